This design comes from an exercise in tuning for small area on the open sky130 flow, not from production work. Where RTL was checked, it was by simulation tests only, not by an equivalence proof against the original. Order is by start time. A run may have started before the one above it ended, and the first run may already hold edits. The series may have gaps, and a smaller design here may also do less where the tests do not look. Function not checked in runs 7, 8, 12 and 14 to 17: the RTL went through the layout flow alone. The flow treats the clock pin as an ideal source, which a real chip does not have.

`design.v`:
```
`timescale 1ns / 1ps
module param_counter #(
    parameter STEP = 1,
    parameter UPPER_BOUND = 65536)(
    input clk, input por, input en, input rst,
    output reg [$clog2(UPPER_BOUND)-1:0] cnt
    );
    always@(posedge clk) begin
        if (por)
            cnt <= 0;
        else if (en) begin
            if (rst)
                cnt <= 0;
            else
                cnt <= (cnt + STEP) % UPPER_BOUND;
        end
    end
endmodule
`timescale 1ns / 1ps
module synchronizer(
    input d, input clk, input por,
    output out
    );
    reg a, b;
    always@ (posedge clk) begin
        if (por) begin
            a <= 0;
            b <= 0;
        end
        else begin
            a <= d;
            b <= a;
        end
    end
    assign out = b;
endmodule
`timescale 1ns / 1ps
module clk_divider #(parameter DIV=2)
    (input clk, input rst, input por, output tick);
wire [$clog2(DIV)-1:0] cnt;
reg divided_clk;
always@(posedge clk) begin
    if (por)
        divided_clk <= 1'b0;
    else
        divided_clk <= (cnt < DIV / 2) ? 1'b1 : 1'b0;
end
assign tick = (cnt < DIV / 2) & ~divided_clk;
param_counter #(.STEP(1), .UPPER_BOUND(DIV))
        counter(.clk(clk),
                .por(por),
                .en(1'b1),
                .rst(rst),
                .cnt(cnt));
endmodule
`timescale 1ns / 1ps
module debouncer (
    input clk, input por, input clock_enable, input in_signal,
    output out_signal, output out_signal_enable
    );
    localparam UPPER_BOUND = 512;
    wire rst, tmp;
    wire synch;
    synchronizer synchronizer_inst(.d(in_signal), .clk(clk), .por(por), .out(synch));
    reg out_signal_reg;
    reg out_signal_enable_reg;
    wire [$clog2(UPPER_BOUND)-1:0] streak;
    param_counter #(.UPPER_BOUND(UPPER_BOUND))
        counter(.clk(clk), .por(por), .en(1'b1), .rst(rst), .cnt(streak));
    assign out_signal_enable = out_signal_enable_reg;
    assign out_signal = out_signal_reg;
    assign tmp = (streak == UPPER_BOUND-1) && clock_enable;
    assign rst = synch ~^ out_signal_reg;
    always @(posedge clk) begin
        if (por) begin
            out_signal_enable_reg <= 0;
            out_signal_reg        <= 0;
        end
        else begin
            out_signal_enable_reg <= tmp & synch;
            if (tmp)
                out_signal_reg <= synch;
            else
                out_signal_reg <= out_signal_reg;
        end
    end
endmodule
`timescale 1ns / 1ps
module shift_reg(
        input clk,
        input por,
        input reset,
        input enter,
        input [3:0] switches,
        output reg [7:0] MASK,
        output reg [31:0] NUMB
    );
    always@(posedge clk) begin
        if (por) begin
            NUMB <= 0;
            MASK <= 8'b11111111;
        end
        else if (enter) begin
            NUMB <= {NUMB[27:0], switches};
            MASK <= MASK << 1;
        end
        else if (reset) begin
            NUMB <= 0;
            MASK <= 8'b11111111;
        end
        else begin
            NUMB <= NUMB;
        end
    end
endmodule
`timescale 1ns / 1ps
module PS2(
    input clk,
    input por,
    input PS2_clk,
    input PS2_dat,
    output [7:0] out,
    output reg R_O,
    output reg ERROR
);
parameter WAIT_START_BIT = 0,
          IDLE = 1,
          WRITE = 2,
          PARITY_BIT = 3,
          STOP_BIT = 4;
reg [2:0] state_reg;
reg [3:0] cnt_reg;
reg [7:0] PS2_buf_reg;
reg [1:0] PS2_clk_sync_reg, PS2_dat_sync_reg;
reg PS2_clk_prev_reg;
wire PS2_fall = PS2_clk_prev_reg & ~PS2_clk_sync_reg[1];
assign out = PS2_buf_reg;
always@(posedge clk) begin
    if (por) begin
        PS2_clk_sync_reg <= 2'b11;
        PS2_dat_sync_reg <= 2'b11;
        PS2_clk_prev_reg <= 1'b1;
    end
    else begin
        PS2_clk_sync_reg <= {PS2_clk_sync_reg[0], PS2_clk};
        PS2_dat_sync_reg <= {PS2_dat_sync_reg[0], PS2_dat};
        PS2_clk_prev_reg <= PS2_clk_sync_reg[1];
    end
end
always@(posedge clk) begin
    if (por) begin
        R_O <= 0;
        ERROR <= 0;
        state_reg <= WAIT_START_BIT;
        PS2_buf_reg <= 0;
    end
    else if (PS2_fall) begin
        case(state_reg)
        WAIT_START_BIT:
        begin
            R_O <= 0;
            ERROR <= 0;
            state_reg <= ~PS2_dat ? WRITE : IDLE;
        end
        IDLE:
            if (cnt_reg == 4'd10) begin
                ERROR <= 1;
                R_O <= 1;
                state_reg <= WAIT_START_BIT;
            end
        WRITE:
        begin
        if (cnt_reg == 4'd8)
            state_reg <= PARITY_BIT;
        PS2_buf_reg <= {PS2_dat_sync_reg[1], PS2_buf_reg[7:1]};
        end
        PARITY_BIT:
        begin
            if ((~^PS2_buf_reg) == PS2_dat_sync_reg[1])
                state_reg <= STOP_BIT;
            else
                state_reg <= IDLE;
        end
        STOP_BIT:
        begin
            if (!PS2_dat)
                ERROR <= 1;
            R_O <= 1;
            state_reg <= WAIT_START_BIT;
        end
        endcase
    end
end
always@(posedge clk) begin
    if (por)
        cnt_reg <= 0;
    else if (PS2_fall) begin
        cnt_reg <= cnt_reg + 1;
        if (cnt_reg == 4'd10)
            cnt_reg <= 0;
    end
end
endmodule
`timescale 1ns / 1ps
module PS2_DC(
    input [7:0] keycode,
    output reg [3:0] out,
    output reg [1:0] flags
);
localparam [7:0] NUMBERS_0  = 8'h45,
                 NUMBERS_1  = 8'h16,
                 NUMBERS_2  = 8'h1E,
                 NUMBERS_3  = 8'h26,
                 NUMBERS_4  = 8'h25,
                 NUMBERS_5  = 8'h2E,
                 NUMBERS_6  = 8'h36,
                 NUMBERS_7  = 8'h3D,
                 NUMBERS_8  = 8'h3E,
                 NUMBERS_9  = 8'h46,
                 NUMBERS_10 = 8'h1C,
                 NUMBERS_11 = 8'h32,
                 NUMBERS_12 = 8'h21,
                 NUMBERS_13 = 8'h23,
                 NUMBERS_14 = 8'h24,
                 NUMBERS_15 = 8'h2B;
parameter [7:0] ENTER_CODE = 8'h5A;
parameter NUMBER_F = 0, ENTER_F = 1;
always@(*) begin
    case(keycode)
    NUMBERS_0 : out = 4'h0;
    NUMBERS_1 : out = 4'h1;
    NUMBERS_2 : out = 4'h2;
    NUMBERS_3 : out = 4'h3;
    NUMBERS_4 : out = 4'h4;
    NUMBERS_5 : out = 4'h5;
    NUMBERS_6 : out = 4'h6;
    NUMBERS_7 : out = 4'h7;
    NUMBERS_8 : out = 4'h8;
    NUMBERS_9 : out = 4'h9;
    NUMBERS_10: out = 4'hA;
    NUMBERS_11: out = 4'hB;
    NUMBERS_12: out = 4'hC;
    NUMBERS_13: out = 4'hD;
    NUMBERS_14: out = 4'hE;
    NUMBERS_15: out = 4'hF;
    ENTER_CODE: out = 0;
    default: out = 0;
    endcase
end
always@(*) begin
    case(keycode)
    NUMBERS_0, NUMBERS_1, NUMBERS_2, NUMBERS_3,
    NUMBERS_4, NUMBERS_5, NUMBERS_6, NUMBERS_7,
    NUMBERS_8, NUMBERS_9, NUMBERS_10, NUMBERS_11,
    NUMBERS_12, NUMBERS_13, NUMBERS_14, NUMBERS_15:
    flags = 1 << NUMBER_F;
    ENTER_CODE: flags = 1 << ENTER_F;
    default: flags = 0;
    endcase
end
endmodule
`timescale 1ns / 1ps
module PS2_Manager (
    input clk,
    input por,
    input PS2_dat,
    input PS2_clk,
    output reg R_O,
    output [3:0] out,
    output [1:0] flags
);
parameter WAIT_ONE = 0;
parameter WAIT_ZERO = 1;
reg state;
wire PS2_R_O, PS2_ERROR;
wire [7:0] PS2_out;
reg release_flag;
always@(posedge clk) begin
    if (por) begin
        state <= WAIT_ONE;
        R_O <= 0;
        release_flag <= 0;
    end
    else
    case(state)
    WAIT_ONE: begin
        if (PS2_R_O) begin
            if (!PS2_ERROR) begin
                if (PS2_out == 8'hF0)
                    release_flag <= 1;
                else if (release_flag) begin
                    R_O <= 1;
                    release_flag <= 0;
                end
            end
            state <= WAIT_ZERO;
        end
    end
    WAIT_ZERO: begin
        R_O <= 0;
        if (!PS2_R_O)
            state <= WAIT_ONE;
        end
    endcase
end
PS2 ps2(
    .PS2_clk (PS2_clk),
    .PS2_dat (PS2_dat),
    .out     (PS2_out),
    .R_O     (PS2_R_O),
    .ERROR   (PS2_ERROR),
    .clk     (clk),
    .por     (por)
);
PS2_DC dc(.keycode(PS2_out), .out(out), .flags(flags));
endmodule
`timescale 1ns / 1ps
module fsm(
    input [15:0] dataIn,
    input R_I,
    input reset,
    input por,
    input clk,
    output reg REG_ERROR,
    output [15:0] dataOut,
    output reg R_O
);
parameter S0 = 0,
          S1 = 1,
          S2 = 2,
          S3 = 3,
          S4 = 4,
          S5 = 5,
          S6 = 6;
reg [3:0] state;
reg [15:0] REG_IN, REG_RES;
reg [16:0] REG_TMP;
reg REG_SIGN;
integer i, j;
reg [3:0] point;
always@(*) begin
    point = 0;
    for (i = 0; i < 12; i = i + 1) begin
        if (REG_TMP[i] == 1)
            point = i;
    end
end
always@(posedge clk) begin
    if (por) begin
        state     <= S0;
        REG_ERROR <= 0;
        REG_RES   <= 0;
        REG_IN    <= 0;
        REG_TMP   <= 0;
        REG_SIGN  <= 0;
        R_O       <= 0;
    end
    else if (reset)
        state <= S0;
    else begin
        case(state)
            S0: begin
                R_O       <= 0;
                REG_IN    <= 0;
                REG_RES   <= 0;
                REG_TMP   <= 0;
                REG_SIGN  <= 0;
                REG_ERROR <= 0;
                state <= S1;
            end
            S1: begin
                if (R_I) begin
                    REG_IN <= dataIn;
                    state <= S2;
                end
            end
            S2: begin
                REG_SIGN <= REG_IN[15];
                REG_TMP  <= REG_IN;
                if (REG_IN[15])
                    state <= S3;
                else
                    state <= S4;
            end
            S3: begin
                REG_TMP <= {1'b0, ~REG_TMP[15:0]} + 17'd1;
                state <= S4;
            end
            S4: begin
                if (REG_TMP > 2048)
                    state <= S5;
                else
                    state <= S6;
            end
            S5: begin
                REG_ERROR <= 1;
                state <= S5;
            end
            S6: begin
                if (REG_IN == 0) begin
                    REG_RES <= 0;
                end
                else begin
                    REG_RES[15] <= REG_SIGN;
                    REG_RES[14:10] <= 15 + point;
                    case(point)
                        0:  for (j = 0; j < 0; j = j + 1)  REG_RES[9-j] <= REG_TMP[point-j-1];
                        1:  for (j = 0; j < 1; j = j + 1)  REG_RES[9-j] <= REG_TMP[point-j-1];
                        2:  for (j = 0; j < 2; j = j + 1)  REG_RES[9-j] <= REG_TMP[point-j-1];
                        3:  for (j = 0; j < 3; j = j + 1)  REG_RES[9-j] <= REG_TMP[point-j-1];
                        4:  for (j = 0; j < 4; j = j + 1)  REG_RES[9-j] <= REG_TMP[point-j-1];
                        5:  for (j = 0; j < 5; j = j + 1)  REG_RES[9-j] <= REG_TMP[point-j-1];
                        6:  for (j = 0; j < 6; j = j + 1)  REG_RES[9-j] <= REG_TMP[point-j-1];
                        7:  for (j = 0; j < 7; j = j + 1)  REG_RES[9-j] <= REG_TMP[point-j-1];
                        8:  for (j = 0; j < 8; j = j + 1)  REG_RES[9-j] <= REG_TMP[point-j-1];
                        9:  for (j = 0; j < 9; j = j + 1)  REG_RES[9-j] <= REG_TMP[point-j-1];
                        10: for (j = 0; j < 10; j = j + 1) REG_RES[9-j] <= REG_TMP[point-j-1];
                        default: ;
                    endcase
                end
                R_O <= 1;
                state <= S0;
            end
            default: ;
        endcase
    end
end
assign dataOut = REG_RES;
endmodule
`timescale 1ns / 1ps
module segment_controller(
    input clk,
    input por,
    input en,
    input [31:0] NUMB,
    input ERROR,
    input [7:0] MASK,
    output reg [7:0] anodes,
    output reg [7:0] cathodes
);
    wire [2:0] current_number_digit;
    reg [3:0] current_digit;
    always@(*) begin
        case(current_number_digit)
        3'b000: current_digit = NUMB[3:0];
        3'b001: current_digit = NUMB[7:4];
        3'b010: current_digit = NUMB[11:8];
        3'b011: current_digit = NUMB[15:12];
        3'b100: current_digit = NUMB[19:16];
        3'b101: current_digit = NUMB[23:20];
        3'b110: current_digit = NUMB[27:24];
        3'b111: current_digit = NUMB[31:28];
        endcase
    end
    always@(posedge clk) begin
        if (por) begin
            anodes   <= 8'b11111111;
            cathodes <= 8'b11111111;
        end
        else if (en) begin
        if (ERROR == 0) begin
            case(current_digit)
            4'h0: cathodes <= 8'b11000000;
            4'h1: cathodes <= 8'b11111001;
            4'h2: cathodes <= 8'b10100100;
            4'h3: cathodes <= 8'b10110000;
            4'h4: cathodes <= 8'b10011001;
            4'h5: cathodes <= 8'b10010010;
            4'h6: cathodes <= 8'b10000010;
            4'h7: cathodes <= 8'b11111000;
            4'h8: cathodes <= 8'b10000000;
            4'h9: cathodes <= 8'b10010000;
            4'ha: cathodes <= 8'b10001000;
            4'hb: cathodes <= 8'b10000011;
            4'hc: cathodes <= 8'b11000110;
            4'hd: cathodes <= 8'b10100001;
            4'he: cathodes <= 8'b10000110;
            4'hf: cathodes <= 8'b10001110;
            default: cathodes <= 8'b11111111;
            endcase
            if (MASK[current_number_digit] == 1'b0) begin
                case(current_number_digit)
                3'h0: anodes <= 8'b11111110;
                3'h1: anodes <= 8'b11111101;
                3'h2: anodes <= 8'b11111011;
                3'h3: anodes <= 8'b11110111;
                3'h4: anodes <= 8'b11101111;
                3'h5: anodes <= 8'b11011111;
                3'h6: anodes <= 8'b10111111;
                3'h7: anodes <= 8'b01111111;
                default: anodes <= 8'b11111111;
                endcase
            end
            else
                anodes <= 8'b11111111;
        end  
        else begin
            if (current_number_digit <= 4) begin
                case(current_number_digit)
                0: cathodes <= 8'b11001100;  
                1: cathodes <= 8'b11000000;  
                2: cathodes <= 8'b11001100;  
                3: cathodes <= 8'b11001100;  
                4: cathodes <= 8'b10000110;  
                default: ;
                endcase
                case(current_number_digit)
                3'h0: anodes <= 8'b11111110;
                3'h1: anodes <= 8'b11111101;
                3'h2: anodes <= 8'b11111011;
                3'h3: anodes <= 8'b11110111;
                3'h4: anodes <= 8'b11101111;
                default: ;
                endcase
            end
            else
                anodes <= 8'b11111111;
        end  
        end
    end  
    param_counter #(.UPPER_BOUND(8))
        counter(.clk(clk), .por(por), .en(en), .rst(1'b0), .cnt(current_number_digit));
endmodule
`timescale 1ns / 1ps
module top(
    input PS2_dat,
    input PS2_clk,
    input clk100mhz,
    input rst,
    input reset,
    output [7:0] anodes,
    output [7:0] cathodes
);
wire clk100khz_tick;
wire enter_emul;
wire [3:0] ps2_out;
wire R_O;
wire reset_sync, reset_sync_enable;
wire fsm_R_I;
wire [7:0] mask;
reg  [7:0] mask_reg;
wire [31:0] numb;
reg  [31:0] numb_reg;
wire fsm_error;
wire [15:0] fsm_res;
wire fsm_R_O;
reg fsm_R_O_reg;
wire [1:0] flags;
always@(posedge clk100mhz) begin
    if (rst) begin
        numb_reg <= 0;
        mask_reg <= 8'b1111_1111;
        fsm_R_O_reg <= 0;
    end
    else if (fsm_R_O) begin
        mask_reg <= 8'b1111_0000;
        numb_reg[15:0] <= fsm_res;
        fsm_R_O_reg <= 1;
    end
    else if (reset_sync_enable)
        fsm_R_O_reg <= 0;
    else if (fsm_R_O_reg == 0) begin
        mask_reg <= mask;
        numb_reg <= numb;
    end
    else begin
        mask_reg <= mask_reg;
        numb_reg <= numb_reg;
    end
end
assign enter_emul = R_O && flags[0];
assign fsm_R_I = R_O && flags[1];
clk_divider #(
    .DIV(1000)  
)
clk_divider_100khz(
    .tick        (clk100khz_tick),
    .clk         (clk100mhz),
    .por         (rst      ),
    .rst         (1'b0     )
);
debouncer resest_debouncer(
    .clock_enable      (1'b1             ),
    .in_signal         (reset            ),
    .out_signal        (reset_sync       ),
    .out_signal_enable (reset_sync_enable),
    .clk               (clk100mhz        ),
    .por               (rst              )
);
segment_controller display(
    .NUMB     (numb_reg ),
    .MASK     (mask_reg ),
    .ERROR    (fsm_error),
    .anodes   (anodes   ),
    .cathodes (cathodes ),
    .clk      (clk100mhz     ),
    .en       (clk100khz_tick),
    .por      (rst           )
);
shift_reg shift_register(
    .enter    (enter_emul),
    .switches (ps2_out   ),
    .MASK     (mask      ),
    .NUMB     (numb      ),
    .clk      (clk100mhz ),
    .por      (rst       ),
    .reset    (reset     )
);
PS2_Manager ps2(
    .PS2_dat (PS2_dat  ),
    .PS2_clk (PS2_clk  ),
    .R_O     (R_O      ),
    .out     (ps2_out  ),
    .flags   (flags    ),
    .clk     (clk100mhz),
    .por     (rst      )
);
fsm fsm_inst(
    .dataIn    (numb_reg[15:0]   ),
    .R_I       (fsm_R_I          ),
    .REG_ERROR (fsm_error        ),
    .dataOut   (fsm_res          ),
    .R_O       (fsm_R_O          ),
    .reset     (reset_sync_enable),
    .por       (rst              ),
    .clk       (clk100mhz        )
);
endmodule
```
`run.sh`:
```
#!/bin/bash
# synth_recipe.tcl (not shown) runs the flow's synth.tcl, then flattens the netlist and writes it again
# the make line also repeats each setting of config.mk as NAME=value (left out here)
make -C /OpenROAD-flow-scripts/flow DESIGN_CONFIG=/design/flow/config.mk WORK_HOME=/design/flow/orfs CLKGATE_MAP_FILE= SYNTH_SCRIPT=/design/flow/synth_recipe.tcl finish
```
`config.mk`:
```
export PLATFORM = sky130hd
export DESIGN_NAME = top
export DESIGN_NICKNAME = top
export VERILOG_FILES = /design/flow/design.v
export SDC_FILE = /design/flow/constraint.sdc
export NUM_CORES = 4
export LEC_CHECK = 0
export CAP_MARGIN = 20
export CORE_MARGIN = 2
export CORE_UTILIZATION = 40
export SLEW_MARGIN = 20
```
`constraint.sdc`:
```
create_clock -name core_clock -period 10.0 [get_ports {clk100mhz}]
set_input_delay 2.0000 -clock core_clock [delete_from_list [all_inputs] [get_ports {clk100mhz}]]
set_output_delay 2.0000 -clock core_clock [all_outputs]
set_load 0.01 [all_outputs]
```
==> flow_summary_export.csv, run 1 <==
group,metric,value,unit
synth,ys_seq_area_frac,0.3698,
clock_network,h-tree-depth,1,
clock_network,cts_tree,"done",
drt,vias_per_cell,5.587,
global_route,grt_pass1_wl,47.84,mm
synth,synth_top_area_share,0.3698,
layout,drive_above_1_share,0.05688,
sta,finalSetupViolations,0,
setup_path,critPathKind,"register to register",
clock_network,clk_latency,0.53,ns
die,die_w,173.0,um
sta,drv_slew,0,
drt,wl,29.06,mm
clock_network,cts.sinks,211,
synth,synth_edf_count,0,
synth,synth_flop_cell,"dfxtp_1",
global_route,grt-ovfl-total,0,
setup_path,worstPathMaxFanout,19,
clock_network,clockBufferDepth,3,
sta,min_period,4.161,ns
sta,hold_viol_final,0,
clock_network,postCtsSetupRepairBufs,0,
synth,yosysUniqueCellTypes,78,
flow_run,cap_violations,0,
synth,ys_ff_latch,211,
synth,synthTopCellsByCount,"dfxtp_1, nand2_1, nor2_1",
placed_design,port_buffers,19,
synth,syn-cell-area,11420,um2
clock_network,clk_pin_slew,0.06,ns
global_route,antenna_found_initial,0,
die,die_area,29920,um2
synth,yosysTopAreaCell,"dfxtp_1",
global_route,grt_pass1_vias,9373,
setup_path,cp_data_arrival_time,4.58,ns
drt,drc,0,
die,ios,21,
hold_path,hold_start,"ps2.state$_SDFF_PP0_",
setup_path,crit_path_start_kind,"register",
outcome,outcome,"no timing/DRC/antenna violations",
drt,avgRoutedWirePerCell,16.12,um
setup_path,rrSetupSlack,5.84,ns
layout,nets,1465,
placed_design,dp_hpwl,20.03,mm
sta,tightestPinTransition,1.069,ns
synth,synth_nets,1519,
hold_path,min_to,"ps2.R_O$_SDFFE_PP0P_",
synth,syn_area_per_cell,7.823,um2
drt,vias,10070,
synth,synth.most_common_cell,"dfxtp_1",
die,core,27930,um2
clock_network,cts_buffers,25,
die,die_h,173.0,um
clock_network,root_buffer,"clkbuf_16",
sta,tns,0,ns
placed_design,place_ws,5.782,ns
sta,slew_headroom,0.2866,
clock_network,post_cts_resized,0,
layout,layout.cells.non_filler,1802,
drt,dr.pass1.iters,5,
synth,synth_cells,1460,
layout,n_antenna_cell,0,
sta,grt_setup_unrepaired,"false",
setup_path,worst_r2r_endpoint,"fsm_inst.REG_RES[0]$_SDFFE_PP0P_",
sta,finalCritPeriodShare,0.4161,
hold_path,hold_depth,1,
global_route,grt_use_total,0.1891,
global_route,grt_max_degree,115,
sta,clock.fmax,0.2403,GHz
sta,setup_slack,5.839,ns
hold_path,min-delay-path-class,"register to register",
synth,synth_area_leaders,"dfxtp_1, a21oi_1, nand2_1",
layout,fillers,2840,
synth,synth-async-reset-ratio,0,
drt,drt_iter0_drc,891,
setup_path,reg2reg_depth,11,
setup_path,endpoint_kind,"register",
clock_network,cts_hold_buf,0,
setup_path,required,10.42,ns
sta,fin_worst_skew,0.01451,ns
placed_design,gp_congestion,0.8976,
drt,ant_nets,0,
die,initial_utilization,0.4089,
synth,synth_warnings,13,
setup_path,r2r_start,"fsm_inst.REG_TMP[2]$_SDFFE_PP0P_",
placed_design,placed_cells,1756,
layout,syn2layout_area_growth,9.913,%
die,row_count,61,
[worst max-delay path: stages, from the launching register on]
cell      delay [ns]
dfxtp_1         0.54
nor2_1          0.20
o311ai_0        0.57
nand2_1         0.65
inv_1           0.43
ha_1            0.37
clkinv_1        0.36
nor2_1          0.27
nand2_1         0.13
xor2_1          0.20
mux2i_1         0.16
a21o_1          0.18
[kinds of logic after synthesis]
logic type,count (synthesis),synth area share
other cells,1,0.0003283
mux,40,0.04721
buf+inv,157,0.05324
compound gates,377,0.2102
fa+ha+maj,54,0.05915
simple gates,588,0.2355
xor+xnor,32,0.02454
flops,211,0.3698
[area by class of cell]
cell class              instances  area, um2  share of cell area
flip-flops and latches        211       4224              0.3365
repair buffers                 27      259.0             0.02063
well taps                     378      473.0             0.03767
multi-input cells            1092       6614              0.5268
clock inverters                 6      50.05            0.003986
inverters                      49      186.4             0.01485
clock buffers                  39      748.2             0.05960
[per-layer routing]
metal | vias up | global-route usage | wire (um)
li1 | 5031 | - | -
met1 | 4772 | 0.2569 | 13590
met2 | 218 | 0.3137 | 13460
met3 | 46 | 0.02463 | 1308
met4 | 0 | 0.05579 | 695
met5 | - | 0 | 0
[cells in the final DEF (no fill, tap or decap), types with 7 or more instances in the layout]
cell type	count
dfxtp_1	211
nand2_1	192
nor2_1	157
a21oi_1	156
nand3_1	85
ha_1	54
o21ai_0	50
inv_1	47
nor3_1	41
mux2i_1	28
clkbuf_16	25
nor2b_1	22
xnor2_1	21
a211oi_1	19
clkdlybuf4s50_1	18
a22oi_1	17
o21bai_1	16
nand2b_1	15
o31ai_1	13
a31oi_1	12
xor2_1	11
mux4_2	11
and3_1	10
or2_2	10
a21o_1	10
or3_1	9
nand4_1	9
o22ai_1	7
nor4_1	7
a221oi_1	7
clkbuf_8	7
clkbuf_1	7
buf_4	7
[metrics by stage]
stage                     hold slack, ns  instance area [um2]    util
after floorplan                   0.3884                11420       -
after global placement            0.3934                11740  0.4202
after detailed placement          0.4008                11740  0.4202
after CTS                         0.4130                12540  0.4488
after global routing              0.4277                12550  0.4494
final                             0.4108                12550  0.4494
[how the worst max path moves through the flow]
stage	to	slack, ns	cells past startpoint	from
global placement	register	5.80	5	rst
CTS	fsm_inst.REG_RES[0]$_SDFFE_PP0P_	5.90	11	fsm_inst.REG_TMP[2]$_SDFFE_PP0P_
detailed placement	register	5.78	5	rst
global route	fsm_inst.REG_RES[1]$_SDFFE_PP0P_	5.34	12	fsm_inst.REG_TMP[2]$_SDFFE_PP0P_
floorplan	fsm_inst.REG_RES[7]$_SDFFE_PP0P_	6.28	14	fsm_inst.REG_TMP[9]$_SDFFE_PP0P_
finish	fsm_inst.REG_RES[0]$_SDFFE_PP0P_	5.84	11	fsm_inst.REG_TMP[2]$_SDFFE_PP0P_
Power of run 1 is not shown: the default activity estimate is doubtful for this run.
==> run 2: changes to the inputs <==
==> design.v (replaced) <==
`timescale 1ns / 1ps
module top(
    input PS2_dat,
    input PS2_clk,
    input clk100mhz,
    input rst,
    input reset,
    output [7:0] anodes,
    output [7:0] cathodes
);
wire clk = clk100mhz;
reg [1:0] kc_s;
reg       kc_p;
reg [1:0] kd_s;
always @(posedge clk) begin
    if (rst) begin
        kc_s <= 2'b11;
        kc_p <= 1'b1;
    end
    else begin
        kc_s <= {kc_s[0], PS2_clk};
        kc_p <= kc_s[1];
    end
    kd_s <= {kd_s[0], PS2_dat};
end
wire fall = kc_p & ~kc_s[1];
reg [3:0] cnt;
reg       bad;
reg [7:0] kbuf;
wire ws = (cnt == 4'd0);
always @(posedge clk) begin
    if (rst) begin
        cnt <= 4'd0;
        bad <= 1'b1;
    end
    else if (fall) begin
        cnt <= (cnt == 4'd10) ? 4'd0 : cnt + 4'd1;
        if (ws)
            bad <= PS2_dat;
        else if (!bad && cnt == 4'd9)
            bad <= (~^kbuf) != kd_s[1];
        else if (!bad && cnt == 4'd10)
            bad <= ~PS2_dat;
    end
end
always @(posedge clk)
    if (fall && !bad && !ws && cnt <= 4'd8)
        kbuf <= {kd_s[1], kbuf[7:1]};
reg [3:0] nib;
reg       isdig;
always @(*) begin
    isdig = 1'b1;
    case (kbuf)
    8'h45: nib = 4'h0;
    8'h16: nib = 4'h1;
    8'h1E: nib = 4'h2;
    8'h26: nib = 4'h3;
    8'h25: nib = 4'h4;
    8'h2E: nib = 4'h5;
    8'h36: nib = 4'h6;
    8'h3D: nib = 4'h7;
    8'h3E: nib = 4'h8;
    8'h46: nib = 4'h9;
    8'h1C: nib = 4'hA;
    8'h32: nib = 4'hB;
    8'h21: nib = 4'hC;
    8'h23: nib = 4'hD;
    8'h24: nib = 4'hE;
    8'h2B: nib = 4'hF;
    default: begin nib = 4'hx; isdig = 1'b0; end
    endcase
end
wire isent = (kbuf == 8'h5A);
wire isF0  = (kbuf == 8'hF0);
reg [1:0] mst;
reg       rel;
always @(posedge clk) begin
    if (rst) begin
        mst <= 2'd0;
        rel <= 1'b0;
    end
    else case (mst)
    2'd0: if (ws) begin
        if (!bad) begin
            if (isF0)
                rel <= 1'b1;
            else if (rel)
                rel <= 1'b0;
        end
        mst <= (!bad && !isF0 && rel) ? 2'd1 : 2'd3;
    end
    2'd1: mst <= 2'd2;
    2'd2: mst <= ws ? 2'd3 : 2'd0;
    2'd3: if (!ws) mst <= 2'd0;
    endcase
end
wire key_now  = (mst == 2'd1);    
wire key_prev = (mst == 2'd2);    
wire dig_now  = key_now & isdig;
wire ent_now  = key_now & isent;
wire dig_prev = key_prev & isdig;
reg       ra, rb;
reg [8:0] streak;
reg       dout, den;
wire tmp = &streak;
always @(posedge clk) begin
    if (rst) begin
        ra <= 1'b0;
        rb <= 1'b0;
        streak <= 9'd0;
        dout <= 1'b0;
        den <= 1'b0;
    end
    else begin
        ra <= reset;
        rb <= ra;
        streak <= (rb == dout) ? 9'd0 : streak + 9'd1;
        den <= tmp & rb;
        if (tmp)
            dout <= rb;
    end
end
reg [1:0]  tc;      
reg [3:0]  tn;
always @(posedge clk) begin
    if (rst)
        tc <= 2'd0;
    else if (dig_now) begin
        tn <= nib;
        tc <= (tc == 2'd0) ? 2'd1 : 2'd2;
    end
    else if (reset)
        tc <= 2'd0;
end
reg [31:0] D;
reg [3:0]  Dm;      
reg        F;       
wire [31:0] numb = !tc[1] ? {28'd0, tc[0] ? tn : 4'd0} :
                   dig_prev ? {D[27:0], nib} :
                   ra ? 32'd0 : D;
wire [3:0]  mcnt = !tc[1] ? {3'd0, tc[0]} :
                   dig_prev ? (Dm[3] ? Dm : Dm + 4'd1) :
                   ra ? 4'd0 : Dm;
wire        fsm_ro;
wire        fsm_err;
wire [15:0] fsm_res;
always @(posedge clk) begin
    if (rst) begin
        D  <= 32'd0;
        Dm <= 4'd0;
        F  <= 1'b0;
    end
    else if (fsm_ro) begin
        Dm <= 4'd4;
        D[15:0] <= fsm_res;
        F <= 1'b1;
    end
    else if (den)
        F <= 1'b0;
    else if (!F) begin
        D  <= numb;
        Dm <= mcnt;
    end
end
localparam [3:0] S0 = 4'd0, S1 = 4'd1, S2 = 4'd2, S3 = 4'd3, S4 = 4'd4,
                 S5A = 4'd5, S5B = 4'd6, S6 = 4'd7, S0R = 4'd8, S0E = 4'd9;
reg [3:0]  st;
reg        vs;      
reg [11:0] vm;      
wire [15:0] x = D[15:0];
wire xerr = x[15] ? ~&x[14:11] : (|x[14:12] | (x[11] & |x[10:0]));
wire [11:0] xm = x[15] ? (~x[11:0] + 12'd1) : x[11:0];
wire verr = vm[11] & |vm[10:0];
always @(posedge clk) begin
    if (rst)
        st <= S0;
    else if (den)
        st <= (st == S5B || st == S0E) ? S0E : (st == S0R) ? S0R : S0;
    else case (st)
    S0, S0R, S0E: st <= S1;
    S1: if (ent_now) begin
        st <= S2;
        vs <= x[15];
        vm <= {xm[11] | xerr, xm[10:1], xm[0] | xerr};
    end
    S2: st <= vs ? S3 : S4;
    S3: st <= S4;
    S4: st <= verr ? S5A : S6;
    S5A, S5B: st <= S5B;
    S6: st <= S0R;
    default: st <= S0;
    endcase
end
assign fsm_ro  = (st == S0R);
assign fsm_err = (st == S5B) || (st == S0E);
reg [3:0] p;
integer i;
always @(*) begin
    p = 4'd0;
    for (i = 0; i < 12; i = i + 1)
        if (vm[i])
            p = i;
end
wire [11:0] vn = vm << (4'd11 - p);
assign fsm_res = (vm == 12'd0) ? 16'd0 : {vs, 5'd15 + {1'b0, p}, vn[10:1]};
reg [9:0] dc;
always @(posedge clk)
    if (rst)
        dc <= 10'd0;
    else
        dc <= (dc == 10'd999) ? 10'd0 : dc + 10'd1;
wire tick = (dc == 10'd0);
reg [2:0] dg;
reg       blank;
reg [4:0] cc;       
reg [3:0] dn;
always @(*) begin
    case (dg)
    3'd0: dn = D[3:0];
    3'd1: dn = D[7:4];
    3'd2: dn = D[11:8];
    3'd3: dn = D[15:12];
    3'd4: dn = D[19:16];
    3'd5: dn = D[23:20];
    3'd6: dn = D[27:24];
    default: dn = D[31:28];
    endcase
end
always @(posedge clk) begin
    if (rst) begin
        dg <= 3'd0;
        blank <= 1'b1;
        cc <= 5'd31;
    end
    else if (tick) begin
        dg <= dg + 3'd1;
        if (!fsm_err) begin
            cc <= {1'b0, dn};
            blank <= ({1'b0, dg} >= Dm);
        end
        else if (dg <= 3'd4) begin
            cc <= (dg == 3'd1) ? 5'd0 : (dg == 3'd4) ? 5'd14 : 5'd16;
            blank <= 1'b0;
        end
        else
            blank <= 1'b1;
    end
end
wire [2:0] lit = dg - 3'd1;
assign anodes = blank ? 8'hFF : ~(8'd1 << lit);
reg [6:0] seg;
always @(*) begin
    case (cc)
    5'd0:  seg = 7'b1000000;
    5'd1:  seg = 7'b1111001;
    5'd2:  seg = 7'b0100100;
    5'd3:  seg = 7'b0110000;
    5'd4:  seg = 7'b0011001;
    5'd5:  seg = 7'b0010010;
    5'd6:  seg = 7'b0000010;
    5'd7:  seg = 7'b1111000;
    5'd8:  seg = 7'b0000000;
    5'd9:  seg = 7'b0010000;
    5'd10: seg = 7'b0001000;
    5'd11: seg = 7'b0000011;
    5'd12: seg = 7'b1000110;
    5'd13: seg = 7'b0100001;
    5'd14: seg = 7'b0000110;
    5'd15: seg = 7'b0001110;
    5'd16: seg = 7'b1001100;
    default: seg = 7'b1111111;
    endcase
end
assign cathodes = {1'b1, seg};
endmodule
--- a/config.mk
+++ b/config.mk
@@ -5,6 +5,7 @@
 export SDC_FILE = /design/flow/constraint.sdc
 export NUM_CORES = 4
 export LEC_CHECK = 0
+export ABC_AREA = 1
 export CAP_MARGIN = 20
 export CORE_MARGIN = 2
 export CORE_UTILIZATION = 40
==> flow_summary_export.csv, run 2 <==
group,metric,value,unit
clock_network,h-tree-depth,4,
synth,synth_area_leaders,"dfxtp_1, nand2_1, edfxtp_1",
synth,yosysUniqueCellTypes,52,
sta,tightestPinTransition,0.7807,ns
global_route,grt_pass1_wl,26.56,mm
synth,synth_warnings,1,
synth,syn_area_per_cell,7.253,um2
setup_path,endpoint_kind,"output port",
drt,avgRoutedWirePerCell,13.06,um
sta,slew_headroom,0.4738,
layout,syn2layout_area_growth,13.62,%
layout,final_common_cell,"nand2_1",
global_route,antenna_found_initial,0,
setup_path,rrSetupSlack,7.04,ns
drt,topRoutingLayerUsed,"met4",
drt,drc,0,
layout,mostFrequentLayoutCells,"nand2_1, inv_1, dfxtp_1",
synth,synth.most_common_cell,"nand2_1",
placed_design,dp_hpwl,11.80,mm
clock_network,post_cts_resized,0,
setup_path,cp_data_arrival_time,2.26,ns
clock_network,cts_tree,"done",
die,die_w,135.6,um
setup_path,path_buf_inv,3,
drt,wl_met1,8.293,mm
synth,synthTopCellsByCount,"nand2_1, inv_1, dfxtp_1",
drt,route.met2.wl,6.958,mm
setup_path,critPathTopFamily,"buffers and inverters",
drt,wl_met3,353,um
setup_path,cpMaxStageDelayCell,"clkdlybuf4s50_1",
die,die_h,135.6,um
die,ios,21,
placed_design,gp_congestion,0.8358,
sta,clock.fmax,0.2346,GHz
layout,n_antenna_cell,0,
setup_path,crit_path_start_kind,"register",
setup_path,worstPathMaxFanout,5,
layout,final_util,0.4598,
synth,synth_nets,1002,
layout,drive_above_1_share,0.06991,
drt,ant_nets,0,
setup_path,path_cells,"inv_1 > ha_1 > or2_2 > nand2_1 > inv_1 > nand3_1 > clkdlybuf4s50_1",
layout,largest_reg_flops,32,
sta,drv_slew,0,
synth,syn-cell-area,6927,um2
sta,finalCritPeriodShare,0.4262,
synth,ys_ff_latch,120,
sta,grt_setup_unrepaired,"false",
clock_network,cts.sinks,120,
clock_network,clk_pin_slew,0.05,ns
clock_network,root_buffer,"clkbuf_16",
die,die_area,18380,um2
setup_path,crit_top_cell,"inv_1",
drt,vias_per_cell,5.007,
sta,min_period,4.262,ns
synth,yosysTopAreaCell,"dfxtp_1",
global_route,grt_use_total,0.1802,
setup_path,cp_slowest_stage_delay,0.54,ns
sta,fin_worst_skew,0.008483,ns
global_route,grt-ovfl-total,0,
global_route,grt_pass1_vias,5533,
setup_path,required,8.00,ns
flow_run,cap_violations,0,
layout,nets,1021,
placed_design,port_buffers,19,
drt,dr.pass1.iters,5,
synth,synth_edf_count,25,
global_route,grt_max_degree,42,
synth,synth_cells,955,
synth,ys_seq_area_frac,0.3829,
die,core,17120,um2
setup_path,critPathKind,"register to output port",
clock_network,clockBufferDepth,2,
die,initial_utilization,0.4047,
clock_network,cts_buffers,17,
clock_network,cts_hold_buf,0,
synth,synth-async-reset-ratio,0,
sta,hold_viol_final,0,
layout,regMostFlops,"D",
sta,tns,0,ns
hold_path,min-delay-path-class,"register to register",
sta,finalSetupViolations,0,
drt,vias,6068,
synth,synth_flop_cell,"dfxtp_1",
drt,wl,15.83,mm
clock_network,postCtsSetupRepairBufs,0,
die,row_count,48,
synth,synth_top_area_share,0.2746,
outcome,outcome,"no timing/DRC/antenna violations",
clock_network,clk_latency,0.41,ns
drt,drt_iter0_drc,355,
[run 2: cell count changes in the layout (fill, tap and decap cells not counted), moves of 16 or more]
cell      previous run  this run
nor2b_1             22         0
dfxtp_1            211        95
inv_1               47       123
xnor2_1             21         2
nor3_1              41        25
nor2_1             157        93
mux2i_1             28         0
edfxtp_1             0        25
a21oi_1            156        66
[run 2: area by class of cell]
class                   instances  area, um2
clock buffers                  25      496.7
clock inverters                 7      66.31
fillers                      1764       9246
inverters                     131      491.7
multi-input cells             681       3661
flip-flops and latches        120       2653
well taps                     225      281.5
repair buffers                 23      220.2
[run 2: logic make-up (layout without fill, tap and decap cells)]
logic type | after synthesis | count (layout) | synth area share
simple gates | 466 | 466 | 0.3017
compound gates | 156 | 156 | 0.1293
buf+inv | 154 | 186 | 0.08941
flops | 120 | 120 | 0.3829
fa+ha+maj | 42 | 42 | 0.07587
xor+xnor | 16 | 16 | 0.02023
other cells | 1 | 1 | 0.0005414
[run 2: through the flow]
| step | instance area, um2 | hold slack [ns] | setup WS, ns | instances |
|---|---|---|---|---|
| 2_1_floorplan | 6927 | 0.3096 | 6.013 | 955 |
| 3_3_place_gp | 7307 | 0.3106 | 5.947 | 1180 |
| 3_5_place_dp | 7307 | 0.3121 | 5.835 | 1180 |
| 4_1_cts | 7870 | 0.3241 | 5.728 | 1212 |
| 5_1_grt | 7870 | 0.3283 | 5.586 | 1212 |
| 6_report | 7870 | 0.3246 | 5.738 | 1212 |
[run 2: worst paths after layout]
kind / start / to / cells after the start
worst max register to register: dg[1]$_SDFFE_PP0N_ / seg[6]$_SDFF_PP1_ / 14
worst min-delay path: kd_s[0]$_DFF_P_ / kd_s[1]$_DFF_P_ / 0
worst min register to register: kd_s[0]$_DFF_P_ / kd_s[1]$_DFF_P_ / 0
worst max-delay path: dg[0]$_SDFFE_PP0N_ / anodes[5] / 7
[run 2: routing by layer]
layer	vias to the layer above	track usage
li1	3205	-
met1	2775	0.2532
met2	68	0.2769
met3	20	0.03591
met4	0	0.05903
met5	-	0
Power of run 2 is not shown: the default activity estimate is doubtful for this run.
==> run 3: changes to the inputs <==
--- a/design.v
+++ b/design.v
@@ -72,33 +72,33 @@
 end
 wire isent = (kbuf == 8'h5A);
 wire isF0  = (kbuf == 8'hF0);
-reg [1:0] mst;
+reg [2:0] mst;
 reg       rel;
 always @(posedge clk) begin
     if (rst) begin
-        mst <= 2'd0;
+        mst <= 3'd0;
         rel <= 1'b0;
     end
     else case (mst)
-    2'd0: if (ws) begin
+    3'd0: if (ws) begin
         if (!bad) begin
             if (isF0)
                 rel <= 1'b1;
             else if (rel)
                 rel <= 1'b0;
         end
-        mst <= (!bad && !isF0 && rel) ? 2'd1 : 2'd3;
-    end
-    2'd1: mst <= 2'd2;
-    2'd2: mst <= ws ? 2'd3 : 2'd0;
-    2'd3: if (!ws) mst <= 2'd0;
-    endcase
-end
-wire key_now  = (mst == 2'd1);    
-wire key_prev = (mst == 2'd2);    
-wire dig_now  = key_now & isdig;
-wire ent_now  = key_now & isent;
-wire dig_prev = key_prev & isdig;
+        mst <= (!bad && !isF0 && rel) ? 3'd1 : 3'd4;
+    end
+    3'd1: mst <= 3'd2;
+    3'd2: mst <= ws ? 3'd4 : 3'd3;
+    3'd3: mst <= ws ? 3'd4 : 3'd0;
+    default: if (!ws) mst <= 3'd0;
+    endcase
+end
+wire dig_now = (mst == 3'd1) & isdig;    
+wire ent_now = (mst == 3'd1) & isent;
+wire dig_1   = (mst == 3'd2) & isdig;    
+wire dig_2   = (mst == 3'd3) & isdig;    
 reg       ra, rb;
 reg [8:0] streak;
 reg       dout, den;
@@ -120,56 +120,52 @@
             dout <= rb;
     end
 end
-reg [1:0]  tc;      
-reg [3:0]  tn;
-always @(posedge clk) begin
-    if (rst)
-        tc <= 2'd0;
-    else if (dig_now) begin
-        tn <= nib;
-        tc <= (tc == 2'd0) ? 2'd1 : 2'd2;
-    end
-    else if (reset)
-        tc <= 2'd0;
-end
 reg [31:0] D;
 reg [3:0]  Dm;      
-reg        F;       
-wire [31:0] numb = !tc[1] ? {28'd0, tc[0] ? tn : 4'd0} :
-                   dig_prev ? {D[27:0], nib} :
-                   ra ? 32'd0 : D;
-wire [3:0]  mcnt = !tc[1] ? {3'd0, tc[0]} :
-                   dig_prev ? (Dm[3] ? Dm : Dm + 4'd1) :
-                   ra ? 4'd0 : Dm;
+reg [15:0] U;
+reg        Fd;      
+reg        H;       
 wire        fsm_ro;
-wire        fsm_err;
 wire [15:0] fsm_res;
+wire dbl = H & ~Fd;              
+wire e1  = dbl & dig_2;          
+wire c1  = dbl & rb;             
+wire [31:0] n1  = e1 ? {D[27:0], nib} : c1 ? 32'd0 : D;
+wire [3:0]  m1  = e1 ? (Dm[3] ? Dm : Dm + 4'd1) : c1 ? 4'd0 : Dm;
+wire [31:0] numb = dig_1 ? {n1[27:0], nib} : ra ? 32'd0 : n1;
+wire [3:0]  mcnt = dig_1 ? (m1[3] ? m1 : m1 + 4'd1) : ra ? 4'd0 : m1;
 always @(posedge clk) begin
     if (rst) begin
         D  <= 32'd0;
         Dm <= 4'd0;
-        F  <= 1'b0;
-    end
-    else if (fsm_ro) begin
-        Dm <= 4'd4;
-        D[15:0] <= fsm_res;
-        F <= 1'b1;
-    end
-    else if (den)
-        F <= 1'b0;
-    else if (!F) begin
-        D  <= numb;
-        Dm <= mcnt;
-    end
-end
+        Fd <= 1'b0;
+        H  <= 1'b0;
+    end
+    else begin
+        H <= den & ~fsm_ro;
+        if (fsm_ro)
+            Fd <= 1'b1;
+        else if (H)
+            Fd <= 1'b0;
+        if (fsm_ro || !(den && !Fd)) begin
+            D  <= numb;
+            Dm <= mcnt;
+        end
+    end
+end
+always @(posedge clk)
+    if (fsm_ro && !Fd)
+        U <= D[31:16];
 localparam [3:0] S0 = 4'd0, S1 = 4'd1, S2 = 4'd2, S3 = 4'd3, S4 = 4'd4,
-                 S5A = 4'd5, S5B = 4'd6, S6 = 4'd7, S0R = 4'd8, S0E = 4'd9;
+                 S5A = 4'd5, S5B = 4'd6, S6 = 4'd7, S0R = 4'd8, S0E = 4'd9,
+                 S2F = 4'd10, S3F = 4'd11, S4F = 4'd12;
 reg [3:0]  st;
 reg        vs;      
 reg [11:0] vm;      
 wire [15:0] x = D[15:0];
 wire xerr = x[15] ? ~&x[14:11] : (|x[14:12] | (x[11] & |x[10:0]));
 wire [11:0] xm = x[15] ? (~x[11:0] + 12'd1) : x[11:0];
+wire vnz  = |vm;
 wire verr = vm[11] & |vm[10:0];
 always @(posedge clk) begin
     if (rst)
@@ -179,20 +175,25 @@
     else case (st)
     S0, S0R, S0E: st <= S1;
     S1: if (ent_now) begin
-        st <= S2;
-        vs <= x[15];
-        vm <= {xm[11] | xerr, xm[10:1], xm[0] | xerr};
+        st <= Fd ? S2F : S2;
+        if (!Fd) begin
+            vs <= x[15];
+            vm <= {xm[11] | xerr, xm[10:1], xm[0] | xerr};
+        end
     end
     S2: st <= vs ? S3 : S4;
     S3: st <= S4;
     S4: st <= verr ? S5A : S6;
+    S2F: st <= vs ? S3F : S4F;
+    S3F: st <= S4F;
+    S4F: st <= vnz ? S5A : S6;
     S5A, S5B: st <= S5B;
     S6: st <= S0R;
     default: st <= S0;
     endcase
 end
-assign fsm_ro  = (st == S0R);
-assign fsm_err = (st == S5B) || (st == S0E);
+assign fsm_ro = (st == S0R);
+wire fsm_err = (st == S5B) || (st == S0E);
 reg [3:0] p;
 integer i;
 always @(*) begin
@@ -202,7 +203,9 @@
             p = i;
 end
 wire [11:0] vn = vm << (4'd11 - p);
-assign fsm_res = (vm == 12'd0) ? 16'd0 : {vs, 5'd15 + {1'b0, p}, vn[10:1]};
+assign fsm_res = vnz ? {vs, 5'd15 + {1'b0, p}, vn[10:1]} : 16'd0;
+wire [31:0] shown = Fd ? {U, fsm_res} : D;
+wire [3:0]  shown_m = Fd ? 4'd4 : Dm;
 reg [9:0] dc;
 always @(posedge clk)
     if (rst)
@@ -216,14 +219,14 @@
 reg [3:0] dn;
 always @(*) begin
     case (dg)
-    3'd0: dn = D[3:0];
-    3'd1: dn = D[7:4];
-    3'd2: dn = D[11:8];
-    3'd3: dn = D[15:12];
-    3'd4: dn = D[19:16];
-    3'd5: dn = D[23:20];
-    3'd6: dn = D[27:24];
-    default: dn = D[31:28];
+    3'd0: dn = shown[3:0];
+    3'd1: dn = shown[7:4];
+    3'd2: dn = shown[11:8];
+    3'd3: dn = shown[15:12];
+    3'd4: dn = shown[19:16];
+    3'd5: dn = shown[23:20];
+    3'd6: dn = shown[27:24];
+    default: dn = shown[31:28];
     endcase
 end
 always @(posedge clk) begin
@@ -236,7 +239,7 @@
         dg <= dg + 3'd1;
         if (!fsm_err) begin
             cc <= {1'b0, dn};
-            blank <= ({1'b0, dg} >= Dm);
+            blank <= ({1'b0, dg} >= shown_m);
         end
         else if (dg <= 3'd4) begin
             cc <= (dg == 3'd1) ? 5'd0 : (dg == 3'd4) ? 5'd14 : 5'd16;
--- a/config.mk
+++ b/config.mk
@@ -5,7 +5,6 @@
 export SDC_FILE = /design/flow/constraint.sdc
 export NUM_CORES = 4
 export LEC_CHECK = 0
-export ABC_AREA = 1
 export CAP_MARGIN = 20
 export CORE_MARGIN = 2
 export CORE_UTILIZATION = 40
==> flow_summary_export.csv, run 3 <==
group,metric,value,unit
drt,avgRoutedWirePerCell,16.97,um
sta,setup_slack,5.234,ns
sta,clock.fmax,0.2098,GHz
setup_path,endpoint_kind,"register",
layout,syn2layout_area_growth,10.77,%
synth,yosysTopAreaCell,"dfxtp_1",
synth,synth_area_leaders,"dfxtp_1, edfxtp_1, ha_1",
sta,finalSetupViolations,0,
clock_network,root_buffer,"clkbuf_16",
sta,slew_headroom,0.3346,
sta,fin_worst_skew,0.01152,ns
clock_network,postCtsSetupRepairBufs,0,
die,ios,21,
die,row_count,52,
layout,n_antenna_cell,0,
synth,syn_area_per_cell,8.427,um2
layout,mostFrequentLayoutCells,"nor2_1, dfxtp_1, nand2_1",
layout,regMostFlops,"D",
sta,drv_slew,0,
synth,synth_warnings,1,
die,core,20300,um2
synth,yosysUniqueCellTypes,92,
synth,synthTopCellsByCount,"nor2_1, dfxtp_1, nand2_1",
setup_path,cp_data_arrival_time,5.06,ns
synth,synth_nets,1031,
clock_network,clk_pin_slew,0.06,ns
placed_design,gp_congestion,0.9090,
clock_network,h-tree-depth,4,
clock_network,cts_tree,"done",
placed_design,dp_hpwl,14.42,mm
clock_network,cts.sinks,132,
die,die_area,21880,um2
layout,nets,1008,
layout,final_common_cell,"nor2_1",
layout,post-route-cell-area,9176,um2
synth,synth_top_area_share,0.2296,
setup_path,required,10.29,ns
synth,synth-async-reset-ratio,0,
layout,drive_above_1_share,0.07605,
global_route,antenna_found_initial,0,
sta,grt_setup_unrepaired,"false",
layout,fillers,2023,
synth,ys_ff_latch,132,
global_route,grt_max_degree,57,
global_route,grt-ovfl-total,0,
sta,hold_viol_final,0,
clock_network,clockBufferDepth,2,
placed_design,place_ws,4.832,ns
setup_path,worstPathMaxFanout,17,
clock_network,cts_hold_buf,0,
global_route,grt_pass1_wl,34.24,mm
drt,drc,0,
synth,synth_flop_cell,"dfxtp_1",
synth,synth.most_common_cell,"nor2_1",
global_route,grt_use_total,0.1939,
clock_network,post_cts_resized,0,
drt,wl,21.09,mm
placed_design,postPlaceCellArea,8594,um2
layout,largest_reg_flops,32,
die,die_h,147.9,um
setup_path,crit_path_start_kind,"input port",
outcome,outcome,"no timing/DRC/antenna violations",
setup_path,critPathKind,"input port to register",
synth,ys_seq_area_frac,0.3637,
clock_network,clk_latency,0.42,ns
synth,synth_edf_count,37,
synth,synth_cells,983,
die,die_w,147.9,um
placed_design,port_buffers,19,
drt,ant_nets,0,
drt,drt_iter0_drc,581,
drt,dr.pass1.iters,5,
sta,hold_ws,0.3276,ns
flow_run,cap_violations,0,
sta,min_period,4.766,ns
sta,tns,0,ns
drt,vias,7241,
clock_network,cts_buffers,17,
sta,finalCritPeriodShare,0.4766,
hold_path,min-delay-path-class,"register to register",
global_route,grt_pass1_vias,6599,
drt,vias_per_cell,5.825,
sta,tightestPinTransition,0.9980,ns
die,initial_utilization,0.4081,
synth,syn-cell-area,8284,um2
## run 3: cell count changes in the layout (fill, tap and decap cells not counted), sizes merged, moves of 15 or more
cell / change
nand3: -70
nor2b: +16
nand2: -138
o21ai: +15
xnor2: +17
inv: -86
and3: +37
o221ai: +25
nand2b: +18
a22oi: +15
## run 3: path summary, 6_finish.rpt
| check | startpoint | endpoint | slack, ns | cells after the start |
|---|---|---|---|---|
| setup / recovery | rst | seg[0]$_DFF_P_ | 5.23 | 12 |
| hold / removal | kd_s[0]$_DFF_P_ | kd_s[1]$_DFF_P_ | 0.33 | 0 |
| setup reg to reg | vm[9]$_DFFE_PP_ | seg[0]$_DFF_P_ | 5.28 | 14 |
| hold reg to reg | kd_s[0]$_DFF_P_ | kd_s[1]$_DFF_P_ | 0.33 | 0 |
## run 3: stage by stage
step / cells / util
2_1_floorplan: 983 / -
3_3_place_gp: 1211 / 0.4234
3_5_place_dp: 1211 / 0.4234
4_1_cts: 1243 / 0.4520
5_1_grt: 1243 / 0.4520
6_report: 1243 / 0.4520
## run 3: cell type report
cell class                      instances  area [um2]  area share
Clock buffer                           23       520.5     0.05672
Clock inverter                          9       61.31    0.006681
Inverter                               41       161.4     0.01759
Multi-Input combinational cell        741        4837      0.5271
Sequential cell                       132        3013      0.3283
Tap cell                              270       337.8     0.03681
Timing Repair Buffer                   27       245.2     0.02672
## run 3: cell families (layout without fill, tap and decap cells)
group                    Yosys count  count (layout)  synth area share
adder cells (fa/ha/maj)           43              43           0.06495
XOR/XNOR                          32              32           0.03383
multiplexers                      16              16           0.02069
AND/OR/NAND/NOR                  353             353            0.2142
other                              1               1         0.0004527
AO/OA/AOI/OAI                    296             296            0.2483
buffers and inverters            110             100           0.05392
flip-flops                       132             132            0.3637
## run 3: layer usage
metal | global-route usage | up-vias | share of wire
met5 | 0 | - | 0
met4 | 0.06571 | 0 | 0.019
met3 | 0.03488 | 26 | 0.047
met2 | 0.3028 | 194 | 0.46
met1 | 0.2712 | 3435 | 0.48
li1 | - | 3586 | -
## run 3: worst max-delay path, cell delays in order
cell and delay (ns):
buf_2 0.15, inv_1 0.52, o2111ai_1 0.28, a311oi_1 0.28
o21ai_0 0.14, o31ai_2 0.48, inv_1 0.18, ha_1 0.25
and3_1 0.17, o2111a_1 0.14, a2111oi_1 0.34, o21ai_1 0.11
Power of run 3 is not shown: the default activity estimate is doubtful for this run.
==> run 4: changes to the inputs <==
--- a/design.v
+++ b/design.v
@@ -90,7 +90,7 @@
         mst <= (!bad && !isF0 && rel) ? 3'd1 : 3'd4;
     end
     3'd1: mst <= 3'd2;
-    3'd2: mst <= ws ? 3'd4 : 3'd3;
+    3'd2: mst <= 3'd3;
     3'd3: mst <= ws ? 3'd4 : 3'd0;
     default: if (!ws) mst <= 3'd0;
     endcase
@@ -102,7 +102,7 @@
 reg       ra, rb;
 reg [8:0] streak;
 reg       dout, den;
-wire tmp = &streak;
+wire tmp = (streak == 9'h100);    
 always @(posedge clk) begin
     if (rst) begin
         ra <= 1'b0;
@@ -114,7 +114,7 @@
     else begin
         ra <= reset;
         rb <= ra;
-        streak <= (rb == dout) ? 9'd0 : streak + 9'd1;
+        streak <= (rb == dout) ? 9'd0 : {streak[7:0], streak[8] ^ streak[4] ^ ~|streak[7:0]};
         den <= tmp & rb;
         if (tmp)
             dout <= rb;
@@ -130,10 +130,12 @@
 wire dbl = H & ~Fd;              
 wire e1  = dbl & dig_2;          
 wire c1  = dbl & rb;             
-wire [31:0] n1  = e1 ? {D[27:0], nib} : c1 ? 32'd0 : D;
-wire [3:0]  m1  = e1 ? (Dm[3] ? Dm : Dm + 4'd1) : c1 ? 4'd0 : Dm;
-wire [31:0] numb = dig_1 ? {n1[27:0], nib} : ra ? 32'd0 : n1;
-wire [3:0]  mcnt = dig_1 ? (m1[3] ? m1 : m1 + 4'd1) : ra ? 4'd0 : m1;
+wire sh  = dig_1 | e1;                           
+wire zh  = (dig_1 & c1) | (e1 & ra) | (~sh & (ra | c1));    
+wire zl  = sh ? (e1 & ra) : (ra | c1);           
+wire [31:0] numb = {zh ? 28'd0 : (sh ? D[27:0] : D[31:4]),
+                    zl ? 4'd0 : (sh ? nib : D[3:0])};
+wire [3:0]  mcnt = (dig_1 & c1) ? 4'd1 : (zh ? 4'd0 : (sh ? (Dm[3] ? Dm : Dm + 4'd1) : Dm));
 always @(posedge clk) begin
     if (rst) begin
         D  <= 32'd0;
@@ -164,7 +166,14 @@
 reg [11:0] vm;      
 wire [15:0] x = D[15:0];
 wire xerr = x[15] ? ~&x[14:11] : (|x[14:12] | (x[11] & |x[10:0]));
-wire [11:0] xm = x[15] ? (~x[11:0] + 12'd1) : x[11:0];
+reg [11:0] lowor;
+integer k;
+always @(*) begin
+    lowor[0] = 1'b0;
+    for (k = 1; k < 12; k = k + 1)
+        lowor[k] = lowor[k-1] | x[k-1];
+end
+wire [11:0] xm = x[11:0] ^ ({12{x[15]}} & lowor);
 wire vnz  = |vm;
 wire verr = vm[11] & |vm[10:0];
 always @(posedge clk) begin
@@ -194,25 +203,25 @@
 end
 assign fsm_ro = (st == S0R);
 wire fsm_err = (st == S5B) || (st == S0E);
-reg [3:0] p;
-integer i;
-always @(*) begin
-    p = 4'd0;
-    for (i = 0; i < 12; i = i + 1)
-        if (vm[i])
-            p = i;
-end
-wire [11:0] vn = vm << (4'd11 - p);
-assign fsm_res = vnz ? {vs, 5'd15 + {1'b0, p}, vn[10:1]} : 16'd0;
+wire        z3 = ~|vm[11:4];
+wire [11:0] r1 = z3 ? {vm[3:0], 8'd0} : vm;
+wire        z2 = ~|r1[11:8];
+wire [11:0] r2 = z2 ? {r1[7:0], 4'd0} : r1;
+wire        z1 = ~|r2[11:10];
+wire [11:0] r3 = z1 ? {r2[9:0], 2'd0} : r2;
+wire        z0 = ~r3[11];
+wire [11:0] r4 = z0 ? {r3[10:0], 1'b0} : r3;
+wire [4:0]  ex = 5'd26 - {1'b0, z3, z2, z1, z0};
+assign fsm_res = vnz ? {vs, ex, r4[10:1]} : 16'd0;
 wire [31:0] shown = Fd ? {U, fsm_res} : D;
 wire [3:0]  shown_m = Fd ? 4'd4 : Dm;
 reg [9:0] dc;
+wire tick = (dc == 10'h238);
 always @(posedge clk)
     if (rst)
-        dc <= 10'd0;
+        dc <= 10'h238;
     else
-        dc <= (dc == 10'd999) ? 10'd0 : dc + 10'd1;
-wire tick = (dc == 10'd0);
+        dc <= {dc[8:0], dc[9] ^ dc[6] ^ tick};
 reg [2:0] dg;
 reg       blank;
 reg [4:0] cc;       
==> flow_summary_export.csv, run 4 <==
group,metric,value,unit
die,die_w,141.2,um
clock_network,cts_buffers,17,
layout,syn2layout_area_growth,11.79,%
sta,min_period,4.689,ns
hold_path,hold_depth,0,
sta,finalSetupViolations,0,
setup_path,worst_r2r_endpoint,"seg[3]$_SDFF_PP1_",
layout,mostFrequentLayoutCells,"dfxtp_1, nor2_1, nand2_1",
placed_design,place_ws,4.999,ns
synth,synth_edf_count,37,
global_route,grt_pass1_vias,5563,
drt,wl,17.08,mm
clock_network,h-tree-depth,4,
synth,synth_cells,801,
sta,drv_slew,0,
clock_network,cts_tree,"done",
placed_design,gp_congestion,0.8412,
setup_path,critPathTopFamily,"compound AO/OA/AOI/OAI gates",
hold_path,min_to,"kd_s[1]$_DFF_P_",
setup_path,path_cells,"buf_2 > buf_4 > inv_1 > nand3_1 > a2111oi_0 > o221ai_1 > o21bai_1 > inv_1 > o211ai_1 > o211ai_1",
drt,vias_per_cell,5.668,
sta,fin_worst_skew,0.01104,ns
layout,post-route-cell-area,8414,um2
clock_network,post_cts_resized,0,
setup_path,cp_slowest_stage_delay,0.67,ns
clock_network,clk_latency,0.42,ns
setup_path,endpoint_kind,"register",
layout,fillers,1796,
hold_path,min-delay-path-class,"register to register",
clock_network,root_buffer,"clkbuf_16",
drt,drc,0,
clock_network,cts_hold_buf,0,
setup_path,reg2reg_depth,11,
die,initial_utilization,0.4051,
sta,slew_headroom,0.4054,
die,row_count,50,
layout,largest_reg_flops,32,
sta,hold_viol_final,0,
setup_path,critPathKind,"input port to register",
setup_path,cp_data_arrival_time,4.97,ns
synth,synthTopCellsByCount,"dfxtp_1, nor2_1, nand2_1",
drt,vias,5900,
sta,setup_slack,5.311,ns
global_route,antenna_found_initial,0,
sta,hold_ws,0.3259,ns
layout,regMostFlops,"D",
setup_path,crit_path_start_kind,"input port",
synth,yosysUniqueCellTypes,94,
synth,synth_top_area_share,0.2527,
die,ios,21,
die,die_h,141.2,um
global_route,grt_pass1_wl,28.56,mm
synth,synth_flop_cell,"dfxtp_1",
die,die_area,19930,um2
placed_design,port_buffers,19,
synth,synth_nets,841,
global_route,grt_max_degree,48,
placed_design,postPlaceCellArea,7839,um2
layout,n_antenna_cell,0,
sta,tns,0,ns
drt,avgRoutedWirePerCell,16.41,um
synth,synth-async-reset-ratio,0,
sta,grt_setup_unrepaired,"false",
sta,finalCritPeriodShare,0.4689,
clock_network,clockBufferDepth,2,
die,core,18580,um2
setup_path,worstPathMaxFanout,47,
clock_network,clk_pin_slew,0.06,ns
synth,syn-cell-area,7527,um2
layout,nets,834,
drt,drt_iter0_drc,573,
synth,ys_ff_latch,132,
layout,drive_above_1_share,0.1066,
drt,dr.pass1.iters,7,
synth,synth.most_common_cell,"dfxtp_1",
global_route,grt-ovfl-total,0,
placed_design,dp_hpwl,11.86,mm
setup_path,required,10.28,ns
clock_network,cts.sinks,132,
outcome,outcome,"no timing/DRC/antenna violations",
synth,syn_area_per_cell,9.397,um2
synth,ys_seq_area_frac,0.4003,
global_route,grt_use_total,0.1759,
sta,tightestPinTransition,0.8910,ns
sta,clock.fmax,0.2133,GHz
layout,final_common_cell,"dfxtp_1",
clock_network,postCtsSetupRepairBufs,0,
synth,yosysTopAreaCell,"dfxtp_1",
synth,synth_warnings,1,
setup_path,rrSetupSlack,5.74,ns
hold_path,hold_start,"kd_s[0]$_DFF_P_",
setup_path,cpMaxStageDelayCell,"o21bai_1",
setup_path,r2r_start,"dg[2]$_SDFFE_PP0N_",
drt,ant_nets,0,
synth,synth_area_leaders,"dfxtp_1, edfxtp_1, ha_1",
flow_run,cap_violations,0,
setup_path,path_buf_inv,4,
[run 4: changes by cell type in the layout (fill, tap and decap cells not counted), moves of 24 or more]
cell | before | now
o21ai_0 | 64 | 23
a21oi_1 | 71 | 39
and3_1 | 37 | 6
mux2i_1 | 10 | 37
nor2_1 | 105 | 78
nand2_1 | 75 | 51
[run 4: per-stage QoR]
step | util | cells
floorplan | - | 801
global placement | 0.4219 | 1009
detailed placement | 0.4219 | 1009
CTS | 0.4529 | 1041
global route | 0.4529 | 1041
finish | 0.4529 | 1041
[run 4: worst max-delay path by stage]
stage | cells after the start | slack [ns] | endpoint | from
2_1_floorplan | 11 | 5.77 | seg[4]$_DFF_P_ | rst
3_5_place_dp | 10 | 5.00 | seg[3]$_SDFF_PP1_ | rst
3_3_place_gp | 10 | 5.11 | seg[3]$_SDFF_PP1_ | rst
5_1_grt | 10 | 5.10 | seg[3]$_SDFF_PP1_ | rst
4_1_cts | 4 | 5.34 | anodes[7] | dg[2]$_SDFFE_PP0N_
6_report | 10 | 5.31 | seg[3]$_SDFF_PP1_ | rst
[run 4: final cells by class]
cell class	instances	area, um2	share of cell area
clock buffers	18	439.2	0.05219
clock inverters	14	136.4	0.01621
inverters	29	108.9	0.01294
multi-input cells	588	4187	0.4975
flip-flops and latches	132	3013	0.3581
well taps	234	292.8	0.03480
repair buffers	26	237.7	0.02825
[run 4: logic make-up after synthesis]
family / Yosys count / synth area share
and+or+nand+nor: 290 / 0.2096
muxes: 43 / 0.05818
other: 1 / 0.0004982
xor gates and xnor gates: 22 / 0.02560
DFF: 132 / 0.4003
buffers and inverters: 81 / 0.04754
adders and majority gates: 35 / 0.05818
AOI/OAI and AO/OA: 197 / 0.2001
[run 4: metal layers]
metal / GRT usage / wire length [um] / vias up
met1: 0.2482 / 8534 / 2810
met2: 0.2767 / 7783 / 119
li1: - / - / 2954
met5: 0 / 0 / -
met3: 0.03295 / 575 / 17
met4: 0.04842 / 187 / 0
Power of run 4 is not shown: the default activity estimate is doubtful for this run.
==> run 5: changes to the inputs <==
--- a/config.mk
+++ b/config.mk
@@ -8,4 +8,7 @@
 export CAP_MARGIN = 20
 export CORE_MARGIN = 2
 export CORE_UTILIZATION = 40
+export CTS_BUF_LIST = sky130_fd_sc_hd__clkbuf_4
+export CTS_CLUSTER_DIAMETER = 100
+export CTS_CLUSTER_SIZE = 30
 export SLEW_MARGIN = 20
==> flow_summary_export.csv, run 5 <==
group,metric,value,unit
sta,fin_worst_skew,0.01627,ns
sta,finalSetupViolations,0,
flow_run,cap_violations,0,
drt,avgRoutedWirePerCell,16.28,um
synth,syn-cell-area,7527,um2
sta,grt_setup_unrepaired,"false",
global_route,grt_max_degree,48,
synth,synthTopCellsByCount,"dfxtp_1, nor2_1, nand2_1",
sta,clock.fmax,0.2082,GHz
sta,drv_slew,0,
clock_network,clk_pin_slew,0.11,ns
outcome,outcome,"no timing/DRC/antenna violations",
layout,layout.cells.non_filler,1042,
synth,synth_nets,841,
layout,fillers,1835,
setup_path,required,8.00,ns
global_route,grt-ovfl-total,0,
setup_path,worstPathMaxFanout,20,
layout,nets,834,
layout,final_common_cell,"dfxtp_1",
hold_path,min-delay-path-class,"register to register",
drt,drt_iter0_drc,520,
clock_network,postCtsSetupRepairBufs,0,
clock_network,post_cts_resized,0,
setup_path,endpoint_kind,"output port",
clock_network,h-tree-depth,4,
synth,yosysUniqueCellTypes,94,
drt,wl,16.97,mm
drt,dr.pass1.iters,5,
setup_path,cp_data_arrival_time,2.80,ns
global_route,grt_pass1_wl,28.34,mm
synth,synth_area_leaders,"dfxtp_1, edfxtp_1, ha_1",
synth,synth.most_common_cell,"dfxtp_1",
layout,multi_input_area,4187,um2
drt,drc,0,
clock_network,root_buffer,"clkbuf_4",
sta,hold_viol_final,0,
die,die_h,141.2,um
clock_network,cts.sinks,132,
synth,ys_seq_area_frac,0.4003,
global_route,grt_pass1_vias,5503,
setup_path,critPathKind,"register to output port",
placed_design,placed_cells,1009,
sta,min_period,4.802,ns
layout,mostFrequentLayoutCells,"dfxtp_1, nor2_1, nand2_1",
sta,tightestPinTransition,0.9102,ns
synth,synth_flop_cell,"dfxtp_1",
drt,vias_per_cell,5.676,
clock_network,clk_latency,0.56,ns
die,row_count,50,
synth,synth_cells,801,
placed_design,dp_hpwl,11.86,mm
drt,vias,5914,
die,core,18580,um2
synth,synth-async-reset-ratio,0,
sta,slew_headroom,0.3925,
die,ios,21,
clock_network,cts_tree,"done",
synth,ys_ff_latch,132,
layout,drive_above_1_share,0.1053,
global_route,antenna_found_initial,1,
die,initial_utilization,0.4051,
sta,tns,0,ns
synth,synth_edf_count,37,
synth,syn_area_per_cell,9.397,um2
layout,regMostFlops,"D",
synth,synth_warnings,1,
placed_design,port_buffers,19,
setup_path,crit_path_start_kind,"register",
placed_design,gp_congestion,0.8412,
die,die_area,19930,um2
clock_network,cts_buffers,17,
global_route,grt_use_total,0.1752,
die,die_w,141.2,um
clock_network,cts_hold_buf,0,
clock_network,clockBufferDepth,2,
synth,yosysTopAreaCell,"dfxtp_1",
drt,ant_nets,0,
layout,ff_latch_area,3013,um2
layout,syn2layout_area_growth,7.729,%
synth,synth_top_area_share,0.2527,
layout,largest_reg_flops,32,
sta,finalCritPeriodShare,0.4802,
run 5: cell counts after synthesis:
Identical to the previous run, type by type.
run 5: metrics by stage:
step                hold WS (ns)  setup slack (ns)  area, um2  utilization
CTS                       0.3412             5.160       8107       0.4363
floorplan                 0.3096             5.765       7527            -
global placement          0.3115             5.114       7839       0.4219
finish                    0.3367             5.198       8109       0.4364
global route              0.3437             5.007       8109       0.4364
detailed placement        0.3146             4.999       7839       0.4219
run 5: worst paths after layout:
check,startpoint,end,slack [ns],depth (start not counted)
setup / recovery,dg[2]$_SDFFE_PP0N_,anodes[7],5.20,4
hold / removal,kd_s[0]$_DFF_P_,kd_s[1]$_DFF_P_,0.34,0
setup reg to reg,dg[2]$_SDFFE_PP0N_,seg[3]$_SDFF_PP1_,5.76,11
hold reg to reg,kd_s[0]$_DFF_P_,kd_s[1]$_DFF_P_,0.34,0
run 5: area by class of cell:
cell class	instances	share of cell area
inverter	29	0.01342
antenna	1	0.0003086
timing repair buffer	26	0.02932
clock buffer	17	0.01574
multi-input combinational	588	0.5163
tap	234	0.03611
clock inverter	15	0.01728
sequential	132	0.3715
run 5: routing by layer:
| layer | vias to the layer above | track usage | routed length, um |
|---|---|---|---|
| li1 | 2956 | - | - |
| met1 | 2789 | 0.2473 | 8361 |
| met2 | 146 | 0.2716 | 7673 |
| met3 | 23 | 0.03702 | 739 |
| met4 | 0 | 0.04947 | 191 |
| met5 | - | 0 | 0 |
run 5: worst max-delay path, cell delays in order (launching register included):
cell and delay (ns):
dfxtp_1 0.79, inv_1 0.15, ha_1 0.37, or3b_2 0.45, clkdlybuf4s50_1 0.49
run 5: cells by family after synthesis:
| logic type | Yosys count | share of synthesized area |
|---|---|---|
| simple gates | 290 | 0.2096 |
| compound gates | 197 | 0.2001 |
| flops | 132 | 0.4003 |
| buf+inv | 81 | 0.04754 |
| mux | 43 | 0.05818 |
| fa+ha+maj | 35 | 0.05818 |
| xor+xnor | 22 | 0.02560 |
| other cells | 1 | 0.0004982 |
Power of run 5 is not shown: the default activity estimate is doubtful for this run.
==> run 6: changes to the inputs <==
--- a/config.mk
+++ b/config.mk
@@ -8,7 +8,5 @@
 export CAP_MARGIN = 20
 export CORE_MARGIN = 2
 export CORE_UTILIZATION = 40
-export CTS_BUF_LIST = sky130_fd_sc_hd__clkbuf_4
-export CTS_CLUSTER_DIAMETER = 100
-export CTS_CLUSTER_SIZE = 30
+export CTS_BUF_LIST = sky130_fd_sc_hd__clkbuf_4 sky130_fd_sc_hd__clkbuf_8
 export SLEW_MARGIN = 20
==> flow_summary_export.csv, run 6 <==
group,metric,value,unit
synth,synth_warnings,1,
setup_path,worstPathMaxFanout,20,
setup_path,worst_r2r_endpoint,"seg[3]$_SDFF_PP1_",
drt,avgRoutedWirePerCell,16.30,um
synth,ys_ff_latch,132,
setup_path,critPathTopFamily,"flip-flops",
synth,syn-cell-area,7527,um2
synth,synth_edf_count,37,
setup_path,path_buf_inv,2,
clock_network,cts_buffers,17,
placed_design,port_buffers,19,
setup_path,crit_path_start_kind,"register",
clock_network,root_buffer,"clkbuf_8",
drt,drc,0,
synth,syn_area_per_cell,9.397,um2
drt,ant_nets,0,
setup_path,endpoint_kind,"output port",
synth,synthMuxAreaShare,0.05818,
global_route,grt-ovfl-total,0,
synth,synth_compound_area_frac,0.2001,
setup_path,path_cells,"inv_1 > ha_1 > or3b_2 > clkdlybuf4s50_1",
synth,synth_top_area_share,0.2527,
hold_path,min-delay-path-class,"register to register",
clock_network,cts.sinks,132,
layout,drive_above_1_share,0.1066,
clock_network,h-tree-depth,4,
global_route,grt_use_total,0.1760,
die,die_h,141.2,um
sta,drv_slew,0,
sta,fin_worst_skew,0.009976,ns
setup_path,required,8.00,ns
die,die_area,19930,um2
sta,hold_viol_final,0,
synth,synth_simple_gate_area_frac,0.2096,
layout,regMostFlops,"D",
sta,tns,0,ns
synth,yosysTopAreaCell,"dfxtp_1",
sta,clock.fmax,0.2112,GHz
synth,synthAdderAreaFrac,0.05818,
drt,vias_per_cell,5.662,
sta,min_period,4.735,ns
synth,synth-async-reset-ratio,0,
hold_path,min_to,"kd_s[1]$_DFF_P_",
clock_network,postCtsSetupRepairBufs,0,
clock_network,clockBufferDepth,2,
synth,synth_xor_area_frac,0.02560,
die,die_w,141.2,um
setup_path,cp_data_arrival_time,2.74,ns
layout,syn2layout_area_growth,9.242,%
synth,ys_seq_area_frac,0.4003,
global_route,grt_pass1_vias,5525,
synth,synth_nets,841,
clock_network,clk_latency,0.45,ns
sta,finalCritPeriodShare,0.4735,
synth,synth_cells,801,
synth,synth_top_family_by_area,"simple AND/OR/NAND/NOR gates",
die,initial_utilization,0.4051,
clock_network,clk_pin_slew,0.08,ns
setup_path,r2r_start,"dg[2]$_SDFFE_PP0N_",
hold_path,hold_depth,0,
sta,slew_headroom,0.4065,
clock_network,cts_hold_buf,0,
synth,synth.most_common_cell,"dfxtp_1",
setup_path,cpMaxStageDelayCell,"dfxtp_1",
setup_path,critPathKind,"register to output port",
synth,yosysUniqueCellTypes,94,
sta,finalSetupViolations,0,
layout,largest_reg_flops,32,
setup_path,rrSetupSlack,5.78,ns
die,row_count,50,
placed_design,gp_congestion,0.8412,
drt,wl,16.97,mm
clock_network,cts_tree,"done",
global_route,grt_pass1_wl,28.37,mm
die,ios,21,
hold_path,hold_start,"kd_s[0]$_DFF_P_",
global_route,antenna_found_initial,0,
synth,synth_flop_cell,"dfxtp_1",
clock_network,post_cts_resized,0,
synth,synthTopCellsByCount,"dfxtp_1, nor2_1, nand2_1",
layout,nets,834,
layout,mostFrequentLayoutCells,"dfxtp_1, nor2_1, nand2_1",
layout,final_common_cell,"dfxtp_1",
layout,n_antenna_cell,0,
outcome,outcome,"no timing/DRC/antenna violations",
die,core,18580,um2
synth,synth_area_leaders,"dfxtp_1, edfxtp_1, ha_1",
global_route,grt_max_degree,48,
sta,grt_setup_unrepaired,"false",
layout,final_util,0.4426,
drt,dr.pass1.iters,5,
setup_path,reg2reg_depth,11,
sta,tightestPinTransition,0.8892,ns
setup_path,cp_slowest_stage_delay,0.81,ns
drt,drt_iter0_drc,581,
flow_run,cap_violations,0,
placed_design,dp_hpwl,11.86,mm
drt,vias,5894,
[run 6: cell counts after synthesis]
No cell type changed its count.
[run 6: cell type report]
cell class | instances | area, um2
timing repair buffer | 26 | 237.7
multi-input combinational | 588 | 4187
inverter | 29 | 108.9
clock buffer | 18 | 247.7
sequential | 132 | 3013
fill | 1823 | 10360
clock inverter | 14 | 136.4
tap | 234 | 292.8
[run 6: worst max path at each step]
stage / cells past startpoint / endpoint / startpoint / slack (ns)
after floorplan: 11 / seg[4]$_DFF_P_ / rst / 5.77
after global placement: 10 / seg[3]$_SDFF_PP1_ / rst / 5.11
after detailed placement: 10 / seg[3]$_SDFF_PP1_ / rst / 5.00
after CTS: 4 / anodes[7] / dg[2]$_SDFFE_PP0N_ / 5.28
after global routing: 4 / anodes[7] / dg[2]$_SDFFE_PP0N_ / 5.15
final: 4 / anodes[7] / dg[2]$_SDFFE_PP0N_ / 5.26
[run 6: kinds of logic after synthesis]
group | after synthesis
buffers and inverters | 81
other | 1
xor gates and xnor gates | 22
and+or+nand+nor | 290
DFF | 132
AOI/OAI and AO/OA | 197
muxes | 43
adders and majority gates | 35
[run 6: layer usage]
| layer | track usage | part of all wire |
|---|---|---|
| met4 | 0.06421 | 0.016 |
| met1 | 0.2478 | 0.50 |
| met5 | 0 | 0 |
| met3 | 0.03091 | 0.034 |
| met2 | 0.2713 | 0.45 |
[run 6: stage by stage]
step                std cells  cell area (um2)  hold slack [ns]  setup WS (ns)
floorplan                 801             7527           0.3096          5.765
global placement         1009             7839           0.3115          5.114
detailed placement       1009             7839           0.3146          4.999
CTS                      1041             8223           0.3325          5.276
global route             1041             8223           0.3345          5.147
finish                   1041             8223           0.3295          5.265
Power of run 6 is not shown: the default activity estimate is doubtful for this run.
==> run 7: changes to the inputs <==
--- a/design.v
+++ b/design.v
@@ -130,16 +130,17 @@
 wire dbl = H & ~Fd;              
 wire e1  = dbl & dig_2;          
 wire c1  = dbl & rb;             
-wire sh  = dig_1 | e1;                           
-wire zh  = (dig_1 & c1) | (e1 & ra) | (~sh & (ra | c1));    
-wire zl  = sh ? (e1 & ra) : (ra | c1);           
+wire hold = den & ~Fd & ~fsm_ro;
+wire sh  = (dig_1 | e1) & ~hold;                            
+wire zh  = rst | (~hold & ((dig_1 & c1) | (e1 & ra) | (~(dig_1 | e1) & (ra | c1))));   
+wire zl  = rst | (~hold & ((dig_1 | e1) ? (e1 & ra) : (ra | c1)));                      
 wire [31:0] numb = {zh ? 28'd0 : (sh ? D[27:0] : D[31:4]),
                     zl ? 4'd0 : (sh ? nib : D[3:0])};
-wire [3:0]  mcnt = (dig_1 & c1) ? 4'd1 : (zh ? 4'd0 : (sh ? (Dm[3] ? Dm : Dm + 4'd1) : Dm));
-always @(posedge clk) begin
-    if (rst) begin
-        D  <= 32'd0;
-        Dm <= 4'd0;
+wire [3:0]  mcnt = (zh & ~zl) ? 4'd1 : (zh ? 4'd0 : (sh ? (Dm[3] ? Dm : Dm + 4'd1) : Dm));
+always @(posedge clk) begin
+    D  <= numb;
+    Dm <= mcnt;
+    if (rst) begin
         Fd <= 1'b0;
         H  <= 1'b0;
     end
@@ -149,10 +150,6 @@
             Fd <= 1'b1;
         else if (H)
             Fd <= 1'b0;
-        if (fsm_ro || !(den && !Fd)) begin
-            D  <= numb;
-            Dm <= mcnt;
-        end
     end
 end
 always @(posedge clk)
--- a/config.mk
+++ b/config.mk
@@ -7,6 +7,6 @@
 export LEC_CHECK = 0
 export CAP_MARGIN = 20
 export CORE_MARGIN = 2
-export CORE_UTILIZATION = 40
-export CTS_BUF_LIST = sky130_fd_sc_hd__clkbuf_4 sky130_fd_sc_hd__clkbuf_8
+export CORE_UTILIZATION = 65
+export CTS_BUF_LIST = sky130_fd_sc_hd__clkbuf_2 sky130_fd_sc_hd__clkbuf_4
 export SLEW_MARGIN = 20
==> flow_summary_export.csv, run 7 <==
group,metric,value,unit
outcome,outcome,"no timing/DRC/antenna violations",
synth,ys_ff_latch,132,
synth,synth_warnings,1,
setup_path,worst_r2r_endpoint,"seg[4]$_DFF_P_",
global_route,grt_pass1_vias,5707,
placed_design,port_buffers,19,
drt,wl,16.69,mm
synth,synthTopCellsByCount,"dfxtp_1, nor2_1, nand2_1",
hold_path,hold_start,"kd_s[0]$_DFF_P_",
synth,synth_top_area_share,0.2591,
hold_path,min-delay-path-class,"register to register",
synth,synth-async-reset-ratio,0,
layout,nets,836,
clock_network,cts_hold_buf,0,
layout,syn2layout_area_growth,7.176,%
drt,dr.pass1.iters,5,
die,ios,21,
synth,synth.most_common_cell,"dfxtp_1",
clock_network,postCtsSetupRepairBufs,0,
setup_path,worstPathMaxFanout,44,
drt,ant_nets,0,
setup_path,rrSetupSlack,5.29,ns
setup_path,cp_data_arrival_time,5.49,ns
setup_path,cpMaxStageDelayCell,"o31ai_1",
die,die_w,110.3,um
layout,largest_reg_flops,32,
clock_network,cts_buffers,17,
clock_network,cts_tree,"done",
clock_network,clk_latency,0.55,ns
placed_design,dp_hpwl,11.76,mm
clock_network,post_cts_resized,0,
die,die_area,12160,um2
synth,synth_flop_cell,"dfxtp_1",
layout,ff_latch_area,3013,um2
global_route,antenna_found_initial,0,
sta,finalCritPeriodShare,0.5091,
layout,multi_input_area,4020,um2
clock_network,root_buffer,"clkbuf_4",
sta,tightestPinTransition,1.033,ns
synth,yosysTopAreaCell,"dfxtp_1",
die,initial_utilization,0.6713,
synth,ys_seq_area_frac,0.4104,
sta,finalSetupViolations,0,
drt,vias,6092,
placed_design,postPlaceCellArea,7541,um2
clock_network,clk_pin_slew,0.12,ns
layout,post-route-cell-area,7868,um2
setup_path,crit_cells,12,
global_route,grt_pass1_wl,27.51,mm
synth,synth_area_leaders,"dfxtp_1, edfxtp_1, ha_1",
placed_design,gp_congestion,0.9186,
global_route,grt-ovfl-total,0,
drt,drc,0,
synth,synth_nets,846,
synth,syn_area_per_cell,9.108,um2
setup_path,critPathCapture,"seg[4]$_DFF_P_",
sta,slew_headroom,0.3104,
sta,clock.fmax,0.1964,GHz
setup_path,cp_slowest_stage_delay,0.83,ns
setup_path,critPathTopFamily,"compound AO/OA/AOI/OAI gates",
layout,n_antenna_cell,0,
setup_path,reg2reg_depth,13,
sta,grt_setup_unrepaired,"false",
setup_path,crit_path_start_kind,"input port",
setup_path,r2r_start,"dg[2]$_SDFFE_PP0N_",
global_route,grt_use_total,0.2943,
sta,drv_slew,0,
sta,tns,0,ns
setup_path,critPathKind,"input port to register",
layout,fillers,869,
clock_network,cts.sinks,132,
synth,syn-cell-area,7341,um2
drt,avgRoutedWirePerCell,17.58,um
clock_network,clockBufferDepth,2,
synth,synth_edf_count,37,
setup_path,endpoint_kind,"register",
drt,vias_per_cell,6.419,
setup_path,crit_top_cell,"a21oi_1",
global_route,grt_max_degree,45,
setup_path,path_cells,"clkdlybuf4s50_1 > buf_4 > a21oi_1 > o221ai_1 > a221oi_1 > o21ai_0 > o31ai_1 > inv_1 > ha_1 > or3_1 > a31oi_1 > a21oi_1",
sta,hold_viol_final,0,
clock_network,h-tree-depth,4,
layout,final_common_cell,"dfxtp_1",
setup_path,path_buf_inv,3,
flow_run,cap_violations,0,
die,core,10940,um2
synth,synth_cells,806,
layout,drive_above_1_share,0.08776,
die,die_h,110.3,um
layout,regMostFlops,"D",
layout,mostFrequentLayoutCells,"dfxtp_1, nor2_1, nand2_1",
sta,min_period,5.091,ns
drt,drt_iter0_drc,675,
sta,fin_worst_skew,0.02057,ns
synth,yosysUniqueCellTypes,82,
die,row_count,38,
setup_path,required,10.40,ns
setup_path,startpoint,"rst",
run 7: cell types whose count changed after synthesis, sizes merged, moves of 5 or more:
cell     before  now
a211o         1    6
a21o          8    3
a21oi        40   47
a22oi         7   12
a31oi         8   13
a32oi         7    1
buf          21   12
clkbuf       31   41
nor2         79   91
nor4b         5    0
o2111ai       8    0
o211ai       10    3
run 7: through the flow:
stage / utilization / hold WS (ns) / instances / worst slack, ns
floorplan: - / 0.3096 / 806 / 5.440
global placement: 0.6896 / 0.3126 / 917 / 4.615
detailed placement: 0.6896 / 0.3136 / 917 / 4.408
CTS: 0.7192 / 0.3422 / 949 / 4.983
global route: 0.7195 / 0.3592 / 949 / 4.679
finish: 0.7195 / 0.3391 / 949 / 4.909
run 7: worst min-delay path by stage:
stage	end	cells after the start
finish	kd_s[1]$_DFF_P_	0
global route	kd_s[1]$_DFF_P_	0
CTS	kd_s[1]$_DFF_P_	0
detailed placement	kd_s[1]$_DFF_P_	0
global placement	kd_s[1]$_DFF_P_	0
floorplan	kd_s[1]$_DFF_P_	0
run 7: routing by layer:
layer | vias up | GRT usage | wire (um)
met5 | - | 0 | 0
met4 | 0 | 0.1214 | 462
met3 | 53 | 0.07172 | 1028
met2 | 225 | 0.4838 | 7984
met1 | 2891 | 0.3713 | 7212
li1 | 2923 | - | -
run 7: kinds of logic (layout without fill, tap and decap cells):
family          Yosys count  in the layout  synth area share
simple gates            303            303            0.2153
compound gates          185            185            0.1802
flops                   132            132            0.4104
buf+inv                  81             84           0.04329
mux                      43             43           0.05948
fa+ha+maj                36             36           0.06102
xor+xnor                 25             25           0.02983
other cells               1              1         0.0005108
run 7: final cells by class:
class | count | share of cell area
Clock buffer | 19 | 0.01813
Clock inverter | 13 | 0.02306
Inverter | 28 | 0.01368
Multi-Input combinational cell | 593 | 0.5110
Sequential cell | 132 | 0.3830
Tap cell | 140 | 0.02226
Timing Repair Buffer | 24 | 0.02894
run 7: worst reg2reg max path, stage by stage, from the launching register on:
cell,delay [ns]
dfxtp_1,0.84
inv_1,0.19
ha_1,0.38
a221o_1,0.36
a21oi_1,0.21
o221ai_1,0.18
a221oi_1,0.26
o21ai_0,0.13
o31ai_1,0.83
inv_1,0.23
ha_1,0.33
or3_1,0.42
a31oi_1,0.18
a21oi_1,0.06
Power of run 7 is not shown: the default activity estimate is doubtful for this run.
==> run 8: changes to the inputs <==
--- a/config.mk
+++ b/config.mk
@@ -8,5 +8,5 @@
 export CAP_MARGIN = 20
 export CORE_MARGIN = 2
 export CORE_UTILIZATION = 65
-export CTS_BUF_LIST = sky130_fd_sc_hd__clkbuf_2 sky130_fd_sc_hd__clkbuf_4
+export CTS_BUF_LIST = sky130_fd_sc_hd__clkbuf_4
 export SLEW_MARGIN = 20
==> flow_summary_export.csv, run 8 <==
group,metric,value,unit
outcome,outcome,"no timing/DRC/antenna violations",
sta,finalCritPeriodShare,0.5091,
clock_network,clockBufferDepth,2,
hold_path,min-delay-path-class,"register to register",
die,initial_utilization,0.6713,
setup_path,cpMaxStageDelayCell,"o31ai_1",
synth,yosysTopAreaCell,"dfxtp_1",
clock_network,postCtsSetupRepairBufs,0,
sta,grt_setup_unrepaired,"false",
setup_path,critPathTopFamily,"compound AO/OA/AOI/OAI gates",
setup_path,cp_slowest_stage_delay,0.83,ns
sta,fin_worst_skew,0.02057,ns
sta,slew_headroom,0.3104,
synth,ys_ff_latch,132,
layout,drive_above_1_share,0.08776,
die,die_area,12160,um2
clock_network,clk_latency,0.55,ns
clock_network,clk_pin_slew,0.12,ns
drt,drc,0,
layout,multi_input_area,4020,um2
layout,nets,836,
layout,ff_latch_area,3013,um2
sta,min_period,5.091,ns
die,die_h,110.3,um
synth,synth_xor_area_frac,0.02983,
setup_path,cp_data_arrival_time,5.49,ns
synth,ys_seq_area_frac,0.4104,
drt,vias,6092,
clock_network,root_buffer,"clkbuf_4",
die,die_w,110.3,um
synth,synth.most_common_cell,"dfxtp_1",
sta,tns,0,ns
placed_design,port_buffers,19,
setup_path,worstPathMaxFanout,44,
sta,drv_slew,0,
flow_run,cap_violations,0,
synth,synth_edf_count,37,
setup_path,path_buf_inv,3,
sta,finalSetupViolations,0,
synth,synthTopCellsByCount,"dfxtp_1, nor2_1, nand2_1",
placed_design,dp_hpwl,11.76,mm
synth,synthMuxAreaShare,0.05949,
layout,final_util,0.7195,
synth,synth_area_leaders,"dfxtp_1, edfxtp_1, ha_1",
global_route,grt_use_total,0.2943,
setup_path,path_cells,"clkdlybuf4s50_1 > buf_4 > a21oi_1 > o221ai_1 > a221oi_1 > o21ai_0 > o31ai_1 > inv_1 > ha_1 > or3_1 > a31oi_1 > a21oi_1",
layout,syn2layout_area_growth,7.176,%
synth,synth-async-reset-ratio,0,
global_route,grt_max_degree,45,
layout,final_common_cell,"dfxtp_1",
layout,regMostFlops,"D",
synth,yosysUniqueCellTypes,82,
sta,hold_ws,0.3391,ns
setup_path,critPathKind,"input port to register",
drt,avgRoutedWirePerCell,17.58,um
setup_path,crit_path_start_kind,"input port",
layout,fillers,869,
setup_path,required,10.40,ns
synth,synth_compound_area_frac,0.1802,
drt,drt_iter0_drc,675,
synth,synth_top_area_share,0.2591,
sta,clock.fmax,0.1964,GHz
synth,syn_area_per_cell,9.108,um2
global_route,grt_use_met3,0.07172,
clock_network,h-tree-depth,4,
synth,synth_nets,846,
layout,mostFrequentLayoutCells,"dfxtp_1, nor2_1, nand2_1",
global_route,grt_pass1_wl,27.51,mm
drt,wl,16.69,mm
placed_design,gp_congestion,0.9186,
layout,n_antenna_cell,0,
clock_network,post_cts_resized,0,
clock_network,cts.sinks,132,
synth,synth_cells,806,
global_route,met1_usage,0.3713,
die,row_count,38,
clock_network,cts_buffers,17,
sta,hold_viol_final,0,
drt,ant_nets,0,
synth,synth_simple_gate_area_frac,0.2153,
clock_network,cts_hold_buf,0,
synth,synth_top_family_by_area,"simple AND/OR/NAND/NOR gates",
die,ios,21,
setup_path,endpoint_kind,"register",
die,core,10940,um2
global_route,antenna_found_initial,0,
synth,synthAdderAreaFrac,0.06102,
sta,tightestPinTransition,1.033,ns
global_route,grt-ovfl-total,0,
synth,synth_warnings,1,
global_route,busiest_layer,"met2",
synth,synth_flop_cell,"dfxtp_1",
drt,dr.pass1.iters,5,
clock_network,cts_tree,"done",
layout,largest_reg_flops,32,
global_route,grt_pass1_vias,5707,
synth,syn-cell-area,7341,um2
setup_path,crit_top_cell,"a21oi_1",
drt,vias_per_cell,6.419,
global_route,use_met2,0.4838,
-- run 8: cell counts in the layout (fill, tap and decap cells not counted) --
Identical to the previous run, type by type.
-- run 8: metrics by stage --
stage          area, um2  cells  setup WS (ns)
6_report            7868    949          4.909
5_1_grt             7868    949          4.679
4_1_cts             7865    949          4.983
3_5_place_dp        7541    917          4.408
3_3_place_gp        7541    917          4.615
2_1_floorplan       7341    806          5.440
-- run 8: layout make-up --
type                       instances  area share
multi-input combinational        593      0.5110
sequential                       132      0.3830
timing repair buffer              24     0.02894
clock inverter                    13     0.02306
tap                              140     0.02226
clock buffer                      19     0.01813
inverter                          28     0.01368
-- run 8: final timing paths --
kind / cells after the start / startpoint / endpoint / slack, ns
min: 0 / kd_s[0]$_DFF_P_ / kd_s[1]$_DFF_P_ / 0.34
max reg2reg: 13 / dg[2]$_SDFFE_PP0N_ / seg[4]$_DFF_P_ / 5.29
max: 12 / rst / seg[4]$_DFF_P_ / 4.91
min reg2reg: 0 / kd_s[0]$_DFF_P_ / kd_s[1]$_DFF_P_ / 0.34
-- run 8: cell families after synthesis --
group / count (synthesis)
compound gates: 185
xor+xnor: 25
fa+ha+maj: 36
buf+inv: 81
flops: 132
mux: 43
other cells: 1
simple gates: 303
-- run 8: layer usage --
layer | vias up | share of wire
met5 | - | 0
met4 | 0 | 0.028
met3 | 53 | 0.062
met2 | 225 | 0.48
met1 | 2891 | 0.43
li1 | 2923 | -
Power of run 8 is not shown: the default activity estimate is doubtful for this run.
==> run 9: changes to the inputs <==
--- a/design.v
+++ b/design.v
@@ -13,14 +13,11 @@
 reg       kc_p;
 reg [1:0] kd_s;
 always @(posedge clk) begin
-    if (rst) begin
+    if (rst)
         kc_s <= 2'b11;
-        kc_p <= 1'b1;
-    end
-    else begin
+    else
         kc_s <= {kc_s[0], PS2_clk};
-        kc_p <= kc_s[1];
-    end
+    kc_p <= kc_s[1];    
     kd_s <= {kd_s[0], PS2_dat};
 end
 wire fall = kc_p & ~kc_s[1];
@@ -200,16 +197,17 @@
 end
 assign fsm_ro = (st == S0R);
 wire fsm_err = (st == S5B) || (st == S0E);
-wire        z3 = ~|vm[11:4];
-wire [11:0] r1 = z3 ? {vm[3:0], 8'd0} : vm;
-wire        z2 = ~|r1[11:8];
-wire [11:0] r2 = z2 ? {r1[7:0], 4'd0} : r1;
-wire        z1 = ~|r2[11:10];
-wire [11:0] r3 = z1 ? {r2[9:0], 2'd0} : r2;
-wire        z0 = ~r3[11];
-wire [11:0] r4 = z0 ? {r3[10:0], 1'b0} : r3;
-wire [4:0]  ex = 5'd26 - {1'b0, z3, z2, z1, z0};
-assign fsm_res = vnz ? {vs, ex, r4[10:1]} : 16'd0;
+wire [10:0] na = vm[10:0];
+wire        z3 = ~|na[10:3];
+wire [10:0] r1 = {na[10:8] | ({3{z3}} & na[2:0]), na[7:3], na[2:0] & {3{~z3}}};
+wire        z2 = ~|r1[10:7];
+wire [10:0] r2 = {r1[10:7] | ({4{z2}} & r1[6:3]), z2 ? r1[2:0] : r1[6:4], r1[3] & ~z2, r1[2:0] & {3{~z2}}};
+wire        z1 = ~|r2[10:9];
+wire [10:0] r3 = z1 ? {r2[8:0], 2'd0} : r2;
+wire        z0 = ~r3[10];
+wire [10:0] r4 = z0 ? {r3[9:0], 1'b0} : r3;
+wire [4:0]  ex = 5'd25 - {1'b0, z3, z2, z1, z0};
+assign fsm_res = vm[11] ? {vs, 5'd26, 10'd0} : (|na) ? {vs, ex, r4[9:0]} : 16'd0;
 wire [31:0] shown = Fd ? {U, fsm_res} : D;
 wire [3:0]  shown_m = Fd ? 4'd4 : Dm;
 reg [9:0] dc;
@@ -277,7 +275,8 @@
     5'd14: seg = 7'b0000110;
     5'd15: seg = 7'b0001110;
     5'd16: seg = 7'b1001100;
-    default: seg = 7'b1111111;
+    5'd31: seg = 7'b1111111;
+    default: seg = 7'bxxxxxxx;
     endcase
 end
 assign cathodes = {1'b1, seg};
==> config.mk (replaced) <==
export PLATFORM = sky130hd
export DESIGN_NAME = top
export DESIGN_NICKNAME = top
export VERILOG_FILES = /design/flow/design.v
export SDC_FILE = /design/flow/constraint.sdc
export NUM_CORES = 4
export LEC_CHECK = 0
export ABC_AREA = 1
export CAP_MARGIN = 20
export CORE_MARGIN = 2
export CORE_UTILIZATION = 60
export CTS_BUF_LIST = sky130_fd_sc_hd__clkbuf_4 sky130_fd_sc_hd__clkbuf_8
export SLEW_MARGIN = 20
==> flow_summary_export.csv, run 9 <==
group,metric,value,unit
drt,ant_nets,0,
setup_path,cp_data_arrival_time,2.50,ns
sta,slew_headroom,0.3187,
global_route,grt_max_degree,37,
setup_path,critPathTopFamily,"buffers and inverters",
synth,synth_edf_count,37,
layout,mostFrequentLayoutCells,"nand2_1, inv_1, dfxtp_1",
synth,synthAdderAreaFrac,0.06269,
synth,synth_compound_area_frac,0.1165,
layout,drive_above_1_share,0.08714,
drt,drc,0,
setup_path,crit_top_cell,"inv_1",
sta,tns,0,ns
synth,syn-cell-area,7186,um2
synth,synth_xor_area_frac,0.02316,
setup_path,path_cells,"inv_1 > ha_1 > inv_1 > nand3_1 > clkdlybuf4s50_1",
clock_network,postCtsSetupRepairBufs,0,
setup_path,worstPathMaxFanout,14,
synth,synth.most_common_cell,"nand2_1",
setup_path,r2r_start,"Fd$_SDFFE_PP0P_",
synth,synth-async-reset-ratio,0,
die,die_h,113.4,um
drt,vias,6125,
setup_path,rrSetupSlack,6.19,ns
synth,synth_top_family_by_area,"simple AND/OR/NAND/NOR gates",
drt,wl,16.34,mm
synth,ys_ff_latch,132,
die,core,11560,um2
clock_network,clockBufferDepth,2,
die,ios,21,
layout,nets,993,
setup_path,startpoint,"dg[2]$_SDFFE_PP0N_",
synth,synth_area_leaders,"dfxtp_1, edfxtp_1, nand2_1",
synth,yosysUniqueCellTypes,56,
setup_path,path_buf_inv,3,
global_route,grt_pass1_wl,27.81,mm
sta,hold_ws,0.3436,ns
global_route,grt_pass1_vias,5926,
layout,syn2layout_area_growth,10.69,%
placed_design,gp_congestion,0.8714,
sta,finalSetupViolations,0,
setup_path,crit_path_start_kind,"register",
sta,finalCritPeriodShare,0.4498,
global_route,grt-ovfl-total,0,
setup_path,worst_r2r_endpoint,"seg[3]$_SDFF_PP1_",
clock_network,cts_buffers,17,
setup_path,critPathKind,"register to output port",
layout,largest_reg_flops,32,
setup_path,cp_slowest_stage_delay,0.67,ns
die,row_count,39,
sta,grt_setup_unrepaired,"false",
clock_network,h-tree-depth,4,
setup_path,crit_cells,5,
synth,synth_nets,974,
sta,fin_worst_skew,0.01449,ns
hold_path,min-delay-path-class,"register to register",
drt,dr.pass1.iters,5,
clock_network,cts_hold_buf,0,
placed_design,dp_hpwl,11.98,mm
global_route,grt_use_total,0.2687,
clock_network,root_buffer,"clkbuf_8",
synth,synth_top_area_share,0.2647,
synth,ys_seq_area_frac,0.4193,
layout,n_antenna_cell,0,
synth,synthTopCellsByCount,"nand2_1, inv_1, dfxtp_1",
outcome,outcome,"no timing/DRC/antenna violations",
global_route,antenna_found_initial,0,
sta,clock.fmax,0.2223,GHz
sta,min_period,4.498,ns
sta,tightestPinTransition,1.021,ns
drt,vias_per_cell,5.533,
drt,avgRoutedWirePerCell,14.76,um
setup_path,cpMaxStageDelayCell,"dfxtp_1",
clock_network,clk_pin_slew,0.07,ns
die,die_area,12870,um2
clock_network,cts_tree,"done",
synth,synth_flop_cell,"dfxtp_1",
die,initial_utilization,0.6213,
setup_path,critPathCapture,"anodes[5]",
die,die_w,113.4,um
setup_path,required,8.00,ns
clock_network,cts.sinks,132,
synth,synth_cells,933,
sta,drv_slew,0,
layout,regMostFlops,"D",
synth,synthMuxAreaShare,0,
flow_run,cap_violations,0,
clock_network,post_cts_resized,0,
synth,synth_warnings,1,
synth,synth_simple_gate_area_frac,0.2958,
setup_path,endpoint_kind,"output port",
drt,drt_iter0_drc,501,
synth,yosysTopAreaCell,"dfxtp_1",
clock_network,clk_latency,0.44,ns
sta,hold_viol_final,0,
layout,final_common_cell,"nand2_1",
synth,syn_area_per_cell,7.702,um2
setup_path,reg2reg_depth,14,
placed_design,port_buffers,19,
-- run 9: cell families after synthesis --
logic type	Yosys count
simple gates	453
xor+xnor	19
flops	132
fa+ha+maj	36
other cells	1
buf+inv	153
compound gates	139
-- run 9: worst min-delay path by stage --
stage          cells past startpoint               to       startpoint  slack, ns
2_1_floorplan                      0  kd_s[1]$_DFF_P_  kd_s[0]$_DFF_P_       0.31
4_1_cts                            0  kd_s[1]$_DFF_P_  kd_s[0]$_DFF_P_       0.34
3_3_place_gp                       0  kd_s[1]$_DFF_P_  kd_s[0]$_DFF_P_       0.32
3_5_place_dp                       0  kd_s[1]$_DFF_P_  kd_s[0]$_DFF_P_       0.31
5_1_grt                            0  kd_s[1]$_DFF_P_  kd_s[0]$_DFF_P_       0.34
6_report                           0  kd_s[1]$_DFF_P_  kd_s[0]$_DFF_P_       0.34
-- run 9: worst reg2reg max path, cell delays in order (launching register included) --
cell	delay, ns
dfxtp_1	0.84
clkinv_1	0.87
o21ai_0	0.40
o2111ai_1	0.19
a21oi_1	0.17
nand2_1	0.09
nand2_1	0.06
nand2_1	0.09
a21oi_2	0.31
inv_1	0.14
ha_1	0.31
nand2_1	0.08
nand3_1	0.06
nand2_1	0.07
nand2_1	0.04
-- run 9: layout make-up --
class	count	area [um2]
clock inverter	8	145.1
fill	1004	3611
sequential	132	3013
timing repair buffer	23	217.7
inverter	130	495.5
clock buffer	23	310.3
multi-input combinational	648	3593
tap	143	178.9
-- run 9: routing by layer --
layer,part of all wire,global-route usage,vias up
met5,0,0,-
met1,0.44,0.3362,2830
met4,0.016,0.1041,0
met2,0.50,0.4595,179
met3,0.044,0.05420,26
li1,-,-,3090
-- run 9: per-stage QoR --
step / worst slack (ns) / cell area, um2 / cells / utilization
after floorplan: 6.150 / 7186 / 933 / -
after global routing: 5.320 / 7954 / 1107 / 0.6878
after detailed placement: 5.582 / 7493 / 1075 / 0.6480
after global placement: 5.636 / 7493 / 1075 / 0.6480
after CTS: 5.510 / 7949 / 1106 / 0.6873
final: 5.502 / 7954 / 1107 / 0.6878
Power of run 9 is not shown: the default activity estimate is doubtful for this run.
==> run 10: changes to the inputs <==
--- a/config.mk
+++ b/config.mk
@@ -9,5 +9,5 @@
 export CAP_MARGIN = 20
 export CORE_MARGIN = 2
 export CORE_UTILIZATION = 60
-export CTS_BUF_LIST = sky130_fd_sc_hd__clkbuf_4 sky130_fd_sc_hd__clkbuf_8
+export CTS_BUF_LIST = sky130_fd_sc_hd__clkbuf_8
 export SLEW_MARGIN = 20
==> flow_summary_export.csv, run 10 <==
group,metric,value,unit
drt,drt_iter0_drc,498,
die,core,11560,um2
drt,vias_per_cell,5.531,
sta,drv_slew,0,
layout,syn2layout_area_growth,10.64,%
global_route,grt-ovfl-total,0,
sta,finalSetupViolations,0,
synth,synth_flop_cell,"dfxtp_1",
setup_path,startpoint,"dg[2]$_SDFFE_PP0N_",
sta,hold_viol_final,0,
hold_path,min-delay-path-class,"register to register",
die,ios,21,
setup_path,endpoint_kind,"output port",
placed_design,gp_congestion,0.8714,
global_route,antenna_found_initial,0,
outcome,outcome,"no timing/DRC/antenna violations",
setup_path,cp_data_arrival_time,2.48,ns
setup_path,critPathKind,"register to output port",
die,die_area,12870,um2
setup_path,crit_cells,5,
synth,synth-async-reset-ratio,0,
clock_network,cts.sinks,132,
drt,dr.pass1.iters,5,
clock_network,clockBufferDepth,2,
layout,n_antenna_cell,0,
synth,synth_area_leaders,"dfxtp_1, edfxtp_1, nand2_1",
synth,yosysTopAreaCell,"dfxtp_1",
synth,synthTopCellsByCount,"nand2_1, inv_1, dfxtp_1",
setup_path,worst_r2r_endpoint,"seg[3]$_SDFF_PP1_",
setup_path,path_buf_inv,3,
clock_network,cts_tree,"done",
setup_path,rrSetupSlack,6.19,ns
layout,final_common_cell,"nand2_1",
synth,synth_edf_count,37,
layout,mostFrequentLayoutCells,"nand2_1, inv_1, dfxtp_1",
drt,avgRoutedWirePerCell,14.73,um
clock_network,postCtsSetupRepairBufs,0,
synth,synth_cells,933,
die,die_h,113.4,um
sta,grt_setup_unrepaired,"false",
sta,tightestPinTransition,1.018,ns
global_route,grt_pass1_wl,27.81,mm
synth,ys_seq_area_frac,0.4193,
synth,ys_ff_latch,132,
clock_network,clk_latency,0.45,ns
layout,largest_reg_flops,32,
clock_network,clk_pin_slew,0.07,ns
setup_path,critPathCapture,"anodes[5]",
sta,fin_worst_skew,0.01502,ns
layout,drive_above_1_share,0.08610,
clock_network,cts_buffers,17,
drt,ant_nets,0,
synth,synth_top_area_share,0.2647,
setup_path,crit_path_start_kind,"register",
placed_design,port_buffers,19,
setup_path,worstPathMaxFanout,14,
synth,yosysUniqueCellTypes,56,
sta,clock.fmax,0.2232,GHz
placed_design,dp_hpwl,11.98,mm
global_route,grt_use_total,0.2687,
setup_path,critPathTopFamily,"buffers and inverters",
flow_run,cap_violations,0,
sta,hold_ws,0.3436,ns
synth,synth_warnings,1,
setup_path,path_cells,"inv_1 > ha_1 > inv_1 > nand3_1 > clkdlybuf4s50_1",
setup_path,crit_top_cell,"inv_1",
layout,regMostFlops,"D",
synth,syn-cell-area,7186,um2
global_route,grt_max_degree,37,
synth,synth.most_common_cell,"nand2_1",
die,die_w,113.4,um
sta,finalCritPeriodShare,0.4480,
synth,synth_nets,974,
clock_network,h-tree-depth,4,
die,row_count,39,
layout,nets,993,
sta,slew_headroom,0.3203,
clock_network,cts_hold_buf,0,
clock_network,root_buffer,"clkbuf_8",
synth,syn_area_per_cell,7.702,um2
sta,tns,0,ns
drt,wl,16.31,mm
setup_path,cpMaxStageDelayCell,"dfxtp_1",
die,initial_utilization,0.6213,
setup_path,reg2reg_depth,14,
layout,fillers,1004,
setup_path,cp_slowest_stage_delay,0.66,ns
setup_path,r2r_start,"Fd$_SDFFE_PP0P_",
placed_design,postPlaceCellArea,7493,um2
drt,vias,6123,
drt,drc,0,
sta,min_period,4.480,ns
layout,post-route-cell-area,7950,um2
global_route,grt_pass1_vias,5926,
setup_path,required,8.00,ns
clock_network,post_cts_resized,0,
-- run 10: area by class of cell --
class / instances / area [um2] / area share
Inverter: 130 / 495.5 / 0.06232
Clock inverter: 9 / 148.9 / 0.01873
Clock buffer: 22 / 302.8 / 0.03809
Sequential cell: 132 / 3013 / 0.3790
Tap cell: 143 / 178.9 / 0.02251
Multi-Input combinational cell: 648 / 3593 / 0.4520
Timing Repair Buffer: 23 / 217.7 / 0.02738
-- run 10: routing by layer --
metal,GRT usage,wire length (um)
met1,0.3362,7232
met3,0.05420,731
met5,0,0
met4,0.1041,264
met2,0.4595,8083
-- run 10: worst reg2reg max path, delay by kind of cell, from the launching register on --
kind	cells	cell delay, ns
AO/OA/AOI/OAI	4	1.07
AND/OR/NAND/NOR	7	0.49
flip-flops	1	0.84
buffers and inverters	2	1.01
adder cells (fa/ha/maj)	1	0.31
-- run 10: worst min-delay path by stage --
stage,startpoint,to,slack [ns],cells after the start
2_1_floorplan,kd_s[0]$_DFF_P_,kd_s[1]$_DFF_P_,0.31,0
3_3_place_gp,kd_s[0]$_DFF_P_,kd_s[1]$_DFF_P_,0.32,0
3_5_place_dp,kd_s[0]$_DFF_P_,kd_s[1]$_DFF_P_,0.31,0
4_1_cts,kd_s[0]$_DFF_P_,kd_s[1]$_DFF_P_,0.34,0
5_1_grt,kd_s[0]$_DFF_P_,kd_s[1]$_DFF_P_,0.34,0
6_report,kd_s[0]$_DFF_P_,kd_s[1]$_DFF_P_,0.34,0
-- run 10: kinds of logic after synthesis --
group / share of synthesized area
AND/OR/NAND/NOR: 0.2958
buffers and inverters: 0.08201
AO/OA/AOI/OAI: 0.1165
flip-flops: 0.4193
adder cells (fa/ha/maj): 0.06268
XOR/XNOR: 0.02316
other: 0.0005219
-- run 10: per-stage QoR --
step	cells	util	setup slack, ns
after global placement	1075	0.6480	5.636
after global routing	1107	0.6874	5.320
after floorplan	933	-	6.150
after CTS	1106	0.6870	5.510
after detailed placement	1075	0.6480	5.582
final	1107	0.6874	5.520
Power of run 10 is not shown: the default activity estimate is doubtful for this run.
==> run 11: changes to the inputs <==
==> flow/run.sh (new file) <==
#!/bin/bash
# Own layout flow: the standard ORFS flow (standard.sh) with three changes to how the
# layout is built, none to what it builds:
#  1. synthesis is the standard one (synth_recipe.tcl, the same passes and registers), except
#     that abc maps the combinational logic with an area-oriented script (abc_area2.script);
#  2. the port buffers are sky130_fd_sc_hd__buf_1 (every port still gets one);
#  3. clock tree synthesis uses clkbuf_4/clkbuf_8 and inserts no dummy loads.
# standard.log holds the full output of the ORFS run; ORFS keeps each step's log in orfs/logs.
set -euo pipefail
W=$(pwd)
{ cat flow/abc_override.tcl; cat synth_recipe.tcl; } > my_synth.tcl
sed "s#SYNTH_SCRIPT=[^ ]*#SYNTH_SCRIPT=$W/my_synth.tcl#" standard.sh > my_standard.sh
grep -q "SYNTH_SCRIPT=$W/my_synth.tcl" my_standard.sh
export MY_ABC_SCRIPT=$W/flow/abc_area2.script
export BUFFER_PORTS_ARGS="-buffer_cell sky130_fd_sc_hd__buf_1"
export CTS_ARGS="-sink_clustering_enable -repair_clock_nets -buf_list {sky130_fd_sc_hd__clkbuf_4 sky130_fd_sc_hd__clkbuf_8} -dont_use_dummy_load"
bash my_standard.sh > standard.log 2>&1
==> flow/abc_area2.script (new file) <==
strash; &get -n; &fraig -x; &put; scorr; dc2; dretime; strash; &get -n; &dch -f; &nf -R 1000; &put; strash; &get -n; &dch -f; &nf -R 1000; &put
==> flow/abc_override.tcl (new file) <==
# Same synthesis as synth_recipe.tcl, but abc maps the logic with the script in MY_ABC_SCRIPT
# (an area-oriented script) instead of ORFS's abc_area.script. abc only maps combinational
# logic: registers, their names and cell types are those of the standard synthesis.
proc abc {args} {
  set i [lsearch -exact $args -script]
  if {$i >= 0} { lset args [expr {$i + 1}] $::env(MY_ABC_SCRIPT) }
  yosys abc {*}$args
}
==> standard.sh (new file) <==
#!/bin/bash
# synth_recipe.tcl (not shown) runs the flow's synth.tcl, then flattens the netlist and writes it again
# the make line also repeats each setting of config.mk as NAME=value (left out here)
make -C /OpenROAD-flow-scripts/flow DESIGN_CONFIG=/design/flow/config.mk WORK_HOME=/design/flow/orfs CLKGATE_MAP_FILE= SYNTH_SCRIPT=/design/flow/synth_recipe.tcl "${@:-finish}"
--- a/config.mk
+++ b/config.mk
@@ -9,5 +9,4 @@
 export CAP_MARGIN = 20
 export CORE_MARGIN = 2
 export CORE_UTILIZATION = 60
-export CTS_BUF_LIST = sky130_fd_sc_hd__clkbuf_8
 export SLEW_MARGIN = 20
removed: run.sh
==> flow_summary_export.csv, run 11 <==
group,metric,value,unit
setup_path,critPathKind,"register to register",
drt,ant_nets,0,
synth,synth_cells,713,
outcome,outcome,"no timing/DRC/antenna violations",
global_route,grt_max_degree,37,
die,initial_utilization,0.6217,
die,ios,21,
layout,mostFrequentLayoutCells,"nand2_1, dfxtp_1, a21oi_1",
clock_network,cts_hold_buf,0,
sta,clock.fmax,0.1918,GHz
setup_path,reg2reg_depth,19,
synth,synth_edf_count,37,
drt,drt_iter0_drc,378,
layout,layout.cells.non_filler,892,
layout,final_util,0.6737,
hold_path,min-delay-path-class,"register to register",
clock_network,clk_latency,0.45,ns
synth,yosysUniqueCellTypes,55,
die,die_w,107.7,um
sta,slew_headroom,0.3208,
setup_path,worst_r2r_endpoint,"seg[3]$_SDFF_PP1_",
setup_path,path_cells,"nor4_1 > and2_0 > a21o_1 > nor2_1 > and3_1 > a21boi_0 > and2_0 > clkinv_1 > mux2i_1 > and2_0 > a221oi_1 > o21ai_0 > a21oi_1 > o21ai_0 > clkinv_1 > nand2_1 > nor2_1 > a311oi_1 > o21ai_0",
clock_network,cts_buffers,17,
setup_path,worstPathMaxFanout,11,
hold_path,min_to,"kd_s[1]$_DFF_P_",
drt,wl,14.43,mm
hold_path,hold_start,"kd_s[0]$_DFF_P_",
die,core,10370,um2
global_route,grt_pass1_wl,23.65,mm
sta,tns,0,ns
global_route,grt_use_total,0.2593,
synth,synth.most_common_cell,"nand2_1",
drt,dr.pass1.iters,5,
setup_path,crit_path_start_kind,"register",
synth,synth_xor_area_frac,0.02853,
die,die_area,11590,um2
global_route,grt-ovfl-total,0,
flow_run,cap_violations,0,
global_route,antenna_found_initial,0,
clock_network,postCtsSetupRepairBufs,0,
synth,synth-async-reset-ratio,0,
die,row_count,37,
setup_path,required,10.30,ns
synth,synthAdderAreaFrac,0.06986,
drt,vias_per_cell,6.073,
drt,avgRoutedWirePerCell,16.17,um
synth,syn_area_per_cell,9.043,um2
drt,vias,5417,
layout,syn2layout_area_growth,8.364,%
die,die_h,107.7,um
sta,hold_viol_final,0,
synth,synth_top_area_share,0.2950,
clock_network,clockBufferDepth,2,
sta,drv_slew,0,
setup_path,cpMaxStageDelayCell,"o21ai_0",
layout,final_common_cell,"nand2_1",
synth,synth_warnings,1,
synth,ys_ff_latch,132,
layout,n_antenna_cell,0,
clock_network,cts.sinks,132,
synth,yosysTopAreaCell,"dfxtp_1",
synth,synth_flop_cell,"dfxtp_1",
drt,drc,0,
layout,regMostFlops,"D",
setup_path,rrSetupSlack,4.79,ns
clock_network,post_cts_resized,0,
synth,ys_seq_area_frac,0.4673,
synth,synth_area_leaders,"dfxtp_1, edfxtp_1, ha_1",
layout,post-route-cell-area,6987,um2
clock_network,h-tree-depth,4,
clock_network,root_buffer,"clkbuf_8",
placed_design,dp_hpwl,10.14,mm
sta,min_period,5.213,ns
synth,synthTopCellsByCount,"nand2_1, dfxtp_1, a21oi_1",
setup_path,r2r_start,"vm[3]$_DFFE_PP_",
placed_design,placed_cells,875,
sta,finalSetupViolations,0,
sta,grt_setup_unrepaired,"false",
synth,synth_simple_gate_area_frac,0.2183,
sta,finalCritPeriodShare,0.5213,
hold_path,hold_depth,0,
synth,syn-cell-area,6447,um2
layout,nets,799,
placed_design,postPlaceCellArea,6745,um2
global_route,grt_pass1_vias,5026,
sta,fin_worst_skew,0.03403,ns
setup_path,startpoint,"vm[3]$_DFFE_PP_",
synth,synth_compound_area_frac,0.1816,
synth,synth_top_family_by_area,"simple AND/OR/NAND/NOR gates",
setup_path,cp_slowest_stage_delay,0.79,ns
setup_path,endpoint_kind,"register",
clock_network,clk_pin_slew,0.05,ns
placed_design,port_buffers,19,
layout,fillers,837,
synth,synthMuxAreaShare,0.01572,
layout,drive_above_1_share,0.03704,
placed_design,gp_congestion,0.9757,
synth,synth_nets,754,
setup_path,cp_data_arrival_time,5.51,ns
layout,largest_reg_flops,32,
sta,tightestPinTransition,1.008,ns
clock_network,cts_tree,"done",
## run 11: cell count changes in the layout (fill, tap and decap cells not counted), moves of 12 or more
| cell | previous run | this run |
|---|---|---|
| nor2b_1 | 0 | 14 |
| nand2_1 | 213 | 120 |
| nand2_4 | 14 | 0 |
| a21oi_1 | 62 | 75 |
| nand3_1 | 62 | 15 |
| nor3_1 | 25 | 13 |
| nor2_1 | 88 | 53 |
| inv_1 | 127 | 0 |
| and2_0 | 0 | 17 |
| clkdlybuf4s50_1 | 19 | 0 |
| clkinv_1 | 1 | 29 |
| xnor2_1 | 6 | 19 |
| buf_1 | 0 | 19 |
## run 11: logic make-up after synthesis
family          Yosys count
compound gates          189
xor+xnor                 21
fa+ha+maj                36
buf+inv                  30
flops                   132
mux                      10
other cells               1
simple gates            294
## run 11: per-layer routing
layer	share of wire	global-route usage	routed length, um	vias to the layer above
met2	0.49	0.4353	7135	151
met5	0	0	0	-
met3	0.046	0.05206	663	30
met4	0.021	0.1099	305	0
met1	0.44	0.3250	6323	2558
li1	-	-	-	2678
## run 11: area by class of cell
type                            instances  area [um2]  share of cell area
Timing Repair Buffer                   27       131.4             0.01880
Inverter                               29       108.9             0.01558
Multi-Input combinational cell        551        3329              0.4765
Sequential cell                       132        3013              0.4312
Clock buffer                           17       234.0             0.03349
Tap cell                              136       170.2             0.02436
## run 11: how the worst max path moves through the flow
stage / to / depth (start not counted) / slack [ns]
after floorplan: seg[3]$_SDFF_PP1_ / 19 / 5.69
after global placement: seg[3]$_SDFF_PP1_ / 19 / 5.28
after detailed placement: seg[3]$_SDFF_PP1_ / 19 / 4.86
after CTS: seg[3]$_SDFF_PP1_ / 19 / 4.89
after global routing: seg[3]$_SDFF_PP1_ / 19 / 4.30
final: seg[3]$_SDFF_PP1_ / 19 / 4.79
## run 11: per-stage QoR
step	hold slack, ns	worst slack [ns]
2_1_floorplan	0.3096	5.694
3_3_place_gp	0.3227	5.277
3_5_place_dp	0.3164	4.860
4_1_cts	0.3524	4.891
5_1_grt	0.3509	4.296
6_report	0.3438	4.787
## run 11: worst max-delay path, delay by kind of cell, from the launching register on
kind                   cells  cell delay, ns
AOI/OAI and AO/OA          8            2.02
and+or+nand+nor            8            1.79
buffers and inverters      2            0.62
DFF                        1            0.41
muxes                      1            0.24
Power of run 11 is not shown: the default activity estimate is doubtful for this run.
==> run 12: changes to the inputs <==
--- a/design.v
+++ b/design.v
@@ -35,7 +35,7 @@
         if (ws)
             bad <= PS2_dat;
         else if (!bad && cnt == 4'd9)
-            bad <= (~^kbuf) != kd_s[1];
+            bad <= (par == kd_s[1]);     
         else if (!bad && cnt == 4'd10)
             bad <= ~PS2_dat;
     end
@@ -43,6 +43,14 @@
 always @(posedge clk)
     if (fall && !bad && !ws && cnt <= 4'd8)
         kbuf <= {kd_s[1], kbuf[7:1]};
+reg par;
+always @(posedge clk)
+    if (fall) begin
+        if (ws)
+            par <= 1'b0;
+        else if (!bad && cnt <= 4'd8)
+            par <= par ^ kd_s[1];
+    end
 reg [3:0] nib;
 reg       isdig;
 always @(*) begin
@@ -220,24 +228,31 @@
 reg [2:0] dg;
 reg       blank;
 reg [4:0] cc;       
-reg [3:0] dn;
+reg [3:0] dn_d, dn_u, dn_r;
 always @(*) begin
     case (dg)
-    3'd0: dn = shown[3:0];
-    3'd1: dn = shown[7:4];
-    3'd2: dn = shown[11:8];
-    3'd3: dn = shown[15:12];
-    3'd4: dn = shown[19:16];
-    3'd5: dn = shown[23:20];
-    3'd6: dn = shown[27:24];
-    default: dn = shown[31:28];
-    endcase
-end
+    3'd0: dn_d = D[3:0];
+    3'd1: dn_d = D[7:4];
+    3'd2: dn_d = D[11:8];
+    3'd3: dn_d = D[15:12];
+    3'd4: dn_d = D[19:16];
+    3'd5: dn_d = D[23:20];
+    3'd6: dn_d = D[27:24];
+    default: dn_d = D[31:28];
+    endcase
+    case (dg[1:0])
+    2'd0: begin dn_u = U[3:0];   dn_r = fsm_res[3:0];   end
+    2'd1: begin dn_u = U[7:4];   dn_r = fsm_res[7:4];   end
+    2'd2: begin dn_u = U[11:8];  dn_r = fsm_res[11:8];  end
+    default: begin dn_u = U[15:12]; dn_r = fsm_res[15:12]; end
+    endcase
+end
+wire [3:0] dn = Fd ? (dg[2] ? dn_u : dn_r) : dn_d;
 always @(posedge clk) begin
     if (rst) begin
         dg <= 3'd0;
         blank <= 1'b1;
-        cc <= 5'd31;
+        cc <= 5'd17;
     end
     else if (tick) begin
         dg <= dg + 3'd1;
@@ -275,7 +290,7 @@
     5'd14: seg = 7'b0000110;
     5'd15: seg = 7'b0001110;
     5'd16: seg = 7'b1001100;
-    5'd31: seg = 7'b1111111;
+    5'd17: seg = 7'b1111111;
     default: seg = 7'bxxxxxxx;
     endcase
 end
==> flow_summary_export.csv, run 12 <==
group,metric,value,unit
clock_network,clk_pin_slew,0.07,ns
setup_path,rrSetupSlack,4.19,ns
layout,n_antenna_cell,0,
synth,synth_flop_cell,"dfxtp_1",
die,core,10230,um2
drt,dr.pass1.iters,6,
synth,synth_edf_count,38,
layout,drive_above_1_share,0.03654,
sta,tns,0,ns
clock_network,cts_tree,"done",
layout,regMostFlops,"D",
global_route,met1_usage,0.3505,
synth,synth_top_area_share,0.3037,
global_route,grt-ovfl-total,0,
die,ios,21,
drt,wl,14.28,mm
layout,syn2layout_area_growth,8.731,%
sta,hold_viol_final,0,
drt,vias_per_cell,6.078,
setup_path,required,10.32,ns
placed_design,port_buffers,19,
sta,finalCritPeriodShare,0.5811,
placed_design,gp_congestion,0.9704,
layout,final_common_cell,"nor2_1",
synth,syn_area_per_cell,8.997,um2
clock_network,post_cts_resized,0,
die,die_h,106.2,um
placed_design,dp_hpwl,9.948,mm
sta,grt_setup_unrepaired,"false",
sta,tightestPinTransition,1.076,ns
synth,synthTopCellsByCount,"nor2_1, dfxtp_1, nand2_1",
die,die_area,11270,um2
drt,ant_nets,0,
sta,finalSetupViolations,0,
global_route,grt_use_total,0.2692,
global_route,use_met2,0.4542,
die,die_w,106.2,um
layout,mostFrequentLayoutCells,"nor2_1, dfxtp_1, nand2_1",
drt,vias,5318,
setup_path,cp_data_arrival_time,6.13,ns
clock_network,root_buffer,"clkbuf_8",
drt,avgRoutedWirePerCell,16.32,um
clock_network,clk_latency,0.44,ns
clock_network,postCtsSetupRepairBufs,0,
setup_path,crit_path_start_kind,"register",
clock_network,cts_hold_buf,0,
global_route,antenna_found_initial,0,
layout,largest_reg_flops,32,
synth,yosysUniqueCellTypes,53,
outcome,outcome,"no timing/DRC/antenna violations",
drt,drc,0,
setup_path,endpoint_kind,"register",
die,initial_utilization,0.6121,
synth,synth_cells,696,
synth,ys_seq_area_frac,0.4859,
global_route,grt_use_met3,0.05579,
flow_run,cap_violations,0,
synth,synth.most_common_cell,"nor2_1",
synth,syn-cell-area,6262,um2
clock_network,h-tree-depth,4,
synth,yosysTopAreaCell,"dfxtp_1",
sta,drv_slew,0,
synth,synth_warnings,1,
clock_network,cts.sinks,133,
sta,min_period,5.811,ns
die,row_count,37,
synth,ys_ff_latch,133,
sta,slew_headroom,0.2762,
layout,nets,769,
synth,synth_area_leaders,"dfxtp_1, edfxtp_1, nor2_1",
global_route,busiest_layer,"met2",
synth,synth-async-reset-ratio,0,
global_route,grt_pass1_vias,5070,
clock_network,cts_buffers,17,
hold_path,min-delay-path-class,"register to register",
global_route,grt_max_degree,38,
setup_path,worstPathMaxFanout,13,
sta,clock.fmax,0.1721,GHz
sta,fin_worst_skew,0.03216,ns
synth,synth_nets,724,
clock_network,clockBufferDepth,2,
setup_path,critPathKind,"register to register",
drt,drt_iter0_drc,551,
global_route,grt_pass1_wl,24.28,mm
==> run 12: final cells by class <==
| type | instances | area, um2 |
|---|---|---|
| Timing Repair Buffer | 27 | 131.4 |
| Clock buffer | 17 | 234.0 |
| Fill cell | 824 | 3422 |
| Tap cell | 136 | 170.2 |
| Inverter | 18 | 67.56 |
| Multi-Input combinational cell | 544 | 3163 |
| Sequential cell | 133 | 3043 |
==> run 12: logic make-up (layout without fill, tap and decap cells) <==
logic type                 after synthesis  count (layout)  share of synthesized area
and+or+nand+nor                        343             343                     0.2659
AOI/OAI and AO/OA                      155             155                     0.1582
DFF                                    133             133                     0.4859
adders and majority gates               23              23                    0.04595
xor gates and xnor gates                20              20                    0.02797
buffers and inverters                   19              62                    0.01199
muxes                                    2               2                   0.003397
other                                    1               1                  0.0005988
==> run 12: through the flow <==
step	cell area, um2	hold WS [ns]	std cells	setup slack (ns)	utilization
finish	6809	0.3291	875	4.189	0.6655
global route	6809	0.3375	875	3.622	0.6655
CTS	6804	0.3302	875	4.301	0.6650
detailed placement	6570	0.3136	858	4.315	0.6422
global placement	6570	0.3158	858	4.753	0.6422
floorplan	6262	0.3096	696	4.524	-
==> run 12: final timing paths <==
kind                   startpoint                 to  depth (start not counted)
setup / recovery  vm[7]$_DFFE_PP_  seg[3]$_SDFF_PP1_                         22
hold / removal    kd_s[0]$_DFF_P_    kd_s[1]$_DFF_P_                          0
hold reg to reg   kd_s[0]$_DFF_P_    kd_s[1]$_DFF_P_                          0
setup reg to reg  vm[7]$_DFFE_PP_  seg[3]$_SDFF_PP1_                         22
==> run 12: metal layers <==
layer,part of all wire,vias to the layer above
li1,-,2621
met5,0,-
met2,0.48,193
met1,0.45,2478
met4,0.017,0
met3,0.056,26
==> run 12: worst max-delay path, stage by stage, from the launching register on <==
cell and delay (ns):
edfxtp_1 0.42, or4_1 0.57, nor2_1 0.34, a21oi_1 0.17, nand2_1 0.12, a2111oi_1 0.07, buf_4 0.19, a21boi_0 0.39
nand2_1 0.36, a221oi_1 0.30, a21oi_1 0.09, a21oi_1 0.15, o21ai_0 0.09, a21oi_1 0.17, o21ai_0 0.10, and4_1 0.23
a211oi_1 0.81, clkinv_1 0.30, ha_1 0.33, nand2_1 0.09, nand2_1 0.08, o21ai_0 0.25, nand2b_1 0.08
Power of run 12 is not shown: the default activity estimate is doubtful for this run.
==> run 13: changes to the inputs <==
--- a/design.v
+++ b/design.v
@@ -51,28 +51,18 @@
         else if (!bad && cnt <= 4'd8)
             par <= par ^ kd_s[1];
     end
-reg [3:0] nib;
-reg       isdig;
+wire [5:0] kb = kbuf[5:0];
+wire [3:0] nib;
+assign nib[0] = ~((kb[3] & ~kb[5]) | (~kb[1] & ~kb[4]) | (kb[1] & kb[2] & kb[4] & kb[5]));
+assign nib[1] = (kb[0] & kb[3]) | (kb[3] & ~kb[5]) | (~kb[0] & ~kb[3] & kb[5]);
+assign nib[2] = (~kb[2] & ~kb[4]) | (kb[3] & ~kb[4]) | (kb[2] & ~kb[3] & kb[4] & kb[5]) | (~kb[1] & kb[5]);
+assign nib[3] = (kb[1] & kb[3] & kb[4] & kb[5]) | ~kb[2] | (~kb[0] & ~kb[4] & ~kb[5]) | (~kb[0] & ~kb[1]);
+reg isdig;
 always @(*) begin
-    isdig = 1'b1;
     case (kbuf)
-    8'h45: nib = 4'h0;
-    8'h16: nib = 4'h1;
-    8'h1E: nib = 4'h2;
-    8'h26: nib = 4'h3;
-    8'h25: nib = 4'h4;
-    8'h2E: nib = 4'h5;
-    8'h36: nib = 4'h6;
-    8'h3D: nib = 4'h7;
-    8'h3E: nib = 4'h8;
-    8'h46: nib = 4'h9;
-    8'h1C: nib = 4'hA;
-    8'h32: nib = 4'hB;
-    8'h21: nib = 4'hC;
-    8'h23: nib = 4'hD;
-    8'h24: nib = 4'hE;
-    8'h2B: nib = 4'hF;
-    default: begin nib = 4'hx; isdig = 1'b0; end
+    8'h45, 8'h16, 8'h1E, 8'h26, 8'h25, 8'h2E, 8'h36, 8'h3D,
+    8'h3E, 8'h46, 8'h1C, 8'h32, 8'h21, 8'h23, 8'h24, 8'h2B: isdig = 1'b1;
+    default: isdig = 1'b0;
     endcase
 end
 wire isent = (kbuf == 8'h5A);
@@ -270,29 +260,13 @@
 end
 wire [2:0] lit = dg - 3'd1;
 assign anodes = blank ? 8'hFF : ~(8'd1 << lit);
-reg [6:0] seg;
-always @(*) begin
-    case (cc)
-    5'd0:  seg = 7'b1000000;
-    5'd1:  seg = 7'b1111001;
-    5'd2:  seg = 7'b0100100;
-    5'd3:  seg = 7'b0110000;
-    5'd4:  seg = 7'b0011001;
-    5'd5:  seg = 7'b0010010;
-    5'd6:  seg = 7'b0000010;
-    5'd7:  seg = 7'b1111000;
-    5'd8:  seg = 7'b0000000;
-    5'd9:  seg = 7'b0010000;
-    5'd10: seg = 7'b0001000;
-    5'd11: seg = 7'b0000011;
-    5'd12: seg = 7'b1000110;
-    5'd13: seg = 7'b0100001;
-    5'd14: seg = 7'b0000110;
-    5'd15: seg = 7'b0001110;
-    5'd16: seg = 7'b1001100;
-    5'd17: seg = 7'b1111111;
-    default: seg = 7'bxxxxxxx;
-    endcase
-end
+wire [6:0] seg;
+assign seg[0] = ~((~cc[0] & ~cc[2]) | (~cc[1] & ~cc[2] & cc[3]) | (cc[1] & ~cc[3]) | (~cc[0] & cc[3]) | (cc[1] & cc[2]) | (cc[0] & cc[2] & ~cc[3]));  
+assign seg[1] = ~((~cc[0] & ~cc[1] & ~cc[3]) | (~cc[0] & ~cc[2]) | (~cc[2] & ~cc[3] & ~cc[4]) | (cc[0] & cc[1] & ~cc[3]) | (cc[0] & ~cc[1] & cc[3]));  
+assign seg[2] = (~cc[0] & cc[2] & cc[3]) | (cc[4]) | (~cc[0] & cc[1] & ~cc[2] & ~cc[3]) | (cc[1] & cc[2] & cc[3]);  
+assign seg[3] = ~((cc[0] & cc[1] & ~cc[2]) | (cc[0] & ~cc[1] & cc[2]) | (~cc[0] & cc[1] & cc[2]) | (~cc[0] & ~cc[2] & ~cc[3] & ~cc[4]) | (~cc[1] & cc[3]));  
+assign seg[4] = (cc[0] & ~cc[1] & ~cc[2]) | (~cc[1] & cc[2] & ~cc[3]) | (cc[0] & ~cc[3]);  
+assign seg[5] = ~((~cc[0] & cc[2]) | (cc[1] & cc[3]) | (~cc[0] & ~cc[1]) | (~cc[2] & cc[3]) | (~cc[1] & cc[2] & ~cc[3]));  
+assign seg[6] = (~cc[0] & ~cc[1] & cc[2] & cc[3]) | (cc[0] & cc[1] & cc[2] & ~cc[3]) | (~cc[1] & ~cc[2] & ~cc[3]);  
 assign cathodes = {1'b1, seg};
 endmodule
==> flow_summary_export.csv, run 13 <==
group,metric,value,unit
placed_design,dp_hpwl,9.569,mm
hold_path,min-delay-path-class,"register to register",
clock_network,h-tree-depth,4,
drt,vias_per_cell,6.039,
drt,vias,4910,
layout,syn2layout_area_growth,9.044,%
die,die_w,103.9,um
global_route,grt-ovfl-total,0,
layout,regMostFlops,"D",
outcome,outcome,"no timing/DRC/antenna violations",
setup_path,r2r_start,"vm[3]$_DFFE_PP_",
die,ios,21,
synth,synth_edf_count,38,
setup_path,crit_path_start_kind,"register",
setup_path,cp_data_arrival_time,2.42,ns
clock_network,clk_latency,0.43,ns
sta,fin_worst_skew,0.02503,ns
drt,drt_iter0_drc,501,
layout,fillers,836,
sta,min_period,4.416,ns
hold_path,hold_start,"kd_s[0]$_DFF_P_",
sta,drv_slew,0,
global_route,grt_use_total,0.2619,
layout,ff_latch_area,2903,um2
clock_network,root_buffer,"clkbuf_8",
sta,clock.fmax,0.2264,GHz
sta,grt_setup_unrepaired,"false",
synth,synth-async-reset-ratio,0,
clock_network,clk_pin_slew,0.06,ns
sta,finalSetupViolations,0,
synth,synth_warnings,1,
clock_network,cts_tree,"done",
clock_network,cts_hold_buf,0,
drt,wl,13.43,mm
layout,drive_above_1_share,0.03824,
sta,finalCritPeriodShare,0.4416,
drt,ant_nets,0,
layout,mostFrequentLayoutCells,"dfxtp_1, nor2_1, nand2_1",
synth,syn-cell-area,5991,um2
synth,ys_ff_latch,126,
flow_run,cap_violations,0,
synth,synth_top_area_share,0.2941,
clock_network,cts_buffers,17,
die,core,9729,um2
setup_path,worstPathMaxFanout,19,
synth,yosysTopAreaCell,"dfxtp_1",
die,row_count,36,
layout,n_antenna_cell,0,
synth,synth_flop_cell,"dfxtp_1",
die,die_area,10800,um2
global_route,grt_max_degree,39,
clock_network,post_cts_resized,0,
drt,dr.pass1.iters,5,
synth,syn_area_per_cell,9.375,um2
setup_path,endpoint_kind,"output port",
sta,tns,0,ns
drt,drc,0,
clock_network,clockBufferDepth,2,
placed_design,gp_congestion,0.9004,
setup_path,startpoint,"dg[2]$_SDFFE_PP0P_",
layout,multi_input_area,3037,um2
clock_network,postCtsSetupRepairBufs,0,
sta,tightestPinTransition,1.107,ns
synth,synth_nets,661,
placed_design,port_buffers,19,
setup_path,required,8.00,ns
synth,synth.most_common_cell,"dfxtp_1",
synth,ys_seq_area_frac,0.4845,
drt,avgRoutedWirePerCell,16.52,um
die,die_h,103.9,um
layout,final_common_cell,"dfxtp_1",
global_route,grt_pass1_vias,4612,
clock_network,cts.sinks,126,
global_route,grt_pass1_wl,22.75,mm
synth,synth_area_leaders,"dfxtp_1, edfxtp_1, nor2_1",
global_route,antenna_found_initial,0,
sta,slew_headroom,0.2623,
synth,synth_cells,639,
sta,hold_viol_final,0,
synth,yosysUniqueCellTypes,57,
synth,synthTopCellsByCount,"dfxtp_1, nor2_1, nand2_1",
layout,nets,704,
die,initial_utilization,0.6157,
setup_path,critPathKind,"register to output port",
layout,largest_reg_flops,32,
## run 13: changes by cell type after synthesis, sizes merged, moves of 5 or more
cell,delta
nor3b,+6
mux2i,+29
and3,-6
nor3,-28
o21ai,+5
a22o,+6
nor2,-25
dfxtp,-7
ha,-6
a32oi,+5
a211oi,+5
## run 13: kinds of logic after synthesis
kind of cell,after synthesis,share of synthesized area
buffers and inverters,18,0.01191
multiplexers,31,0.05201
AO/OA/AOI/OAI,162,0.1740
AND/OR/NAND/NOR,263,0.2107
flip-flops,126,0.4845
adder cells (fa/ha/maj),17,0.03550
XOR/XNOR,21,0.03070
other,1,0.0006260
## run 13: final timing paths
check,endpoint,slack [ns],depth (start not counted)
worst max register to register,cc[3]$_SDFFE_PP0P_,5.93,19
worst min register to register,kd_s[1]$_DFF_P_,0.35,0
worst min-delay path,kd_s[1]$_DFF_P_,0.35,0
worst max-delay path,anodes[1],5.58,5
## run 13: critical path: stages (launching register included)
cell	delay, ns
dfxtp_1	0.74
clkinv_1	0.36
ha_1	0.41
nor2b_1	0.25
nand2_1	0.10
buf_1	0.13
## run 13: per-stage QoR
step,hold WS [ns],setup WS (ns),std cells,area [um2],util
2_1_floorplan,0.3096,5.440,639,5991,-
3_3_place_gp,0.3183,5.937,795,6274,0.6448
3_5_place_dp,0.3273,5.832,795,6274,0.6448
4_1_cts,0.3571,5.613,812,6507,0.6689
5_1_grt,0.3641,5.369,813,6533,0.6714
6_report,0.3521,5.584,813,6533,0.6714
## run 13: routing by layer
layer | wire length (um) | track usage | vias to the layer above | share of wire
met4 | 166 | 0.07529 | 0 | 0.012
li1 | - | - | 2436 | -
met2 | 6535 | 0.4384 | 158 | 0.49
met3 | 671 | 0.05576 | 16 | 0.050
met1 | 6054 | 0.3441 | 2300 | 0.45
met5 | 0 | 0 | - | 0
## run 13: final cells by class
cell class / instances / area share
Tap cell: 133 / 0.02547
Timing Repair Buffer: 25 / 0.01973
Inverter: 17 / 0.009768
Sequential cell: 126 / 0.4444
Clock buffer: 17 / 0.03582
Multi-Input combinational cell: 495 / 0.4649
Power of run 13 is not shown: the default activity estimate is doubtful for this run.
==> run 14: changes to the inputs <==
--- a/design.v
+++ b/design.v
@@ -25,30 +25,33 @@
 reg       bad;
 reg [7:0] kbuf;
 wire ws = (cnt == 4'd0);
+wire c9  = cnt[3] & cnt[0];
+wire c10 = cnt[3] & cnt[1];
+wire le8 = ~(cnt[3] & (cnt[1] | cnt[0]));
 always @(posedge clk) begin
     if (rst) begin
         cnt <= 4'd0;
         bad <= 1'b1;
     end
     else if (fall) begin
-        cnt <= (cnt == 4'd10) ? 4'd0 : cnt + 4'd1;
+        cnt <= c10 ? 4'd0 : cnt + 4'd1;
         if (ws)
             bad <= PS2_dat;
-        else if (!bad && cnt == 4'd9)
+        else if (!bad && c9)
             bad <= (par == kd_s[1]);     
-        else if (!bad && cnt == 4'd10)
+        else if (!bad && c10)
             bad <= ~PS2_dat;
     end
 end
 always @(posedge clk)
-    if (fall && !bad && !ws && cnt <= 4'd8)
+    if (fall && !bad && !ws && le8)
         kbuf <= {kd_s[1], kbuf[7:1]};
 reg par;
 always @(posedge clk)
     if (fall) begin
         if (ws)
             par <= 1'b0;
-        else if (!bad && cnt <= 4'd8)
+        else if (!bad && le8)
             par <= par ^ kd_s[1];
     end
 wire [5:0] kb = kbuf[5:0];
@@ -248,7 +251,7 @@
         dg <= dg + 3'd1;
         if (!fsm_err) begin
             cc <= {1'b0, dn};
-            blank <= ({1'b0, dg} >= shown_m);
+            blank <= Fd ? dg[2] : ({1'b0, dg} >= Dm);
         end
         else if (dg <= 3'd4) begin
             cc <= (dg == 3'd1) ? 5'd0 : (dg == 3'd4) ? 5'd14 : 5'd16;
--- a/config.mk
+++ b/config.mk
@@ -9,4 +9,5 @@
 export CAP_MARGIN = 20
 export CORE_MARGIN = 2
 export CORE_UTILIZATION = 60
+export GPL_TIMING_DRIVEN = 0
 export SLEW_MARGIN = 20
==> flow_summary_export.csv, run 14 <==
group,metric,value,unit
outcome,outcome,"no timing/DRC/antenna violations",
drt,drc,0,
setup_path,worstPathMaxFanout,24,
layout,syn2layout_area_growth,9.523,%
die,ios,21,
drt,ant_nets,0,
sta,clock.fmax,0.2168,GHz
synth,synth.most_common_cell,"nor2_1",
setup_path,endpoint_kind,"output port",
placed_design,port_buffers,19,
synth,synth_top_area_share,0.2960,
global_route,grt_use_total,0.2536,
synth,syn_area_per_cell,9.018,um2
die,die_area,10730,um2
die,row_count,36,
sta,grt_setup_unrepaired,"false",
synth,synth_warnings,1,
hold_path,hold_depth,0,
global_route,grt-ovfl-total,0,
sta,hold_ws,0.3390,ns
synth,synth_area_leaders,"dfxtp_1, edfxtp_1, nor2_1",
drt,dr.pass1.iters,5,
synth,syn-cell-area,5952,um2
clock_network,cts_buffers,17,
layout,mostFrequentLayoutCells,"nor2_1, dfxtp_1, nand2_1",
die,die_w,103.6,um
synth,synth-async-reset-ratio,0,
clock_network,clk_pin_slew,0.06,ns
global_route,grt_max_degree,37,
synth,ys_ff_latch,126,
setup_path,required,8.00,ns
drt,vias,5012,
clock_network,cts.sinks,126,
sta,fin_worst_skew,0.02714,ns
setup_path,cp_data_arrival_time,2.61,ns
die,initial_utilization,0.6146,
sta,min_period,4.612,ns
sta,finalSetupViolations,0,
drt,drt_iter0_drc,333,
synth,synth_flop_cell,"dfxtp_1",
flow_run,cap_violations,0,
setup_path,reg2reg_depth,16,
synth,synth_nets,684,
hold_path,min-delay-path-class,"register to register",
die,die_h,103.6,um
drt,wl,13.32,mm
synth,synthTopCellsByCount,"nor2_1, dfxtp_1, nand2_1",
synth,synth_cells,660,
sta,finalCritPeriodShare,0.4612,
layout,largest_reg_flops,32,
sta,hold_viol_final,0,
clock_network,postCtsSetupRepairBufs,0,
layout,regMostFlops,"D",
drt,vias_per_cell,6.024,
layout,fillers,833,
layout,drive_above_1_share,0.04149,
clock_network,root_buffer,"clkbuf_8",
global_route,antenna_found_initial,0,
setup_path,crit_path_start_kind,"register",
synth,ys_seq_area_frac,0.4877,
sta,tns,0,ns
synth,synth_edf_count,38,
synth,yosysUniqueCellTypes,56,
sta,drv_slew,0,
layout,nets,725,
drt,avgRoutedWirePerCell,16.01,um
global_route,grt_pass1_vias,4615,
sta,slew_headroom,0.3188,
layout,post-route-cell-area,6519,um2
sta,tightestPinTransition,1.013,ns
clock_network,clockBufferDepth,2,
layout,n_antenna_cell,0,
placed_design,postPlaceCellArea,6280,um2
clock_network,clk_latency,0.44,ns
synth,yosysTopAreaCell,"dfxtp_1",
placed_design,gp_congestion,0.8596,
global_route,grt_pass1_wl,21.80,mm
clock_network,post_cts_resized,0,
layout,final_common_cell,"nor2_1",
clock_network,h-tree-depth,4,
clock_network,cts_hold_buf,0,
die,core,9684,um2
clock_network,cts_tree,"done",
placed_design,dp_hpwl,9.183,mm
setup_path,critPathKind,"register to output port",
-- run 14: cell types whose count changed in the layout (fill, tap and decap cells not counted), sizes merged, moves of 4 or more --
cell	delta
o21ai	-6
nor2	+23
nor3	+32
nor3b	-4
a21oi	+5
mux2i	-29
nand2	-12
nand3	+4
nand2b	-5
-- run 14: worst max-delay path, stage by stage, from the launching register on --
cell	delay, ns
dfxtp_1	0.88
clkinv_1	0.36
ha_1	0.44
nor2b_1	0.28
nand2_1	0.09
buf_1	0.13
-- run 14: worst paths after layout --
kind	start	to	slack [ns]
worst max-delay path	dg[2]$_SDFFE_PP0P_	anodes[3]	5.39
worst min-delay path	kd_s[0]$_DFF_P_	kd_s[1]$_DFF_P_	0.34
worst max register to register	vm[3]$_DFFE_PP_	cc[3]$_SDFFE_PP0P_	5.89
worst min register to register	kd_s[0]$_DFF_P_	kd_s[1]$_DFF_P_	0.34
-- run 14: area by class of cell --
| type | count | area (um2) | share of cell area |
|---|---|---|---|
| multi-input combinational | 513 | 3008 | 0.4614 |
| sequential | 126 | 2903 | 0.4453 |
| clock buffer | 17 | 234.0 | 0.03589 |
| tap | 133 | 166.4 | 0.02553 |
| timing repair buffer | 22 | 125.1 | 0.01919 |
| inverter | 20 | 75.07 | 0.01152 |
| buffer | 1 | 7.507 | 0.001152 |
-- run 14: routing by layer --
layer,part of all wire,vias to the layer above,track usage
met4,0.013,0,0.1004
met1,0.47,2348,0.3494
met5,0,-,0
met2,0.45,143,0.3846
met3,0.060,15,0.06482
li1,-,2506,-
-- run 14: cells by family after synthesis --
group	count (synthesis)	share of synthesized area
muxes	3	0.005465
buffers and inverters	21	0.01387
DFF	126	0.4877
other	1	0.0006300
AOI/OAI and AO/OA	162	0.1745
adders and majority gates	19	0.03994
xor gates and xnor gates	21	0.03090
and+or+nand+nor	307	0.2470
-- run 14: per-stage QoR --
step / instances / worst slack [ns] / utilization
2_1_floorplan: 660 / 5.332 / -
3_3_place_gp: 812 / 4.647 / 0.6391
3_5_place_dp: 815 / 5.406 / 0.6485
4_1_cts: 832 / 5.381 / 0.6726
5_1_grt: 832 / 5.155 / 0.6731
6_report: 832 / 5.388 / 0.6731
Power of run 14 is not shown: the default activity estimate is doubtful for this run.
==> run 15: changes to the inputs <==
--- a/config.mk
+++ b/config.mk
@@ -6,8 +6,8 @@
 export NUM_CORES = 4
 export LEC_CHECK = 0
 export ABC_AREA = 1
-export CAP_MARGIN = 20
+export CAP_MARGIN = 0
 export CORE_MARGIN = 2
 export CORE_UTILIZATION = 60
 export GPL_TIMING_DRIVEN = 0
-export SLEW_MARGIN = 20
+export SLEW_MARGIN = 0
==> flow_summary_export.csv, run 15 <==
group,metric,value,unit
setup_path,cpMaxStageDelayCell,"dfxtp_1",
layout,regMostFlops,"D",
flow_run,cap_violations,0,
synth,syn-cell-area,5952,um2
synth,synthTopCellsByCount,"nor2_1, dfxtp_1, nand2_1",
sta,hold_ws,0.3352,ns
setup_path,critPathKind,"register to output port",
drt,dr.pass1.iters,5,
global_route,grt_pass1_vias,4649,
global_route,grt_max_degree,35,
setup_path,rrSetupSlack,5.70,ns
synth,syn_area_per_cell,9.018,um2
die,row_count,36,
clock_network,post_cts_resized,0,
synth,synth_xor_area_frac,0.03090,
clock_network,postCtsSetupRepairBufs,0,
global_route,use_met2,0.3822,
global_route,antenna_found_initial,0,
setup_path,crit_path_start_kind,"register",
layout,largest_reg_flops,32,
setup_path,cp_data_arrival_time,2.60,ns
drt,vias,5029,
sta,clock.fmax,0.2173,GHz
synth,synth_top_family_by_area,"simple AND/OR/NAND/NOR gates",
global_route,grt_pass1_wl,22.09,mm
setup_path,r2r_start,"vm[7]$_DFFE_PP_",
clock_network,cts_hold_buf,0,
setup_path,cp_slowest_stage_delay,0.87,ns
synth,synth_simple_gate_area_frac,0.2470,
sta,drv_slew,0,
sta,finalSetupViolations,0,
die,die_area,10730,um2
die,die_h,103.6,um
clock_network,cts.sinks,126,
layout,final_util,0.6696,
synth,ys_ff_latch,126,
synth,yosysTopAreaCell,"dfxtp_1",
global_route,grt_use_total,0.2562,
hold_path,min-delay-path-class,"register to register",
synth,synth_edf_count,38,
drt,drc,0,
drt,avgRoutedWirePerCell,15.88,um
clock_network,clockBufferDepth,2,
die,die_w,103.6,um
sta,finalCritPeriodShare,0.4601,
drt,ant_nets,0,
drt,vias_per_cell,6.052,
clock_network,cts_tree,"done",
synth,synth_compound_area_frac,0.1745,
layout,drive_above_1_share,0.03582,
layout,final_common_cell,"nor2_1",
setup_path,reg2reg_depth,16,
synth,synth_flop_cell,"dfxtp_1",
synth,synth_area_leaders,"dfxtp_1, edfxtp_1, nor2_1",
global_route,met1_usage,0.3583,
placed_design,gp_congestion,0.8596,
sta,slew_headroom,0.1322,
die,initial_utilization,0.6146,
sta,fin_worst_skew,0.02796,ns
synth,synth.most_common_cell,"nor2_1",
drt,wl,13.19,mm
synth,synth_cells,660,
clock_network,h-tree-depth,4,
setup_path,endpoint_kind,"output port",
synth,yosysUniqueCellTypes,56,
sta,grt_setup_unrepaired,"false",
synth,ys_seq_area_frac,0.4877,
sta,tightestPinTransition,1.290,ns
clock_network,root_buffer,"clkbuf_8",
layout,syn2layout_area_growth,8.955,%
hold_path,min_to,"kd_s[1]$_DFF_P_",
synth,synth_top_area_share,0.2960,
global_route,grt-ovfl-total,0,
hold_path,hold_depth,0,
drt,drt_iter0_drc,353,
synth,synth_warnings,1,
die,ios,21,
clock_network,clk_latency,0.43,ns
die,core,9684,um2
synth,synth-async-reset-ratio,0,
placed_design,port_buffers,19,
layout,mostFrequentLayoutCells,"nor2_1, dfxtp_1, nand2_1",
hold_path,hold_start,"kd_s[0]$_DFF_P_",
synth,synth_nets,684,
outcome,outcome,"no timing/DRC/antenna violations",
layout,nets,724,
synth,synthMuxAreaShare,0.005466,
sta,hold_viol_final,0,
setup_path,path_cells,"clkinv_1 > ha_1 > nor2b_1 > nand2_1 > buf_1",
synth,synthAdderAreaFrac,0.03994,
clock_network,clk_pin_slew,0.06,ns
setup_path,worstPathMaxFanout,24,
setup_path,required,8.00,ns
sta,min_period,4.601,ns
placed_design,dp_hpwl,9.174,mm
setup_path,worst_r2r_endpoint,"cc[3]$_SDFFE_PP0P_",
clock_network,cts_buffers,17,
global_route,busiest_layer,"met2",
global_route,grt_use_met3,0.06671,
sta,tns,0,ns
layout,n_antenna_cell,0,
## run 15: cell counts after synthesis
No cell type changed its count.
## run 15: area by class of cell
type,instances,area (um2)
multi-input cells,513,2984
well taps,133,166.4
plain buffers,1,7.507
clock buffers,17,234.0
flip-flops and latches,126,2903
fillers,815,3199
inverters,20,75.07
repair buffers,21,115.1
## run 15: worst max path at each step
stage	from	endpoint	slack [ns]	cells past startpoint
final	dg[2]$_SDFFE_PP0P_	anodes[3]	5.40	5
after global routing	vm[7]$_DFFE_PP_	cc[3]$_SDFFE_PP0P_	5.14	16
after CTS	rst	D[9]$_SDFFE_PP0P_	5.01	5
after detailed placement	rst	D[9]$_SDFFE_PP0P_	4.53	5
after global placement	vm[8]$_DFFE_PP_	cc[3]$_SDFFE_PP0P_	4.65	16
after floorplan	vm[8]$_DFFE_PP_	cc[3]$_SDFFE_PP0P_	5.33	16
## run 15: layer usage
layer,vias to the layer above,share of wire
met2,152,0.45
met1,2358,0.48
li1,2500,-
met4,0,0.017
met5,-,0
met3,19,0.052
## run 15: kinds of logic after synthesis
kind of cell | count (synthesis)
compound gates | 162
xor+xnor | 21
fa+ha+maj | 19
buf+inv | 21
flops | 126
mux | 3
other cells | 1
simple gates | 307
## run 15: stage by stage
| stage | instances | worst slack (ns) | area [um2] |
|---|---|---|---|
| after floorplan | 660 | 5.332 | 5952 |
| after global placement | 812 | 4.647 | 6190 |
| after detailed placement | 814 | 4.532 | 6247 |
| after CTS | 831 | 5.006 | 6481 |
| after global routing | 831 | 5.142 | 6485 |
| final | 831 | 5.399 | 6485 |
## run 15: worst max-delay path, delay by kind of cell, from the launching register on
| kind | cells | cell delay [ns] |
|---|---|---|
| simple gates | 2 | 0.38 |
| flops | 1 | 0.87 |
| buf+inv | 2 | 0.49 |
| fa+ha+maj | 1 | 0.43 |
Power of run 15 is not shown: the default activity estimate is doubtful for this run.
==> run 16: changes to the inputs <==
--- a/config.mk
+++ b/config.mk
@@ -6,8 +6,8 @@
 export NUM_CORES = 4
 export LEC_CHECK = 0
 export ABC_AREA = 1
-export CAP_MARGIN = 0
+export CAP_MARGIN = 20
 export CORE_MARGIN = 2
 export CORE_UTILIZATION = 60
-export GPL_TIMING_DRIVEN = 0
-export SLEW_MARGIN = 0
+export GPL_TIMING_DRIVEN = 1
+export SLEW_MARGIN = 20
==> flow_summary_export.csv, run 16 <==
group,metric,value,unit
global_route,grt_pass1_wl,22.80,mm
layout,regMostFlops,"D",
setup_path,r2r_start,"vm[5]$_DFFE_PP_",
die,core,9684,um2
setup_path,rrSetupSlack,5.93,ns
clock_network,cts_tree,"done",
placed_design,dp_hpwl,9.307,mm
flow_run,cap_violations,0,
setup_path,worstPathMaxFanout,24,
drt,vias_per_cell,6.118,
global_route,grt_use_total,0.2650,
layout,mostFrequentLayoutCells,"nor2_1, dfxtp_1, nand2_1",
global_route,antenna_found_initial,0,
hold_path,min_to,"kd_s[1]$_DFF_P_",
clock_network,clk_latency,0.44,ns
layout,final_common_cell,"nor2_1",
synth,ys_seq_area_frac,0.4877,
hold_path,hold_depth,0,
hold_path,hold_start,"kd_s[0]$_DFF_P_",
layout,drive_above_1_share,0.03868,
synth,synthTopCellsByCount,"nor2_1, dfxtp_1, nand2_1",
drt,wl,13.47,mm
synth,syn-cell-area,5952,um2
clock_network,h-tree-depth,4,
setup_path,required,8.00,ns
sta,finalCritPeriodShare,0.4519,
synth,yosysTopAreaCell,"dfxtp_1",
clock_network,root_buffer,"clkbuf_8",
clock_network,postCtsSetupRepairBufs,0,
synth,synth_nets,684,
drt,dr.pass1.iters,5,
clock_network,post_cts_resized,0,
sta,tns,0,ns
layout,largest_reg_flops,32,
synth,synth_cells,660,
layout,n_antenna_cell,0,
sta,clock.fmax,0.2213,GHz
sta,drv_slew,0,
die,die_area,10730,um2
setup_path,worst_r2r_endpoint,"cc[3]$_SDFFE_PP0P_",
layout,multi_input_area,3018,um2
die,ios,21,
setup_path,reg2reg_depth,15,
global_route,grt_pass1_vias,4763,
synth,synth_top_area_share,0.2960,
clock_network,cts_buffers,17,
layout,nets,724,
sta,min_period,4.519,ns
sta,finalSetupViolations,0,
synth,syn_area_per_cell,9.018,um2
clock_network,clockBufferDepth,2,
sta,tightestPinTransition,0.9622,ns
setup_path,critPathKind,"register to output port",
layout,ff_latch_area,2903,um2
synth,ys_ff_latch,126,
clock_network,clk_pin_slew,0.06,ns
synth,synth_area_leaders,"dfxtp_1, edfxtp_1, nor2_1",
synth,synth.most_common_cell,"nor2_1",
sta,hold_viol_final,0,
synth,synth_flop_cell,"dfxtp_1",
setup_path,endpoint_kind,"output port",
clock_network,cts.sinks,126,
sta,fin_worst_skew,0.02532,ns
placed_design,port_buffers,19,
drt,avgRoutedWirePerCell,16.21,um
clock_network,cts_hold_buf,0,
sta,slew_headroom,0.3526,
layout,syn2layout_area_growth,9.039,%
die,initial_utilization,0.6146,
sta,grt_setup_unrepaired,"false",
global_route,grt_max_degree,37,
hold_path,min-delay-path-class,"register to register",
synth,yosysUniqueCellTypes,56,
global_route,grt-ovfl-total,0,
drt,vias,5084,
synth,synth_edf_count,38,
placed_design,gp_congestion,0.8427,
setup_path,crit_path_start_kind,"register",
drt,drc,0,
outcome,outcome,"no timing/DRC/antenna violations",
die,die_w,103.6,um
drt,ant_nets,0,
drt,drt_iter0_drc,394,
die,die_h,103.6,um
die,row_count,36,
layout,fillers,835,
synth,synth_warnings,1,
synth,synth-async-reset-ratio,0,
setup_path,cp_data_arrival_time,2.52,ns
-- run 16: cell counts after synthesis --
Identical to the previous run, type by type.
-- run 16: cells by family (layout without fill, tap and decap cells) --
group	after synthesis	in the layout	synth area share
muxes	3	3	0.005465
xor gates and xnor gates	21	21	0.03090
DFF	126	126	0.4877
other	1	1	0.0006300
AOI/OAI and AO/OA	162	162	0.1745
adders and majority gates	19	19	0.03994
and+or+nand+nor	307	307	0.2470
buffers and inverters	21	59	0.01387
-- run 16: worst max-delay path by stage --
stage,startpoint,end,slack [ns],cells after the start
floorplan,vm[8]$_DFFE_PP_,cc[3]$_SDFFE_PP0P_,5.33,16
global placement,rst,D[14]$_SDFFE_PP0P_,5.88,6
detailed placement,vm[8]$_DFFE_PP_,cc[3]$_SDFFE_PP0P_,5.71,16
CTS,dg[2]$_SDFFE_PP0P_,anodes[2],5.48,5
global route,dg[2]$_SDFFE_PP0P_,anodes[1],5.26,5
finish,dg[2]$_SDFFE_PP0P_,anodes[2],5.48,5
-- run 16: layer usage --
layer	track usage	vias to the layer above	share of wire
li1	-	2505	-
met1	0.3739	2365	0.46
met2	0.4030	194	0.45
met3	0.06230	20	0.073
met4	0.09170	0	0.014
met5	0	-	0
-- run 16: through the flow --
step	hold slack, ns	setup WS (ns)	instances	utilization	instance area, um2
global placement	0.3166	5.885	814	0.6422	6220
finish	0.3276	5.481	831	0.6702	6490
floorplan	0.3096	5.332	660	-	5952
CTS	0.3276	5.481	831	0.6672	6461
detailed placement	0.3121	5.707	814	0.6430	6227
global route	0.3343	5.256	831	0.6702	6490
-- run 16: area by class of cell --
| cell class | instances | share of cell area |
|---|---|---|
| inverters | 20 | 0.01157 |
| flip-flops and latches | 126 | 0.4473 |
| multi-input cells | 513 | 0.4650 |
| well taps | 133 | 0.02564 |
| repair buffers | 22 | 0.01446 |
| clock buffers | 17 | 0.03605 |
-- run 16: worst max-delay path: stages, from the launching register on --
cell and delay (ns):
dfxtp_1 0.86, clkinv_1 0.34, ha_1 0.41, nor2b_1 0.26, nand2_1 0.09, buf_1 0.13
Power of run 16 is not shown: the default activity estimate is doubtful for this run.
==> run 17: changes to the inputs <==
==> flow/run.sh (replaced) <==
#!/bin/bash
# Own layout flow: the standard ORFS flow (standard.sh) with three changes to how the
# layout is built, none to what it builds:
#  1. synthesis is the standard one (synth_recipe.tcl, the same passes and registers), except
#     that abc maps the combinational logic with an area-oriented script (abc_area2.script);
#  2. the port buffers are sky130_fd_sc_hd__buf_1 (every port still gets one);
#  3. the clock tree is built by flow/manual_cts.tcl (a root clkbuf_8 and 16 clkbuf_4 leaves,
#     one per group of registers) instead of TritonCTS's H-tree of 17 larger buffers.
# standard.log holds the full output of the ORFS run; ORFS keeps each step's log in orfs/logs.
set -euo pipefail
W=$(pwd)
{ cat flow/abc_override.tcl; cat synth_recipe.tcl; } > my_synth.tcl
sed "s#SYNTH_SCRIPT=[^ ]*#SYNTH_SCRIPT=$W/my_synth.tcl#" standard.sh > my_standard.sh
grep -q "SYNTH_SCRIPT=$W/my_synth.tcl" my_standard.sh
export MY_ABC_SCRIPT=$W/flow/abc_area2.script
export BUFFER_PORTS_ARGS="-buffer_cell sky130_fd_sc_hd__buf_1"
export PRE_CTS_TCL=$W/flow/manual_cts.tcl
export CTS_ARGS="-clk_nets clk100mhz -buf_list {sky130_fd_sc_hd__clkbuf_8} -dont_use_dummy_load"
bash my_standard.sh > standard.log 2>&1
==> flow/manual_cts.tcl (new file) <==
proc mct_place {inst x y} {
  $inst setLocation [expr {int($x)}] [expr {int($y)}]
  $inst setPlacementStatus PLACED
}
proc manual_clock_tree {netname rootcell leafcell k} {
  set db [ord::get_db]
  set block [ord::get_db_block]
  set net [$block findNet $netname]
  set sinks {}
  foreach it [$net getITerms] {
    if {[$it getIoType] == "INPUT"} { lappend sinks $it }
  }
  set sx 0; set sy 0
  set pts {}
  foreach it $sinks {
    set b [[$it getInst] getBBox]
    set x [expr {([$b xMin] + [$b xMax]) / 2.0}]
    set y [expr {([$b yMin] + [$b yMax]) / 2.0}]
    lappend pts [list $it $x $y]
    set sx [expr {$sx + $x}]; set sy [expr {$sy + $y}]
  }
  set n [llength $pts]
  set cx [expr {$sx / $n}]; set cy [expr {$sy / $n}]
  set rm [$db findMaster $rootcell]
  set root [odb::dbInst_create $block $rm "clkroot_buf"]
  set rnet [odb::dbNet_create $block "clk_root"]
  $rnet setSigType CLOCK
  foreach it $sinks { $it disconnect }
  [$root findITerm A] connect $net
  [$root findITerm X] connect $rnet
  mct_place $root $cx $cy
  if {$k <= 1} {
    foreach it $sinks { $it connect $rnet }
    return
  }
  # k = nx * ny groups: cut by x into nx slices, each slice by y into ny groups
  set nx [expr {$k >= 4 ? 2 : 1}]
  if {$k >= 16} { set nx 4 }
  if {$k == 2} { set nx 2 }
  set ny [expr {$k / $nx}]
  set byx [lsort -real -index 1 $pts]
  set groups {}
  for {set i 0} {$i < $nx} {incr i} {
    set sl [lrange $byx [expr {$i * $n / $nx}] [expr {($i + 1) * $n / $nx - 1}]]
    set byy [lsort -real -index 2 $sl]
    set m [llength $byy]
    for {set j 0} {$j < $ny} {incr j} {
      lappend groups [lrange $byy [expr {$j * $m / $ny}] [expr {($j + 1) * $m / $ny - 1}]]
    }
  }
  set lm [$db findMaster $leafcell]
  set i 0
  foreach g $groups {
    set gx 0; set gy 0
    foreach p $g { set gx [expr {$gx + [lindex $p 1]}]; set gy [expr {$gy + [lindex $p 2]}] }
    set gx [expr {$gx / [llength $g]}]; set gy [expr {$gy / [llength $g]}]
    set leaf [odb::dbInst_create $block $lm "clkleaf_buf_$i"]
    set lnet [odb::dbNet_create $block "clk_leaf_$i"]
    $lnet setSigType CLOCK
    [$leaf findITerm A] connect $rnet
    [$leaf findITerm X] connect $lnet
    foreach p $g { [lindex $p 0] connect $lnet }
    mct_place $leaf $gx $gy
    incr i
  }
}

manual_clock_tree clk100mhz sky130_fd_sc_hd__clkbuf_8 sky130_fd_sc_hd__clkbuf_4 16
--- a/config.mk
+++ b/config.mk
@@ -9,5 +9,4 @@
 export CAP_MARGIN = 20
 export CORE_MARGIN = 2
 export CORE_UTILIZATION = 60
-export GPL_TIMING_DRIVEN = 1
 export SLEW_MARGIN = 20
==> flow_summary_export.csv, run 17 <==
group,metric,value,unit
outcome,outcome,"no timing/DRC/antenna violations",
setup_path,cp_data_arrival_time,2.52,ns
layout,multi_input_area,3018,um2
die,row_count,36,
global_route,grt_pass1_vias,4792,
clock_network,post_cts_resized,0,
clock_network,cts_hold_buf,0,
setup_path,endpoint_kind,"output port",
sta,grt_setup_unrepaired,"false",
layout,drive_above_1_share,0.03868,
synth,synth_nets,684,
global_route,grt_pass1_wl,22.96,mm
global_route,antenna_found_initial,0,
sta,tns,0,ns
die,ios,21,
setup_path,critPathKind,"register to output port",
drt,vias,5061,
placed_design,gp_congestion,0.8427,
layout,largest_reg_flops,32,
layout,regMostFlops,"D",
die,die_area,10730,um2
sta,finalSetupViolations,0,
synth,yosysUniqueCellTypes,56,
die,die_h,103.6,um
sta,setup_slack,5.478,ns
placed_design,postPlaceCellArea,6227,um2
drt,drt_iter0_drc,391,
clock_network,postCtsSetupRepairBufs,0,
sta,min_period,4.522,ns
drt,drc,0,
sta,hold_viol_final,0,
drt,dr.pass1.iters,5,
drt,vias_per_cell,6.090,
layout,nets,724,
sta,finalCritPeriodShare,0.4522,
layout,post-route-cell-area,6390,um2
hold_path,min-delay-path-class,"register to register",
layout,ff_latch_area,2903,um2
layout,fillers,855,
sta,drv_slew,0,
drt,ant_nets,0,
sta,tightestPinTransition,0.9137,ns
synth,synth_warnings,1,
synth,yosysTopAreaCell,"dfxtp_1",
synth,synthTopCellsByCount,"nor2_1, dfxtp_1, nand2_1",
clock_network,clk_pin_slew,0.09,ns
synth,synth-async-reset-ratio,0,
synth,synth_top_area_share,0.2960,
setup_path,crit_path_start_kind,"register",
drt,avgRoutedWirePerCell,16.20,um
die,core,9684,um2
sta,clock.fmax,0.2212,GHz
layout,syn2layout_area_growth,7.358,%
layout,mostFrequentLayoutCells,"nor2_1, dfxtp_1, nand2_1",
synth,synth.most_common_cell,"nor2_1",
synth,synth_flop_cell,"dfxtp_1",
placed_design,place_ws,5.707,ns
flow_run,cap_violations,0,
synth,syn_area_per_cell,9.018,um2
synth,ys_ff_latch,126,
synth,synth_area_leaders,"dfxtp_1, edfxtp_1, nor2_1",
placed_design,port_buffers,19,
sta,fin_worst_skew,0.01834,ns
die,initial_utilization,0.6146,
clock_network,clk_latency,0.42,ns
drt,wl,13.47,mm
setup_path,rrSetupSlack,5.89,ns
global_route,grt_max_degree,37,
synth,ys_seq_area_frac,0.4877,
layout,n_antenna_cell,0,
placed_design,dp_hpwl,9.307,mm
layout,final_common_cell,"nor2_1",
setup_path,required,8.00,ns
global_route,grt_use_total,0.2510,
die,die_w,103.6,um
global_route,grt-ovfl-total,0,
setup_path,worstPathMaxFanout,24,
sta,slew_headroom,0.3853,
synth,synth_cells,660,
synth,syn-cell-area,5952,um2
synth,synth_edf_count,38,
-- run 17: changes by cell type in the layout (fill, tap and decap cells not counted) --
| cell | previous run | this run |
|---|---|---|
| clkbuf_4 | 0 | 16 |
| clkbuf_8 | 17 | 1 |
-- run 17: layer usage --
metal  track usage  vias up  wire [um]  part of all wire
met2        0.4044      154       6038              0.45
met4       0.04923        0        291             0.022
li1              -     2508          -                 -
met5             0        -          0                 0
met1        0.3750     2370       6416              0.48
met3       0.02140       29        719             0.053
-- run 17: metrics by stage --
step / utilization / cells / hold slack, ns
final: 0.6598 / 831 / 0.3232
after global routing: 0.6598 / 831 / 0.3377
after CTS: 0.6568 / 831 / 0.3121
after detailed placement: 0.6430 / 814 / 0.3121
after global placement: 0.6422 / 814 / 0.3166
after floorplan: - / 660 / 0.3096
-- run 17: cell families (layout without fill, tap and decap cells) --
| family | count (synthesis) | after routing | share of synthesized area |
|---|---|---|---|
| other cells | 1 | 1 | 0.0006300 |
| mux | 3 | 3 | 0.005465 |
| buf+inv | 21 | 59 | 0.01387 |
| xor+xnor | 21 | 21 | 0.03090 |
| compound gates | 162 | 162 | 0.1745 |
| fa+ha+maj | 19 | 19 | 0.03994 |
| flops | 126 | 126 | 0.4877 |
| simple gates | 307 | 307 | 0.2470 |
-- run 17: worst max-delay path, cell delays in order (launching register included) --
cell	delay, ns
dfxtp_1	0.87
clkinv_1	0.34
ha_1	0.41
nor2b_1	0.26
nand2_1	0.09
buf_1	0.13
-- run 17: final cells by class --
| cell class | instances | share of cell area |
|---|---|---|
| plain buffers | 17 | 0.02095 |
| inverters | 20 | 0.01175 |
| multi-input cells | 513 | 0.4723 |
| flip-flops and latches | 126 | 0.4543 |
| well taps | 133 | 0.02604 |
| repair buffers | 22 | 0.01469 |
-- run 17: worst paths after layout --
path | from | end | depth (start not counted)
worst max register to register | vm[3]$_DFFE_PP_ | cc[3]$_SDFFE_PP0P_ | 15
worst min register to register | kd_s[0]$_DFF_P_ | kd_s[1]$_DFF_P_ | 0
worst max-delay path | dg[2]$_SDFFE_PP0P_ | anodes[2] | 5
worst min-delay path | kd_s[0]$_DFF_P_ | kd_s[1]$_DFF_P_ | 0
Power of run 17 is not shown: the default activity estimate is doubtful for this run.
==> run 18: changes to the inputs <==
--- a/design.v
+++ b/design.v
@@ -24,6 +24,7 @@
 reg [3:0] cnt;
 reg       bad;
 reg [7:0] kbuf;
+reg       par;
 wire ws = (cnt == 4'd0);
 wire c9  = cnt[3] & cnt[0];
 wire c10 = cnt[3] & cnt[1];
@@ -46,7 +47,6 @@
 always @(posedge clk)
     if (fall && !bad && !ws && le8)
         kbuf <= {kd_s[1], kbuf[7:1]};
-reg par;
 always @(posedge clk)
     if (fall) begin
         if (ws)
@@ -264,12 +264,12 @@
 wire [2:0] lit = dg - 3'd1;
 assign anodes = blank ? 8'hFF : ~(8'd1 << lit);
 wire [6:0] seg;
-assign seg[0] = ~((~cc[0] & ~cc[2]) | (~cc[1] & ~cc[2] & cc[3]) | (cc[1] & ~cc[3]) | (~cc[0] & cc[3]) | (cc[1] & cc[2]) | (cc[0] & cc[2] & ~cc[3]));  
-assign seg[1] = ~((~cc[0] & ~cc[1] & ~cc[3]) | (~cc[0] & ~cc[2]) | (~cc[2] & ~cc[3] & ~cc[4]) | (cc[0] & cc[1] & ~cc[3]) | (cc[0] & ~cc[1] & cc[3]));  
-assign seg[2] = (~cc[0] & cc[2] & cc[3]) | (cc[4]) | (~cc[0] & cc[1] & ~cc[2] & ~cc[3]) | (cc[1] & cc[2] & cc[3]);  
-assign seg[3] = ~((cc[0] & cc[1] & ~cc[2]) | (cc[0] & ~cc[1] & cc[2]) | (~cc[0] & cc[1] & cc[2]) | (~cc[0] & ~cc[2] & ~cc[3] & ~cc[4]) | (~cc[1] & cc[3]));  
-assign seg[4] = (cc[0] & ~cc[1] & ~cc[2]) | (~cc[1] & cc[2] & ~cc[3]) | (cc[0] & ~cc[3]);  
-assign seg[5] = ~((~cc[0] & cc[2]) | (cc[1] & cc[3]) | (~cc[0] & ~cc[1]) | (~cc[2] & cc[3]) | (~cc[1] & cc[2] & ~cc[3]));  
-assign seg[6] = (~cc[0] & ~cc[1] & cc[2] & cc[3]) | (cc[0] & cc[1] & cc[2] & ~cc[3]) | (~cc[1] & ~cc[2] & ~cc[3]);  
+assign seg[0] = ~((~cc[0] & ~cc[2]) | (~cc[1] & ~cc[2] & cc[3]) | (cc[1] & ~cc[3]) | (~cc[0] & cc[3]) | (cc[1] & cc[2]) | (cc[0] & cc[2] & ~cc[3]));
+assign seg[1] = ~((~cc[0] & ~cc[1] & ~cc[3]) | (~cc[0] & ~cc[2]) | (~cc[2] & ~cc[3] & ~cc[4]) | (cc[0] & cc[1] & ~cc[3]) | (cc[0] & ~cc[1] & cc[3]));
+assign seg[2] = (~cc[0] & cc[2] & cc[3]) | (cc[4]) | (~cc[0] & cc[1] & ~cc[2] & ~cc[3]) | (cc[1] & cc[2] & cc[3]);
+assign seg[3] = ~((cc[0] & cc[1] & ~cc[2]) | (cc[0] & ~cc[1] & cc[2]) | (~cc[0] & cc[1] & cc[2]) | (~cc[0] & ~cc[2] & ~cc[3] & ~cc[4]) | (~cc[1] & cc[3]));
+assign seg[4] = (cc[0] & ~cc[1] & ~cc[2]) | (~cc[1] & cc[2] & ~cc[3]) | (cc[0] & ~cc[3]);
+assign seg[5] = ~((~cc[0] & cc[2]) | (cc[1] & cc[3]) | (~cc[0] & ~cc[1]) | (~cc[2] & cc[3]) | (~cc[1] & cc[2] & ~cc[3]));
+assign seg[6] = (~cc[0] & ~cc[1] & cc[2] & cc[3]) | (cc[0] & cc[1] & cc[2] & ~cc[3]) | (~cc[1] & ~cc[2] & ~cc[3]);
 assign cathodes = {1'b1, seg};
 endmodule
==> flow_summary_export.csv, run 18 <==
group,metric,value,unit
synth,syn-cell-area,5952,um2
setup_path,critPathTopFamily,"flip-flops",
synth,ys_seq_area_frac,0.4877,
synth,syn_area_per_cell,9.018,um2
die,initial_utilization,0.6146,
sta,tns,0,ns
global_route,grt_use_total,0.2510,
setup_path,cp_slowest_stage_delay,0.87,ns
layout,regMostFlops,"D",
global_route,antenna_found_initial,0,
synth,synth_top_family_by_area,"simple AND/OR/NAND/NOR gates",
setup_path,rrSetupSlack,5.89,ns
clock_network,clk_pin_slew,0.09,ns
drt,drt_iter0_drc,391,
layout,largest_reg_flops,32,
clock_network,cts_hold_buf,0,
synth,synthMuxAreaShare,0.005466,
layout,nets,724,
synth,synth_nets,684,
setup_path,path_buf_inv,2,
global_route,grt_pass1_wl,22.96,mm
drt,vias_per_cell,6.090,
synth,synth.most_common_cell,"nor2_1",
sta,finalCritPeriodShare,0.4522,
die,ios,21,
drt,dr.pass1.iters,5,
synth,synthAdderAreaFrac,0.03994,
sta,fin_worst_skew,0.01834,ns
drt,ant_nets,0,
layout,final_common_cell,"nor2_1",
placed_design,port_buffers,19,
synth,synth_flop_cell,"dfxtp_1",
setup_path,required,8.00,ns
die,row_count,36,
outcome,outcome,"no timing/DRC/antenna violations",
setup_path,worstPathMaxFanout,24,
sta,finalSetupViolations,0,
drt,drc,0,
hold_path,hold_start,"kd_s[0]$_DFF_P_",
sta,min_period,4.522,ns
synth,synth_cells,660,
sta,grt_setup_unrepaired,"false",
sta,clock.fmax,0.2212,GHz
flow_run,cap_violations,0,
global_route,grt_max_degree,37,
synth,synth_warnings,1,
synth,synth_area_leaders,"dfxtp_1, edfxtp_1, nor2_1",
layout,fillers,855,
synth,yosysTopAreaCell,"dfxtp_1",
layout,syn2layout_area_growth,7.358,%
setup_path,endpoint_kind,"output port",
setup_path,crit_path_start_kind,"register",
die,die_area,10730,um2
synth,synth_compound_area_frac,0.1745,
die,core,9684,um2
setup_path,cpMaxStageDelayCell,"dfxtp_1",
setup_path,r2r_start,"vm[3]$_DFFE_PP_",
synth,synth_edf_count,38,
die,die_h,103.6,um
synth,synth_xor_area_frac,0.03090,
sta,drv_slew,0,
layout,n_antenna_cell,0,
synth,synth_top_area_share,0.2960,
hold_path,hold_depth,0,
sta,hold_viol_final,0,
clock_network,postCtsSetupRepairBufs,0,
setup_path,critPathKind,"register to output port",
clock_network,post_cts_resized,0,
synth,synth_simple_gate_area_frac,0.2470,
drt,wl,13.47,mm
synth,ys_ff_latch,126,
setup_path,reg2reg_depth,15,
synth,synth-async-reset-ratio,0,
die,die_w,103.6,um
setup_path,worst_r2r_endpoint,"cc[3]$_SDFFE_PP0P_",
clock_network,clk_latency,0.42,ns
layout,drive_above_1_share,0.03868,
global_route,grt-ovfl-total,0,
drt,vias,5061,
setup_path,path_cells,"clkinv_1 > ha_1 > nor2b_1 > nand2_1 > buf_1",
global_route,grt_pass1_vias,4792,
placed_design,gp_congestion,0.8427,
sta,tightestPinTransition,0.9137,ns
drt,avgRoutedWirePerCell,16.20,um
setup_path,cp_data_arrival_time,2.52,ns
synth,synthTopCellsByCount,"nor2_1, dfxtp_1, nand2_1",
sta,slew_headroom,0.3853,
hold_path,min_to,"kd_s[1]$_DFF_P_",
hold_path,min-delay-path-class,"register to register",
placed_design,dp_hpwl,9.307,mm
layout,mostFrequentLayoutCells,"nor2_1, dfxtp_1, nand2_1",
synth,yosysUniqueCellTypes,56,
run 18: cell counts in the layout (fill, tap and decap cells not counted):
No cell type changed its count.
run 18: worst reg2reg max path, cell delays in order (launching register included):
cell and delay (ns):
edfxtp_1 0.43, nor4_1 0.37, and3_1 0.35, a21oi_1 0.12, nand2_1 0.15, a2111oi_4 0.11
a21boi_0 0.42, clkinv_1 0.14, o21ai_0 0.67, mux2_1 0.38, a21oi_1 0.15, nor2_1 0.05
o31ai_1 0.28, a311oi_1 0.15, o22ai_1 0.16, nor2_1 0.06
run 18: kinds of logic (layout without fill, tap and decap cells):
logic type	count (synthesis)	count (layout)
other	1	1
XOR/XNOR	21	21
adder cells (fa/ha/maj)	19	19
AND/OR/NAND/NOR	307	307
flip-flops	126	126
buffers and inverters	21	59
multiplexers	3	3
AO/OA/AOI/OAI	162	162
run 18: worst max path at each step:
stage                             from                  to  slack [ns]  cells after the start
floorplan              vm[8]$_DFFE_PP_  cc[3]$_SDFFE_PP0P_        5.33                     16
global placement                   rst  D[14]$_SDFFE_PP0P_        5.88                      6
detailed placement     vm[8]$_DFFE_PP_  cc[3]$_SDFFE_PP0P_        5.71                     16
CTS                    vm[8]$_DFFE_PP_  cc[3]$_SDFFE_PP0P_        5.70                     16
global route        dg[0]$_SDFFE_PP0P_           anodes[1]        5.25                      6
finish              dg[2]$_SDFFE_PP0P_           anodes[2]        5.48                      5
run 18: per-stage QoR:
step                hold slack (ns)  instance area [um2]  instances    util  setup slack [ns]
finish                       0.3232                 6390        831  0.6598             5.478
global route                 0.3377                 6390        831  0.6598             5.246
CTS                          0.3121                 6361        831  0.6568             5.700
detailed placement           0.3121                 6227        814  0.6430             5.707
global placement             0.3166                 6220        814  0.6422             5.885
floorplan                    0.3096                 5952        660       -             5.332
run 18: area by class of cell:
cell class	count	area [um2]	share of cell area
buffer	17	133.9	0.02095
inverter	20	75.07	0.01175
multi-input combinational	513	3018	0.4723
sequential	126	2903	0.4543
tap	133	166.4	0.02604
timing repair buffer	22	93.84	0.01469
run 18: layer usage:
layer  vias up  share of wire  global-route usage
met4         0          0.022             0.04923
met5         -              0                   0
met3        29          0.053             0.02140
met2       154           0.45              0.4044
met1      2370           0.48              0.3750
li1       2508              -                   -
Power of run 18 is not shown: the default activity estimate is doubtful for this run.
==> run 19: changes to the inputs <==
==> flow/abc_area2.script (replaced) <==
strash; &get -n; &fraig -x; &put; scorr; dc2; dretime; strash; &get -n; &dc2; &dch -f; &nf -R 1000; &put; strash; &get -n; &dch -f; &nf -R 1000; &put;
==> flow_summary_export.csv, run 19 <==
group,metric,value,unit
clock_network,postCtsSetupRepairBufs,0,
layout,n_antenna_cell,0,
synth,synthTopCellsByCount,"nor2_1, dfxtp_1, nand2_1",
setup_path,reg2reg_depth,16,
drt,drt_iter0_drc,418,
layout,syn2layout_area_growth,6.962,%
drt,dr.pass1.iters,8,
synth,synth_area_leaders,"dfxtp_1, edfxtp_1, nor2_1",
hold_path,min-delay-path-class,"register to register",
global_route,grt_use_total,0.2606,
layout,mostFrequentLayoutCells,"nor2_1, dfxtp_1, nand2_1",
clock_network,post_cts_resized,0,
flow_run,cap_violations,0,
layout,final_common_cell,"nor2_1",
layout,nets,736,
synth,synth_simple_gate_area_frac,0.2461,
die,die_area,10670,um2
global_route,grt_max_degree,35,
clock_network,clk_pin_slew,0.09,ns
synth,synth_nets,694,
sta,tightestPinTransition,0.9628,ns
placed_design,dp_hpwl,9.699,mm
drt,avgRoutedWirePerCell,16.69,um
sta,finalSetupViolations,0,
synth,syn-cell-area,5913,um2
setup_path,worstPathMaxFanout,27,
drt,vias_per_cell,6.069,
placed_design,gp_congestion,0.8559,
layout,drive_above_1_share,0.03662,
synth,synthAdderAreaFrac,0.04020,
clock_network,clk_latency,0.44,ns
die,initial_utilization,0.6106,
hold_path,hold_depth,0,
global_route,grt_pass1_wl,22.36,mm
setup_path,rrSetupSlack,5.90,ns
drt,route.met2.wl,6.758,mm
synth,yosysUniqueCellTypes,47,
sta,finalCritPeriodShare,0.4506,
die,ios,21,
synth,ys_ff_latch,126,
drt,wl,14.07,mm
drt,vias,5116,
die,die_h,103.3,um
synth,synth_flop_cell,"dfxtp_1",
synth,syn_area_per_cell,8.826,um2
sta,hold_viol_final,0,
synth,synth_xor_area_frac,0.02518,
drt,ant_nets,0,
drt,drc,0,
synth,synth_cells,670,
setup_path,endpoint_kind,"output port",
synth,synth_compound_area_frac,0.1799,
global_route,grt-ovfl-total,0,
synth,synth_edf_count,38,
synth,synthMuxAreaShare,0,
setup_path,critPathKind,"register to output port",
drt,wl_met1,6.332,mm
sta,fin_worst_skew,0.02005,ns
sta,drv_slew,0,
clock_network,cts_hold_buf,0,
synth,synth_warnings,1,
synth,synth.most_common_cell,"nor2_1",
synth,ys_seq_area_frac,0.4909,
die,row_count,36,
die,die_w,103.3,um
drt,wl_met3,682,um
sta,min_period,4.506,ns
sta,tns,0,ns
setup_path,crit_path_start_kind,"register",
setup_path,cp_data_arrival_time,2.51,ns
global_route,grt_pass1_vias,4553,
setup_path,required,8.00,ns
synth,synth-async-reset-ratio,0,
sta,clock.fmax,0.2219,GHz
synth,synth_top_area_share,0.2979,
sta,grt_setup_unrepaired,"false",
synth,synth_top_family_by_area,"simple AND/OR/NAND/NOR gates",
synth,yosysTopAreaCell,"dfxtp_1",
sta,slew_headroom,0.3568,
layout,largest_reg_flops,32,
outcome,outcome,"no timing/DRC/antenna violations",
placed_design,port_buffers,19,
die,core,9684,um2
global_route,antenna_found_initial,0,
layout,regMostFlops,"D",
drt,topRoutingLayerUsed,"met4",
-- run 19: cell count changes after synthesis, sizes merged, moves of 4 or more --
cell,previous run,this run
nor2b,19,15
o21ai,39,47
xnor2,19,15
a21oi,47,51
clkinv,20,25
nand2,52,65
nor2,109,99
o22ai,2,6
-- run 19: path summary, 6_finish.rpt --
path                 startpoint                 end
max          dg[2]$_SDFFE_PP0P_           anodes[2]
min             kd_s[0]$_DFF_P_     kd_s[1]$_DFF_P_
max reg2reg     vm[3]$_DFFE_PP_  cc[3]$_SDFFE_PP0P_
min reg2reg     kd_s[0]$_DFF_P_     kd_s[1]$_DFF_P_
-- run 19: cell families (layout without fill, tap and decap cells) --
| kind of cell | count (synthesis) | in the layout |
|---|---|---|
| AOI/OAI and AO/OA | 171 | 171 |
| other | 1 | 1 |
| and+or+nand+nor | 310 | 310 |
| xor gates and xnor gates | 17 | 17 |
| DFF | 126 | 126 |
| adders and majority gates | 19 | 19 |
| buffers and inverters | 26 | 66 |
-- run 19: routing by layer --
layer,track usage,up-vias
met1,0.3639,2405
met5,0,-
met2,0.4441,158
met4,0.06275,0
met3,0.02083,22
li1,-,2531
-- run 19: layout make-up --
type | instances | area [um2]
sequential | 126 | 2903
timing repair buffer | 24 | 108.9
tap | 133 | 166.4
multi-input combinational | 518 | 2919
fill | 858 | 3359
buffer | 17 | 133.9
inverter | 25 | 93.84
-- run 19: per-stage QoR --
step	util	hold WS (ns)	std cells	setup slack (ns)	cell area, um2
2_1_floorplan	-	0.3096	670	6.438	5913
3_5_place_dp	0.6386	0.3154	826	5.684	6185
6_report	0.6531	0.3355	843	5.494	6325
4_1_cts	0.6525	0.3220	843	5.693	6319
3_3_place_gp	0.6386	0.3203	826	5.843	6185
5_1_grt	0.6531	0.3529	843	5.231	6325
-- run 19: worst max-delay path, stage by stage, from the launching register on --
cell	delay, ns
dfxtp_1	0.93
clkinv_1	0.29
ha_1	0.38
nor2b_1	0.26
nand2_1	0.08
buf_1	0.13
Power of run 19 is not shown: the default activity estimate is doubtful for this run.
==> run 20: changes to the inputs <==
--- a/config.mk
+++ b/config.mk
@@ -8,5 +8,5 @@
 export ABC_AREA = 1
 export CAP_MARGIN = 20
 export CORE_MARGIN = 2
-export CORE_UTILIZATION = 60
+export CORE_UTILIZATION = 70
 export SLEW_MARGIN = 20
==> flow_summary_export.csv, run 20 <==
group,metric,value,unit
setup_path,critPathKind,"register to output port",
setup_path,worstPathMaxFanout,27,
synth,yosysTopAreaCell,"dfxtp_1",
setup_path,rrSetupSlack,5.95,ns
setup_path,path_cells,"clkinv_1 > ha_1 > nor2b_1 > nand2_1 > buf_1",
flow_run,cap_violations,0,
drt,vias,5231,
sta,tns,0,ns
sta,finalCritPeriodShare,0.4498,
die,row_count,33,
drt,drc,0,
sta,tightestPinTransition,0.9706,ns
layout,syn2layout_area_growth,6.369,%
die,ios,21,
setup_path,r2r_start,"vm[3]$_DFFE_PP_",
setup_path,endpoint_kind,"output port",
setup_path,cpMaxStageDelayCell,"dfxtp_1",
synth,synth.most_common_cell,"nor2_1",
synth,synth-async-reset-ratio,0,
sta,slew_headroom,0.3516,
drt,ant_nets,0,
hold_path,min-delay-path-class,"register to register",
layout,largest_reg_flops,32,
synth,synth_cells,670,
setup_path,cp_slowest_stage_delay,0.94,ns
clock_network,cts_hold_buf,0,
drt,avgRoutedWirePerCell,16.56,um
global_route,grt-ovfl-total,0,
synth,synth_flop_cell,"dfxtp_1",
placed_design,port_buffers,19,
drt,drt_iter0_drc,408,
sta,finalSetupViolations,0,
die,die_h,95.91,um
placed_design,place_ws,5.775,ns
layout,final_util,0.7655,
drt,wl,13.49,mm
layout,drive_above_1_share,0.03662,
sta,hold_viol_final,0,
setup_path,path_buf_inv,2,
sta,drv_slew,0,
layout,final_common_cell,"nor2_1",
synth,synth_edf_count,38,
global_route,grt_pass1_vias,4653,
clock_network,clk_pin_slew,0.08,ns
placed_design,placed_cells,798,
drt,vias_per_cell,6.418,
clock_network,postCtsSetupRepairBufs,0,
clock_network,post_cts_resized,0,
layout,nets,736,
setup_path,critPathCapture,"anodes[1]",
sta,setup_slack,5.502,ns
sta,clock.fmax,0.2223,GHz
sta,grt_setup_unrepaired,"false",
global_route,grt_use_total,0.2985,
setup_path,critPathTopFamily,"flip-flops",
synth,syn_area_per_cell,8.826,um2
synth,ys_seq_area_frac,0.4909,
die,die_area,9199,um2
synth,yosysUniqueCellTypes,47,
setup_path,worst_r2r_endpoint,"cc[3]$_SDFFE_PP0P_",
setup_path,reg2reg_depth,16,
drt,dr.pass1.iters,7,
global_route,grt_pass1_wl,21.89,mm
setup_path,cp_data_arrival_time,2.50,ns
placed_design,dp_hpwl,9.475,mm
setup_path,crit_cells,5,
global_route,grt_max_degree,35,
synth,synth_warnings,1,
layout,layout.cells.non_filler,815,
setup_path,crit_path_start_kind,"register",
clock_network,clk_latency,0.43,ns
synth,synth_top_area_share,0.2979,
synth,syn-cell-area,5913,um2
synth,synth_nets,694,
die,core,8217,um2
setup_path,required,8.00,ns
outcome,outcome,"no timing/DRC/antenna violations",
placed_design,gp_congestion,0.9257,
layout,regMostFlops,"D",
synth,ys_ff_latch,126,
synth,synthTopCellsByCount,"nor2_1, dfxtp_1, nand2_1",
setup_path,startpoint,"dg[2]$_SDFFE_PP0P_",
sta,min_period,4.498,ns
layout,mostFrequentLayoutCells,"nor2_1, dfxtp_1, nand2_1",
die,die_w,95.91,um
sta,fin_worst_skew,0.02193,ns
global_route,antenna_found_initial,0,
synth,synth_area_leaders,"dfxtp_1, edfxtp_1, nor2_1",
die,initial_utilization,0.7197,
layout,n_antenna_cell,0,
## run 20: cell counts in the layout (fill, tap and decap cells not counted)
No cell type changed its count.
## run 20: kinds of logic after synthesis
logic type               Yosys count  synth area share
flip-flops                       126            0.4909
XOR/XNOR                          17           0.02518
other                              1         0.0006342
buffers and inverters             26           0.01714
AND/OR/NAND/NOR                  310            0.2461
adder cells (fa/ha/maj)           19           0.04020
AO/OA/AOI/OAI                    171            0.1799
## run 20: worst min-delay path by stage
stage | cells after the start | slack [ns] | from | end
finish | 0 | 0.34 | kd_s[0]$_DFF_P_ | kd_s[1]$_DFF_P_
global route | 0 | 0.36 | kd_s[0]$_DFF_P_ | kd_s[1]$_DFF_P_
CTS | 0 | 0.33 | kd_s[0]$_DFF_P_ | kd_s[1]$_DFF_P_
detailed placement | 0 | 0.33 | kd_s[0]$_DFF_P_ | kd_s[1]$_DFF_P_
global placement | 0 | 0.31 | kd_s[0]$_DFF_P_ | kd_s[1]$_DFF_P_
floorplan | 0 | 0.31 | kd_s[0]$_DFF_P_ | kd_s[1]$_DFF_P_
## run 20: through the flow
step	cell area, um2	hold slack, ns
floorplan	5913	0.3096
global placement	6150	0.3103
detailed placement	6150	0.3320
CTS	6284	0.3320
global route	6290	0.3588
finish	6290	0.3401
## run 20: final cells by class
cell class,instances,area [um2]
Buffer,17,133.9
Fill cell,604,1927
Inverter,25,93.84
Multi-Input combinational cell,518,2919
Sequential cell,126,2903
Tap cell,105,131.4
Timing Repair Buffer,24,108.9
## run 20: layer usage
layer | routed length [um] | vias up | track usage
met5 | 0 | - | 0
met1 | 6092 | 2428 | 0.4424
met4 | 272 | 0 | 0.06429
li1 | - | 2529 | -
met3 | 1120 | 30 | 0.03289
met2 | 6008 | 244 | 0.4767
## run 20: worst register-to-register path, cell delays in order (launching register included)
cell and delay, ns:
edfxtp_1 0.46, nor4_1 0.36, and2_0 0.33, a21o_1 0.21
nor3_1 0.14, a21boi_0 0.29, clkinv_1 0.15, nor2_1 0.27
clkinv_1 0.33, o21ai_0 0.27, a22oi_1 0.10, and2_0 0.19
o32ai_1 0.30, o21ai_0 0.13, nand2_1 0.09, o21ai_0 0.10
a221oi_1 0.26
Power of run 20 is not shown: the default activity estimate is doubtful for this run.
==> run 21: changes to the inputs <==
--- a/config.mk
+++ b/config.mk
@@ -6,7 +6,7 @@
 export NUM_CORES = 4
 export LEC_CHECK = 0
 export ABC_AREA = 1
-export CAP_MARGIN = 20
+export CAP_MARGIN = 5
 export CORE_MARGIN = 2
-export CORE_UTILIZATION = 70
-export SLEW_MARGIN = 20
+export CORE_UTILIZATION = 60
+export SLEW_MARGIN = 5
==> flow_summary_export.csv, run 21 <==
group,metric,value,unit
placed_design,dp_hpwl,9.699,mm
global_route,grt_use_total,0.2606,
layout,largest_reg_flops,32,
die,core,9684,um2
die,ios,21,
flow_run,cap_violations,0,
layout,n_antenna_cell,0,
global_route,grt_use_met3,0.02083,
setup_path,rrSetupSlack,5.96,ns
die,die_w,103.3,um
layout,fillers,859,
clock_network,post_cts_resized,0,
layout,final_util,0.6525,
sta,min_period,4.493,ns
layout,syn2layout_area_growth,6.856,%
layout,mostFrequentLayoutCells,"nor2_1, dfxtp_1, nand2_1",
synth,syn-cell-area,5913,um2
die,initial_utilization,0.6106,
clock_network,clk_pin_slew,0.09,ns
setup_path,crit_path_start_kind,"register",
drt,avgRoutedWirePerCell,16.61,um
hold_path,min-delay-path-class,"register to register",
sta,grt_setup_unrepaired,"false",
setup_path,r2r_start,"vm[3]$_DFFE_PP_",
synth,synth_cells,670,
hold_path,min_to,"kd_s[1]$_DFF_P_",
global_route,antenna_found_initial,0,
synth,synth_top_area_share,0.2979,
global_route,met1_usage,0.3639,
synth,synth_warnings,1,
setup_path,critPathTopFamily,"flip-flops",
hold_path,hold_start,"kd_s[0]$_DFF_P_",
setup_path,cp_slowest_stage_delay,0.91,ns
synth,synth.most_common_cell,"nor2_1",
setup_path,required,8.00,ns
sta,slew_headroom,0.2391,
setup_path,cp_data_arrival_time,2.49,ns
sta,tightestPinTransition,1.141,ns
clock_network,postCtsSetupRepairBufs,0,
clock_network,clk_latency,0.44,ns
sta,drv_slew,0,
global_route,grt_pass1_wl,22.36,mm
synth,syn_area_per_cell,8.826,um2
drt,vias_per_cell,6.069,
layout,drive_above_1_share,0.03239,
global_route,grt_pass1_vias,4553,
drt,drt_iter0_drc,418,
layout,nets,736,
synth,yosysTopAreaCell,"dfxtp_1",
synth,synth_edf_count,38,
synth,synth_flop_cell,"dfxtp_1",
synth,ys_seq_area_frac,0.4909,
sta,hold_viol_final,0,
synth,synthTopCellsByCount,"nor2_1, dfxtp_1, nand2_1",
sta,tns,0,ns
layout,regMostFlops,"D",
sta,clock.fmax,0.2226,GHz
global_route,use_met2,0.4441,
setup_path,endpoint_kind,"output port",
placed_design,placed_cells,826,
setup_path,reg2reg_depth,16,
clock_network,cts_hold_buf,0,
drt,wl,14.00,mm
synth,ys_ff_latch,126,
layout,final_common_cell,"nor2_1",
drt,dr.pass1.iters,5,
setup_path,worst_r2r_endpoint,"cc[3]$_SDFFE_PP0P_",
setup_path,cpMaxStageDelayCell,"dfxtp_1",
sta,finalSetupViolations,0,
setup_path,path_cells,"clkinv_1 > ha_1 > nor2b_1 > nand2_1 > buf_1",
synth,synth_area_leaders,"dfxtp_1, edfxtp_1, nor2_1",
placed_design,gp_congestion,0.8559,
layout,ff_latch_area,2903,um2
setup_path,path_buf_inv,2,
drt,ant_nets,0,
global_route,grt-ovfl-total,0,
die,die_h,103.3,um
placed_design,port_buffers,19,
outcome,outcome,"no timing/DRC/antenna violations",
setup_path,critPathKind,"register to output port",
drt,vias,5116,
drt,drc,0,
hold_path,hold_depth,0,
synth,synth-async-reset-ratio,0,
global_route,busiest_layer,"met2",
sta,finalCritPeriodShare,0.4493,
layout,multi_input_area,2913,um2
synth,yosysUniqueCellTypes,47,
global_route,grt_max_degree,35,
sta,hold_ws,0.3347,ns
synth,synth_nets,694,
setup_path,worstPathMaxFanout,27,
sta,fin_worst_skew,0.01928,ns
die,row_count,36,
layout,layout.cells.non_filler,843,
die,die_area,10670,um2
[run 21: cell counts after synthesis]
No cell type changed its count.
[run 21: routing by layer]
| layer | up-vias | wire length [um] |
|---|---|---|
| li1 | 2531 | - |
| met1 | 2404 | 6218 |
| met2 | 154 | 6669 |
| met3 | 27 | 773 |
| met4 | 0 | 341 |
| met5 | - | 0 |
[run 21: cell type report]
type,instances,area share
buffer,17,0.02119
timing repair buffer,24,0.01723
inverter,25,0.01485
multi-input combinational,518,0.4610
sequential,126,0.4594
tap,133,0.02634
[run 21: per-stage QoR]
step / instance area (um2) / setup slack, ns
floorplan: 5913 / 6.438
global placement: 6185 / 5.843
detailed placement: 6185 / 5.684
CTS: 6319 / 5.693
global route: 6319 / 5.231
finish: 6319 / 5.507
[run 21: logic make-up (layout without fill, tap and decap cells)]
| kind of cell | after synthesis | in the layout | synth area share |
|---|---|---|---|
| compound gates | 171 | 171 | 0.1799 |
| fa+ha+maj | 19 | 19 | 0.04020 |
| other cells | 1 | 1 | 0.0006342 |
| simple gates | 310 | 310 | 0.2461 |
| flops | 126 | 126 | 0.4909 |
| xor+xnor | 17 | 17 | 0.02518 |
| buf+inv | 26 | 66 | 0.01714 |
[run 21: worst max path at each step]
stage,start,endpoint,slack [ns],cells past startpoint
detailed placement,rst,Dm[1]$_SDFFE_PP0P_,5.68,6
floorplan,dg[2]$_SDFFE_PP0P_,anodes[0],6.44,4
global placement,rst,D[12]$_SDFFE_PP0P_,5.84,6
CTS,rst,Dm[1]$_SDFFE_PP0P_,5.69,6
global route,dg[2]$_SDFFE_PP0P_,anodes[3],5.23,5
finish,dg[2]$_SDFFE_PP0P_,anodes[2],5.51,5
Power of run 21 is not shown: the default activity estimate is doubtful for this run.

static timing again, ports no longer ideal:
Ports are ideal in the flow. The routed layouts listed here were re-timed in OpenROAD. Step 1, drivers: a clkbuf_16 drives clk100mhz and a buf_2 each remaining input, both assumed. Step 2 moves the port delays by t, midway between the first and last clock arrival at a register: inputs arrive t later, outputs are due t later. That takes back most of the time a late clock gives input paths. Three values: ideal, step 1, step 2; two values: the first two.
| run | t, ns | setup WS [ns] | worst setup path after step 2 | clock arrival spread, ns | worst data-port slew with drivers (ns) |
|---|---|---|---|---|---|
| run 1 | 0.573 | 5.839 / 5.839 / 5.740 | input to register | 0.015 / 0.015 | 0.04 |
| run 2 | 0.448 | 5.738 / 5.699 / 5.850 | input to register | 0.009 / 0.009 | 0.03 |
| run 3 | 0.460 | 5.234 / 5.255 / 4.795 | input to register | 0.012 / 0.011 | 0.04 |
| run 4 | 0.455 | 5.311 / 5.289 / 4.878 | input to register | 0.011 / 0.011 | 0.03 |
| run 5 | 0.583 | 5.198 / 5.161 / 4.928 | input to register | 0.017 / 0.017 | 0.03 |
| run 6 | 0.486 | 5.265 / 5.228 / 4.945 | input to register | 0.010 / 0.010 | 0.03 |
| run 7 | 0.580 | 4.909 / 4.923 / 4.343 | input to register | 0.020 / 0.020 | 0.03 |
| run 8 | 0.580 | 4.909 / 4.923 / 4.343 | input to register | 0.020 / 0.020 | 0.03 |
| run 9 | 0.473 | 5.502 / 5.467 / 5.581 | input to register | 0.016 / 0.016 | 0.03 |
| run 10 | 0.473 | 5.520 / 5.485 / 5.584 | input to register | 0.015 / 0.015 | 0.03 |
| run 11 | 0.467 | 4.787 / 4.787 / 4.787 | register to register | 0.034 / 0.034 | 0.03 |
| run 12 | 0.455 | 4.189 / 4.189 / 4.189 | register to register | 0.032 / 0.033 | 0.03 |
| run 13 | 0.451 | 5.584 / 5.551 / 5.796 | input to register | 0.025 / 0.025 | 0.03 |
| run 14 | 0.462 | 5.388 / 5.353 / 5.750 | input to register | 0.027 / 0.027 | 0.03 |
| run 15 | 0.456 | 5.399 / 5.363 / 5.265 | input to register | 0.028 / 0.028 | 0.03 |
| run 16 | 0.456 | 5.481 / 5.447 / 5.903 | register to output | 0.026 / 0.026 | 0.03 |
| run 17 | 0.446 | 5.478 / 5.448 / 5.894 | register to register | 0.019 / 0.019 | 0.03 |
| run 18 | 0.446 | 5.478 / 5.448 / 5.894 | register to register | 0.019 / 0.019 | 0.03 |
| run 19 | 0.463 | 5.494 / 5.464 / 5.903 | register to register | 0.020 / 0.020 | 0.03 |
| run 20 | 0.446 | 5.502 / 5.472 / 5.918 | register to output | 0.022 / 0.022 | 0.04 |
| run 21 | 0.461 | 5.507 / 5.477 / 5.698 | input to register | 0.019 / 0.019 | 0.03 |
After both steps every run listed still meets setup and hold.
